What follows belongs to an exercise in optimizing a design on an open flow for small area, a short achievable clock period and few clock cycles per item; a production flow would make more cautious choices.
At most, simulation tests tie the RTL to the original design; equivalence was not proved.
Order is by start time. A run may have started before the one above it ended, and the first run may already hold edits.
Some runs may be left out. An edit can pass the tests and still lose a function that they never use.
Function not checked in run 1: the RTL went through the layout flow alone.
Power and IR drop assume default switching activity.

### flow/config.mk
export PLATFORM = sky130hd
export DESIGN_NAME = division_signed_32
export DESIGN_NICKNAME = division_signed_32
export VERILOG_FILES = /design/flow/design.v
export SDC_FILE = /design/flow/constraint.sdc
export NUM_CORES = 4
export LEC_CHECK = 0
export CAP_MARGIN = 20
export CORE_MARGIN = 2
export CORE_UTILIZATION = 40
export SLEW_MARGIN = 20
### flow/constraint.sdc
create_clock -name core_clock -period 6.5 [get_ports {clock}]
set_input_delay 1.3000 -clock core_clock [delete_from_list [all_inputs] [get_ports {clock}]]
set_output_delay 1.3000 -clock core_clock [all_outputs]
set_load 0.01 [all_outputs]
### flow/design.v
`timescale 1ns / 1ps
module division_signed_32(clock, start, operand1, operand2, result, finish, illegal);  
	input clock;  
	input start;  
	input [31:0] operand1, operand2;  
	output reg [63:0] result;  
	output reg finish;  
	output illegal;  
	reg [63:0] temp_operand1, temp_operand2;  
	reg [5:0] step;  
	reg [31:0] op1_u, op2_u;  
	reg [63:0] sub_result;  
	always @(posedge clock) begin  
		if(start) begin
			op1_u = operand1[31] ? (operand1 ^ 32'hFFFFFFFF) + 1 : operand1;  
			op2_u = operand2[31] ? (operand2 ^ 32'hFFFFFFFF) + 1 : operand2;
			temp_operand1 = op1_u;  
			temp_operand2 = {op2_u, 32'b0};  
			finish = 0;  
			step = 0;  
		end
		if(step == 32) begin  
			sub_result = temp_operand1;  
			result[31:0] = (operand1[31] ^ operand2[31]) ? (sub_result[31:0] ^ 32'hFFFFFFFF) + 1 : sub_result[31:0];
			result[63:32] = operand1[31] ? (sub_result[63:32] ^  32'hFFFFFFFF) + 1 : sub_result[63:32];
			finish = 1;  
		end else begin  
			temp_operand1 = temp_operand1 << 1;  
			if (temp_operand1 >= temp_operand2) temp_operand1 = temp_operand1 - temp_operand2 + 1;
			step = step + 1;  
		end
	end
	assign illegal = (operand2 == 0) ? 1 : 0;  
endmodule
### flow/run.sh
#!/bin/bash
# synth_recipe.tcl (not shown) runs the flow's synth.tcl, then flattens the netlist and writes it again
# the make line also repeats each setting of config.mk as NAME=value (left out here)
make -C /OpenROAD-flow-scripts/flow DESIGN_CONFIG=/design/flow/config.mk WORK_HOME=/design/flow/orfs CLKGATE_MAP_FILE= SYNTH_SCRIPT=/design/flow/synth_recipe.tcl finish
==> flow_summary.html, run 1 <==
<table>
<tr><th>Metric</th><th>Value</th></tr>
<tr><th colspan="2">Outcome</th></tr>
<tr><td>Run status</td><td>complete, no violations</td></tr>
<tr><th colspan="2">Critical path</th></tr>
<tr><td>Data arrival time of the worst path</td><td>6.72 ns</td></tr>
<tr><td>Worst setup EP type</td><td>flip-flop</td></tr>
<tr><td>Destination of the worst register-to-register timing path</td><td>temp_operand1[50]</td></tr>
<tr><td>CP required</td><td>6.90 ns</td></tr>
<tr><td>Logic depth of the worst register-to-register path</td><td>15</td></tr>
<tr><td>Critical setup path kind</td><td>primary input to flip-flop</td></tr>
<tr><td>Crit path launch type</td><td>primary input</td></tr>
<tr><td>Launching point of the worst reg2reg path</td><td>temp_operand1[3]</td></tr>
<tr><td>Reg-to-reg slack, setup</td><td>2.46 ns</td></tr>
<tr><td>Crit path launch</td><td>operand1[13]</td></tr>
<tr><td>Max Fanout on Critical Path</td><td>3</td></tr>
<tr><th colspan="2">Power and ir drop</th></tr>
<tr><td>Part of the power in combinational logic</td><td>0.589</td></tr>
<tr><td>Total power after layout</td><td>6620 uW</td></tr>
<tr><td>Total internal power</td><td>3870 uW</td></tr>
<tr><td>Switching part of the total power</td><td>0.415</td></tr>
<tr><td>Proportion of power drawn by flip-flops and latches</td><td>0.251</td></tr>
<tr><td>Share of power burned in the clock network</td><td>0.161</td></tr>
<tr><td>Peak ir drop on the vdd network</td><td>0.245 mV</td></tr>
<tr><td>Total net switching power</td><td>2750 uW</td></tr>
<tr><td>Leakage component of the power</td><td>0.00880 uW</td></tr>
<tr><td>Power density of the placed cells</td><td>330 nW/um2</td></tr>
<tr><th colspan="2">Clock network</th></tr>
<tr><td>Hold-fix buffer count after cts</td><td>0</td></tr>
<tr><td>Total clock sinks</td><td>199</td></tr>
<tr><td>Clock-pin transition on the worst setup and hold timing paths</td><td>0.08 ns</td></tr>
<tr><td>Largest buffer count on any clock path</td><td>2</td></tr>
<tr><td>Post CTS Setup Buffer Count</td><td>0</td></tr>
<tr><td>Clk Tree Root Cell</td><td>sky130_fd_sc_hd__clkbuf_16</td></tr>
<tr><td>H-tree levels</td><td>4</td></tr>
<tr><td>Worst-Skew Late Latency</td><td>0.47 ns</td></tr>
<tr><td>Clock buffer count from CTS</td><td>17</td></tr>
<tr><td>CTS tree</td><td>built</td></tr>
<tr><th colspan="2">STA</th></tr>
<tr><td>Total count of max-transition violations in the final report</td><td>0</td></tr>
<tr><td>Max_slew headroom</td><td>0.439</td></tr>
<tr><td>Worst Setup Slack, final</td><td>0.178 ns</td></tr>
<tr><td>Final setup violation count</td><td>0</td></tr>
<tr><td>RSZ-0062 raised after global routing</td><td>true</td></tr>
<tr><td>Part of the cycle the worst path needs</td><td>0.973</td></tr>
<tr><td>Final period demand of the worst path</td><td>6.32 ns</td></tr>
<tr><td>Maximum operating frequency</td><td>158 MHz</td></tr>
<tr><td>Clock skew</td><td>0.0252 ns</td></tr>
<tr><td>Number of hold-slack violations in the final timing report</td><td>0</td></tr>
<tr><td>Worst Hold Slack</td><td>0.448 ns</td></tr>
<tr><td>Least-Margin Pin Slew</td><td>0.842 ns</td></tr>
<tr><th colspan="2">Global route</th></tr>
<tr><td>Grt ovf</td><td>0</td></tr>
<tr><td>Initial antenna violation count</td><td>0</td></tr>
<tr><td>GRT Total Usage</td><td>0.234</td></tr>
<tr><td>First-pass GRT wire length</td><td>76100 um</td></tr>
<tr><td>Pin count of the biggest net entering global routing</td><td>71</td></tr>
<tr><td>Via count of the first global-routing pass</td><td>14500</td></tr>
<tr><th colspan="2">Logic synthesis</th></tr>
<tr><td>Simple-gate share of the synthesized area</td><td>0.184</td></tr>
<tr><td>Xor/xnor cell area share of the yosys netlist</td><td>0.0937</td></tr>
<tr><td>Synthesized-area fraction occupied by adder cells</td><td>0.148</td></tr>
<tr><td>Post-synth design cell area</td><td>15700 um2</td></tr>
<tr><td>Post-Synthesis Mean Instance Area</td><td>8.19 um2</td></tr>
<tr><td>Warnings from Yosys</td><td>1</td></tr>
<tr><td>Count of flip-flops with a built-in enable after synthesis</td><td>64</td></tr>
<tr><td>Dominant combinational cell family by area after synthesis</td><td>compound AO/OA/AOI/OAI gates</td></tr>
<tr><td>Area fraction in compound gates after synthesis</td><td>0.208</td></tr>
<tr><td>Number of instances in the synthesized netlist</td><td>1916</td></tr>
<tr><td>Fraction of synthesis flops using an asynchronous set or reset pin</td><td>0</td></tr>
<tr><td>#FFs+latches synth</td><td>199</td></tr>
<tr><td>Most frequently used flop master after synthesis</td><td>sky130_fd_sc_hd__dfxtp_1</td></tr>
<tr><td>Share of synthesized area spent on multiplexers</td><td>0.0139</td></tr>
<tr><td>Sequential cell area fraction in the yosys report</td><td>0.295</td></tr>
<tr><td>Distinct cells, synth</td><td>84</td></tr>
<tr><td>Mapped Nets</td><td>2148</td></tr>
<tr><th colspan="2">Drt</th></tr>
<tr><td>Number of routed nets with antenna violations</td><td>0</td></tr>
<tr><td>Number of search-and-repair iterations in the first detailed-routing pass</td><td>7</td></tr>
<tr><td>Detail-routed via count per cell</td><td>5.31</td></tr>
<tr><td>Drt initial violations</td><td>848</td></tr>
<tr><td>Wire per inst</td><td>17.1 um</td></tr>
<tr><td>Remaining routing DRC violations</td><td>0</td></tr>
<tr><td>Number of vias after detailed routing</td><td>14700</td></tr>
<tr><td>Routed Wire Length</td><td>47400 um</td></tr>
<tr><th colspan="2">Die</th></tr>
<tr><td>Core area</td><td>38700 um2</td></tr>
<tr><td>Die Height</td><td>202 um</td></tr>
<tr><td>Starting density of the core</td><td>0.405</td></tr>
<tr><td>Number of core rows</td><td>72</td></tr>
<tr><td>Number of top-level pins</td><td>132</td></tr>
<tr><td>Die outline width</td><td>202 um</td></tr>
<tr><td>Area of the die</td><td>40800 um2</td></tr>
<tr><th colspan="2">Placement</th></tr>
<tr><td>Estimated wirelength of the detail-placed design</td><td>37600 um</td></tr>
<tr><td>Pre-CTS setup slack</td><td>-0.530 ns</td></tr>
<tr><td>Final estimated routing congestion in global placement</td><td>0.889</td></tr>
<tr><td>Number of buffers inserted by port buffering</td><td>131</td></tr>
<tr><th colspan="2">Min path</th></tr>
<tr><td>End point of the worst hold path</td><td>temp_operand1[57]</td></tr>
<tr><td>Worst hold-check path type</td><td>flip-flop to flip-flop</td></tr>
<tr><td>Worst hold path stage count</td><td>2</td></tr>
<tr><td>Hold path startpoint</td><td>temp_operand1[57]</td></tr>
<tr><th colspan="2">Run</th></tr>
<tr><td>Max Cap Violations</td><td>0</td></tr>
<tr><th colspan="2">Layout</th></tr>
<tr><td>Fraction of layout instances using a drive strength above 1</td><td>0.159</td></tr>
<tr><td>Number of filler cells placed in the layout</td><td>3760</td></tr>
<tr><td>Synthesis-to-layout area growth</td><td>27.5%</td></tr>
<tr><td>Net total in the final layout</td><td>2470</td></tr>
<tr><td>Count of antenna diodes in the layout</td><td>0</td></tr>
</table>
-- kinds of logic (layout without fill, tap and decap cells) --
group / Yosys count / in the layout
AND/OR/NAND/NOR: 603 / 603
AO/OA/AOI/OAI: 521 / 521
buffers and inverters: 240 / 575
flip-flops: 199 / 199
XOR/XNOR: 168 / 168
adder cells (fa/ha/maj): 166 / 166
multiplexers: 19 / 19
-- how the worst max path moves through the flow --
stage,end,slack [ns],cells after the start
2_1_floorplan,temp_operand1[60],0.20,20
3_3_place_gp,temp_operand1[60],-0.37,19
3_5_place_dp,temp_operand1[60],-0.53,19
4_1_cts,temp_operand1[60],0.002,19
5_1_grt,temp_operand1[60],-0.05,19
6_report,temp_operand1[60],0.18,19
-- layout make-up --
cell class / count / area (um2) / share of cell area
inverters: 160 / 603 / 0.0301
clock buffers: 24 / 503 / 0.0251
well taps: 518 / 648 / 0.0324
repair buffers: 383 / 3230 / 0.161
clock inverters: 8 / 61.3 / 0.00306
flip-flops and latches: 199 / 4620 / 0.231
multi-input cells: 1477 / 10300 / 0.517
-- layer usage --
| layer | vias up | GRT usage | share of wire |
|---|---|---|---|
| met3 | 70 | 0.0316 | 0.041 |
| met1 | 6995 | 0.299 | 0.45 |
| met4 | 0 | 0.0743 | 0.022 |
| met2 | 321 | 0.410 | 0.49 |
| li1 | 7323 | - | - |
| met5 | - | 0 | 0 |
-- timing repair --
action | 4_1_cts | 5_1_grt
pin swaps | 0 | 4
endpoints found under the setup margin | 1 | 55
hold endpoints to repair | 0 | 0
gates resized for setup | 2 | 37
-- flip-flops by register name, indices dropped and copies added (netlist names) --
| name | flops |
|---|---|
| step | 6 |
| temp_operand2 | 64 |
| result | 64 |
| finish | 1 |
| temp_operand1 | 64 |
-- cells in the final DEF, fill, tap and decap left out, types with 6 or more instances in the layout --
| cell type | n |
|---|---|
| sky130_fd_sc_hd__nand3_1 | 24 |
| sky130_fd_sc_hd__nor3_1 | 29 |
| sky130_fd_sc_hd__fa_1 | 30 |
| sky130_fd_sc_hd__a21oi_2 | 8 |
| sky130_fd_sc_hd__o41ai_2 | 6 |
| sky130_fd_sc_hd__dfxtp_1 | 135 |
| sky130_fd_sc_hd__o21a_1 | 8 |
| sky130_fd_sc_hd__a211oi_1 | 12 |
| sky130_fd_sc_hd__nor2b_1 | 34 |
| sky130_fd_sc_hd__buf_4 | 250 |
| sky130_fd_sc_hd__edfxtp_1 | 64 |
| sky130_fd_sc_hd__a21o_1 | 53 |
| sky130_fd_sc_hd__o31ai_1 | 18 |
| sky130_fd_sc_hd__or4_1 | 9 |
| sky130_fd_sc_hd__nand2b_1 | 15 |
| sky130_fd_sc_hd__ha_1 | 133 |
| sky130_fd_sc_hd__o21bai_1 | 14 |
| sky130_fd_sc_hd__nor2_1 | 190 |
| sky130_fd_sc_hd__a21oi_1 | 164 |
| sky130_fd_sc_hd__nand3b_1 | 6 |
| sky130_fd_sc_hd__mux2i_1 | 15 |
| sky130_fd_sc_hd__clkdlybuf4s50_1 | 129 |
| sky130_fd_sc_hd__o21ai_0 | 121 |
| sky130_fd_sc_hd__nand2_1 | 184 |
| sky130_fd_sc_hd__and2_1 | 10 |
| sky130_fd_sc_hd__a311oi_1 | 7 |
| sky130_fd_sc_hd__or3_1 | 24 |
| sky130_fd_sc_hd__o211ai_1 | 10 |
| sky130_fd_sc_hd__a31oi_1 | 18 |
| sky130_fd_sc_hd__inv_1 | 156 |
| sky130_fd_sc_hd__nand4_1 | 17 |
| sky130_fd_sc_hd__xor2_1 | 69 |
| sky130_fd_sc_hd__clkbuf_16 | 18 |
| sky130_fd_sc_hd__xnor2_1 | 97 |
| sky130_fd_sc_hd__nor4_1 | 12 |
| sky130_fd_sc_hd__and3_1 | 10 |
-- power groups by stage --
| stage | combinational (uW) | clock (uW) | sequential, uW |
|---|---|---|---|
| after floorplan | 2420 | 0 | 1660 |
| after global placement | 3820 | 0 | 1680 |
| after detailed placement | 3840 | 0 | 1680 |
| after CTS | 3870 | 1090 | 1660 |
| after global routing | 4310 | 1130 | 1680 |
| final | 3900 | 1060 | 1660 |
-- worst max-delay path, stage by stage --
cell	delay [ns]
sky130_fd_sc_hd__clkdlybuf4s50_1	0.42
sky130_fd_sc_hd__or4_4	0.57
sky130_fd_sc_hd__or4_1	0.45
sky130_fd_sc_hd__buf_4	0.18
sky130_fd_sc_hd__o41ai_4	0.44
sky130_fd_sc_hd__xnor2_2	0.12
sky130_fd_sc_hd__mux2i_4	0.15
sky130_fd_sc_hd__inv_1	0.09
sky130_fd_sc_hd__ha_1	0.21
sky130_fd_sc_hd__fa_1	0.54
sky130_fd_sc_hd__nand4_1	0.15
sky130_fd_sc_hd__or4_1	0.56
sky130_fd_sc_hd__a31oi_2	0.20
sky130_fd_sc_hd__o211a_1	0.25
sky130_fd_sc_hd__o31ai_2	0.09
sky130_fd_sc_hd__a211o_1	0.32
sky130_fd_sc_hd__a21boi_1	0.18
sky130_fd_sc_hd__mux2_2	0.36
sky130_fd_sc_hd__a21oi_1	0.13
-- synth_stat cells (5+ instances only) --
master	number	area [um2]
sky130_fd_sc_hd__xor2_1	69	604
sky130_fd_sc_hd__edfxtp_1	64	1920
sky130_fd_sc_hd__nor2b_1	35	219
sky130_fd_sc_hd__nor3_1	29	145
sky130_fd_sc_hd__nand4_1	17	106
sky130_fd_sc_hd__o31ai_1	21	158
sky130_fd_sc_hd__a21boi_0	7	52.6
sky130_fd_sc_hd__nand3b_1	6	45.0
sky130_fd_sc_hd__a31oi_1	20	125
sky130_fd_sc_hd__ha_1	134	1680
sky130_fd_sc_hd__a221o_1	5	50.1
sky130_fd_sc_hd__buf_1	18	67.6
sky130_fd_sc_hd__and3_1	10	62.6
sky130_fd_sc_hd__nand3_1	24	120
sky130_fd_sc_hd__a211o_1	5	43.8
sky130_fd_sc_hd__fa_1	32	641
sky130_fd_sc_hd__a311oi_1	7	61.3
sky130_fd_sc_hd__a21oi_1	172	861
sky130_fd_sc_hd__nand2b_1	15	93.8
sky130_fd_sc_hd__xnor2_1	99	867
sky130_fd_sc_hd__o221ai_1	5	43.8
sky130_fd_sc_hd__nor2_1	190	713
sky130_fd_sc_hd__clkbuf_1	58	218
sky130_fd_sc_hd__and2_1	10	62.6
sky130_fd_sc_hd__nor4_1	13	81.3
sky130_fd_sc_hd__nand2_1	185	694
sky130_fd_sc_hd__or4_1	10	75.1
sky130_fd_sc_hd__dfxtp_1	135	2700
sky130_fd_sc_hd__mux2i_1	15	150
sky130_fd_sc_hd__a211oi_1	14	105
sky130_fd_sc_hd__o21a_1	8	60.1
sky130_fd_sc_hd__o41ai_1	9	78.8
sky130_fd_sc_hd__o211ai_1	10	75.1
sky130_fd_sc_hd__or3_1	26	163
sky130_fd_sc_hd__nor3b_1	5	37.5
sky130_fd_sc_hd__inv_1	158	593
sky130_fd_sc_hd__o21ai_0	124	621
sky130_fd_sc_hd__o21bai_1	14	105
sky130_fd_sc_hd__a21o_1	53	398
-- through the flow --
stage / util / area [um2] / cells / TNS (ns)
3_3_place_gp: 0.498 / 19300 / 2737 / -7.56
4_1_cts: 0.513 / 19900 / 2769 / 0
3_5_place_dp: 0.498 / 19300 / 2737 / -13.33
5_1_grt: 0.517 / 20000 / 2769 / -0.133
2_1_floorplan: - / 15700 / 1916 / 0
6_report: 0.517 / 20000 / 2769 / 0
==> run 2, diff against run 1 <==
==> flow/design.v (replaced) <==
module division_signed_32(clock, start, operand1, operand2, result, finish, illegal);
	input clock;
	input start;
	input [31:0] operand1, operand2;
	output [63:0] result;
	output finish;
	output illegal;
	reg [31:0] X;       
	reg [31:0] Z;       
	reg [31:0] Qo;      
	reg [4:0]  cnt;
	reg        chk, busy, done;
	reg        sA, sB, sQ, bz;
	reg [4:0]  lX, lZ;  
	wire bz_in = (operand2 == 32'd0);
	function [4:0] len31(input [30:0] x);
		integer i;
		begin
			len31 = 5'd0;
			for (i = 0; i < 31; i = i + 1)
				if (x[i]) len31 = i + 1;
		end
	endfunction
	wire [32:0] ya = {X[31], X};
	wire [32:0] yb = {Z[31], Z} ^ {33{~sQ}};
	wire        cin = ~sQ;
	wire [32:0] V;
	wire        vz;
	addbk #(.N(33)) u_add(.a(ya), .b(yb), .ci(cin), .s(V), .z(vz));
	wire        acc = sA ? (V[32] | vz) : ~V[32];
	wire [5:0]  k = {1'b0, lX} - {1'b0, lZ};
	wire [31:0] Za = Z << k[4:0];
	wire        quickL = bz | ((lX < lZ) & ~(sA & ~sB & (lX + 5'd1 == lZ)));
	wire        kend = sQ ? k[5] : (k == 6'd0);
	always @(posedge clock) begin
		sA <= operand1[31];
		sB <= operand2[31];
		sQ <= operand1[31] ^ operand2[31];
		bz <= bz_in;
		lX <= len31(operand1[30:0] ^ {31{operand1[31]}});
		lZ <= len31(operand2[30:0] ^ {31{operand2[31]}});
		chk <= start;
		if (start) begin
			X <= operand1;
			Z <= operand2;
			Qo <= bz_in ? {{31{~operand1[31]}}, 1'b1} : 32'd0;
			busy <= 1'b0;
			done <= 1'b0;
		end else if (chk) begin
			if (quickL | ~acc) begin
				done <= 1'b1;
			end else if (kend) begin
				X <= V[31:0];
				Qo <= {{31{sQ}}, 1'b1};
				done <= 1'b1;
			end else begin
				if (sQ) X <= V[31:0];
				Qo <= {32{sQ}};
				Z <= Za;
				cnt <= k[4:0];
				busy <= 1'b1;
			end
		end else if (busy) begin
			if (acc) X <= V[31:0];
			Qo <= {Qo[30:0], acc ^ sQ};
			Z <= {Z[31], Z[31:1]};
			cnt <= cnt - 5'd1;
			if (cnt == 5'd0) begin
				busy <= 1'b0;
				done <= 1'b1;
			end
		end
	end
	assign finish = done | (chk & quickL);
	assign result = {X, Qo};
	assign illegal = bz_in;
endmodule
module addbk #(parameter N = 33, parameter L = 6) (a, b, ci, s, z);
	input  [N-1:0] a, b;
	input          ci;
	output [N-1:0] s;
	output         z;
	wire [N-1:0] p = a ^ b;
	wire [N-1:0] o = a | b;
	wire [N-1:0] g0 = (a & b) | {{(N-1){1'b0}}, p[0] & ci};
	wire [N-1:0] gg [0:L];
	wire [N-1:0] pp [0:L];
	assign gg[0] = g0;
	assign pp[0] = p;
	genvar l, i;
	generate
		for (l = 0; l < L; l = l + 1) begin : up
			for (i = 0; i < N; i = i + 1) begin : b
				if (((i + 1) % (2 << l)) == 0) begin : n
					assign gg[l+1][i] = gg[l][i] | (pp[l][i] & gg[l][i - (1 << l)]);
					assign pp[l+1][i] = pp[l][i] & pp[l][i - (1 << l)];
				end else begin : t
					assign gg[l+1][i] = gg[l][i];
					assign pp[l+1][i] = pp[l][i];
				end
			end
		end
	endgenerate
	wire [N-1:0] dg [0:L];
	assign dg[L] = gg[L];
	generate
		for (l = L - 1; l >= 0; l = l - 1) begin : dn
			for (i = 0; i < N; i = i + 1) begin : b
				if (l < L - 1 && i >= 3 * (1 << l) - 1 && ((i + 1 - (1 << l)) % (2 << l)) == 0) begin : n
					assign dg[l][i] = dg[l+1][i] | (pp[l][i] & dg[l+1][i - (1 << l)]);
				end else begin : t
					assign dg[l][i] = dg[l+1][i];
				end
			end
		end
	endgenerate
	assign s = p ^ {dg[0][N-2:0], ci};
	assign z = ~|(p ^ {o[N-2:0], ci});
endmodule
--- a/flow/config.mk
+++ b/flow/config.mk
@@ -10,2 +10,3 @@
 export CORE_UTILIZATION = 40
+export SETUP_SLACK_MARGIN = 3
 export SLEW_MARGIN = 20
==> run 2 against run 1 <==
  * Clock power fell by about 10%
  * Wire length fell by 24%
  * Via count fell by 31%
  * Maximum frequency rose by 60%
  * Count of clock-buffer cells in the layout fell by 7
==> flow_summary.html, run 2 <==
<table>
<tr><th>Metric</th><th>Value</th></tr>
<tr><th colspan="2">Critical path</th></tr>
<tr><td>Largest stage delay on the critical path</td><td>0.53 ns (was 0.57 ns)</td></tr>
<tr><td>Top delay family on crit path</td><td>simple AND/OR/NAND/NOR gates (unchanged)</td></tr>
<tr><td>Cell-by-cell trace of the critical path</td><td>buf_8, or4_4, or3_4, nor4_4, buf_2 (was clkdlybuf4s50_1, or4_4, or4_1, buf_4, o41ai_4, xnor2_2, mux2i_4, inv_1, ha_1, fa_1, nand4_1, or4_1, a31oi_2, o211a_1, o31ai_2, a211o_1, a21boi_1, mux2_2, a21oi_1)</td></tr>
<tr><td>Critical setup path kind</td><td>primary input to primary output (was primary input to flip-flop)</td></tr>
<tr><td>Destination of the worst register-to-register timing path</td><td>Z[13] (was temp_operand1[50])</td></tr>
<tr><td>Logic depth of the worst register-to-register path</td><td>16 (was 15)</td></tr>
<tr><td>Worst setup EP type</td><td>primary output (was flip-flop)</td></tr>
<tr><td>CP required</td><td>5.20 ns (was 6.90 ns)</td></tr>
<tr><td>Critical path's slowest cell</td><td>sky130_fd_sc_hd__or4_4 (unchanged)</td></tr>
<tr><td>Crit path launch type</td><td>primary input (unchanged)</td></tr>
<tr><td>Reg-to-reg slack, setup</td><td>2.66 ns (was 2.46 ns)</td></tr>
<tr><td>Data arrival time of the worst path</td><td>2.66 ns (was 6.72 ns)</td></tr>
<tr><td>Total stage count of the critical path</td><td>5 (was 19)</td></tr>
<tr><td>Max Fanout on Critical Path</td><td>2 (was 3)</td></tr>
<tr><td>Launching point of the worst reg2reg path</td><td>sQ (was temp_operand1[3])</td></tr>
<tr><td>Crit path launch</td><td>operand2[4] (was operand1[13])</td></tr>
<tr><td>CP Capture Point</td><td>illegal (was temp_operand1[60])</td></tr>
<tr><td>Worst path bufs/invs</td><td>2 (was 3)</td></tr>
<tr><th colspan="2">STA</th></tr>
<tr><td>Max_slew headroom</td><td>0.368 (was 0.439)</td></tr>
<tr><td>Number of hold-slack violations in the final timing report</td><td>0 (unchanged)</td></tr>
<tr><td>Least-Margin Pin Slew</td><td>0.946 ns (was 0.842 ns)</td></tr>
<tr><td>Final TNS setup</td><td>0 ns (unchanged)</td></tr>
<tr><td>Maximum operating frequency</td><td>253 MHz (was 158 MHz)</td></tr>
<tr><td>RSZ-0062 raised after global routing</td><td>true (unchanged)</td></tr>
<tr><td>Part of the cycle the worst path needs</td><td>0.609 (was 0.973)</td></tr>
<tr><td>Clock skew</td><td>0.0164 ns (was 0.0252 ns)</td></tr>
<tr><td>Final setup violation count</td><td>0 (unchanged)</td></tr>
<tr><td>Final period demand of the worst path</td><td>3.96 ns (was 6.32 ns)</td></tr>
<tr><td>Total count of max-transition violations in the final report</td><td>0 (unchanged)</td></tr>
<tr><th colspan="2">Power and ir drop</th></tr>
<tr><td>Total net switching power</td><td>2820 uW (was 2750 uW)</td></tr>
<tr><td>Switching part of the total power</td><td>0.436 (was 0.415)</td></tr>
<tr><td>Total power after layout</td><td>6470 uW (was 6620 uW)</td></tr>
<tr><td>Part of the power in combinational logic</td><td>0.629 (was 0.589)</td></tr>
<tr><td>Power density of the placed cells</td><td>445 nW/um2 (was 330 nW/um2)</td></tr>
<tr><td>Leakage component of the power</td><td>0.00615 uW (was 0.00880 uW)</td></tr>
<tr><td>Proportion of power drawn by flip-flops and latches</td><td>0.224 (was 0.251)</td></tr>
<tr><td>Peak ir drop on the vdd network</td><td>0.261 mV (was 0.245 mV)</td></tr>
<tr><td>Total internal power</td><td>3650 uW (was 3870 uW)</td></tr>
<tr><td>Share of power burned in the clock network</td><td>0.147 (was 0.161)</td></tr>
<tr><th colspan="2">Global route</th></tr>
<tr><td>Pin count of the biggest net entering global routing</td><td>85 (was 71)</td></tr>
<tr><td>Via count of the first global-routing pass</td><td>9522 (was 14500)</td></tr>
<tr><td>Initial antenna violation count</td><td>0 (unchanged)</td></tr>
<tr><td>First-pass GRT wire length</td><td>53800 um (was 76100 um)</td></tr>
<tr><td>Grt ovf</td><td>0 (unchanged)</td></tr>
<tr><td>GRT Total Usage</td><td>0.249 (was 0.234)</td></tr>
<tr><th colspan="2">Placement</th></tr>
<tr><td>Final estimated routing congestion in global placement</td><td>0.926 (was 0.889)</td></tr>
<tr><td>Estimated wirelength of the detail-placed design</td><td>24600 um (was 37600 um)</td></tr>
<tr><td>Number of buffers inserted by port buffering</td><td>131 (unchanged)</td></tr>
<tr><th colspan="2">Min path</th></tr>
<tr><td>Hold path startpoint</td><td>done (was temp_operand1[57])</td></tr>
<tr><td>Worst hold-check path type</td><td>flip-flop to flip-flop (unchanged)</td></tr>
<tr><th colspan="2">Die</th></tr>
<tr><td>Die Height</td><td>166 um (was 202 um)</td></tr>
<tr><td>Starting density of the core</td><td>0.406 (was 0.405)</td></tr>
<tr><td>Number of core rows</td><td>59 (was 72)</td></tr>
<tr><td>Core area</td><td>26000 um2 (was 38700 um2)</td></tr>
<tr><td>Number of top-level pins</td><td>132 (unchanged)</td></tr>
<tr><td>Die outline width</td><td>166 um (was 202 um)</td></tr>
<tr><td>Area of the die</td><td>27700 um2 (was 40800 um2)</td></tr>
<tr><th colspan="2">Clock network</th></tr>
<tr><td>Clk Tree Root Cell</td><td>sky130_fd_sc_hd__clkbuf_16 (unchanged)</td></tr>
<tr><td>Total clock sinks</td><td>118 (was 199)</td></tr>
<tr><td>Clock buffer count from CTS</td><td>17 (unchanged)</td></tr>
<tr><td>Worst-Skew Late Latency</td><td>0.43 ns (was 0.47 ns)</td></tr>
<tr><td>CTS tree</td><td>built (unchanged)</td></tr>
<tr><td>Largest buffer count on any clock path</td><td>2 (unchanged)</td></tr>
<tr><td>Clock-pin transition on the worst setup and hold timing paths</td><td>0.06 ns (was 0.08 ns)</td></tr>
<tr><td>H-tree levels</td><td>4 (unchanged)</td></tr>
<tr><th colspan="2">Logic synthesis</th></tr>
<tr><td>Portion of synthesized cell area occupied by the leading cell type</td><td>0.287 (was 0.172)</td></tr>
<tr><td>List of most frequent post-synthesis cells</td><td>138 x sky130_fd_sc_hd__nand2_1, 110 x sky130_fd_sc_hd__o21ai_0, 101 x sky130_fd_sc_hd__edfxtp_1 (was 190 x sky130_fd_sc_hd__nor2_1, 185 x sky130_fd_sc_hd__nand2_1, 172 x sky130_fd_sc_hd__a21oi_1)</td></tr>
<tr><td>Post-synth design cell area</td><td>10600 um2 (was 15700 um2)</td></tr>
<tr><td>Warnings from Yosys</td><td>2 (was 1)</td></tr>
<tr><td>Count of flip-flops with a built-in enable after synthesis</td><td>101 (was 64)</td></tr>
<tr><td>Leading cell type by number of instances after synthesis</td><td>sky130_fd_sc_hd__nand2_1 (was sky130_fd_sc_hd__nor2_1)</td></tr>
<tr><td>Mapped Nets</td><td>1380 (was 2148)</td></tr>
<tr><td>Post-Synthesis Mean Instance Area</td><td>8.61 um2 (was 8.19 um2)</td></tr>
<tr><td>Most frequently used flop master after synthesis</td><td>sky130_fd_sc_hd__edfxtp_1 (was sky130_fd_sc_hd__dfxtp_1)</td></tr>
<tr><td>Distinct cells, synth</td><td>63 (was 84)</td></tr>
<tr><td>Sequential cell area fraction in the yosys report</td><td>0.320 (was 0.295)</td></tr>
<tr><td>Dominant cell type by area after synthesis</td><td>sky130_fd_sc_hd__edfxtp_1 (was sky130_fd_sc_hd__dfxtp_1)</td></tr>
<tr><td>#FFs+latches synth</td><td>118 (was 199)</td></tr>
<tr><td>Fraction of synthesis flops using an asynchronous set or reset pin</td><td>0 (unchanged)</td></tr>
<tr><td>Dominant cells by area after synthesis</td><td>sky130_fd_sc_hd__edfxtp_1 29%, sky130_fd_sc_hd__ha_1 8.4%, sky130_fd_sc_hd__xnor2_1 5.3% (was sky130_fd_sc_hd__dfxtp_1 17%, sky130_fd_sc_hd__edfxtp_1 12%, sky130_fd_sc_hd__ha_1 11%)</td></tr>
<tr><td>Number of instances in the synthesized netlist</td><td>1226 (was 1916)</td></tr>
<tr><th colspan="2">Drt</th></tr>
<tr><td>Number of routed nets with antenna violations</td><td>0 (unchanged)</td></tr>
<tr><td>Drt initial violations</td><td>1311 (was 848)</td></tr>
<tr><td>Number of search-and-repair iterations in the first detailed-routing pass</td><td>9 (was 7)</td></tr>
<tr><td>Number of vias after detailed routing</td><td>10100 (was 14700)</td></tr>
<tr><td>Detail-routed via count per cell</td><td>5.79 (was 5.31)</td></tr>
<tr><td>Remaining routing DRC violations</td><td>0 (unchanged)</td></tr>
<tr><td>Routed Wire Length</td><td>35900 um (was 47400 um)</td></tr>
<tr><td>Wire per inst</td><td>20.5 um (was 17.1 um)</td></tr>
<tr><th colspan="2">Layout</th></tr>
<tr><td>Net total in the final layout</td><td>1560 (was 2470)</td></tr>
<tr><td>Most used cells in the layout excluding fill and tap cells</td><td>136 x sky130_fd_sc_hd__nand2_1, 101 x sky130_fd_sc_hd__edfxtp_1, 94 x sky130_fd_sc_hd__clkdlybuf4s50_1, 90 x sky130_fd_sc_hd__o21ai_0, 87 x sky130_fd_sc_hd__inv_1 (was 250 x sky130_fd_sc_hd__buf_4, 190 x sky130_fd_sc_hd__nor2_1, 184 x sky130_fd_sc_hd__nand2_1, 164 x sky130_fd_sc_hd__a21oi_1, 156 x sky130_fd_sc_hd__inv_1)</td></tr>
<tr><td>Count of antenna diodes in the layout</td><td>0 (unchanged)</td></tr>
<tr><td>Synthesis-to-layout area growth</td><td>37.7% (was 27.5%)</td></tr>
<tr><td>Commonest non-fill, non-tap cell in the layout</td><td>sky130_fd_sc_hd__nand2_1 (was sky130_fd_sc_hd__buf_4)</td></tr>
<tr><td>Fraction of layout instances using a drive strength above 1</td><td>0.213 (was 0.159)</td></tr>
<tr><th colspan="2">Outcome</th></tr>
<tr><td>Run status</td><td>complete, no violations (unchanged)</td></tr>
<tr><th colspan="2">Run</th></tr>
<tr><td>Max Cap Violations</td><td>0 (unchanged)</td></tr>
</table>
-- run 2: cell count changes after synthesis, sizes merged, moves of 23 or more --
cell,previous run,this run
a21oi,172,68
dfxtp,135,17
edfxtp,64,101
ha,134,71
inv,160,96
nand2,186,138
nor2,191,90
nor2b,36,13
xnor2,99,64
xor2,69,30
-- run 2: through the flow --
stage,instances,hold WS [ns],instance area (um2),utilization,setup WS (ns)
after CTS,1732,0.537,13900,0.536,2.54
after detailed placement,1638,0.510,12300,0.474,1.44
after floorplan,1226,0.477,10800,-,2.62
after global routing,1754,0.566,14500,0.559,2.50
final,1754,0.520,14500,0.559,2.54
after global placement,1638,0.495,12300,0.474,1.45
-- run 2: power groups by stage --
stage	Combinational, uW	Sequential [uW]	Clock (uW)
final	4070	1450	949
after floorplan	2060	1410	0
after detailed placement	3060	1440	0
after CTS	3660	1430	954
after global placement	3060	1440	0
after global routing	4400	1480	981
-- run 2: worst min-delay path by stage --
stage	endpoint	cells after the start	slack, ns
6_report	done	2	0.52
5_1_grt	done	2	0.57
4_1_cts	busy	2	0.54
3_5_place_dp	busy	2	0.51
3_3_place_gp	busy	2	0.50
2_1_floorplan	busy	2	0.48
-- run 2: area by class of cell --
| cell class | instances | area, um2 |
|---|---|---|
| Timing Repair Buffer | 223 | 2280 |
| Clock inverter | 15 | 146 |
| Clock buffer | 17 | 425 |
| Multi-Input combinational cell | 949 | 7510 |
| Inverter | 97 | 372 |
| Fill cell | 2315 | 11500 |
| Tap cell | 335 | 419 |
| Sequential cell | 118 | 3380 |
-- run 2: repair_timing --
action,in CTS,in global routing
cloned,7,3
endpoints found under the hold margin,0,0
pin swaps,46,50
gates resized for setup,181,78
setup buffers,55,18
setup endpoints to repair,152,138
hold buffers,0,0
-- run 2: kinds of logic after synthesis --
family	count (synthesis)	share of synthesized area
buffers and inverters	164	0.0587
adder cells (fa/ha/maj)	88	0.116
AO/OA/AOI/OAI	340	0.207
XOR/XNOR	94	0.0780
flip-flops	118	0.320
multiplexers	53	0.0589
AND/OR/NAND/NOR	369	0.162
-- run 2: worst reg2reg max path: stages (launching register included) --
cell and delay (ns):
sky130_fd_sc_hd__dfxtp_4 0.41, sky130_fd_sc_hd__buf_16 0.17, sky130_fd_sc_hd__buf_4 0.14, sky130_fd_sc_hd__buf_4 0.14, sky130_fd_sc_hd__xnor2_4 0.18, sky130_fd_sc_hd__inv_2 0.09, sky130_fd_sc_hd__ha_4 0.17, sky130_fd_sc_hd__xnor2_2 0.15
sky130_fd_sc_hd__nor4_2 0.26, sky130_fd_sc_hd__nand4_1 0.20, sky130_fd_sc_hd__nor4_4 0.39, sky130_fd_sc_hd__or4_4 0.20, sky130_fd_sc_hd__o311a_4 0.20, sky130_fd_sc_hd__o211ai_4 0.11, sky130_fd_sc_hd__or3_4 0.47, sky130_fd_sc_hd__buf_4 0.20
sky130_fd_sc_hd__nand2_8 0.09
-- run 2: layer usage --
| layer | vias to the layer above | part of all wire | GRT usage |
|---|---|---|---|
| met5 | - | 0 | 0 |
| met4 | 0 | 0.043 | 0.110 |
| met3 | 75 | 0.082 | 0.0528 |
| met2 | 515 | 0.46 | 0.397 |
| met1 | 4771 | 0.42 | 0.328 |
| li1 | 4787 | - | - |
Testbench counts for the RTL of run 2, summed over its fixed seeds: cycles 14,157, items 2,048.
==> run 3, diff against run 2 <==
--- a/flow/design.v
+++ b/flow/design.v
@@ -12,5 +12,4 @@
 	reg        chk, busy, done;
-	reg        sA, sB, sQ, bz;
+	reg        sA, sB, sQ;
 	reg [4:0]  lX, lZ;  
-	wire bz_in = (operand2 == 32'd0);
 	function [4:0] len31(input [30:0] x);
@@ -32,3 +31,4 @@
 	wire [31:0] Za = Z << k[4:0];
-	wire        quickL = bz | ((lX < lZ) & ~(sA & ~sB & (lX + 5'd1 == lZ)));
+	wire        quickL = (lX < lZ) & ~(sA & ~sB & (lX + 5'd1 == lZ));
+	wire        bz = (lZ == 5'd0) & ~sB;
 	wire        kend = sQ ? k[5] : (k == 6'd0);
@@ -38,3 +38,2 @@
 		sQ <= operand1[31] ^ operand2[31];
-		bz <= bz_in;
 		lX <= len31(operand1[30:0] ^ {31{operand1[31]}});
@@ -42,6 +41,7 @@
 		chk <= start;
+		Z <= start ? operand2 : chk ? Za : {Z[31], Z[31:1]};
+		cnt <= chk ? k[4:0] : cnt - 5'd1;
 		if (start) begin
 			X <= operand1;
-			Z <= operand2;
-			Qo <= bz_in ? {{31{~operand1[31]}}, 1'b1} : 32'd0;
+			Qo <= 32'd0;
 			busy <= 1'b0;
@@ -50,2 +50,5 @@
 			if (quickL | ~acc) begin
+				done <= 1'b1;
+			end else if (bz) begin
+				Qo <= {{31{~sA}}, 1'b1};
 				done <= 1'b1;
@@ -58,4 +61,2 @@
 				Qo <= {32{sQ}};
-				Z <= Za;
-				cnt <= k[4:0];
 				busy <= 1'b1;
@@ -65,4 +66,2 @@
 			Qo <= {Qo[30:0], acc ^ sQ};
-			Z <= {Z[31], Z[31:1]};
-			cnt <= cnt - 5'd1;
 			if (cnt == 5'd0) begin
@@ -75,3 +74,3 @@
 	assign result = {X, Qo};
-	assign illegal = bz_in;
+	assign illegal = (operand2 == 32'd0);
 endmodule
==> run 3 against run 2 <==
  * Maximum frequency down 0.66%
  * Critical path depth unchanged
  * Area after synthesis down 1.8%
  * Worst setup slack worse by 0.026 ns
  * Total power down 20%
  * Synthesized cell count up 9.3%
==> flow_summary.html, run 3 <==
<table>
<tr><th>Metric</th><th>Value</th></tr>
<tr><th colspan="2">Critical path</th></tr>
<tr><td>Reg-to-reg slack, setup</td><td>2.71 ns (was 2.66 ns)</td></tr>
<tr><td>Worst setup EP type</td><td>primary output (unchanged)</td></tr>
<tr><td>Data arrival time of the worst path</td><td>2.68 ns (was 2.66 ns)</td></tr>
<tr><td>Crit path launch</td><td>operand2[5] (was operand2[4])</td></tr>
<tr><td>Cell-by-cell trace of the critical path</td><td>buf_2, or4_4, or3_4, nor4_4, buf_2 (was buf_8, or4_4, or3_4, nor4_4, buf_2)</td></tr>
<tr><td>Crit path launch type</td><td>primary input (unchanged)</td></tr>
<tr><td>Largest stage delay on the critical path</td><td>0.54 ns (was 0.53 ns)</td></tr>
<tr><td>Top delay family on crit path</td><td>simple AND/OR/NAND/NOR gates (unchanged)</td></tr>
<tr><td>Launching point of the worst reg2reg path</td><td>sQ (unchanged)</td></tr>
<tr><td>Worst path bufs/invs</td><td>2 (unchanged)</td></tr>
<tr><td>Cell occurring most often along the worst timing path</td><td>sky130_fd_sc_hd__buf_2</td></tr>
<tr><td>Critical setup path kind</td><td>primary input to primary output (unchanged)</td></tr>
<tr><td>Max Fanout on Critical Path</td><td>6 (was 2)</td></tr>
<tr><td>Critical path's slowest cell</td><td>sky130_fd_sc_hd__or4_4 (unchanged)</td></tr>
<tr><td>CP required</td><td>5.20 ns (about the same)</td></tr>
<tr><th colspan="2">Drt</th></tr>
<tr><td>Number of vias after detailed routing</td><td>10400 (was 10100)</td></tr>
<tr><td>Remaining routing DRC violations</td><td>0 (unchanged)</td></tr>
<tr><td>Drt initial violations</td><td>798 (was 1311)</td></tr>
<tr><td>Routed Wire Length</td><td>35900 um (about the same)</td></tr>
<tr><td>Wire per inst</td><td>19.5 um (was 20.5 um)</td></tr>
<tr><td>Number of routed nets with antenna violations</td><td>0 (unchanged)</td></tr>
<tr><td>Detail-routed via count per cell</td><td>5.68 (was 5.79)</td></tr>
<tr><td>Number of search-and-repair iterations in the first detailed-routing pass</td><td>5 (was 9)</td></tr>
<tr><th colspan="2">STA</th></tr>
<tr><td>Clock skew</td><td>0.0104 ns (was 0.0164 ns)</td></tr>
<tr><td>Max_slew headroom</td><td>0.379 (was 0.368)</td></tr>
<tr><td>Part of the cycle the worst path needs</td><td>0.613 (was 0.609)</td></tr>
<tr><td>Final setup violation count</td><td>0 (unchanged)</td></tr>
<tr><td>Least-Margin Pin Slew</td><td>0.931 ns (was 0.946 ns)</td></tr>
<tr><td>Final period demand of the worst path</td><td>3.98 ns (was 3.96 ns)</td></tr>
<tr><td>Worst Hold Slack</td><td>0.473 ns (was 0.520 ns)</td></tr>
<tr><td>RSZ-0062 raised after global routing</td><td>true (unchanged)</td></tr>
<tr><td>Number of hold-slack violations in the final timing report</td><td>0 (unchanged)</td></tr>
<tr><td>Final TNS setup</td><td>0 ns (unchanged)</td></tr>
<tr><td>Worst Setup Slack, final</td><td>2.52 ns (was 2.54 ns)</td></tr>
<tr><td>Total count of max-transition violations in the final report</td><td>0 (unchanged)</td></tr>
<tr><td>Maximum operating frequency</td><td>251 MHz (was 253 MHz)</td></tr>
<tr><th colspan="2">Die</th></tr>
<tr><td>Die outline width</td><td>165 um (was 166 um)</td></tr>
<tr><td>Number of top-level pins</td><td>132 (unchanged)</td></tr>
<tr><td>Core area</td><td>25300 um2 (was 26000 um2)</td></tr>
<tr><td>Number of core rows</td><td>58 (was 59)</td></tr>
<tr><td>Die Height</td><td>165 um (was 166 um)</td></tr>
<tr><td>Area of the die</td><td>27200 um2 (was 27700 um2)</td></tr>
<tr><td>Starting density of the core</td><td>0.409 (was 0.406)</td></tr>
<tr><th colspan="2">Logic synthesis</th></tr>
<tr><td>Distinct cells, synth</td><td>67 (was 63)</td></tr>
<tr><td>List of most frequent post-synthesis cells</td><td>191 x sky130_fd_sc_hd__nand2_1, 153 x sky130_fd_sc_hd__o21ai_0, 90 x sky130_fd_sc_hd__inv_1 (was 138 x sky130_fd_sc_hd__nand2_1, 110 x sky130_fd_sc_hd__o21ai_0, 101 x sky130_fd_sc_hd__edfxtp_1)</td></tr>
<tr><td>#FFs+latches synth</td><td>117 (was 118)</td></tr>
<tr><td>Mapped Nets</td><td>1493 (was 1380)</td></tr>
<tr><td>Sequential cell area fraction in the yosys report</td><td>0.259 (was 0.320)</td></tr>
<tr><td>Dominant cell type by area after synthesis</td><td>sky130_fd_sc_hd__dfxtp_1 (was sky130_fd_sc_hd__edfxtp_1)</td></tr>
<tr><td>Most frequently used flop master after synthesis</td><td>sky130_fd_sc_hd__dfxtp_1 (was sky130_fd_sc_hd__edfxtp_1)</td></tr>
<tr><td>Warnings from Yosys</td><td>2 (unchanged)</td></tr>
<tr><td>Dominant cells by area after synthesis</td><td>sky130_fd_sc_hd__dfxtp_1 16%, sky130_fd_sc_hd__edfxtp_1 9.9%, sky130_fd_sc_hd__ha_1 8.5% (was sky130_fd_sc_hd__edfxtp_1 29%, sky130_fd_sc_hd__ha_1 8.4%, sky130_fd_sc_hd__xnor2_1 5.3%)</td></tr>
<tr><td>Leading cell type by number of instances after synthesis</td><td>sky130_fd_sc_hd__nand2_1 (unchanged)</td></tr>
<tr><td>Count of flip-flops with a built-in enable after synthesis</td><td>34 (was 101)</td></tr>
<tr><td>Post-Synthesis Mean Instance Area</td><td>7.73 um2 (was 8.61 um2)</td></tr>
<tr><td>Number of instances in the synthesized netlist</td><td>1340 (was 1226)</td></tr>
<tr><td>Post-synth design cell area</td><td>10400 um2 (was 10600 um2)</td></tr>
<tr><td>Portion of synthesized cell area occupied by the leading cell type</td><td>0.160 (was 0.287)</td></tr>
<tr><td>Fraction of synthesis flops using an asynchronous set or reset pin</td><td>0 (unchanged)</td></tr>
<tr><th colspan="2">Power and ir drop</th></tr>
<tr><td>Share of power burned in the clock network</td><td>0.188 (was 0.147)</td></tr>
<tr><td>Total net switching power</td><td>2170 uW (was 2820 uW)</td></tr>
<tr><td>Power density of the placed cells</td><td>358 nW/um2 (was 445 nW/um2)</td></tr>
<tr><td>Peak ir drop on the vdd network</td><td>0.223 mV (was 0.261 mV)</td></tr>
<tr><td>Leakage component of the power</td><td>0.00581 uW (was 0.00615 uW)</td></tr>
<tr><td>Switching part of the total power</td><td>0.419 (was 0.436)</td></tr>
<tr><td>Part of the power in combinational logic</td><td>0.592 (was 0.629)</td></tr>
<tr><td>Total internal power</td><td>3010 uW (was 3650 uW)</td></tr>
<tr><td>Proportion of power drawn by flip-flops and latches</td><td>0.220 (was 0.224)</td></tr>
<tr><th colspan="2">Clock network</th></tr>
<tr><td>Clock-pin transition on the worst setup and hold timing paths</td><td>0.06 ns (about the same)</td></tr>
<tr><td>Hold-fix buffer count after cts</td><td>0 (unchanged)</td></tr>
<tr><td>Total clock sinks</td><td>117 (was 118)</td></tr>
<tr><td>Clock buffer count from CTS</td><td>17 (unchanged)</td></tr>
<tr><td>H-tree levels</td><td>4 (unchanged)</td></tr>
<tr><td>Largest buffer count on any clock path</td><td>2 (unchanged)</td></tr>
<tr><td>Clk Tree Root Cell</td><td>sky130_fd_sc_hd__clkbuf_16 (unchanged)</td></tr>
<tr><td>CTS tree</td><td>built (unchanged)</td></tr>
<tr><td>Worst-Skew Late Latency</td><td>0.43 ns (about the same)</td></tr>
<tr><th colspan="2">Layout</th></tr>
<tr><td>Fraction of layout instances using a drive strength above 1</td><td>0.219 (was 0.213)</td></tr>
<tr><td>Non-Filler Cell Area, Final</td><td>14500 um2 (about the same)</td></tr>
<tr><td>Most used cells in the layout excluding fill and tap cells</td><td>159 x sky130_fd_sc_hd__nand2_1, 143 x sky130_fd_sc_hd__o21ai_0, 105 x sky130_fd_sc_hd__clkdlybuf4s50_1, 77 x sky130_fd_sc_hd__inv_1, 76 x sky130_fd_sc_hd__dfxtp_1 (was 136 x sky130_fd_sc_hd__nand2_1, 101 x sky130_fd_sc_hd__edfxtp_1, 94 x sky130_fd_sc_hd__clkdlybuf4s50_1, 90 x sky130_fd_sc_hd__o21ai_0, 87 x sky130_fd_sc_hd__inv_1)</td></tr>
<tr><td>Commonest non-fill, non-tap cell in the layout</td><td>sky130_fd_sc_hd__nand2_1 (unchanged)</td></tr>
<tr><td>Net total in the final layout</td><td>1647 (was 1560)</td></tr>
<tr><td>Count of antenna diodes in the layout</td><td>0 (unchanged)</td></tr>
<tr><td>Number of filler cells placed in the layout</td><td>2217 (was 2315)</td></tr>
<tr><td>Synthesis-to-layout area growth</td><td>39.8% (was 37.7%)</td></tr>
<tr><th colspan="2">Min path</th></tr>
<tr><td>Worst hold-check path type</td><td>flip-flop to flip-flop (unchanged)</td></tr>
<tr><td>Hold path startpoint</td><td>cnt[0] (was done)</td></tr>
<tr><th colspan="2">Global route</th></tr>
<tr><td>Pin count of the biggest net entering global routing</td><td>101 (was 85)</td></tr>
<tr><td>Initial antenna violation count</td><td>0 (unchanged)</td></tr>
<tr><td>First-pass GRT wire length</td><td>55000 um (was 53800 um)</td></tr>
<tr><td>Via count of the first global-routing pass</td><td>9955 (was 9522)</td></tr>
<tr><td>GRT Total Usage</td><td>0.260 (was 0.249)</td></tr>
<tr><td>Grt ovf</td><td>0 (unchanged)</td></tr>
<tr><th colspan="2">Placement</th></tr>
<tr><td>Estimated wirelength of the detail-placed design</td><td>24200 um (was 24600 um)</td></tr>
<tr><td>Final estimated routing congestion in global placement</td><td>0.936 (was 0.926)</td></tr>
<tr><td>Number of buffers inserted by port buffering</td><td>131 (unchanged)</td></tr>
<tr><td>Pre-CTS setup slack</td><td>1.68 ns (was 1.44 ns)</td></tr>
<tr><td>Post-Place Cell Area</td><td>11900 um2 (was 12300 um2)</td></tr>
<tr><th colspan="2">Run</th></tr>
<tr><td>Max Cap Violations</td><td>0 (unchanged)</td></tr>
<tr><th colspan="2">Outcome</th></tr>
<tr><td>Run status</td><td>complete, no violations (unchanged)</td></tr>
</table>
-- run 3: through the flow --
stage          std cells  power, uW   util
6_report            1837       5180  0.572
5_1_grt             1837       5500  0.572
4_1_cts             1823       4840  0.547
3_5_place_dp        1739       3390  0.471
3_3_place_gp        1739       3360  0.471
2_1_floorplan       1340       2670      -
-- run 3: kinds of logic (layout without fill, tap and decap cells) --
group | count (synthesis) | after routing | synth area share
AND/OR/NAND/NOR | 434 | 434 | 0.193
AO/OA/AOI/OAI | 383 | 384 | 0.224
buffers and inverters | 170 | 336 | 0.0651
flip-flops | 117 | 117 | 0.259
XOR/XNOR | 98 | 98 | 0.0828
adder cells (fa/ha/maj) | 87 | 87 | 0.117
multiplexers | 51 | 51 | 0.0586
-- run 3: routing by layer --
metal / vias up / share of wire / track usage
met1: 5039 / 0.45 / 0.348
met2: 319 / 0.48 / 0.432
li1: 5007 / - / -
met5: - / 0 / 0
met3: 65 / 0.046 / 0.0354
met4: 0 / 0.033 / 0.0917
-- run 3: area by class of cell --
cell class | count | area [um2] | area share
clock inverter | 12 | 140 | 0.00968
timing repair buffer | 213 | 2240 | 0.155
multi-input combinational | 1054 | 8190 | 0.566
sequential | 117 | 2700 | 0.186
tap | 330 | 413 | 0.0285
clock buffer | 20 | 458 | 0.0316
inverter | 91 | 342 | 0.0236
-- run 3: path summary, 6_finish.rpt --
path | to | depth (start not counted)
worst max register to register | Qo[18] | 21
worst min-delay path | cnt[0] | 1
worst min register to register | cnt[0] | 1
worst max-delay path | illegal | 5
-- run 3: what timing repair did --
item,CTS,global route
gates cloned,9,0
setup endpoints to repair,91,84
pin swaps,92,95
gates resized for setup,186,132
buffers inserted,43,14
-- run 3: power groups by stage --
stage | Clock (uW) | Combinational [uW] | Sequential, uW
after floorplan | 0 | 1570 | 1100
after global placement | 0 | 2240 | 1120
after detailed placement | 0 | 2270 | 1130
after CTS | 974 | 2750 | 1120
after global routing | 1010 | 3330 | 1160
final | 974 | 3070 | 1140
Testbench counts for the RTL of run 3, summed over its fixed seeds: cycles 14,209, items 2,048.
==> run 4, diff against run 3 <==
--- a/flow/design.v
+++ b/flow/design.v
@@ -25,5 +25,38 @@
 	wire        cin = ~sQ;
-	wire [32:0] V;
-	wire        vz;
-	addbk #(.N(33)) u_add(.a(ya), .b(yb), .ci(cin), .s(V), .z(vz));
+	wire [32:0] p = ya ^ yb;
+	wire [32:0] o = ya | yb;
+	wire [32:0] g0 = (ya & yb) | {32'd0, p[0] & cin};
+	wire [32:0] gg [0:6];
+	wire [32:0] pp [0:6];
+	assign gg[0] = g0;
+	assign pp[0] = p;
+	genvar l, i;
+	generate
+		for (l = 0; l < 6; l = l + 1) begin : up
+			for (i = 0; i < 33; i = i + 1) begin : b
+				if (((i + 1) % (2 << l)) == 0) begin : n
+					assign gg[l+1][i] = gg[l][i] | (pp[l][i] & gg[l][i - (1 << l)]);
+					assign pp[l+1][i] = pp[l][i] & pp[l][i - (1 << l)];
+				end else begin : t
+					assign gg[l+1][i] = gg[l][i];
+					assign pp[l+1][i] = pp[l][i];
+				end
+			end
+		end
+	endgenerate
+	wire [32:0] dg [0:6];
+	assign dg[6] = gg[6];
+	generate
+		for (l = 5; l >= 0; l = l - 1) begin : dn
+			for (i = 0; i < 33; i = i + 1) begin : b
+				if (l < 5 && i >= 3 * (1 << l) - 1 && ((i + 1 - (1 << l)) % (2 << l)) == 0) begin : n
+					assign dg[l][i] = dg[l+1][i] | (pp[l][i] & dg[l+1][i - (1 << l)]);
+				end else begin : t
+					assign dg[l][i] = dg[l+1][i];
+				end
+			end
+		end
+	endgenerate
+	wire [32:0] V = p ^ {dg[0][31:0], cin};
+	wire        vz = ~|(p ^ {o[31:0], cin});
 	wire        acc = sA ? (V[32] | vz) : ~V[32];
@@ -74,45 +107,19 @@
 	assign result = {X, Qo};
-	assign illegal = (operand2 == 32'd0);
-endmodule
-module addbk #(parameter N = 33, parameter L = 6) (a, b, ci, s, z);
-	input  [N-1:0] a, b;
-	input          ci;
-	output [N-1:0] s;
-	output         z;
-	wire [N-1:0] p = a ^ b;
-	wire [N-1:0] o = a | b;
-	wire [N-1:0] g0 = (a & b) | {{(N-1){1'b0}}, p[0] & ci};
-	wire [N-1:0] gg [0:L];
-	wire [N-1:0] pp [0:L];
-	assign gg[0] = g0;
-	assign pp[0] = p;
-	genvar l, i;
+	wire [7:0] z1;
+	wire [1:0] z2;
 	generate
-		for (l = 0; l < L; l = l + 1) begin : up
-			for (i = 0; i < N; i = i + 1) begin : b
-				if (((i + 1) % (2 << l)) == 0) begin : n
-					assign gg[l+1][i] = gg[l][i] | (pp[l][i] & gg[l][i - (1 << l)]);
-					assign pp[l+1][i] = pp[l][i] & pp[l][i - (1 << l)];
-				end else begin : t
-					assign gg[l+1][i] = gg[l][i];
-					assign pp[l+1][i] = pp[l][i];
-				end
-			end
+		for (i = 0; i < 8; i = i + 1) begin : zl1
+			nor4_t u(.a(operand2[4*i+3:4*i]), .y(z1[i]));
+		end
+		for (i = 0; i < 2; i = i + 1) begin : zl2
+			nand4_t u(.a(z1[4*i+3:4*i]), .y(z2[i]));
 		end
 	endgenerate
-	wire [N-1:0] dg [0:L];
-	assign dg[L] = gg[L];
-	generate
-		for (l = L - 1; l >= 0; l = l - 1) begin : dn
-			for (i = 0; i < N; i = i + 1) begin : b
-				if (l < L - 1 && i >= 3 * (1 << l) - 1 && ((i + 1 - (1 << l)) % (2 << l)) == 0) begin : n
-					assign dg[l][i] = dg[l+1][i] | (pp[l][i] & dg[l+1][i - (1 << l)]);
-				end else begin : t
-					assign dg[l][i] = dg[l+1][i];
-				end
-			end
-		end
-	endgenerate
-	assign s = p ^ {dg[0][N-2:0], ci};
-	assign z = ~|(p ^ {o[N-2:0], ci});
+	assign illegal = ~|z2;
 endmodule
+module nor4_t(input [3:0] a, output y);
+	assign y = ~|a;
+endmodule
+module nand4_t(input [3:0] a, output y);
+	assign y = ~&a;
+endmodule
--- a/flow/config.mk
+++ b/flow/config.mk
@@ -12 +12,2 @@
 export SLEW_MARGIN = 20
+export SYNTH_HIERARCHICAL = 1
==> run 4 against run 3 <==
  * Still clean on timing, DRC and antenna
  * Critical endpoint is now Qo[13]
  * Sequential power increased by 7%
  * Critical path type is now flip-flop to flip-flop
  * Register-to-register slack improved by 0.05 ns
  * Wire length decreased by 4.8%
==> flow_summary.html, run 4 <==
<table>
<tr><th>Metric</th><th>Value</th></tr>
<tr><th colspan="2">STA</th></tr>
<tr><td>Number of hold-slack violations in the final timing report</td><td>0 (unchanged)</td></tr>
<tr><td>Clock skew</td><td>0.0152 ns (was 0.0104 ns)</td></tr>
<tr><td>Part of the cycle the worst path needs</td><td>0.575 (was 0.613)</td></tr>
<tr><td>Max_slew headroom</td><td>0.469 (was 0.379)</td></tr>
<tr><td>Worst Setup Slack, final</td><td>2.76 ns (was 2.52 ns)</td></tr>
<tr><td>Total count of max-transition violations in the final report</td><td>0 (unchanged)</td></tr>
<tr><td>RSZ-0062 raised after global routing</td><td>true (unchanged)</td></tr>
<tr><td>Maximum operating frequency</td><td>268 MHz (was 251 MHz)</td></tr>
<tr><td>Least-Margin Pin Slew</td><td>0.794 ns (was 0.931 ns)</td></tr>
<tr><td>Final TNS setup</td><td>0 ns (unchanged)</td></tr>
<tr><td>Final setup violation count</td><td>0 (unchanged)</td></tr>
<tr><td>Final period demand of the worst path</td><td>3.74 ns (was 3.98 ns)</td></tr>
<tr><th colspan="2">Die</th></tr>
<tr><td>Core area</td><td>26000 um2 (was 25300 um2)</td></tr>
<tr><td>Die Height</td><td>167 um (was 165 um)</td></tr>
<tr><td>Number of top-level pins</td><td>132 (unchanged)</td></tr>
<tr><td>Number of core rows</td><td>59 (was 58)</td></tr>
<tr><td>Starting density of the core</td><td>0.407 (was 0.409)</td></tr>
<tr><td>Area of the die</td><td>27800 um2 (was 27200 um2)</td></tr>
<tr><td>Die outline width</td><td>167 um (was 165 um)</td></tr>
<tr><th colspan="2">Logic synthesis</th></tr>
<tr><td>Most frequently used flop master after synthesis</td><td>sky130_fd_sc_hd__dfxtp_1 (unchanged)</td></tr>
<tr><td>Fraction of synthesis flops using an asynchronous set or reset pin</td><td>0 (unchanged)</td></tr>
<tr><td>#FFs+latches synth</td><td>117 (unchanged)</td></tr>
<tr><td>Leading cell type by number of instances after synthesis</td><td>sky130_fd_sc_hd__nand2_1 (unchanged)</td></tr>
<tr><td>Dominant cell type by area after synthesis</td><td>sky130_fd_sc_hd__dfxtp_1 (unchanged)</td></tr>
<tr><td>Distinct cells, synth</td><td>70 (was 67)</td></tr>
<tr><td>Count of flip-flops with a built-in enable after synthesis</td><td>34 (unchanged)</td></tr>
<tr><td>Portion of synthesized cell area occupied by the leading cell type</td><td>0.157 (was 0.160)</td></tr>
<tr><td>Dominant cells by area after synthesis</td><td>sky130_fd_sc_hd__dfxtp_1 16%, sky130_fd_sc_hd__edfxtp_1 9.6%, sky130_fd_sc_hd__ha_1 8.2% (was sky130_fd_sc_hd__dfxtp_1 16%, sky130_fd_sc_hd__edfxtp_1 9.9%, sky130_fd_sc_hd__ha_1 8.5%)</td></tr>
<tr><td>Number of instances in the synthesized netlist</td><td>1308 (was 1340)</td></tr>
<tr><td>Warnings from Yosys</td><td>7 (was 2)</td></tr>
<tr><td>Post-synth design cell area</td><td>10600 um2 (was 10400 um2)</td></tr>
<tr><td>Sequential cell area fraction in the yosys report</td><td>0.253 (was 0.259)</td></tr>
<tr><td>Post-Synthesis Mean Instance Area</td><td>8.09 um2 (was 7.73 um2)</td></tr>
<tr><td>Mapped Nets</td><td>1460 (was 1493)</td></tr>
<tr><td>List of most frequent post-synthesis cells</td><td>131 x sky130_fd_sc_hd__nand2_1, 121 x sky130_fd_sc_hd__o21ai_0, 120 x sky130_fd_sc_hd__a21oi_1 (was 191 x sky130_fd_sc_hd__nand2_1, 153 x sky130_fd_sc_hd__o21ai_0, 90 x sky130_fd_sc_hd__inv_1)</td></tr>
<tr><th colspan="2">Min path</th></tr>
<tr><td>Hold path startpoint</td><td>cnt[0] (unchanged)</td></tr>
<tr><td>Worst hold path stage count</td><td>1 (unchanged)</td></tr>
<tr><td>Worst hold-check path type</td><td>flip-flop to flip-flop (unchanged)</td></tr>
<tr><td>End point of the worst hold path</td><td>cnt[0] (unchanged)</td></tr>
<tr><th colspan="2">Critical path</th></tr>
<tr><td>CP required</td><td>6.78 ns (was 5.20 ns)</td></tr>
<tr><td>Reg-to-reg slack, setup</td><td>2.76 ns (was 2.71 ns)</td></tr>
<tr><td>Data arrival time of the worst path</td><td>4.02 ns (was 2.68 ns)</td></tr>
<tr><td>Max Fanout on Critical Path</td><td>9 (was 6)</td></tr>
<tr><td>Logic depth of the worst register-to-register path</td><td>15 (was 21)</td></tr>
<tr><td>Critical setup path kind</td><td>flip-flop to flip-flop (was primary input to primary output)</td></tr>
<tr><td>Worst setup EP type</td><td>flip-flop (was primary output)</td></tr>
<tr><td>Crit path launch type</td><td>flip-flop (was primary input)</td></tr>
<tr><td>Destination of the worst register-to-register timing path</td><td>Qo[13] (was Qo[18])</td></tr>
<tr><td>Launching point of the worst reg2reg path</td><td>sQ (unchanged)</td></tr>
<tr><th colspan="2">Power and ir drop</th></tr>
<tr><td>Part of the power in combinational logic</td><td>0.583 (was 0.592)</td></tr>
<tr><td>Proportion of power drawn by flip-flops and latches</td><td>0.238 (was 0.220)</td></tr>
<tr><td>Peak ir drop on the vdd network</td><td>0.221 mV (was 0.223 mV)</td></tr>
<tr><td>Total power after layout</td><td>5150 uW (was 5180 uW)</td></tr>
<tr><td>Switching part of the total power</td><td>0.438 (was 0.419)</td></tr>
<tr><td>Share of power burned in the clock network</td><td>0.179 (was 0.188)</td></tr>
<tr><td>Leakage component of the power</td><td>0.00550 uW (was 0.00581 uW)</td></tr>
<tr><td>Power density of the placed cells</td><td>376 nW/um2 (was 358 nW/um2)</td></tr>
<tr><td>Total net switching power</td><td>2250 uW (was 2170 uW)</td></tr>
<tr><td>Total internal power</td><td>2900 uW (was 3010 uW)</td></tr>
<tr><th colspan="2">Placement</th></tr>
<tr><td>Pre-CTS setup slack</td><td>1.89 ns (was 1.68 ns)</td></tr>
<tr><td>Number of buffers inserted by port buffering</td><td>131 (unchanged)</td></tr>
<tr><td>Post-Place Cell Area</td><td>12100 um2 (was 11900 um2)</td></tr>
<tr><td>Final estimated routing congestion in global placement</td><td>0.932 (was 0.936)</td></tr>
<tr><td>Estimated wirelength of the detail-placed design</td><td>23700 um (was 24200 um)</td></tr>
<tr><th colspan="2">Clock network</th></tr>
<tr><td>Worst-Skew Late Latency</td><td>0.43 ns (about the same)</td></tr>
<tr><td>CTS tree</td><td>built (unchanged)</td></tr>
<tr><td>Hold-fix buffer count after cts</td><td>0 (unchanged)</td></tr>
<tr><td>Largest buffer count on any clock path</td><td>2 (unchanged)</td></tr>
<tr><td>Clock buffer count from CTS</td><td>17 (unchanged)</td></tr>
<tr><td>Clk Tree Root Cell</td><td>sky130_fd_sc_hd__clkbuf_16 (unchanged)</td></tr>
<tr><td>Total clock sinks</td><td>117 (unchanged)</td></tr>
<tr><td>H-tree levels</td><td>4 (unchanged)</td></tr>
<tr><td>Clock-pin transition on the worst setup and hold timing paths</td><td>0.06 ns (about the same)</td></tr>
<tr><th colspan="2">Drt</th></tr>
<tr><td>Wire per inst</td><td>19.1 um (was 19.5 um)</td></tr>
<tr><td>Routed Wire Length</td><td>34200 um (was 35900 um)</td></tr>
<tr><td>Number of search-and-repair iterations in the first detailed-routing pass</td><td>5 (unchanged)</td></tr>
<tr><td>Number of vias after detailed routing</td><td>10200 (was 10400)</td></tr>
<tr><td>Detail-routed via count per cell</td><td>5.70 (was 5.68)</td></tr>
<tr><td>Number of routed nets with antenna violations</td><td>0 (unchanged)</td></tr>
<tr><td>Drt initial violations</td><td>988 (was 798)</td></tr>
<tr><td>Remaining routing DRC violations</td><td>0 (unchanged)</td></tr>
<tr><th colspan="2">Layout</th></tr>
<tr><td>Fraction of layout instances using a drive strength above 1</td><td>0.199 (was 0.219)</td></tr>
<tr><td>Most used cells in the layout excluding fill and tap cells</td><td>131 x sky130_fd_sc_hd__nand2_1, 115 x sky130_fd_sc_hd__a21oi_1, 115 x sky130_fd_sc_hd__o21ai_0, 90 x sky130_fd_sc_hd__clkdlybuf4s50_1, 83 x sky130_fd_sc_hd__nor2_1 (was 159 x sky130_fd_sc_hd__nand2_1, 143 x sky130_fd_sc_hd__o21ai_0, 105 x sky130_fd_sc_hd__clkdlybuf4s50_1, 77 x sky130_fd_sc_hd__inv_1, 76 x sky130_fd_sc_hd__dfxtp_1)</td></tr>
<tr><td>Share of the core filled with cells</td><td>0.527 (was 0.572)</td></tr>
<tr><td>Synthesis-to-layout area growth</td><td>29.3% (was 39.8%)</td></tr>
<tr><td>Non-Filler Cell Area, Final</td><td>13700 um2 (was 14500 um2)</td></tr>
<tr><td>Count of antenna diodes in the layout</td><td>0 (unchanged)</td></tr>
<tr><td>Commonest non-fill, non-tap cell in the layout</td><td>sky130_fd_sc_hd__nand2_1 (unchanged)</td></tr>
<tr><td>Net total in the final layout</td><td>1590 (was 1647)</td></tr>
<tr><th colspan="2">Global route</th></tr>
<tr><td>Pin count of the biggest net entering global routing</td><td>70 (was 101)</td></tr>
<tr><td>First-pass GRT wire length</td><td>51800 um (was 55000 um)</td></tr>
<tr><td>Via count of the first global-routing pass</td><td>9383 (was 9955)</td></tr>
<tr><td>Initial antenna violation count</td><td>1 (was 0)</td></tr>
<tr><td>GRT Total Usage</td><td>0.232 (was 0.260)</td></tr>
<tr><td>Grt ovf</td><td>0 (unchanged)</td></tr>
<tr><th colspan="2">Run</th></tr>
<tr><td>Max Cap Violations</td><td>0 (unchanged)</td></tr>
<tr><th colspan="2">Outcome</th></tr>
<tr><td>Run status</td><td>complete, no violations (unchanged)</td></tr>
</table>
run 4: cell types whose count changed in the layout (fill, tap and decap cells not counted), sizes merged, moves of 11 or more:
cell,previous run,this run
o21ai,159,122
a211oi,11,52
nor3,17,29
nor2,74,118
buf,92,79
or2,34,3
clkdlybuf4s50,105,90
a21oi,102,122
nand2,191,131
dlygate4sd2,11,0
nand3,37,18
run 4: kinds of logic after synthesis:
family | synth area share
flip-flops | 0.253
buffers and inverters | 0.0694
multiplexers | 0.0615
XOR/XNOR | 0.0811
AND/OR/NAND/NOR | 0.174
adder cells (fa/ha/maj) | 0.114
AO/OA/AOI/OAI | 0.247
run 4: worst max-delay path by stage:
stage	slack (ns)	to	from	depth (start not counted)
2_1_floorplan	2.95	Qo[23]	sQ	17
3_3_place_gp	1.96	Qo[0]	sQ	14
3_5_place_dp	1.89	Qo[0]	sQ	13
4_1_cts	2.79	finish	lX[0]	10
5_1_grt	2.68	Qo[0]	sQ	14
6_report	2.76	Qo[13]	sQ	15
run 4: power by group through the flow:
stage,combinational [uW],sequential [uW],clock [uW]
floorplan,1810,1200,0
global placement,2600,1230,0
CTS,2730,1210,939
global route,3280,1250,971
detailed placement,2620,1230,0
finish,3000,1220,923
run 4: Yosys stat by module (local to each module, per instance):
module              flops+latches  copies in the design  cells
division_signed_32            117                     1   1298
nand4_t                         0                     2      1
nor4_t                          0                     8      1
run 4: repair_timing:
item / in CTS / in global routing
endpoints found under the hold margin: 0 / 0
setup endpoints to repair: 92 / 88
setup buffers: 9 / 25
cloned: 4 / 8
pin swaps: 22 / 41
gates resized for setup: 173 / 126
run 4: through the flow:
step | std cells | hold WS, ns
floorplan | 1308 | 0.435
global placement | 1708 | 0.457
detailed placement | 1708 | 0.469
CTS | 1753 | 0.482
global route | 1786 | 0.497
finish | 1786 | 0.482
run 4: final cells by class:
type / instances / area (um2)
inverter: 90 / 342
timing repair inverter: 1 / 7.51
multi-input combinational: 1028 / 7870
clock buffer: 17 / 425
fill: 2471 / 12300
sequential: 117 / 2690
clock inverter: 15 / 144
tap: 335 / 419
timing repair buffer: 183 / 1780
run 4: worst max-delay path, cell delays in order (launching register included):
cell and delay, ns:
sky130_fd_sc_hd__dfxtp_4 0.41, sky130_fd_sc_hd__buf_12 0.17, sky130_fd_sc_hd__xor2_4 0.18, sky130_fd_sc_hd__fa_2 0.36, sky130_fd_sc_hd__or2b_1 0.26, sky130_fd_sc_hd__a21oi_2 0.21, sky130_fd_sc_hd__o41ai_4 0.09, sky130_fd_sc_hd__a211o_1 0.29
sky130_fd_sc_hd__o21a_1 0.20, sky130_fd_sc_hd__o31ai_2 0.28, sky130_fd_sc_hd__mux2_4 0.35, sky130_fd_sc_hd__nor2b_4 0.17, sky130_fd_sc_hd__mux2_4 0.31, sky130_fd_sc_hd__buf_12 0.16, sky130_fd_sc_hd__nor2_2 0.09, sky130_fd_sc_hd__a211oi_2 0.05
run 4: per-layer routing:
metal	track usage	vias to the layer above	wire length [um]
met5	0	-	0
met4	0.0532	0	490
met3	0.0304	43	1820
met2	0.375	323	16000
met1	0.329	4891	15800
li1	-	4918	-
Testbench counts for the RTL of run 4, summed over its fixed seeds: cycles 14,209, items 2,048.
==> run 5, diff against run 4 <==
==> flow/flow/run.sh (new file) <==
#!/bin/bash
# The standard flow, except that the port buffers start as buf_1 cells
# (the resizer still upsizes them where timing needs it).
set -euo pipefail
bash standard.sh synth > synth.log 2>&1
export BUFFER_PORTS_ARGS="-buffer_cell sky130_fd_sc_hd__buf_1"
bash standard.sh > layout.log 2>&1
==> flow/standard.sh (new file) <==
#!/bin/bash
# synth_recipe.tcl (not shown) runs the flow's synth.tcl, then flattens the netlist and writes it again
# the make line also repeats each setting of config.mk as NAME=value (left out here)
make -C /OpenROAD-flow-scripts/flow DESIGN_CONFIG=/design/flow/config.mk WORK_HOME=/design/flow/orfs CLKGATE_MAP_FILE= SYNTH_SCRIPT=/design/flow/synth_recipe.tcl "${@:-finish}"
--- a/flow/config.mk
+++ b/flow/config.mk
@@ -9,3 +9,3 @@
 export CORE_MARGIN = 2
-export CORE_UTILIZATION = 40
+export CORE_UTILIZATION = 55
 export SETUP_SLACK_MARGIN = 3
removed: flow/run.sh
==> run 5 against run 4 <==
  * Total power fell by 4.3%
  * First-iteration DRC count down 7.4%
  * Sequential power about the same
  * Core utilization grew 15 points
  * Still clean on timing, DRC and antenna
  * Non-clock buffer count down 13
  * Worst setup slack worse by 0.12 ns
  * Critical path depth rose by 1
  * Worst hold slack lost 0.013 ns
  * Combinational power down 7.0%
  * Synthesized cell count unchanged
  * Largest power group unchanged
  * Wire length is 6.3% lower
==> flow_summary.html, run 5 <==
<table>
<tr><th>Metric</th><th>Value</th></tr>
<tr><th colspan="2">Min path</th></tr>
<tr><td>Hold path startpoint</td><td>cnt[0] (unchanged)</td></tr>
<tr><td>Worst hold path stage count</td><td>1 (unchanged)</td></tr>
<tr><td>End point of the worst hold path</td><td>cnt[0] (unchanged)</td></tr>
<tr><td>Worst hold-check path type</td><td>flip-flop to flip-flop (unchanged)</td></tr>
<tr><th colspan="2">Die</th></tr>
<tr><td>Area of the die</td><td>20400 um2 (was 27800 um2)</td></tr>
<tr><td>Die outline width</td><td>143 um (was 167 um)</td></tr>
<tr><td>Number of core rows</td><td>50 (was 59)</td></tr>
<tr><td>Core area</td><td>18800 um2 (was 26000 um2)</td></tr>
<tr><td>Die Height</td><td>143 um (was 167 um)</td></tr>
<tr><td>Starting density of the core</td><td>0.564 (was 0.407)</td></tr>
<tr><td>Number of top-level pins</td><td>132 (unchanged)</td></tr>
<tr><th colspan="2">Drt</th></tr>
<tr><td>Detail-routed via count per cell</td><td>6.04 (was 5.70)</td></tr>
<tr><td>Number of search-and-repair iterations in the first detailed-routing pass</td><td>5 (unchanged)</td></tr>
<tr><td>Number of vias after detailed routing</td><td>10100 (was 10200)</td></tr>
<tr><td>Remaining routing DRC violations</td><td>0 (unchanged)</td></tr>
<tr><td>Wire per inst</td><td>19.1 um (about the same)</td></tr>
<tr><td>Drt initial violations</td><td>915 (was 988)</td></tr>
<tr><td>Routed Wire Length</td><td>32000 um (was 34200 um)</td></tr>
<tr><td>Number of routed nets with antenna violations</td><td>0 (unchanged)</td></tr>
<tr><th colspan="2">Placement</th></tr>
<tr><td>Placed cell count</td><td>1606 (was 1708)</td></tr>
<tr><td>Final estimated routing congestion in global placement</td><td>0.893 (was 0.932)</td></tr>
<tr><td>Number of buffers inserted by port buffering</td><td>131 (unchanged)</td></tr>
<tr><td>Pre-CTS setup slack</td><td>1.85 ns (was 1.89 ns)</td></tr>
<tr><td>Post-Place Cell Area</td><td>11100 um2 (was 12100 um2)</td></tr>
<tr><td>Estimated wirelength of the detail-placed design</td><td>21700 um (was 23700 um)</td></tr>
<tr><th colspan="2">Logic synthesis</th></tr>
<tr><td>Portion of synthesized cell area occupied by the leading cell type</td><td>0.157 (unchanged)</td></tr>
<tr><td>Mapped Nets</td><td>1460 (unchanged)</td></tr>
<tr><td>Number of instances in the synthesized netlist</td><td>1308 (unchanged)</td></tr>
<tr><td>Post-synth design cell area</td><td>10600 um2 (unchanged)</td></tr>
<tr><td>#FFs+latches synth</td><td>117 (unchanged)</td></tr>
<tr><td>Post-Synthesis Mean Instance Area</td><td>8.09 um2 (unchanged)</td></tr>
<tr><td>Leading cell type by number of instances after synthesis</td><td>sky130_fd_sc_hd__nand2_1 (unchanged)</td></tr>
<tr><td>Warnings from Yosys</td><td>7 (unchanged)</td></tr>
<tr><td>Count of flip-flops with a built-in enable after synthesis</td><td>34 (unchanged)</td></tr>
<tr><td>Fraction of synthesis flops using an asynchronous set or reset pin</td><td>0 (unchanged)</td></tr>
<tr><td>Sequential cell area fraction in the yosys report</td><td>0.253 (unchanged)</td></tr>
<tr><td>Dominant cell type by area after synthesis</td><td>sky130_fd_sc_hd__dfxtp_1 (unchanged)</td></tr>
<tr><td>List of most frequent post-synthesis cells</td><td>131 x sky130_fd_sc_hd__nand2_1, 121 x sky130_fd_sc_hd__o21ai_0, 120 x sky130_fd_sc_hd__a21oi_1 (unchanged)</td></tr>
<tr><td>Distinct cells, synth</td><td>70 (unchanged)</td></tr>
<tr><td>Most frequently used flop master after synthesis</td><td>sky130_fd_sc_hd__dfxtp_1 (unchanged)</td></tr>
<tr><td>Dominant cells by area after synthesis</td><td>sky130_fd_sc_hd__dfxtp_1 16%, sky130_fd_sc_hd__edfxtp_1 9.6%, sky130_fd_sc_hd__ha_1 8.2% (unchanged)</td></tr>
<tr><th colspan="2">Critical path</th></tr>
<tr><td>Cell-by-cell trace of the critical path</td><td>buf_8, buf_16, nor2_4, a21oi_2, fa_2, or2b_1, a21oi_2, o41ai_4, a211o_1, o21a_1, o31ai_2, mux2_4, nor2b_4, mux2_4, nor2_2, a211oi_2 (was buf_12, xor2_4, fa_2, or2b_1, a21oi_2, o41ai_4, a211o_1, o21a_1, o31ai_2, mux2_4, nor2b_4, mux2_4, buf_12, nor2_2, a211oi_2)</td></tr>
<tr><td>Max Fanout on Critical Path</td><td>8 (was 9)</td></tr>
<tr><td>Logic depth of the worst register-to-register path</td><td>16 (was 15)</td></tr>
<tr><td>Destination of the worst register-to-register timing path</td><td>Qo[5] (was Qo[13])</td></tr>
<tr><td>Crit path launch type</td><td>flip-flop (unchanged)</td></tr>
<tr><td>Worst path bufs/invs</td><td>2 (unchanged)</td></tr>
<tr><td>Reg-to-reg slack, setup</td><td>2.65 ns (was 2.76 ns)</td></tr>
<tr><td>Data arrival time of the worst path</td><td>4.12 ns (was 4.02 ns)</td></tr>
<tr><td>Launching point of the worst reg2reg path</td><td>sQ (unchanged)</td></tr>
<tr><td>Critical path's slowest cell</td><td>sky130_fd_sc_hd__fa_2 (was sky130_fd_sc_hd__dfxtp_4)</td></tr>
<tr><td>Worst setup EP type</td><td>flip-flop (unchanged)</td></tr>
<tr><td>CP required</td><td>6.77 ns (was 6.78 ns)</td></tr>
<tr><td>Critical setup path kind</td><td>flip-flop to flip-flop (unchanged)</td></tr>
<tr><td>Top delay family on crit path</td><td>compound AO/OA/AOI/OAI gates (unchanged)</td></tr>
<tr><td>Largest stage delay on the critical path</td><td>0.39 ns (was 0.41 ns)</td></tr>
<tr><th colspan="2">Clock network</th></tr>
<tr><td>CTS tree</td><td>built (unchanged)</td></tr>
<tr><td>Clock-pin transition on the worst setup and hold timing paths</td><td>0.06 ns (about the same)</td></tr>
<tr><td>Largest buffer count on any clock path</td><td>2 (unchanged)</td></tr>
<tr><td>Worst-Skew Late Latency</td><td>0.43 ns (about the same)</td></tr>
<tr><td>Clock buffer count from CTS</td><td>17 (unchanged)</td></tr>
<tr><td>H-tree levels</td><td>4 (unchanged)</td></tr>
<tr><td>Total clock sinks</td><td>117 (unchanged)</td></tr>
<tr><td>Clk Tree Root Cell</td><td>sky130_fd_sc_hd__clkbuf_16 (unchanged)</td></tr>
<tr><th colspan="2">Layout</th></tr>
<tr><td>Share of the core filled with cells</td><td>0.672 (was 0.527)</td></tr>
<tr><td>Commonest non-fill, non-tap cell in the layout</td><td>sky130_fd_sc_hd__nand2_1 (unchanged)</td></tr>
<tr><td>Non-Filler Cell Area, Final</td><td>12600 um2 (was 13700 um2)</td></tr>
<tr><td>Fraction of layout instances using a drive strength above 1</td><td>0.172 (was 0.199)</td></tr>
<tr><td>Most used cells in the layout excluding fill and tap cells</td><td>131 x sky130_fd_sc_hd__nand2_1, 116 x sky130_fd_sc_hd__o21ai_0, 114 x sky130_fd_sc_hd__a21oi_1, 114 x sky130_fd_sc_hd__buf_1, 86 x sky130_fd_sc_hd__inv_1 (was 131 x sky130_fd_sc_hd__nand2_1, 115 x sky130_fd_sc_hd__a21oi_1, 115 x sky130_fd_sc_hd__o21ai_0, 90 x sky130_fd_sc_hd__clkdlybuf4s50_1, 83 x sky130_fd_sc_hd__nor2_1)</td></tr>
<tr><td>Synthesis-to-layout area growth</td><td>19.1% (was 29.3%)</td></tr>
<tr><td>Count of antenna diodes in the layout</td><td>0 (unchanged)</td></tr>
<tr><td>Layout Cells excl Fill</td><td>1672 (was 1786)</td></tr>
<tr><td>Net total in the final layout</td><td>1577 (was 1590)</td></tr>
<tr><th colspan="2">Global route</th></tr>
<tr><td>Met1 track demand over resource</td><td>0.433 (was 0.329)</td></tr>
<tr><td>GRT Total Usage</td><td>0.309 (was 0.232)</td></tr>
<tr><td>Global routing met2 resource utilization</td><td>0.495 (was 0.375)</td></tr>
<tr><td>Via count of the first global-routing pass</td><td>9088 (was 9383)</td></tr>
<tr><td>Layer with the highest usage</td><td>met2 (unchanged)</td></tr>
<tr><td>Grt ovf</td><td>0 (unchanged)</td></tr>
<tr><td>Pin count of the biggest net entering global routing</td><td>95 (was 70)</td></tr>
<tr><td>Initial antenna violation count</td><td>1 (unchanged)</td></tr>
<tr><td>First-pass GRT wire length</td><td>49100 um (was 51800 um)</td></tr>
<tr><td>Met3 capacity usage during global routing</td><td>0.0506 (was 0.0304)</td></tr>
<tr><th colspan="2">STA</th></tr>
<tr><td>RSZ-0062 raised after global routing</td><td>true (unchanged)</td></tr>
<tr><td>Worst Setup Slack, final</td><td>2.65 ns (was 2.76 ns)</td></tr>
<tr><td>Final period demand of the worst path</td><td>3.85 ns (was 3.74 ns)</td></tr>
<tr><td>Final setup violation count</td><td>0 (unchanged)</td></tr>
<tr><td>Least-Margin Pin Slew</td><td>0.896 ns (was 0.794 ns)</td></tr>
<tr><td>Final TNS setup</td><td>0 ns (unchanged)</td></tr>
<tr><td>Total count of max-transition violations in the final report</td><td>0 (unchanged)</td></tr>
<tr><td>Part of the cycle the worst path needs</td><td>0.593 (was 0.575)</td></tr>
<tr><td>Max_slew headroom</td><td>0.402 (was 0.469)</td></tr>
<tr><td>Number of hold-slack violations in the final timing report</td><td>0 (unchanged)</td></tr>
<tr><td>Clock skew</td><td>0.0138 ns (was 0.0152 ns)</td></tr>
<tr><td>Maximum operating frequency</td><td>260 MHz (was 268 MHz)</td></tr>
<tr><th colspan="2">Power and ir drop</th></tr>
<tr><td>Power density of the placed cells</td><td>391 nW/um2 (was 376 nW/um2)</td></tr>
<tr><td>Peak ir drop on the vdd network</td><td>0.320 mV (was 0.221 mV)</td></tr>
<tr><td>Leakage component of the power</td><td>0.00501 uW (was 0.00550 uW)</td></tr>
<tr><th colspan="2">Run</th></tr>
<tr><td>Max Cap Violations</td><td>0 (unchanged)</td></tr>
<tr><th colspan="2">Outcome</th></tr>
<tr><td>Run status</td><td>complete, no violations (unchanged)</td></tr>
</table>
[run 5: cell types whose count changed in the layout (fill, tap and decap cells not counted), moves of 7 or more]
| cell | before | now |
|---|---|---|
| sky130_fd_sc_hd__buf_2 | 19 | 6 |
| sky130_fd_sc_hd__buf_4 | 44 | 31 |
| sky130_fd_sc_hd__buf_1 | 0 | 114 |
| sky130_fd_sc_hd__xnor2_1 | 59 | 68 |
| sky130_fd_sc_hd__clkdlybuf4s50_1 | 90 | 0 |
| sky130_fd_sc_hd__xnor2_2 | 12 | 5 |
[run 5: worst max-delay path by stage]
stage / cells after the start / slack [ns] / end / start
finish: 16 / 2.65 / Qo[5] / sQ
global route: 15 / 2.56 / Qo[0] / sQ
CTS: 15 / 2.85 / Qo[0] / sQ
detailed placement: 13 / 1.85 / Qo[0] / sQ
global placement: 13 / 1.94 / Qo[0] / sQ
floorplan: 17 / 2.95 / Qo[23] / sQ
[run 5: final cells by class]
cell class | instances | area, um2
repair buffers | 170 | 961
flip-flops and latches | 117 | 2690
inverters | 90 | 342
well taps | 234 | 293
multi-input cells | 1028 | 7730
clock buffers | 17 | 425
clock inverters | 15 | 156
repair inverters | 1 | 7.51
fillers | 1604 | 6160
[run 5: modules after synthesis (local to each module, per instance)]
module | cells | flops+latches | copies in the design | cell area [um2]
division_signed_32 | 1298 | 117 | 1 | 10500
nand4_t | 1 | 0 | 2 | 6.26
nor4_t | 1 | 0 | 8 | 12.5
[run 5: timing repair]
action / CTS / global route
gates cloned: 7 / 3
buffers inserted: 15 / 9
gates resized for setup: 61 / 72
pin swaps: 19 / 30
setup endpoints to repair: 91 / 84
hold buffers: 0 / 0
[run 5: worst register-to-register path, stage by stage (launching register included)]
cell	delay [ns]
sky130_fd_sc_hd__dfxtp_4	0.36
sky130_fd_sc_hd__buf_8	0.15
sky130_fd_sc_hd__buf_16	0.13
sky130_fd_sc_hd__nor2_4	0.09
sky130_fd_sc_hd__a21oi_2	0.05
sky130_fd_sc_hd__fa_2	0.39
sky130_fd_sc_hd__or2b_1	0.27
sky130_fd_sc_hd__a21oi_2	0.23
sky130_fd_sc_hd__o41ai_4	0.11
sky130_fd_sc_hd__a211o_1	0.30
sky130_fd_sc_hd__o21a_1	0.23
sky130_fd_sc_hd__o31ai_2	0.27
sky130_fd_sc_hd__mux2_4	0.38
sky130_fd_sc_hd__nor2b_4	0.17
sky130_fd_sc_hd__mux2_4	0.38
sky130_fd_sc_hd__nor2_2	0.14
sky130_fd_sc_hd__a211oi_2	0.06
[run 5: cells by family (layout without fill, tap and decap cells)]
group	after synthesis	after routing	share of synthesized area
AO/OA/AOI/OAI	401	401	0.247
XOR/XNOR	98	98	0.0811
flip-flops	117	117	0.253
adder cells (fa/ha/maj)	86	86	0.114
buffers and inverters	171	293	0.0694
AND/OR/NAND/NOR	381	382	0.174
multiplexers	54	61	0.0615
[run 5: where the power goes]
part | switching (uW) | internal, uW
logic | 1620 | 1170
clock network | 393 | 542
registers | 224 | 983
total | 2240 | 2690
[run 5: per-layer routing]
layer	up-vias	share of wire	wire length (um)
met5	-	0	0
met1	4824	0.45	14400
met3	29	0.060	1930
li1	4904	-	-
met4	0	0.013	422
met2	340	0.48	15300
[run 5: through the flow]
stage / power (uW) / hold slack, ns
2_1_floorplan: 3000 / 0.435
3_3_place_gp: 3590 / 0.451
3_5_place_dp: 3620 / 0.456
4_1_cts: 4770 / 0.468
5_1_grt: 5250 / 0.487
6_report: 4930 / 0.469
==> run 6, diff against run 5 <==
--- a/flow/config.mk
+++ b/flow/config.mk
@@ -7,2 +7,3 @@
 export LEC_CHECK = 0
+export ABC_AREA = 1
 export CAP_MARGIN = 20
==> run 6 against run 5 <==
  * Synthesized cell count is 14% higher
  * Critical path depth up 7
  * Critical endpoint is now X[14]
  * Critical path type unchanged
  * Largest cell class unchanged
  * Total power is 16% higher
==> flow_summary.html, run 6 <==
<table>
<tr><th>Metric</th><th>Value</th></tr>
<tr><th colspan="2">STA</th></tr>
<tr><td>Maximum operating frequency</td><td>272 MHz (was 260 MHz)</td></tr>
<tr><td>Clock skew</td><td>0.0116 ns (was 0.0138 ns)</td></tr>
<tr><td>RSZ-0062 raised after global routing</td><td>true (unchanged)</td></tr>
<tr><td>Final TNS setup</td><td>0 ns (unchanged)</td></tr>
<tr><td>Least-Margin Pin Slew</td><td>1.03 ns (was 0.896 ns)</td></tr>
<tr><td>Max_slew headroom</td><td>0.310 (was 0.402)</td></tr>
<tr><td>Part of the cycle the worst path needs</td><td>0.565 (was 0.593)</td></tr>
<tr><td>Final setup violation count</td><td>0 (unchanged)</td></tr>
<tr><td>Total count of max-transition violations in the final report</td><td>0 (unchanged)</td></tr>
<tr><td>Final period demand of the worst path</td><td>3.67 ns (was 3.85 ns)</td></tr>
<tr><td>Number of hold-slack violations in the final timing report</td><td>0 (unchanged)</td></tr>
<tr><th colspan="2">Die</th></tr>
<tr><td>Area of the die</td><td>19800 um2 (was 20400 um2)</td></tr>
<tr><td>Starting density of the core</td><td>0.556 (was 0.564)</td></tr>
<tr><td>Number of core rows</td><td>50 (unchanged)</td></tr>
<tr><td>Die Height</td><td>141 um (was 143 um)</td></tr>
<tr><td>Core area</td><td>18500 um2 (was 18800 um2)</td></tr>
<tr><td>Number of top-level pins</td><td>132 (unchanged)</td></tr>
<tr><td>Die outline width</td><td>141 um (was 143 um)</td></tr>
<tr><th colspan="2">Placement</th></tr>
<tr><td>Number of buffers inserted by port buffering</td><td>131 (unchanged)</td></tr>
<tr><td>Estimated wirelength of the detail-placed design</td><td>21400 um (was 21700 um)</td></tr>
<tr><td>Post-Place Cell Area</td><td>10900 um2 (was 11100 um2)</td></tr>
<tr><td>Final estimated routing congestion in global placement</td><td>0.906 (was 0.893)</td></tr>
<tr><td>Placed cell count</td><td>1793 (was 1606)</td></tr>
<tr><th colspan="2">Critical path</th></tr>
<tr><td>Destination of the worst register-to-register timing path</td><td>X[14] (was Qo[5])</td></tr>
<tr><td>Max Fanout on Critical Path</td><td>8 (unchanged)</td></tr>
<tr><td>Data arrival time of the worst path</td><td>3.81 ns (was 4.12 ns)</td></tr>
<tr><td>Cell-by-cell trace of the critical path</td><td>buf_6, xor2_4, fa_2, inv_2, nand3_2, nand3_4, a31oi_4, o21ai_2, a21oi_2, nand3b_4, o21ai_4, nand3_2, nand2_1, nand2_1, nand2_1, o21ai_2, nand2_2, nand2_2, nor2_4, nor2_4, a211oi_4, buf_6, buf_12 (was buf_8, buf_16, nor2_4, a21oi_2, fa_2, or2b_1, a21oi_2, o41ai_4, a211o_1, o21a_1, o31ai_2, mux2_4, nor2b_4, mux2_4, nor2_2, a211oi_2)</td></tr>
<tr><td>Top delay family on crit path</td><td>simple AND/OR/NAND/NOR gates (was compound AO/OA/AOI/OAI gates)</td></tr>
<tr><td>Largest stage delay on the critical path</td><td>0.37 ns (was 0.39 ns)</td></tr>
<tr><td>Worst path bufs/invs</td><td>4 (was 2)</td></tr>
<tr><td>Total stage count of the critical path</td><td>23 (was 16)</td></tr>
<tr><td>Worst setup EP type</td><td>flip-flop (unchanged)</td></tr>
<tr><td>Cell occurring most often along the worst timing path</td><td>sky130_fd_sc_hd__nand2_1</td></tr>
<tr><td>Reg-to-reg slack, setup</td><td>2.83 ns (was 2.65 ns)</td></tr>
<tr><td>CP required</td><td>6.63 ns (was 6.77 ns)</td></tr>
<tr><td>Critical path's slowest cell</td><td>sky130_fd_sc_hd__fa_2 (unchanged)</td></tr>
<tr><td>Crit path launch type</td><td>flip-flop (unchanged)</td></tr>
<tr><td>Logic depth of the worst register-to-register path</td><td>23 (was 16)</td></tr>
<tr><td>Critical setup path kind</td><td>flip-flop to flip-flop (unchanged)</td></tr>
<tr><td>Launching point of the worst reg2reg path</td><td>sQ (unchanged)</td></tr>
<tr><th colspan="2">Layout</th></tr>
<tr><td>Net total in the final layout</td><td>1783 (was 1577)</td></tr>
<tr><td>Most used cells in the layout excluding fill and tap cells</td><td>371 x sky130_fd_sc_hd__nand2_1, 193 x sky130_fd_sc_hd__inv_1, 137 x sky130_fd_sc_hd__o21ai_0, 126 x sky130_fd_sc_hd__buf_1, 103 x sky130_fd_sc_hd__nor2_1 (was 131 x sky130_fd_sc_hd__nand2_1, 116 x sky130_fd_sc_hd__o21ai_0, 114 x sky130_fd_sc_hd__a21oi_1, 114 x sky130_fd_sc_hd__buf_1, 86 x sky130_fd_sc_hd__inv_1)</td></tr>
<tr><td>Area used by multi-input combinational logic</td><td>7090 um2 (was 7730 um2)</td></tr>
<tr><td>Fraction of layout instances using a drive strength above 1</td><td>0.130 (was 0.172)</td></tr>
<tr><td>Count of antenna diodes in the layout</td><td>0 (unchanged)</td></tr>
<tr><td>Non-Filler Cell Area, Final</td><td>12700 um2 (was 12600 um2)</td></tr>
<tr><td>Synthesis-to-layout area growth</td><td>23.2% (was 19.1%)</td></tr>
<tr><td>Commonest non-fill, non-tap cell in the layout</td><td>sky130_fd_sc_hd__nand2_1 (unchanged)</td></tr>
<tr><td>Register cell area after layout</td><td>2690 um2 (unchanged)</td></tr>
<tr><td>Number of filler cells placed in the layout</td><td>1685 (was 1604)</td></tr>
<tr><td>Layout Cells excl Fill</td><td>1878 (was 1672)</td></tr>
<tr><th colspan="2">Logic synthesis</th></tr>
<tr><td>Fraction of synthesis flops using an asynchronous set or reset pin</td><td>0 (unchanged)</td></tr>
<tr><td>Mapped Nets</td><td>1638 (was 1460)</td></tr>
<tr><td>Count of flip-flops with a built-in enable after synthesis</td><td>34 (unchanged)</td></tr>
<tr><td>Warnings from Yosys</td><td>7 (unchanged)</td></tr>
<tr><td>Dominant cells by area after synthesis</td><td>sky130_fd_sc_hd__dfxtp_1 16%, sky130_fd_sc_hd__nand2_1 14%, sky130_fd_sc_hd__edfxtp_1 9.9% (was sky130_fd_sc_hd__dfxtp_1 16%, sky130_fd_sc_hd__edfxtp_1 9.6%, sky130_fd_sc_hd__ha_1 8.2%)</td></tr>
<tr><td>Sequential cell area fraction in the yosys report</td><td>0.261 (was 0.253)</td></tr>
<tr><td>Number of instances in the synthesized netlist</td><td>1486 (was 1308)</td></tr>
<tr><td>Leading cell type by number of instances after synthesis</td><td>sky130_fd_sc_hd__nand2_1 (unchanged)</td></tr>
<tr><td>Dominant cell type by area after synthesis</td><td>sky130_fd_sc_hd__dfxtp_1 (unchanged)</td></tr>
<tr><td>Post-synth design cell area</td><td>10300 um2 (was 10600 um2)</td></tr>
<tr><td>Post-Synthesis Mean Instance Area</td><td>6.92 um2 (was 8.09 um2)</td></tr>
<tr><td>Most frequently used flop master after synthesis</td><td>sky130_fd_sc_hd__dfxtp_1 (unchanged)</td></tr>
<tr><td>Distinct cells, synth</td><td>50 (was 70)</td></tr>
<tr><td>Portion of synthesized cell area occupied by the leading cell type</td><td>0.162 (was 0.157)</td></tr>
<tr><td>#FFs+latches synth</td><td>117 (unchanged)</td></tr>
<tr><td>List of most frequent post-synthesis cells</td><td>377 x sky130_fd_sc_hd__nand2_1, 198 x sky130_fd_sc_hd__inv_1, 153 x sky130_fd_sc_hd__o21ai_0 (was 131 x sky130_fd_sc_hd__nand2_1, 121 x sky130_fd_sc_hd__o21ai_0, 120 x sky130_fd_sc_hd__a21oi_1)</td></tr>
<tr><th colspan="2">Global route</th></tr>
<tr><td>GRT Total Usage</td><td>0.304 (was 0.309)</td></tr>
<tr><td>Initial antenna violation count</td><td>0 (was 1)</td></tr>
<tr><td>Pin count of the biggest net entering global routing</td><td>95 (unchanged)</td></tr>
<tr><td>Grt ovf</td><td>0 (unchanged)</td></tr>
<tr><td>Via count of the first global-routing pass</td><td>9455 (was 9088)</td></tr>
<tr><td>First-pass GRT wire length</td><td>47900 um (was 49100 um)</td></tr>
<tr><th colspan="2">Drt</th></tr>
<tr><td>Number of routed nets with antenna violations</td><td>0 (unchanged)</td></tr>
<tr><td>Number of search-and-repair iterations in the first detailed-routing pass</td><td>5 (unchanged)</td></tr>
<tr><td>Routed Wire Length</td><td>30900 um (was 32000 um)</td></tr>
<tr><td>Drt initial violations</td><td>843 (was 915)</td></tr>
<tr><td>Remaining routing DRC violations</td><td>0 (unchanged)</td></tr>
<tr><td>Number of vias after detailed routing</td><td>10200 (was 10100)</td></tr>
<tr><td>Wire per inst</td><td>16.5 um (was 19.1 um)</td></tr>
<tr><td>Detail-routed via count per cell</td><td>5.42 (was 6.04)</td></tr>
<tr><th colspan="2">Min path</th></tr>
<tr><td>Hold path startpoint</td><td>cnt[0] (unchanged)</td></tr>
<tr><td>Worst hold-check path type</td><td>flip-flop to flip-flop (unchanged)</td></tr>
<tr><td>Worst hold path stage count</td><td>1 (unchanged)</td></tr>
<tr><td>End point of the worst hold path</td><td>cnt[0] (unchanged)</td></tr>
<tr><th colspan="2">Clock network</th></tr>
<tr><td>Largest buffer count on any clock path</td><td>2 (unchanged)</td></tr>
<tr><td>Hold-fix buffer count after cts</td><td>0 (unchanged)</td></tr>
<tr><td>Clock-pin transition on the worst setup and hold timing paths</td><td>0.06 ns (about the same)</td></tr>
<tr><td>Worst-Skew Late Latency</td><td>0.43 ns (about the same)</td></tr>
<tr><td>Clock buffer count from CTS</td><td>17 (unchanged)</td></tr>
<tr><td>CTS tree</td><td>built (unchanged)</td></tr>
<tr><td>Clk Tree Root Cell</td><td>sky130_fd_sc_hd__clkbuf_16 (unchanged)</td></tr>
<tr><td>H-tree levels</td><td>4 (unchanged)</td></tr>
<tr><td>Total clock sinks</td><td>117 (unchanged)</td></tr>
<tr><th colspan="2">Power and ir drop</th></tr>
<tr><td>Power density of the placed cells</td><td>453 nW/um2 (was 391 nW/um2)</td></tr>
<tr><td>Peak ir drop on the vdd network</td><td>0.226 mV (was 0.320 mV)</td></tr>
<tr><td>Leakage component of the power</td><td>0.00598 uW (was 0.00501 uW)</td></tr>
<tr><th colspan="2">Run</th></tr>
<tr><td>Max Cap Violations</td><td>0 (unchanged)</td></tr>
<tr><th colspan="2">Outcome</th></tr>
<tr><td>Run status</td><td>complete, no violations (unchanged)</td></tr>
</table>
-- run 6: cell types whose count changed after synthesis, moves of 24 or more --
cell | before | now
sky130_fd_sc_hd__a211oi_2 | 31 | 0
sky130_fd_sc_hd__a21oi_1 | 120 | 30
sky130_fd_sc_hd__inv_1 | 89 | 198
sky130_fd_sc_hd__nand2_1 | 131 | 377
sky130_fd_sc_hd__nor2_1 | 89 | 130
sky130_fd_sc_hd__nor2_2 | 29 | 0
sky130_fd_sc_hd__nor3_1 | 29 | 5
sky130_fd_sc_hd__o21ai_0 | 121 | 153
sky130_fd_sc_hd__xor2_1 | 25 | 72
-- run 6: worst max path at each step --
| stage | startpoint | end |
|---|---|---|
| 6_report | sQ | X[14] |
| 3_5_place_dp | sQ | X[3] |
| 4_1_cts | sQ | X[30] |
| 2_1_floorplan | sQ | X[0] |
| 3_3_place_gp | sQ | X[6] |
| 5_1_grt | sQ | X[14] |
-- run 6: logic make-up (layout without fill, tap and decap cells) --
logic type,Yosys count,after routing,share of synthesized area
simple gates,576,578,0.225
xor+xnor,128,128,0.109
compound gates,285,285,0.162
fa+ha+maj,86,86,0.117
buf+inv,272,428,0.104
flops,117,117,0.261
mux,22,22,0.0214
-- run 6: power breakdown --
| group | switching [uW] | internal (uW) |
|---|---|---|
| sequential | 258 | 1070 |
| combinational | 2090 | 1450 |
| clock | 387 | 495 |
| total | 2730 | 3010 |
-- run 6: per-module statistics from Yosys (local to each module, per instance) --
module              cells inside  times used  flip-flops and latches  cell area [um2]
division_signed_32          1420           1                     117            10000
nand4_t                        5           2                       0             18.8
nor4_t                         7           8                       0             26.3
-- run 6: stage by stage --
stage | hold WS, ns | utilization | setup slack [ns] | power, uW
2_1_floorplan | 0.411 | - | 2.46 | 3360
3_3_place_gp | 0.429 | 0.588 | 2.14 | 4040
3_5_place_dp | 0.442 | 0.588 | 2.04 | 4070
4_1_cts | 0.450 | 0.649 | 2.96 | 5280
5_1_grt | 0.477 | 0.684 | 2.70 | 6200
6_report | 0.460 | 0.684 | 2.83 | 5740
-- run 6: layer usage --
| layer | up-vias | GRT usage | wire length (um) |
|---|---|---|---|
| met1 | 4738 | 0.430 | 14400 |
| met2 | 311 | 0.491 | 14200 |
| met4 | 0 | 0.0811 | 639 |
| met3 | 51 | 0.0425 | 1680 |
| met5 | - | 0 | 0 |
| li1 | 5083 | - | - |
-- run 6: final cells by class --
type | count | share of cell area
Tap cell | 234 | 0.0231
Clock buffer | 17 | 0.0336
Multi-Input combinational cell | 1099 | 0.559
Clock inverter | 15 | 0.00948
Timing Repair Buffer | 190 | 0.0964
Timing Repair inverter | 4 | 0.00346
Sequential cell | 117 | 0.213
Inverter | 202 | 0.0622
-- run 6: repair_timing --
item,in CTS,in global routing
gates cloned,4,6
buffers inserted,28,14
pin swaps,16,21
endpoints found under the hold margin,0,0
setup endpoints to repair,88,80
gates resized for setup,61,112
==> run 7, diff against run 6 <==
--- a/flow/config.mk
+++ b/flow/config.mk
@@ -11,2 +11,3 @@
 export CORE_UTILIZATION = 55
+export CTS_BUF_LIST = sky130_fd_sc_hd__clkbuf_8
 export SETUP_SLACK_MARGIN = 3
==> run 7 against run 6 <==
  * Worst hold slack worse by 0.0065 ns
  * Wire length shrank 0.99%
  * Total power is 6.0% lower
  * Global-route usage fell by 0.082 points
  * Sequential cell count did not move
  * Sequential power is essentially flat
  * Register-to-register slack better by 0.02 ns
  * Critical path type unchanged
  * Largest cell class unchanged
  * Highest routed layer unchanged
==> flow_summary.html, run 7 <==
<table>
<tr><th>Metric</th><th>Value</th></tr>
<tr><th colspan="2">Logic synthesis</th></tr>
<tr><td>#FFs+latches synth</td><td>117 (unchanged)</td></tr>
<tr><td>Area fraction in compound gates after synthesis</td><td>0.162 (unchanged)</td></tr>
<tr><td>Number of instances in the synthesized netlist</td><td>1486 (unchanged)</td></tr>
<tr><td>Xor/xnor cell area share of the yosys netlist</td><td>0.109 (unchanged)</td></tr>
<tr><td>Warnings from Yosys</td><td>7 (unchanged)</td></tr>
<tr><td>Dominant combinational cell family by area after synthesis</td><td>simple AND/OR/NAND/NOR gates (unchanged)</td></tr>
<tr><td>Portion of synthesized cell area occupied by the leading cell type</td><td>0.162 (unchanged)</td></tr>
<tr><td>Leading cell type by number of instances after synthesis</td><td>sky130_fd_sc_hd__nand2_1 (unchanged)</td></tr>
<tr><td>Count of flip-flops with a built-in enable after synthesis</td><td>34 (unchanged)</td></tr>
<tr><td>List of most frequent post-synthesis cells</td><td>377 x sky130_fd_sc_hd__nand2_1, 198 x sky130_fd_sc_hd__inv_1, 153 x sky130_fd_sc_hd__o21ai_0 (unchanged)</td></tr>
<tr><td>Mapped Nets</td><td>1638 (unchanged)</td></tr>
<tr><td>Distinct cells, synth</td><td>50 (unchanged)</td></tr>
<tr><td>Synthesized-area fraction occupied by adder cells</td><td>0.117 (unchanged)</td></tr>
<tr><td>Dominant cells by area after synthesis</td><td>sky130_fd_sc_hd__dfxtp_1 16%, sky130_fd_sc_hd__nand2_1 14%, sky130_fd_sc_hd__edfxtp_1 9.9% (unchanged)</td></tr>
<tr><td>Most frequently used flop master after synthesis</td><td>sky130_fd_sc_hd__dfxtp_1 (unchanged)</td></tr>
<tr><td>Post-synth design cell area</td><td>10300 um2 (unchanged)</td></tr>
<tr><td>Share of synthesized area spent on multiplexers</td><td>0.0214 (unchanged)</td></tr>
<tr><td>Simple-gate share of the synthesized area</td><td>0.225 (unchanged)</td></tr>
<tr><td>Dominant cell type by area after synthesis</td><td>sky130_fd_sc_hd__dfxtp_1 (unchanged)</td></tr>
<tr><td>Fraction of synthesis flops using an asynchronous set or reset pin</td><td>0 (unchanged)</td></tr>
<tr><td>Post-Synthesis Mean Instance Area</td><td>6.92 um2 (unchanged)</td></tr>
<tr><td>Sequential cell area fraction in the yosys report</td><td>0.261 (unchanged)</td></tr>
<tr><th colspan="2">STA</th></tr>
<tr><td>Clock skew</td><td>0.0201 ns (was 0.0116 ns)</td></tr>
<tr><td>Final period demand of the worst path</td><td>3.65 ns (was 3.67 ns)</td></tr>
<tr><td>Max_slew headroom</td><td>0.342 (was 0.310)</td></tr>
<tr><td>Number of hold-slack violations in the final timing report</td><td>0 (unchanged)</td></tr>
<tr><td>Worst Setup Slack, final</td><td>2.85 ns (was 2.83 ns)</td></tr>
<tr><td>Total count of max-transition violations in the final report</td><td>0 (unchanged)</td></tr>
<tr><td>Final setup violation count</td><td>0 (unchanged)</td></tr>
<tr><td>Part of the cycle the worst path needs</td><td>0.562 (was 0.565)</td></tr>
<tr><td>Final TNS setup</td><td>0 ns (unchanged)</td></tr>
<tr><td>RSZ-0062 raised after global routing</td><td>true (unchanged)</td></tr>
<tr><td>Least-Margin Pin Slew</td><td>0.983 ns (was 1.03 ns)</td></tr>
<tr><td>Maximum operating frequency</td><td>274 MHz (was 272 MHz)</td></tr>
<tr><th colspan="2">Power and ir drop</th></tr>
<tr><td>Power density of the placed cells</td><td>436 nW/um2 (was 453 nW/um2)</td></tr>
<tr><td>Share of power burned in the clock network</td><td>0.117 (was 0.154)</td></tr>
<tr><td>Part of the power in combinational logic</td><td>0.638 (was 0.616)</td></tr>
<tr><td>Total power after layout</td><td>5400 uW (was 5740 uW)</td></tr>
<tr><td>Peak ir drop on the vdd network</td><td>0.176 mV (was 0.226 mV)</td></tr>
<tr><td>Total internal power</td><td>2740 uW (was 3010 uW)</td></tr>
<tr><td>Total net switching power</td><td>2660 uW (was 2730 uW)</td></tr>
<tr><td>Leakage component of the power</td><td>0.00586 uW (was 0.00598 uW)</td></tr>
<tr><td>Proportion of power drawn by flip-flops and latches</td><td>0.245 (was 0.231)</td></tr>
<tr><td>Switching part of the total power</td><td>0.493 (was 0.476)</td></tr>
<tr><th colspan="2">Clock network</th></tr>
<tr><td>Total clock sinks</td><td>117 (unchanged)</td></tr>
<tr><td>CTS tree</td><td>built (unchanged)</td></tr>
<tr><td>Clock-pin transition on the worst setup and hold timing paths</td><td>0.08 ns (was 0.06 ns)</td></tr>
<tr><td>Worst-Skew Late Latency</td><td>0.47 ns (was 0.43 ns)</td></tr>
<tr><td>Clock buffer count from CTS</td><td>17 (unchanged)</td></tr>
<tr><td>Hold-fix buffer count after cts</td><td>0 (unchanged)</td></tr>
<tr><td>Largest buffer count on any clock path</td><td>2 (unchanged)</td></tr>
<tr><td>H-tree levels</td><td>4 (unchanged)</td></tr>
<tr><td>Clk Tree Root Cell</td><td>sky130_fd_sc_hd__clkbuf_8 (was sky130_fd_sc_hd__clkbuf_16)</td></tr>
<tr><th colspan="2">Die</th></tr>
<tr><td>Die Height</td><td>141 um (unchanged)</td></tr>
<tr><td>Starting density of the core</td><td>0.556 (unchanged)</td></tr>
<tr><td>Area of the die</td><td>19800 um2 (unchanged)</td></tr>
<tr><td>Number of top-level pins</td><td>132 (unchanged)</td></tr>
<tr><td>Number of core rows</td><td>50 (unchanged)</td></tr>
<tr><td>Core area</td><td>18500 um2 (unchanged)</td></tr>
<tr><td>Die outline width</td><td>141 um (unchanged)</td></tr>
<tr><th colspan="2">Critical path</th></tr>
<tr><td>Max Fanout on Critical Path</td><td>8 (unchanged)</td></tr>
<tr><td>Worst path bufs/invs</td><td>3 (was 4)</td></tr>
<tr><td>Top delay family on crit path</td><td>simple AND/OR/NAND/NOR gates (unchanged)</td></tr>
<tr><td>Crit path launch type</td><td>flip-flop (unchanged)</td></tr>
<tr><td>Cell-by-cell trace of the critical path</td><td>buf_12, xor2_4, ha_4, nand3_2, nand3_2, a31oi_4, o21ai_2, a21oi_2, nand3b_4, o21ai_4, nand3_2, nand2_1, nand2_1, nand2_1, o21ai_2, nand2_2, nand2_2, nor2_4, nor2_4, a211oi_4, buf_6, clkbuf_16 (was buf_6, xor2_4, fa_2, inv_2, nand3_2, nand3_4, a31oi_4, o21ai_2, a21oi_2, nand3b_4, o21ai_4, nand3_2, nand2_1, nand2_1, nand2_1, o21ai_2, nand2_2, nand2_2, nor2_4, nor2_4, a211oi_4, buf_6, buf_12)</td></tr>
<tr><td>Worst setup EP type</td><td>flip-flop (unchanged)</td></tr>
<tr><td>Critical setup path kind</td><td>flip-flop to flip-flop (unchanged)</td></tr>
<tr><td>Launching point of the worst reg2reg path</td><td>sQ (unchanged)</td></tr>
<tr><td>CP required</td><td>6.68 ns (was 6.63 ns)</td></tr>
<tr><td>Largest stage delay on the critical path</td><td>0.42 ns (was 0.37 ns)</td></tr>
<tr><td>Data arrival time of the worst path</td><td>3.84 ns (was 3.81 ns)</td></tr>
<tr><td>Crit path launch</td><td>sQ (unchanged)</td></tr>
<tr><td>Critical path's slowest cell</td><td>sky130_fd_sc_hd__dfxtp_4 (was sky130_fd_sc_hd__fa_2)</td></tr>
<tr><th colspan="2">Drt</th></tr>
<tr><td>Detail-routed via count per cell</td><td>5.41 (was 5.42)</td></tr>
<tr><td>Number of search-and-repair iterations in the first detailed-routing pass</td><td>7 (was 5)</td></tr>
<tr><td>Routed Wire Length</td><td>30600 um (was 30900 um)</td></tr>
<tr><td>Number of routed nets with antenna violations</td><td>0 (unchanged)</td></tr>
<tr><td>Remaining routing DRC violations</td><td>0 (unchanged)</td></tr>
<tr><td>Number of vias after detailed routing</td><td>10100 (was 10200)</td></tr>
<tr><td>Wire per inst</td><td>16.3 um (was 16.5 um)</td></tr>
<tr><td>Drt initial violations</td><td>789 (was 843)</td></tr>
<tr><th colspan="2">Global route</th></tr>
<tr><td>Grt ovf</td><td>0 (unchanged)</td></tr>
<tr><td>Pin count of the biggest net entering global routing</td><td>95 (unchanged)</td></tr>
<tr><td>Initial antenna violation count</td><td>0 (unchanged)</td></tr>
<tr><td>Via count of the first global-routing pass</td><td>9411 (was 9455)</td></tr>
<tr><td>GRT Total Usage</td><td>0.303 (was 0.304)</td></tr>
<tr><td>First-pass GRT wire length</td><td>47900 um (about the same)</td></tr>
<tr><th colspan="2">Min path</th></tr>
<tr><td>Hold path startpoint</td><td>cnt[0] (unchanged)</td></tr>
<tr><td>Worst hold-check path type</td><td>flip-flop to flip-flop (unchanged)</td></tr>
<tr><th colspan="2">Placement</th></tr>
<tr><td>Post-Place Cell Area</td><td>10900 um2 (unchanged)</td></tr>
<tr><td>Placed cell count</td><td>1793 (unchanged)</td></tr>
<tr><td>Final estimated routing congestion in global placement</td><td>0.906 (unchanged)</td></tr>
<tr><td>Number of buffers inserted by port buffering</td><td>131 (unchanged)</td></tr>
<tr><td>Estimated wirelength of the detail-placed design</td><td>21400 um (unchanged)</td></tr>
<tr><td>Pre-CTS setup slack</td><td>2.04 ns (unchanged)</td></tr>
<tr><th colspan="2">Run</th></tr>
<tr><td>Max Cap Violations</td><td>0 (unchanged)</td></tr>
<tr><th colspan="2">Layout</th></tr>
<tr><td>Non-Filler Cell Area, Final</td><td>12400 um2 (was 12700 um2)</td></tr>
<tr><td>Layout Cells excl Fill</td><td>1875 (was 1878)</td></tr>
<tr><td>Commonest non-fill, non-tap cell in the layout</td><td>sky130_fd_sc_hd__nand2_1 (unchanged)</td></tr>
<tr><td>Synthesis-to-layout area growth</td><td>20.4% (was 23.2%)</td></tr>
<tr><td>Net total in the final layout</td><td>1780 (was 1783)</td></tr>
<tr><td>Fraction of layout instances using a drive strength above 1</td><td>0.124 (was 0.130)</td></tr>
<tr><td>Count of antenna diodes in the layout</td><td>0 (unchanged)</td></tr>
<tr><td>Most used cells in the layout excluding fill and tap cells</td><td>371 x sky130_fd_sc_hd__nand2_1, 191 x sky130_fd_sc_hd__inv_1, 144 x sky130_fd_sc_hd__o21ai_0, 126 x sky130_fd_sc_hd__buf_1, 118 x sky130_fd_sc_hd__nor2_1 (was 371 x sky130_fd_sc_hd__nand2_1, 193 x sky130_fd_sc_hd__inv_1, 137 x sky130_fd_sc_hd__o21ai_0, 126 x sky130_fd_sc_hd__buf_1, 103 x sky130_fd_sc_hd__nor2_1)</td></tr>
<tr><th colspan="2">Outcome</th></tr>
<tr><td>Run status</td><td>complete, no violations (unchanged)</td></tr>
</table>
==> run 7: final cells by class <==
| type | instances | area [um2] |
|---|---|---|
| inverter | 202 | 788 |
| timing repair inverter | 3 | 27.5 |
| multi-input combinational | 1101 | 7110 |
| clock inverter | 15 | 120 |
| sequential | 117 | 2690 |
| timing repair buffer | 186 | 1120 |
| tap | 234 | 293 |
| fill | 1722 | 6130 |
| clock buffer | 17 | 234 |
==> run 7: routing by layer <==
metal | track usage | up-vias | part of all wire
met4 | 0.0858 | 0 | 0.020
met5 | 0 | - | 0
met1 | 0.432 | 4728 | 0.47
li1 | - | 5067 | -
met3 | 0.0472 | 46 | 0.052
met2 | 0.480 | 301 | 0.46
==> run 7: Yosys stat by module, one instance, submodules excluded <==
module              flip-flops and latches  area (um2)
division_signed_32                     117       10000
nor4_t                                   0        26.3
nand4_t                                  0        18.8
==> run 7: worst paths after layout <==
path / endpoint / slack, ns / depth (start not counted)
worst min register to register: cnt[0] / 0.45 / 1
worst max register to register: X[25] / 2.85 / 22
worst min-delay path: cnt[0] / 0.45 / 1
worst max-delay path: X[25] / 2.85 / 22
==> run 7: cells by family (layout without fill, tap and decap cells) <==
kind of cell,Yosys count,in the layout
AOI/OAI and AO/OA,285,285
DFF,117,117
adders and majority gates,86,86
muxes,22,22
and+or+nand+nor,576,580
buffers and inverters,272,423
xor gates and xnor gates,128,128
==> run 7: timing repair <==
| action | 4_1_cts | 5_1_grt |
|---|---|---|
| setup endpoints to repair | 87 | 78 |
| setup buffers | 28 | 11 |
| hold endpoints to repair | 0 | 0 |
| resized for setup | 49 | 98 |
| pin swaps | 10 | 29 |
| cloned | 4 | 7 |
==> run 7: worst register-to-register path: cells and delay by family, from the launching register on <==
family                   cells  cell delay [ns]
AND/OR/NAND/NOR             11             1.06
flip-flops                   1             0.42
AO/OA/AOI/OAI                6             0.89
adder cells (fa/ha/maj)      1             0.29
buffers and inverters        3             0.51
XOR/XNOR                     1             0.19
==> run 7: power by group through the flow <==
| stage | logic (uW) | registers [uW] | clock network [uW] |
|---|---|---|---|
| 2_1_floorplan | 2030 | 1330 | 0 |
| 3_3_place_gp | 2720 | 1320 | 0 |
| 3_5_place_dp | 2750 | 1320 | 0 |
| 4_1_cts | 3040 | 1300 | 632 |
| 5_1_grt | 3830 | 1360 | 668 |
| 6_report | 3440 | 1320 | 630 |
==> run 7: metrics by stage <==
step	hold slack, ns	utilization
final	0.454	0.669
after global routing	0.476	0.669
after CTS	0.452	0.636
after detailed placement	0.442	0.588
after global placement	0.429	0.588
after floorplan	0.411	-
==> run 8, diff against run 7 <==
--- a/flow/design.v
+++ b/flow/design.v
@@ -23,3 +23,3 @@
 	wire [32:0] ya = {X[31], X};
-	wire [32:0] yb = {Z[31], Z} ^ {33{~sQ}};
+	wire [32:0] yb = {Z[31], Z};
 	wire        cin = ~sQ;
@@ -63,3 +63,3 @@
 	wire [5:0]  k = {1'b0, lX} - {1'b0, lZ};
-	wire [31:0] Za = Z << k[4:0];
+	wire [31:0] Za = (Z << k[4:0]) | ({32{~sQ}} & ~(32'hFFFFFFFF << k[4:0]));
 	wire        quickL = (lX < lZ) & ~(sA & ~sB & (lX + 5'd1 == lZ));
@@ -74,3 +74,3 @@
 		chk <= start;
-		Z <= start ? operand2 : chk ? Za : {Z[31], Z[31:1]};
+		Z <= start ? operand2 ^ {32{~(operand1[31] ^ operand2[31])}} : chk ? Za : {Z[31], Z[31:1]};
 		cnt <= chk ? k[4:0] : cnt - 5'd1;
==> run 8 against run 7 <==
  * First-iteration DRC count decreased by 2.8%
  * Still clean on timing, DRC and antenna
  * Maximum frequency is 3.1% higher
  * Largest power group unchanged
  * Via count is 8.2% higher
  * Synthesized cell count increased by 6.7%
  * Final area about the same
  * Sequential cell count did not move
==> flow_summary.html, run 8 <==
<table>
<tr><th>Metric</th><th>Value</th></tr>
<tr><th colspan="2">Logic synthesis</th></tr>
<tr><td>Count of flip-flops with a built-in enable after synthesis</td><td>33 (was 34)</td></tr>
<tr><td>Dominant cell type by area after synthesis</td><td>sky130_fd_sc_hd__dfxtp_1 (unchanged)</td></tr>
<tr><td>Dominant cells by area after synthesis</td><td>sky130_fd_sc_hd__dfxtp_1 16%, sky130_fd_sc_hd__nand2_1 16%, sky130_fd_sc_hd__edfxtp_1 9.2% (was sky130_fd_sc_hd__dfxtp_1 16%, sky130_fd_sc_hd__nand2_1 14%, sky130_fd_sc_hd__edfxtp_1 9.9%)</td></tr>
<tr><td>Mapped Nets</td><td>1740 (was 1638)</td></tr>
<tr><td>Warnings from Yosys</td><td>7 (unchanged)</td></tr>
<tr><td>Most frequently used flop master after synthesis</td><td>sky130_fd_sc_hd__dfxtp_1 (unchanged)</td></tr>
<tr><td>Fraction of synthesis flops using an asynchronous set or reset pin</td><td>0 (unchanged)</td></tr>
<tr><td>Portion of synthesized cell area occupied by the leading cell type</td><td>0.157 (was 0.162)</td></tr>
<tr><td>List of most frequent post-synthesis cells</td><td>447 x sky130_fd_sc_hd__nand2_1, 185 x sky130_fd_sc_hd__inv_1, 136 x sky130_fd_sc_hd__o21ai_0 (was 377 x sky130_fd_sc_hd__nand2_1, 198 x sky130_fd_sc_hd__inv_1, 153 x sky130_fd_sc_hd__o21ai_0)</td></tr>
<tr><td>Post-synth design cell area</td><td>10700 um2 (was 10300 um2)</td></tr>
<tr><td>Leading cell type by number of instances after synthesis</td><td>sky130_fd_sc_hd__nand2_1 (unchanged)</td></tr>
<tr><td>Distinct cells, synth</td><td>53 (was 50)</td></tr>
<tr><td>Sequential cell area fraction in the yosys report</td><td>0.249 (was 0.261)</td></tr>
<tr><td>Post-Synthesis Mean Instance Area</td><td>6.77 um2 (was 6.92 um2)</td></tr>
<tr><td>#FFs+latches synth</td><td>117 (unchanged)</td></tr>
<tr><td>Number of instances in the synthesized netlist</td><td>1586 (was 1486)</td></tr>
<tr><th colspan="2">Die</th></tr>
<tr><td>Number of top-level pins</td><td>132 (unchanged)</td></tr>
<tr><td>Core area</td><td>19300 um2 (was 18500 um2)</td></tr>
<tr><td>Starting density of the core</td><td>0.555 (was 0.556)</td></tr>
<tr><td>Die Height</td><td>144 um (was 141 um)</td></tr>
<tr><td>Area of the die</td><td>20700 um2 (was 19800 um2)</td></tr>
<tr><td>Die outline width</td><td>144 um (was 141 um)</td></tr>
<tr><td>Number of core rows</td><td>51 (was 50)</td></tr>
<tr><th colspan="2">Clock network</th></tr>
<tr><td>CTS tree</td><td>built (unchanged)</td></tr>
<tr><td>Clock-pin transition on the worst setup and hold timing paths</td><td>0.08 ns (about the same)</td></tr>
<tr><td>H-tree levels</td><td>4 (unchanged)</td></tr>
<tr><td>Largest buffer count on any clock path</td><td>2 (unchanged)</td></tr>
<tr><td>Worst-Skew Late Latency</td><td>0.47 ns (about the same)</td></tr>
<tr><td>Clk Tree Root Cell</td><td>sky130_fd_sc_hd__clkbuf_8 (unchanged)</td></tr>
<tr><td>Total clock sinks</td><td>117 (unchanged)</td></tr>
<tr><td>Clock buffer count from CTS</td><td>17 (unchanged)</td></tr>
<tr><td>Hold-fix buffer count after cts</td><td>0 (unchanged)</td></tr>
<tr><th colspan="2">STA</th></tr>
<tr><td>Total count of max-transition violations in the final report</td><td>0 (unchanged)</td></tr>
<tr><td>Maximum operating frequency</td><td>282 MHz (was 274 MHz)</td></tr>
<tr><td>Part of the cycle the worst path needs</td><td>0.545 (was 0.562)</td></tr>
<tr><td>Final TNS setup</td><td>0 ns (unchanged)</td></tr>
<tr><td>RSZ-0062 raised after global routing</td><td>true (unchanged)</td></tr>
<tr><td>Final setup violation count</td><td>0 (unchanged)</td></tr>
<tr><td>Final period demand of the worst path</td><td>3.54 ns (was 3.65 ns)</td></tr>
<tr><td>Clock skew</td><td>0.0163 ns (was 0.0201 ns)</td></tr>
<tr><td>Max_slew headroom</td><td>0.468 (was 0.342)</td></tr>
<tr><td>Number of hold-slack violations in the final timing report</td><td>0 (unchanged)</td></tr>
<tr><td>Least-Margin Pin Slew</td><td>0.798 ns (was 0.983 ns)</td></tr>
<tr><th colspan="2">Layout</th></tr>
<tr><td>Count of antenna diodes in the layout</td><td>0 (unchanged)</td></tr>
<tr><td>Non-Filler Cell Area, Final</td><td>12400 um2 (about the same)</td></tr>
<tr><td>Net total in the final layout</td><td>1871 (was 1780)</td></tr>
<tr><td>Area used by multi-input combinational logic</td><td>7130 um2 (was 7110 um2)</td></tr>
<tr><td>Register cell area after layout</td><td>2690 um2 (about the same)</td></tr>
<tr><td>Most used cells in the layout excluding fill and tap cells</td><td>440 x sky130_fd_sc_hd__nand2_1, 176 x sky130_fd_sc_hd__inv_1, 133 x sky130_fd_sc_hd__o21ai_0, 126 x sky130_fd_sc_hd__buf_1, 121 x sky130_fd_sc_hd__nor2_1 (was 371 x sky130_fd_sc_hd__nand2_1, 191 x sky130_fd_sc_hd__inv_1, 144 x sky130_fd_sc_hd__o21ai_0, 126 x sky130_fd_sc_hd__buf_1, 118 x sky130_fd_sc_hd__nor2_1)</td></tr>
<tr><td>Commonest non-fill, non-tap cell in the layout</td><td>sky130_fd_sc_hd__nand2_1 (unchanged)</td></tr>
<tr><td>Fraction of layout instances using a drive strength above 1</td><td>0.110 (was 0.124)</td></tr>
<tr><td>Synthesis-to-layout area growth</td><td>15.4% (was 20.4%)</td></tr>
<tr><td>Number of filler cells placed in the layout</td><td>1867 (was 1722)</td></tr>
<tr><th colspan="2">Critical path</th></tr>
<tr><td>Destination of the worst register-to-register timing path</td><td>X[9] (was X[25])</td></tr>
<tr><td>Critical setup path kind</td><td>flip-flop to flip-flop (unchanged)</td></tr>
<tr><td>Logic depth of the worst register-to-register path</td><td>21 (was 22)</td></tr>
<tr><td>Worst setup EP type</td><td>flip-flop (unchanged)</td></tr>
<tr><td>Data arrival time of the worst path</td><td>3.73 ns (was 3.84 ns)</td></tr>
<tr><td>Crit path launch type</td><td>flip-flop (unchanged)</td></tr>
<tr><td>CP required</td><td>6.68 ns (about the same)</td></tr>
<tr><td>Max Fanout on Critical Path</td><td>7 (was 8)</td></tr>
<tr><td>Launching point of the worst reg2reg path</td><td>Z[10] (was sQ)</td></tr>
<tr><td>Crit path launch</td><td>Z[10] (was sQ)</td></tr>
<tr><td>Reg-to-reg slack, setup</td><td>2.96 ns (was 2.85 ns)</td></tr>
<tr><td>CP Capture Point</td><td>X[9] (was X[25])</td></tr>
<tr><th colspan="2">Global route</th></tr>
<tr><td>First-pass GRT wire length</td><td>55500 um (was 47900 um)</td></tr>
<tr><td>Pin count of the biggest net entering global routing</td><td>52 (was 95)</td></tr>
<tr><td>GRT Total Usage</td><td>0.352 (was 0.303)</td></tr>
<tr><td>Grt ovf</td><td>0 (unchanged)</td></tr>
<tr><td>Via count of the first global-routing pass</td><td>10100 (was 9411)</td></tr>
<tr><td>Initial antenna violation count</td><td>0 (unchanged)</td></tr>
<tr><th colspan="2">Drt</th></tr>
<tr><td>Drt initial violations</td><td>767 (was 789)</td></tr>
<tr><td>Number of search-and-repair iterations in the first detailed-routing pass</td><td>6 (was 7)</td></tr>
<tr><td>Number of vias after detailed routing</td><td>11000 (was 10100)</td></tr>
<tr><td>Wire per inst</td><td>18.3 um (was 16.3 um)</td></tr>
<tr><td>Remaining routing DRC violations</td><td>0 (unchanged)</td></tr>
<tr><td>Detail-routed via count per cell</td><td>5.50 (was 5.41)</td></tr>
<tr><td>Number of routed nets with antenna violations</td><td>0 (unchanged)</td></tr>
<tr><td>Routed Wire Length</td><td>36400 um (was 30600 um)</td></tr>
<tr><th colspan="2">Power and ir drop</th></tr>
<tr><td>Total power after layout</td><td>5100 uW (was 5400 uW)</td></tr>
<tr><td>Total net switching power</td><td>2590 uW (was 2660 uW)</td></tr>
<tr><td>Share of power burned in the clock network</td><td>0.134 (was 0.117)</td></tr>
<tr><td>Peak ir drop on the vdd network</td><td>0.206 mV (was 0.176 mV)</td></tr>
<tr><td>Power density of the placed cells</td><td>411 nW/um2 (was 436 nW/um2)</td></tr>
<tr><td>Switching part of the total power</td><td>0.507 (was 0.493)</td></tr>
<tr><td>Part of the power in combinational logic</td><td>0.606 (was 0.638)</td></tr>
<tr><td>Proportion of power drawn by flip-flops and latches</td><td>0.260 (was 0.245)</td></tr>
<tr><td>Leakage component of the power</td><td>0.00581 uW (was 0.00586 uW)</td></tr>
<tr><td>Total internal power</td><td>2510 uW (was 2740 uW)</td></tr>
<tr><th colspan="2">Min path</th></tr>
<tr><td>Hold path startpoint</td><td>cnt[0] (unchanged)</td></tr>
<tr><td>Worst hold-check path type</td><td>flip-flop to flip-flop (unchanged)</td></tr>
<tr><th colspan="2">Placement</th></tr>
<tr><td>Estimated wirelength of the detail-placed design</td><td>26900 um (was 21400 um)</td></tr>
<tr><td>Post-Place Cell Area</td><td>11300 um2 (was 10900 um2)</td></tr>
<tr><td>Final estimated routing congestion in global placement</td><td>0.950 (was 0.906)</td></tr>
<tr><td>Number of buffers inserted by port buffering</td><td>131 (unchanged)</td></tr>
<tr><th colspan="2">Outcome</th></tr>
<tr><td>Run status</td><td>complete, no violations (unchanged)</td></tr>
<tr><th colspan="2">Run</th></tr>
<tr><td>Max Cap Violations</td><td>0 (unchanged)</td></tr>
</table>
## run 8: cell count changes after synthesis, moves of 17 or more
cell	before	now
sky130_fd_sc_hd__nand2_1	377	447
sky130_fd_sc_hd__xor2_1	72	17
sky130_fd_sc_hd__a22oi_1	32	0
sky130_fd_sc_hd__nor2_2	0	30
sky130_fd_sc_hd__o21ai_0	153	136
sky130_fd_sc_hd__xnor2_1	56	84
sky130_fd_sc_hd__o21ai_1	13	30
## run 8: kinds of logic after synthesis
family                     share of synthesized area
xor gates and xnor gates                      0.0824
AOI/OAI and AO/OA                              0.154
DFF                                            0.249
and+or+nand+nor                                0.270
adders and majority gates                      0.115
buffers and inverters                          0.101
muxes                                         0.0280
## run 8: worst max-delay path, cell delays in order, from the launching register on
cell and delay [ns]:
sky130_fd_sc_hd__dfxtp_1 0.57, sky130_fd_sc_hd__inv_1 0.14, sky130_fd_sc_hd__ha_1 0.38, sky130_fd_sc_hd__nand2_1 0.11
sky130_fd_sc_hd__inv_1 0.04, sky130_fd_sc_hd__a221oi_1 0.29, sky130_fd_sc_hd__nand2_2 0.10, sky130_fd_sc_hd__nand3_2 0.07
sky130_fd_sc_hd__nand2_2 0.06, sky130_fd_sc_hd__a21oi_2 0.17, sky130_fd_sc_hd__inv_2 0.09, sky130_fd_sc_hd__nand4_4 0.08
sky130_fd_sc_hd__nand3b_1 0.12, sky130_fd_sc_hd__nand2_2 0.08, sky130_fd_sc_hd__nand2_2 0.06, sky130_fd_sc_hd__nand2_4 0.13
sky130_fd_sc_hd__nand2_8 0.08, sky130_fd_sc_hd__o21ai_2 0.12, sky130_fd_sc_hd__nand2_2 0.10, sky130_fd_sc_hd__buf_6 0.14
sky130_fd_sc_hd__a21oi_4 0.17, sky130_fd_sc_hd__buf_6 0.17
## run 8: final cells by class
cell class                 count  share of cell area
timing repair buffer         183              0.0884
timing repair inverter         3             0.00182
clock inverter                15              0.0125
sequential                   117               0.217
multi-input combinational   1205               0.575
inverter                     190              0.0595
clock buffer                  17              0.0189
tap                          265              0.0268
## run 8: how the worst min path moves through the flow
stage / end / cells after the start / slack [ns]
2_1_floorplan: cnt[0] / 1 / 0.45
3_3_place_gp: Qo[31] / 2 / 0.48
3_5_place_dp: cnt[0] / 1 / 0.49
4_1_cts: cnt[0] / 1 / 0.50
5_1_grt: Qo[31] / 2 / 0.54
6_report: cnt[0] / 1 / 0.50
## run 8: per-module statistics from Yosys (local to each module, per instance)
module,flip-flops and latches,area (um2),cells
division_signed_32,117,10500,1520
nor4_t,0,26.3,7
nand4_t,0,18.8,5
## run 8: per-layer routing
metal,global-route usage,part of all wire,vias up
met5,0,0,-
met4,0.156,0.045,0
met2,0.576,0.47,431
li1,-,-,5398
met1,0.448,0.42,5046
met3,0.0730,0.067,103
## run 8: per-stage QoR
| stage | worst slack [ns] | hold WS (ns) | cells | utilization |
|---|---|---|---|---|
| after floorplan | 2.98 | 0.450 | 1586 | - |
| after global placement | 2.18 | 0.482 | 1919 | 0.586 |
| after CTS | 2.97 | 0.502 | 1976 | 0.626 |
| final | 2.96 | 0.500 | 1995 | 0.641 |
| after detailed placement | 2.13 | 0.488 | 1919 | 0.586 |
| after global routing | 2.80 | 0.540 | 1995 | 0.641 |
## run 8: timing repair
action	CTS	global route
pin swaps	13	14
resized for setup	35	31
gates cloned	7	3
buffers inserted	18	16
endpoints found under the setup margin	83	71
## run 8: power by group through the flow
stage / Clock (uW) / Sequential, uW / Combinational (uW)
final: 682 / 1330 / 3090
after global routing: 724 / 1360 / 3390
after CTS: 689 / 1320 / 2870
after detailed placement: 0 / 1330 / 2700
after global placement: 0 / 1330 / 2680
after floorplan: 0 / 1300 / 1920
Testbench counts for the RTL of run 8, summed over its fixed seeds: cycles 14,209, items 2,048.
==> run 9, diff against run 8 <==
--- a/flow/config.mk
+++ b/flow/config.mk
@@ -7,3 +7,2 @@
 export LEC_CHECK = 0
-export ABC_AREA = 1
 export CAP_MARGIN = 20
==> run 9 against run 8 <==
  * Wire length fell by 7.5%
  * Critical path depth fell by 5
  * Sequential cell count did not move
  * Clock skew rose by 0.0037 ns
  * Maximum frequency fell by 7.5%
  * Combinational power fell by 9.7%
==> flow_summary.html, run 9 <==
<table>
<tr><th>Metric</th><th>Value</th></tr>
<tr><th colspan="2">Layout</th></tr>
<tr><td>Share of the core filled with cells</td><td>0.647 (was 0.641)</td></tr>
<tr><td>Net total in the final layout</td><td>1652 (was 1871)</td></tr>
<tr><td>Fraction of layout instances using a drive strength above 1</td><td>0.132 (was 0.110)</td></tr>
<tr><td>Synthesis-to-layout area growth</td><td>16.2% (was 15.4%)</td></tr>
<tr><td>Most used cells in the layout excluding fill and tap cells</td><td>160 x sky130_fd_sc_hd__nand2_1, 139 x sky130_fd_sc_hd__o21ai_0, 128 x sky130_fd_sc_hd__a21oi_1, 112 x sky130_fd_sc_hd__buf_1, 92 x sky130_fd_sc_hd__nor2_1 (was 440 x sky130_fd_sc_hd__nand2_1, 176 x sky130_fd_sc_hd__inv_1, 133 x sky130_fd_sc_hd__o21ai_0, 126 x sky130_fd_sc_hd__buf_1, 121 x sky130_fd_sc_hd__nor2_1)</td></tr>
<tr><td>Layout Cells excl Fill</td><td>1776 (was 1995)</td></tr>
<tr><td>Commonest non-fill, non-tap cell in the layout</td><td>sky130_fd_sc_hd__nand2_1 (unchanged)</td></tr>
<tr><td>Count of antenna diodes in the layout</td><td>0 (unchanged)</td></tr>
<tr><th colspan="2">Clock network</th></tr>
<tr><td>Hold-fix buffer count after cts</td><td>0 (unchanged)</td></tr>
<tr><td>Largest buffer count on any clock path</td><td>2 (unchanged)</td></tr>
<tr><td>CTS tree</td><td>built (unchanged)</td></tr>
<tr><td>Worst-Skew Late Latency</td><td>0.48 ns (was 0.47 ns)</td></tr>
<tr><td>Clk Tree Root Cell</td><td>sky130_fd_sc_hd__clkbuf_8 (unchanged)</td></tr>
<tr><td>H-tree levels</td><td>4 (unchanged)</td></tr>
<tr><td>Total clock sinks</td><td>117 (unchanged)</td></tr>
<tr><td>Clock-pin transition on the worst setup and hold timing paths</td><td>0.09 ns (was 0.08 ns)</td></tr>
<tr><td>Clock buffer count from CTS</td><td>17 (unchanged)</td></tr>
<tr><th colspan="2">STA</th></tr>
<tr><td>Least-Margin Pin Slew</td><td>0.947 ns (was 0.798 ns)</td></tr>
<tr><td>Part of the cycle the worst path needs</td><td>0.589 (was 0.545)</td></tr>
<tr><td>Final TNS setup</td><td>0 ns (unchanged)</td></tr>
<tr><td>Maximum operating frequency</td><td>261 MHz (was 282 MHz)</td></tr>
<tr><td>Final setup violation count</td><td>0 (unchanged)</td></tr>
<tr><td>Final period demand of the worst path</td><td>3.83 ns (was 3.54 ns)</td></tr>
<tr><td>Max_slew headroom</td><td>0.365 (was 0.468)</td></tr>
<tr><td>Total count of max-transition violations in the final report</td><td>0 (unchanged)</td></tr>
<tr><td>Number of hold-slack violations in the final timing report</td><td>0 (unchanged)</td></tr>
<tr><td>Worst Hold Slack</td><td>0.465 ns (was 0.500 ns)</td></tr>
<tr><td>RSZ-0062 raised after global routing</td><td>true (unchanged)</td></tr>
<tr><td>Clock skew</td><td>0.0200 ns (was 0.0163 ns)</td></tr>
<tr><th colspan="2">Global route</th></tr>
<tr><td>Grt ovf</td><td>0 (unchanged)</td></tr>
<tr><td>First-pass GRT wire length</td><td>51900 um (was 55500 um)</td></tr>
<tr><td>Pin count of the biggest net entering global routing</td><td>89 (was 52)</td></tr>
<tr><td>GRT Total Usage</td><td>0.323 (was 0.352)</td></tr>
<tr><td>Via count of the first global-routing pass</td><td>9496 (was 10100)</td></tr>
<tr><td>Initial antenna violation count</td><td>0 (unchanged)</td></tr>
<tr><th colspan="2">Power and ir drop</th></tr>
<tr><td>Power density of the placed cells</td><td>372 nW/um2 (was 411 nW/um2)</td></tr>
<tr><td>Total power after layout</td><td>4670 uW (was 5100 uW)</td></tr>
<tr><td>Peak ir drop on the vdd network</td><td>0.274 mV (was 0.206 mV)</td></tr>
<tr><td>Leakage component of the power</td><td>0.00514 uW (was 0.00581 uW)</td></tr>
<tr><th colspan="2">Critical path</th></tr>
<tr><td>Launching point of the worst reg2reg path</td><td>X[0] (was Z[10])</td></tr>
<tr><td>Critical path's slowest cell</td><td>sky130_fd_sc_hd__edfxtp_1 (was sky130_fd_sc_hd__dfxtp_1)</td></tr>
<tr><td>Max Fanout on Critical Path</td><td>3 (was 7)</td></tr>
<tr><td>Destination of the worst register-to-register timing path</td><td>X[31] (was X[9])</td></tr>
<tr><td>Crit path launch type</td><td>flip-flop (unchanged)</td></tr>
<tr><td>Largest stage delay on the critical path</td><td>0.40 ns (was 0.57 ns)</td></tr>
<tr><td>Logic depth of the worst register-to-register path</td><td>16 (was 21)</td></tr>
<tr><td>Worst setup EP type</td><td>flip-flop (unchanged)</td></tr>
<tr><td>Critical setup path kind</td><td>flip-flop to flip-flop (unchanged)</td></tr>
<tr><td>Cell occurring most often along the worst timing path</td><td>sky130_fd_sc_hd__a21o_1 (was sky130_fd_sc_hd__nand2_2)</td></tr>
<tr><td>CP required</td><td>6.73 ns (was 6.68 ns)</td></tr>
<tr><td>Reg-to-reg slack, setup</td><td>2.67 ns (was 2.96 ns)</td></tr>
<tr><td>Data arrival time of the worst path</td><td>4.06 ns (was 3.73 ns)</td></tr>
<tr><td>Cell-by-cell trace of the critical path</td><td>inv_2, fa_2, inv_2, fa_2, a21o_1, a21o_1, a21o_1, a31o_4, a21oi_2, a21boi_4, o21bai_1, a21o_1, a21o_1, fa_1, xor2_1, mux2_2 (was inv_1, ha_1, nand2_1, inv_1, a221oi_1, nand2_2, nand3_2, nand2_2, a21oi_2, inv_2, nand4_4, nand3b_1, nand2_2, nand2_2, nand2_4, nand2_8, o21ai_2, nand2_2, buf_6, a21oi_4, buf_6)</td></tr>
<tr><th colspan="2">Logic synthesis</th></tr>
<tr><td>Portion of synthesized cell area occupied by the leading cell type</td><td>0.156 (was 0.157)</td></tr>
<tr><td>Fraction of synthesis flops using an asynchronous set or reset pin</td><td>0 (unchanged)</td></tr>
<tr><td>Number of instances in the synthesized netlist</td><td>1379 (was 1586)</td></tr>
<tr><td>#FFs+latches synth</td><td>117 (unchanged)</td></tr>
<tr><td>Leading cell type by number of instances after synthesis</td><td>sky130_fd_sc_hd__nand2_1 (unchanged)</td></tr>
<tr><td>Mapped Nets</td><td>1533 (was 1740)</td></tr>
<tr><td>Distinct cells, synth</td><td>70 (was 53)</td></tr>
<tr><td>Sequential cell area fraction in the yosys report</td><td>0.247 (was 0.249)</td></tr>
<tr><td>Post-Synthesis Mean Instance Area</td><td>7.84 um2 (was 6.77 um2)</td></tr>
<tr><td>Dominant cells by area after synthesis</td><td>sky130_fd_sc_hd__dfxtp_1 16%, sky130_fd_sc_hd__edfxtp_1 9.2%, sky130_fd_sc_hd__ha_1 8.1% (was sky130_fd_sc_hd__dfxtp_1 16%, sky130_fd_sc_hd__nand2_1 16%, sky130_fd_sc_hd__edfxtp_1 9.2%)</td></tr>
<tr><td>Dominant cell type by area after synthesis</td><td>sky130_fd_sc_hd__dfxtp_1 (unchanged)</td></tr>
<tr><td>Warnings from Yosys</td><td>7 (unchanged)</td></tr>
<tr><td>Most frequently used flop master after synthesis</td><td>sky130_fd_sc_hd__dfxtp_1 (unchanged)</td></tr>
<tr><td>Post-synth design cell area</td><td>10800 um2 (was 10700 um2)</td></tr>
<tr><td>List of most frequent post-synthesis cells</td><td>160 x sky130_fd_sc_hd__nand2_1, 146 x sky130_fd_sc_hd__o21ai_0, 134 x sky130_fd_sc_hd__a21oi_1 (was 447 x sky130_fd_sc_hd__nand2_1, 185 x sky130_fd_sc_hd__inv_1, 136 x sky130_fd_sc_hd__o21ai_0)</td></tr>
<tr><td>Count of flip-flops with a built-in enable after synthesis</td><td>33 (unchanged)</td></tr>
<tr><th colspan="2">Die</th></tr>
<tr><td>Starting density of the core</td><td>0.557 (was 0.555)</td></tr>
<tr><td>Number of top-level pins</td><td>132 (unchanged)</td></tr>
<tr><td>Die outline width</td><td>144 um (about the same)</td></tr>
<tr><td>Die Height</td><td>144 um (about the same)</td></tr>
<tr><td>Number of core rows</td><td>51 (unchanged)</td></tr>
<tr><td>Area of the die</td><td>20800 um2 (was 20700 um2)</td></tr>
<tr><td>Core area</td><td>19400 um2 (was 19300 um2)</td></tr>
<tr><th colspan="2">Outcome</th></tr>
<tr><td>Run status</td><td>complete, no violations (unchanged)</td></tr>
<tr><th colspan="2">Drt</th></tr>
<tr><td>Detail-routed via count per cell</td><td>5.98 (was 5.50)</td></tr>
<tr><td>Number of vias after detailed routing</td><td>10600 (was 11000)</td></tr>
<tr><td>Routed Wire Length</td><td>33700 um (was 36400 um)</td></tr>
<tr><td>Number of routed nets with antenna violations</td><td>0 (unchanged)</td></tr>
<tr><td>Wire per inst</td><td>19.0 um (was 18.3 um)</td></tr>
<tr><td>Drt initial violations</td><td>1184 (was 767)</td></tr>
<tr><td>Remaining routing DRC violations</td><td>0 (unchanged)</td></tr>
<tr><td>Number of search-and-repair iterations in the first detailed-routing pass</td><td>7 (was 6)</td></tr>
<tr><th colspan="2">Min path</th></tr>
<tr><td>End point of the worst hold path</td><td>Qo[31] (was cnt[0])</td></tr>
<tr><td>Worst hold-check path type</td><td>flip-flop to flip-flop (unchanged)</td></tr>
<tr><td>Hold path startpoint</td><td>Qo[31] (was cnt[0])</td></tr>
<tr><td>Worst hold path stage count</td><td>2 (was 1)</td></tr>
<tr><th colspan="2">Run</th></tr>
<tr><td>Max Cap Violations</td><td>0 (unchanged)</td></tr>
<tr><th colspan="2">Placement</th></tr>
<tr><td>Estimated wirelength of the detail-placed design</td><td>23800 um (was 26900 um)</td></tr>
<tr><td>Placed cell count</td><td>1704 (was 1919)</td></tr>
<tr><td>Number of buffers inserted by port buffering</td><td>131 (unchanged)</td></tr>
<tr><td>Final estimated routing congestion in global placement</td><td>0.985 (was 0.950)</td></tr>
</table>
## run 9: cell count changes after synthesis, sizes merged, moves of 22 or more
cell,before,now
a21oi,46,134
nand3,54,28
a21o,2,24
or2,4,32
nor2,154,92
nand2,455,160
inv,188,92
## run 9: area by class of cell
cell class | count | area, um2
multi-input cells | 1092 | 7840
fillers | 1765 | 6840
flip-flops and latches | 117 | 2680
repair buffers | 176 | 972
inverters | 94 | 353
well taps | 265 | 332
clock buffers | 17 | 234
clock inverters | 15 | 151
## run 9: logic make-up after synthesis
family	share of synthesized area
compound gates	0.227
xor+xnor	0.0794
fa+ha+maj	0.114
buf+inv	0.0660
flops	0.247
mux	0.0783
simple gates	0.187
## run 9: per-module statistics from Yosys (local to each module, per instance)
module / flip-flops and latches / times used / cells / cell area (um2)
division_signed_32: 117 / 1 / 1369 / 10700
nand4_t: 0 / 2 / 1 / 6.26
nor4_t: 0 / 8 / 1 / 12.5
## run 9: worst max-delay path: cells and delay by family, from the launching register on
kind | cells | cell delay [ns]
adders and majority gates | 3 | 0.93
muxes | 1 | 0.26
buffers and inverters | 2 | 0.13
DFF | 1 | 0.40
AOI/OAI and AO/OA | 9 | 1.68
xor gates and xnor gates | 1 | 0.17
## run 9: worst max-delay path by stage
| stage | from | endpoint | slack [ns] | cells past startpoint |
|---|---|---|---|---|
| after floorplan | X[0] | X[22] | 2.79 | 17 |
| after global placement | Z[0] | Qo[14] | 2.19 | 15 |
| after detailed placement | Z[0] | Qo[14] | 2.12 | 15 |
| after CTS | X[0] | X[22] | 2.64 | 17 |
| after global routing | X[0] | X[31] | 2.50 | 16 |
| final | X[0] | X[31] | 2.67 | 16 |
## run 9: metrics by stage
stage / cell area, um2 / worst slack [ns]
6_report: 12600 / 2.67
5_1_grt: 12600 / 2.50
4_1_cts: 12300 / 2.64
3_5_place_dp: 11500 / 2.12
3_3_place_gp: 11500 / 2.19
2_1_floorplan: 10800 / 2.79
## run 9: power by group
group	leakage (uW)	internal, uW	switching (uW)
Sequential	0.00103	972	229
Clock	0.000192	287	393
Combinational	0.00392	1270	1520
Total	0.00514	2520	2140
## run 9: what timing repair did
item	4_1_cts	5_1_grt
pin swaps	24	24
hold endpoints to repair	0	0
cloned	8	0
setup buffers	27	5
setup endpoints to repair	90	96
resized for setup	43	58
## run 9: routing by layer
metal / up-vias / wire length [um] / global-route usage
met5: - / 0 / 0
met4: 0 / 811 / 0.0879
met3: 54 / 2720 / 0.0553
met2: 425 / 15200 / 0.511
met1: 5001 / 15000 / 0.456
li1: 5142 / - / -
==> run 10, diff against run 9 <==
--- a/flow/design.v
+++ b/flow/design.v
@@ -63,3 +63,4 @@
 	wire [5:0]  k = {1'b0, lX} - {1'b0, lZ};
-	wire [31:0] Za = (Z << k[4:0]) | ({32{~sQ}} & ~(32'hFFFFFFFF << k[4:0]));
+	wire [31:0] Z0 = operand2 ^ {32{~(operand1[31] ^ operand2[31])}};
+	wire [31:0] Za = (Z0 << k[4:0]) | ({32{~sQ}} & ~(32'hFFFFFFFF << k[4:0]));
 	wire        quickL = (lX < lZ) & ~(sA & ~sB & (lX + 5'd1 == lZ));
@@ -74,3 +75,3 @@
 		chk <= start;
-		Z <= start ? operand2 ^ {32{~(operand1[31] ^ operand2[31])}} : chk ? Za : {Z[31], Z[31:1]};
+		Z <= start ? Z0 : chk ? Za : {Z[31], Z[31:1]};
 		cnt <= chk ? k[4:0] : cnt - 5'd1;
--- a/flow/config.mk
+++ b/flow/config.mk
@@ -7,2 +7,3 @@
 export LEC_CHECK = 0
+export ABC_AREA = 1
 export CAP_MARGIN = 20
==> run 10 against run 9 <==
  * Non-clock buffer count is 10 higher
  * Cell count is 11% higher
  * Critical path depth is 1 lower
  * Worst hold slack better by 0.040 ns
  * Clock skew is 0.00054 ns lower
  * Highest routed layer unchanged
==> flow_summary.html, run 10 <==
<table>
<tr><th>Metric</th><th>Value</th></tr>
<tr><th colspan="2">STA</th></tr>
<tr><td>Total count of max-transition violations in the final report</td><td>0 (unchanged)</td></tr>
<tr><td>Least-Margin Pin Slew</td><td>0.888 ns (was 0.947 ns)</td></tr>
<tr><td>Part of the cycle the worst path needs</td><td>0.545 (was 0.589)</td></tr>
<tr><td>Maximum operating frequency</td><td>282 MHz (was 261 MHz)</td></tr>
<tr><td>Clock skew</td><td>0.0194 ns (was 0.0200 ns)</td></tr>
<tr><td>RSZ-0062 raised after global routing</td><td>true (unchanged)</td></tr>
<tr><td>Number of hold-slack violations in the final timing report</td><td>0 (unchanged)</td></tr>
<tr><td>Final TNS setup</td><td>0 ns (unchanged)</td></tr>
<tr><td>Max_slew headroom</td><td>0.404 (was 0.365)</td></tr>
<tr><td>Final setup violation count</td><td>0 (unchanged)</td></tr>
<tr><td>Final period demand of the worst path</td><td>3.54 ns (was 3.83 ns)</td></tr>
<tr><th colspan="2">Clock network</th></tr>
<tr><td>CTS tree</td><td>built (unchanged)</td></tr>
<tr><td>Clk Tree Root Cell</td><td>sky130_fd_sc_hd__clkbuf_8 (unchanged)</td></tr>
<tr><td>Total clock sinks</td><td>117 (unchanged)</td></tr>
<tr><td>Hold-fix buffer count after cts</td><td>0 (unchanged)</td></tr>
<tr><td>Clock-pin transition on the worst setup and hold timing paths</td><td>0.07 ns (was 0.09 ns)</td></tr>
<tr><td>Largest buffer count on any clock path</td><td>2 (unchanged)</td></tr>
<tr><td>H-tree levels</td><td>4 (unchanged)</td></tr>
<tr><td>Worst-Skew Late Latency</td><td>0.46 ns (was 0.48 ns)</td></tr>
<tr><td>Clock buffer count from CTS</td><td>17 (unchanged)</td></tr>
<tr><th colspan="2">Global route</th></tr>
<tr><td>Initial antenna violation count</td><td>0 (unchanged)</td></tr>
<tr><td>First-pass GRT wire length</td><td>52100 um (was 51900 um)</td></tr>
<tr><td>Via count of the first global-routing pass</td><td>9772 (was 9496)</td></tr>
<tr><td>Global routing met2 resource utilization</td><td>0.505 (was 0.511)</td></tr>
<tr><td>Layer with the highest usage</td><td>met2 (unchanged)</td></tr>
<tr><td>Met3 capacity usage during global routing</td><td>0.0691 (was 0.0553)</td></tr>
<tr><td>Met1 track demand over resource</td><td>0.464 (was 0.456)</td></tr>
<tr><td>Grt ovf</td><td>0 (unchanged)</td></tr>
<tr><td>GRT Total Usage</td><td>0.329 (was 0.323)</td></tr>
<tr><td>Pin count of the biggest net entering global routing</td><td>60 (was 89)</td></tr>
<tr><th colspan="2">Die</th></tr>
<tr><td>Number of top-level pins</td><td>132 (unchanged)</td></tr>
<tr><td>Starting density of the core</td><td>0.562 (was 0.557)</td></tr>
<tr><td>Area of the die</td><td>20400 um2 (was 20800 um2)</td></tr>
<tr><td>Core area</td><td>18800 um2 (was 19400 um2)</td></tr>
<tr><td>Die Height</td><td>143 um (was 144 um)</td></tr>
<tr><td>Number of core rows</td><td>50 (was 51)</td></tr>
<tr><td>Die outline width</td><td>143 um (was 144 um)</td></tr>
<tr><th colspan="2">Logic synthesis</th></tr>
<tr><td>Warnings from Yosys</td><td>7 (unchanged)</td></tr>
<tr><td>Most frequently used flop master after synthesis</td><td>sky130_fd_sc_hd__dfxtp_1 (unchanged)</td></tr>
<tr><td>Distinct cells, synth</td><td>50 (was 70)</td></tr>
<tr><td>Dominant cells by area after synthesis</td><td>sky130_fd_sc_hd__dfxtp_1 16%, sky130_fd_sc_hd__nand2_1 16%, sky130_fd_sc_hd__edfxtp_1 9.4% (was sky130_fd_sc_hd__dfxtp_1 16%, sky130_fd_sc_hd__edfxtp_1 9.2%, sky130_fd_sc_hd__ha_1 8.1%)</td></tr>
<tr><td>Number of instances in the synthesized netlist</td><td>1555 (was 1379)</td></tr>
<tr><td>Post-Synthesis Mean Instance Area</td><td>6.81 um2 (was 7.84 um2)</td></tr>
<tr><td>Leading cell type by number of instances after synthesis</td><td>sky130_fd_sc_hd__nand2_1 (unchanged)</td></tr>
<tr><td>Post-synth design cell area</td><td>10600 um2 (was 10800 um2)</td></tr>
<tr><td>Portion of synthesized cell area occupied by the leading cell type</td><td>0.159 (was 0.156)</td></tr>
<tr><td>Dominant cell type by area after synthesis</td><td>sky130_fd_sc_hd__dfxtp_1 (unchanged)</td></tr>
<tr><td>Fraction of synthesis flops using an asynchronous set or reset pin</td><td>0 (unchanged)</td></tr>
<tr><td>Sequential cell area fraction in the yosys report</td><td>0.252 (was 0.247)</td></tr>
<tr><td>#FFs+latches synth</td><td>117 (unchanged)</td></tr>
<tr><td>Count of flip-flops with a built-in enable after synthesis</td><td>33 (unchanged)</td></tr>
<tr><td>Mapped Nets</td><td>1709 (was 1533)</td></tr>
<tr><td>List of most frequent post-synthesis cells</td><td>440 x sky130_fd_sc_hd__nand2_1, 178 x sky130_fd_sc_hd__inv_1, 163 x sky130_fd_sc_hd__o21ai_0 (was 160 x sky130_fd_sc_hd__nand2_1, 146 x sky130_fd_sc_hd__o21ai_0, 134 x sky130_fd_sc_hd__a21oi_1)</td></tr>
<tr><th colspan="2">Critical path</th></tr>
<tr><td>Crit path launch type</td><td>flip-flop (unchanged)</td></tr>
<tr><td>Launching point of the worst reg2reg path</td><td>Z[24] (was X[0])</td></tr>
<tr><td>Critical setup path kind</td><td>flip-flop to flip-flop (unchanged)</td></tr>
<tr><td>Logic depth of the worst register-to-register path</td><td>15 (was 16)</td></tr>
<tr><td>Crit path launch</td><td>Z[24] (was X[0])</td></tr>
<tr><td>Max Fanout on Critical Path</td><td>5 (was 3)</td></tr>
<tr><td>Reg-to-reg slack, setup</td><td>2.96 ns (was 2.67 ns)</td></tr>
<tr><td>CP required</td><td>6.67 ns (was 6.73 ns)</td></tr>
<tr><td>Destination of the worst register-to-register timing path</td><td>X[3] (was X[31])</td></tr>
<tr><td>Data arrival time of the worst path</td><td>3.71 ns (was 4.06 ns)</td></tr>
<tr><td>Worst setup EP type</td><td>flip-flop (unchanged)</td></tr>
<tr><th colspan="2">Layout</th></tr>
<tr><td>Fraction of layout instances using a drive strength above 1</td><td>0.108 (was 0.132)</td></tr>
<tr><td>Net total in the final layout</td><td>1849 (was 1652)</td></tr>
<tr><td>Count of antenna diodes in the layout</td><td>0 (unchanged)</td></tr>
<tr><td>Commonest non-fill, non-tap cell in the layout</td><td>sky130_fd_sc_hd__nand2_1 (unchanged)</td></tr>
<tr><td>Synthesis-to-layout area growth</td><td>17.4% (was 16.2%)</td></tr>
<tr><td>Most used cells in the layout excluding fill and tap cells</td><td>431 x sky130_fd_sc_hd__nand2_1, 171 x sky130_fd_sc_hd__inv_1, 153 x sky130_fd_sc_hd__o21ai_0, 125 x sky130_fd_sc_hd__buf_1, 117 x sky130_fd_sc_hd__nor2_1 (was 160 x sky130_fd_sc_hd__nand2_1, 139 x sky130_fd_sc_hd__o21ai_0, 128 x sky130_fd_sc_hd__a21oi_1, 112 x sky130_fd_sc_hd__buf_1, 92 x sky130_fd_sc_hd__nor2_1)</td></tr>
<tr><th colspan="2">Power and ir drop</th></tr>
<tr><td>Total power after layout</td><td>5190 uW (was 4670 uW)</td></tr>
<tr><td>Power density of the placed cells</td><td>417 nW/um2 (was 372 nW/um2)</td></tr>
<tr><td>Leakage component of the power</td><td>0.00579 uW (was 0.00514 uW)</td></tr>
<tr><td>Peak ir drop on the vdd network</td><td>0.165 mV (was 0.274 mV)</td></tr>
<tr><th colspan="2">Drt</th></tr>
<tr><td>Detail-routed via count per cell</td><td>5.58 (was 5.98)</td></tr>
<tr><td>Number of search-and-repair iterations in the first detailed-routing pass</td><td>7 (unchanged)</td></tr>
<tr><td>Number of routed nets with antenna violations</td><td>0 (unchanged)</td></tr>
<tr><td>Number of vias after detailed routing</td><td>11000 (was 10600)</td></tr>
<tr><td>Drt initial violations</td><td>1150 (was 1184)</td></tr>
<tr><td>Routed Wire Length</td><td>34600 um (was 33700 um)</td></tr>
<tr><td>Wire per inst</td><td>17.6 um (was 19.0 um)</td></tr>
<tr><td>Remaining routing DRC violations</td><td>0 (unchanged)</td></tr>
<tr><th colspan="2">Placement</th></tr>
<tr><td>Estimated wirelength of the detail-placed design</td><td>24200 um (was 23800 um)</td></tr>
<tr><td>Final estimated routing congestion in global placement</td><td>1.03 (was 0.985)</td></tr>
<tr><td>Number of buffers inserted by port buffering</td><td>131 (unchanged)</td></tr>
<tr><th colspan="2">Min path</th></tr>
<tr><td>End point of the worst hold path</td><td>cnt[0] (was Qo[31])</td></tr>
<tr><td>Hold path startpoint</td><td>cnt[0] (was Qo[31])</td></tr>
<tr><td>Worst hold path stage count</td><td>1 (was 2)</td></tr>
<tr><td>Worst hold-check path type</td><td>flip-flop to flip-flop (unchanged)</td></tr>
<tr><th colspan="2">Run</th></tr>
<tr><td>Max Cap Violations</td><td>0 (unchanged)</td></tr>
<tr><th colspan="2">Outcome</th></tr>
<tr><td>Run status</td><td>complete, no violations (unchanged)</td></tr>
</table>
==> run 10: cell types whose count changed after synthesis, moves of 16 or more <==
cell                       delta
sky130_fd_sc_hd__mux2_2      -21
sky130_fd_sc_hd__a21o_1      -24
sky130_fd_sc_hd__a21oi_1    -102
sky130_fd_sc_hd__or2_1       -30
sky130_fd_sc_hd__o221ai_1    +22
sky130_fd_sc_hd__nand2_1    +280
sky130_fd_sc_hd__o21ai_1     +17
sky130_fd_sc_hd__nor3_1      -16
sky130_fd_sc_hd__xnor2_1     +22
sky130_fd_sc_hd__mux4_2      -18
sky130_fd_sc_hd__nor2_1      +30
sky130_fd_sc_hd__inv_1       +86
sky130_fd_sc_hd__o21ai_0     +17
==> run 10: layout make-up <==
| cell class | count | area (um2) |
|---|---|---|
| Multi-Input combinational cell | 1187 | 7160 |
| Fill cell | 1773 | 6390 |
| Sequential cell | 117 | 2680 |
| Timing Repair Buffer | 186 | 1050 |
| Inverter | 185 | 712 |
| Tap cell | 260 | 325 |
| Clock inverter | 15 | 262 |
| Clock buffer | 17 | 234 |
| Timing Repair inverter | 1 | 7.51 |
==> run 10: how the worst max path moves through the flow <==
stage                  end  slack, ns  cells after the start
global route         X[28]       2.90                     27
floorplan             X[0]       3.10                     23
global placement     Z[30]       1.86                     12
detailed placement   Z[30]       1.96                     12
CTS                 finish       3.00                     12
finish                X[3]       2.96                     15
==> run 10: cell families after synthesis <==
kind of cell | count (synthesis) | share of synthesized area
mux | 8 | 0.00756
simple gates | 666 | 0.260
xor+xnor | 124 | 0.103
flops | 117 | 0.252
buf+inv | 257 | 0.0990
compound gates | 295 | 0.162
fa+ha+maj | 88 | 0.117
==> run 10: report_power, final <==
| group | switching, uW | internal [uW] | total (uW) | leakage (uW) |
|---|---|---|---|---|
| Clock | 334 | 531 | 865 | 0.000252 |
| Sequential | 254 | 1040 | 1300 | 0.00103 |
| Combinational | 1850 | 1170 | 3030 | 0.00451 |
==> run 10: what timing repair did <==
| item | in CTS | in global routing |
|---|---|---|
| setup buffers | 18 | 22 |
| pin swaps | 9 | 22 |
| gates cloned | 4 | 5 |
| endpoints found under the hold margin | 0 | 0 |
| resized for setup | 36 | 53 |
| endpoints found under the setup margin | 95 | 91 |
==> run 10: routing by layer <==
layer,part of all wire,vias to the layer above,wire (um)
met3,0.090,78,3120
met5,0,-,0
met4,0.028,0,976
met2,0.44,560,15100
li1,-,5331,-
met1,0.44,5013,15400
==> run 10: metrics by stage <==
| stage | instances | worst slack [ns] | utilization | hold WS (ns) | area, um2 |
|---|---|---|---|---|---|
| 2_1_floorplan | 1555 | 3.10 | - | 0.450 | 10600 |
| 3_3_place_gp | 1886 | 1.86 | 0.593 | 0.473 | 11200 |
| 3_5_place_dp | 1887 | 1.96 | 0.594 | 0.489 | 11200 |
| 4_1_cts | 1941 | 3.00 | 0.640 | 0.501 | 12100 |
| 5_1_grt | 1968 | 2.90 | 0.661 | 0.548 | 12400 |
| 6_report | 1968 | 2.96 | 0.661 | 0.505 | 12400 |
==> run 10: per-module statistics from Yosys (local to each module, per instance) <==
| module | flip-flops and latches | copies in the design | cell area [um2] | cells inside |
|---|---|---|---|---|
| nand4_t | 0 | 2 | 18.8 | 5 |
| nor4_t | 0 | 8 | 26.3 | 7 |
| division_signed_32 | 117 | 1 | 10300 | 1489 |
==> run 10: critical path: stages, from the launching register on <==
cell                      delay [ns]
sky130_fd_sc_hd__dfxtp_1        0.48
sky130_fd_sc_hd__inv_1          0.13
sky130_fd_sc_hd__ha_1           0.36
sky130_fd_sc_hd__xnor2_1        0.15
sky130_fd_sc_hd__nor4b_1        0.39
sky130_fd_sc_hd__nand4_1        0.24
sky130_fd_sc_hd__nor3_2         0.30
sky130_fd_sc_hd__nand4_1        0.17
sky130_fd_sc_hd__nand2_1        0.12
sky130_fd_sc_hd__nand2_2        0.08
sky130_fd_sc_hd__nand2_4        0.09
sky130_fd_sc_hd__nand2_2        0.07
sky130_fd_sc_hd__o21ai_4        0.21
sky130_fd_sc_hd__and2_4         0.22
sky130_fd_sc_hd__buf_12         0.11
sky130_fd_sc_hd__buf_12         0.12
Testbench counts for the RTL of run 10, summed over its fixed seeds: cycles 14,209, items 2,048.
==> run 11, diff against run 10 <==
--- a/flow/design.v
+++ b/flow/design.v
@@ -63,4 +63,3 @@
 	wire [5:0]  k = {1'b0, lX} - {1'b0, lZ};
-	wire [31:0] Z0 = operand2 ^ {32{~(operand1[31] ^ operand2[31])}};
-	wire [31:0] Za = (Z0 << k[4:0]) | ({32{~sQ}} & ~(32'hFFFFFFFF << k[4:0]));
+	wire [31:0] Za = (Z << k[4:0]) | ({32{~sQ}} & ~(32'hFFFFFFFF << k[4:0]));
 	wire        quickL = (lX < lZ) & ~(sA & ~sB & (lX + 5'd1 == lZ));
@@ -75,3 +74,3 @@
 		chk <= start;
-		Z <= start ? Z0 : chk ? Za : {Z[31], Z[31:1]};
+		Z <= start ? operand2 ^ {32{~(operand1[31] ^ operand2[31])}} : chk ? Za : {Z[31], Z[31:1]};
 		cnt <= chk ? k[4:0] : cnt - 5'd1;
--- a/flow/config.mk
+++ b/flow/config.mk
@@ -10,5 +10,5 @@
 export CORE_MARGIN = 2
-export CORE_UTILIZATION = 55
+export CORE_UTILIZATION = 60
 export CTS_BUF_LIST = sky130_fd_sc_hd__clkbuf_8
-export SETUP_SLACK_MARGIN = 3
+export SETUP_SLACK_MARGIN = 3.2
 export SLEW_MARGIN = 20
==> run 11 against run 10 <==
  * Total power rose by 6.4%
  * Clock power down about 20%
  * Critical endpoint is now X[4]
  * Sequential power increased by 4%
  * Clock skew increased by 0.0073 ns
  * Synthesized cell count is 2.0% higher
  * Via count is 5.5% higher
  * Worst setup slack worse by 0.075 ns
  * Critical path type unchanged
  * Non-clock buffer count grew 18
  * Core utilization grew 8.8 points
  * Worst hold slack worse by 0.0078 ns
  * Critical path depth rose by 2
==> flow_summary.html, run 11 <==
<table>
<tr><th>Metric</th><th>Value</th></tr>
<tr><th colspan="2">Critical path</th></tr>
<tr><td>Reg-to-reg slack, setup</td><td>2.88 ns (was 2.96 ns)</td></tr>
<tr><td>CP required</td><td>6.68 ns (was 6.67 ns)</td></tr>
<tr><td>Worst path bufs/invs</td><td>5 (was 3)</td></tr>
<tr><td>Crit path launch type</td><td>flip-flop (unchanged)</td></tr>
<tr><td>Data arrival time of the worst path</td><td>3.80 ns (was 3.71 ns)</td></tr>
<tr><td>Largest stage delay on the critical path</td><td>0.59 ns (was 0.48 ns)</td></tr>
<tr><td>Top delay family on crit path</td><td>compound AO/OA/AOI/OAI gates (was simple AND/OR/NAND/NOR gates)</td></tr>
<tr><td>Logic depth of the worst register-to-register path</td><td>17 (was 15)</td></tr>
<tr><td>Max Fanout on Critical Path</td><td>8 (was 5)</td></tr>
<tr><td>Worst setup EP type</td><td>flip-flop (unchanged)</td></tr>
<tr><td>Critical setup path kind</td><td>flip-flop to flip-flop (unchanged)</td></tr>
<tr><td>Cell-by-cell trace of the critical path</td><td>inv_1, ha_1, inv_1, nor3_1, nor2_1, nand2_1, a221o_1, a21oi_1, nand3b_1, nand2_1, nand2_2, nand2_4, buf_4, buf_6, nand2_4, a21oi_4, clkbuf_16 (was inv_1, ha_1, xnor2_1, nor4b_1, nand4_1, nor3_2, nand4_1, nand2_1, nand2_2, nand2_4, nand2_2, o21ai_4, and2_4, buf_12, buf_12)</td></tr>
<tr><td>Total stage count of the critical path</td><td>17 (was 15)</td></tr>
<tr><td>Critical path's slowest cell</td><td>sky130_fd_sc_hd__dfxtp_1 (unchanged)</td></tr>
<tr><th colspan="2">STA</th></tr>
<tr><td>Final setup violation count</td><td>0 (unchanged)</td></tr>
<tr><td>Total count of max-transition violations in the final report</td><td>0 (unchanged)</td></tr>
<tr><td>Maximum operating frequency</td><td>276 MHz (was 282 MHz)</td></tr>
<tr><td>Clock skew</td><td>0.0268 ns (was 0.0194 ns)</td></tr>
<tr><td>Final TNS setup</td><td>0 ns (unchanged)</td></tr>
<tr><td>Max_slew headroom</td><td>0.434 (was 0.404)</td></tr>
<tr><td>RSZ-0062 raised after global routing</td><td>true (unchanged)</td></tr>
<tr><td>Part of the cycle the worst path needs</td><td>0.557 (was 0.545)</td></tr>
<tr><td>Worst Setup Slack, final</td><td>2.88 ns (was 2.96 ns)</td></tr>
<tr><td>Number of hold-slack violations in the final timing report</td><td>0 (unchanged)</td></tr>
<tr><td>Least-Margin Pin Slew</td><td>0.845 ns (was 0.888 ns)</td></tr>
<tr><td>Final period demand of the worst path</td><td>3.62 ns (was 3.54 ns)</td></tr>
<tr><td>Worst Hold Slack</td><td>0.497 ns (was 0.505 ns)</td></tr>
<tr><th colspan="2">Logic synthesis</th></tr>
<tr><td>Sequential cell area fraction in the yosys report</td><td>0.249 (was 0.252)</td></tr>
<tr><td>Synthesized-area fraction occupied by adder cells</td><td>0.115 (was 0.117)</td></tr>
<tr><td>Simple-gate share of the synthesized area</td><td>0.270 (was 0.260)</td></tr>
<tr><td>Portion of synthesized cell area occupied by the leading cell type</td><td>0.157 (was 0.159)</td></tr>
<tr><td>Warnings from Yosys</td><td>7 (unchanged)</td></tr>
<tr><td>Post-synth design cell area</td><td>10700 um2 (was 10600 um2)</td></tr>
<tr><td>Number of instances in the synthesized netlist</td><td>1586 (was 1555)</td></tr>
<tr><td>Dominant cells by area after synthesis</td><td>sky130_fd_sc_hd__dfxtp_1 16%, sky130_fd_sc_hd__nand2_1 16%, sky130_fd_sc_hd__edfxtp_1 9.2% (was sky130_fd_sc_hd__dfxtp_1 16%, sky130_fd_sc_hd__nand2_1 16%, sky130_fd_sc_hd__edfxtp_1 9.4%)</td></tr>
<tr><td>Dominant cell type by area after synthesis</td><td>sky130_fd_sc_hd__dfxtp_1 (unchanged)</td></tr>
<tr><td>Mapped Nets</td><td>1740 (was 1709)</td></tr>
<tr><td>Share of synthesized area spent on multiplexers</td><td>0.0280 (was 0.00756)</td></tr>
<tr><td>Post-Synthesis Mean Instance Area</td><td>6.77 um2 (was 6.81 um2)</td></tr>
<tr><td>Area fraction in compound gates after synthesis</td><td>0.154 (was 0.162)</td></tr>
<tr><td>Xor/xnor cell area share of the yosys netlist</td><td>0.0824 (was 0.103)</td></tr>
<tr><td>Fraction of synthesis flops using an asynchronous set or reset pin</td><td>0 (unchanged)</td></tr>
<tr><td>Most frequently used flop master after synthesis</td><td>sky130_fd_sc_hd__dfxtp_1 (unchanged)</td></tr>
<tr><td>List of most frequent post-synthesis cells</td><td>447 x sky130_fd_sc_hd__nand2_1, 185 x sky130_fd_sc_hd__inv_1, 136 x sky130_fd_sc_hd__o21ai_0 (was 440 x sky130_fd_sc_hd__nand2_1, 178 x sky130_fd_sc_hd__inv_1, 163 x sky130_fd_sc_hd__o21ai_0)</td></tr>
<tr><td>Count of flip-flops with a built-in enable after synthesis</td><td>33 (unchanged)</td></tr>
<tr><td>Leading cell type by number of instances after synthesis</td><td>sky130_fd_sc_hd__nand2_1 (unchanged)</td></tr>
<tr><td>Distinct cells, synth</td><td>53 (was 50)</td></tr>
<tr><td>Dominant combinational cell family by area after synthesis</td><td>simple AND/OR/NAND/NOR gates (unchanged)</td></tr>
<tr><td>#FFs+latches synth</td><td>117 (unchanged)</td></tr>
<tr><th colspan="2">Layout</th></tr>
<tr><td>Share of the core filled with cells</td><td>0.748 (was 0.661)</td></tr>
<tr><td>Count of antenna diodes in the layout</td><td>0 (unchanged)</td></tr>
<tr><td>Layout Cells excl Fill</td><td>1977 (was 1968)</td></tr>
<tr><td>Most used cells in the layout excluding fill and tap cells</td><td>427 x sky130_fd_sc_hd__nand2_1, 175 x sky130_fd_sc_hd__inv_1, 126 x sky130_fd_sc_hd__o21ai_0, 120 x sky130_fd_sc_hd__buf_1, 114 x sky130_fd_sc_hd__nor2_1 (was 431 x sky130_fd_sc_hd__nand2_1, 171 x sky130_fd_sc_hd__inv_1, 153 x sky130_fd_sc_hd__o21ai_0, 125 x sky130_fd_sc_hd__buf_1, 117 x sky130_fd_sc_hd__nor2_1)</td></tr>
<tr><td>Synthesis-to-layout area growth</td><td>21.4% (was 17.4%)</td></tr>
<tr><td>Fraction of layout instances using a drive strength above 1</td><td>0.148 (was 0.108)</td></tr>
<tr><td>Commonest non-fill, non-tap cell in the layout</td><td>sky130_fd_sc_hd__nand2_1 (unchanged)</td></tr>
<tr><td>Net total in the final layout</td><td>1893 (was 1849)</td></tr>
<tr><td>Number of filler cells placed in the layout</td><td>1369 (was 1773)</td></tr>
<tr><th colspan="2">Die</th></tr>
<tr><td>Die Height</td><td>138 um (was 143 um)</td></tr>
<tr><td>Area of the die</td><td>19000 um2 (was 20400 um2)</td></tr>
<tr><td>Number of core rows</td><td>48 (was 50)</td></tr>
<tr><td>Starting density of the core</td><td>0.617 (was 0.562)</td></tr>
<tr><td>Core area</td><td>17400 um2 (was 18800 um2)</td></tr>
<tr><td>Die outline width</td><td>138 um (was 143 um)</td></tr>
<tr><td>Number of top-level pins</td><td>132 (unchanged)</td></tr>
<tr><th colspan="2">Drt</th></tr>
<tr><td>Remaining routing DRC violations</td><td>0 (unchanged)</td></tr>
<tr><td>Routed Wire Length</td><td>39000 um (was 34600 um)</td></tr>
<tr><td>Detail-routed via count per cell</td><td>5.86 (was 5.58)</td></tr>
<tr><td>Drt initial violations</td><td>1351 (was 1150)</td></tr>
<tr><td>Number of search-and-repair iterations in the first detailed-routing pass</td><td>6 (was 7)</td></tr>
<tr><td>Wire per inst</td><td>19.7 um (was 17.6 um)</td></tr>
<tr><td>Number of vias after detailed routing</td><td>11600 (was 11000)</td></tr>
<tr><td>Number of routed nets with antenna violations</td><td>0 (unchanged)</td></tr>
<tr><th colspan="2">Placement</th></tr>
<tr><td>Placed cell count</td><td>1879 (was 1887)</td></tr>
<tr><td>Pre-CTS setup slack</td><td>2.16 ns (was 1.96 ns)</td></tr>
<tr><td>Final estimated routing congestion in global placement</td><td>1.01 (was 1.03)</td></tr>
<tr><td>Number of buffers inserted by port buffering</td><td>131 (unchanged)</td></tr>
<tr><td>Estimated wirelength of the detail-placed design</td><td>26500 um (was 24200 um)</td></tr>
<tr><th colspan="2">Clock network</th></tr>
<tr><td>Total clock sinks</td><td>117 (unchanged)</td></tr>
<tr><td>Largest buffer count on any clock path</td><td>2 (unchanged)</td></tr>
<tr><td>H-tree levels</td><td>4 (unchanged)</td></tr>
<tr><td>CTS tree</td><td>built (unchanged)</td></tr>
<tr><td>Clock buffer count from CTS</td><td>17 (unchanged)</td></tr>
<tr><td>Clock-pin transition on the worst setup and hold timing paths</td><td>0.08 ns (was 0.07 ns)</td></tr>
<tr><td>Worst-Skew Late Latency</td><td>0.48 ns (was 0.46 ns)</td></tr>
<tr><td>Clk Tree Root Cell</td><td>sky130_fd_sc_hd__clkbuf_8 (unchanged)</td></tr>
<tr><th colspan="2">Min path</th></tr>
<tr><td>Worst hold path stage count</td><td>1 (unchanged)</td></tr>
<tr><td>Worst hold-check path type</td><td>flip-flop to flip-flop (unchanged)</td></tr>
<tr><th colspan="2">Global route</th></tr>
<tr><td>Via count of the first global-routing pass</td><td>10700 (was 9772)</td></tr>
<tr><td>Grt ovf</td><td>0 (unchanged)</td></tr>
<tr><td>First-pass GRT wire length</td><td>57700 um (was 52100 um)</td></tr>
<tr><td>GRT Total Usage</td><td>0.401 (was 0.329)</td></tr>
<tr><td>Initial antenna violation count</td><td>0 (unchanged)</td></tr>
<tr><td>Pin count of the biggest net entering global routing</td><td>51 (was 60)</td></tr>
<tr><th colspan="2">Power and ir drop</th></tr>
<tr><td>Power density of the placed cells</td><td>424 nW/um2 (was 417 nW/um2)</td></tr>
<tr><td>Leakage component of the power</td><td>0.00607 uW (was 0.00579 uW)</td></tr>
<tr><td>Peak ir drop on the vdd network</td><td>0.296 mV (was 0.165 mV)</td></tr>
<tr><th colspan="2">Outcome</th></tr>
<tr><td>Run status</td><td>complete, no violations (unchanged)</td></tr>
<tr><th colspan="2">Run</th></tr>
<tr><td>Max Cap Violations</td><td>0 (unchanged)</td></tr>
</table>
==> run 11: cell types whose count changed after synthesis, sizes merged, moves of 5 or more <==
cell    delta
nor2      +22
o21ai     -16
mux2i     +22
nand3     +16
a221o      +8
a21oi     +14
xor2      -10
inv        +7
o221ai    -20
xnor2     -13
buf        +5
==> run 11: final cells by class <==
| class | count | area [um2] | area share |
|---|---|---|---|
| Clock buffer | 17 | 234 | 0.0180 |
| Clock inverter | 15 | 153 | 0.0117 |
| Timing Repair inverter | 4 | 65.1 | 0.00499 |
| Sequential cell | 117 | 2680 | 0.206 |
| Timing Repair Buffer | 204 | 1380 | 0.106 |
| Multi-Input combinational cell | 1205 | 7490 | 0.574 |
| Inverter | 190 | 747 | 0.0573 |
| Tap cell | 225 | 282 | 0.0216 |
==> run 11: logic make-up (layout without fill, tap and decap cells) <==
family | Yosys count | in the layout
xor+xnor | 101 | 101
mux | 30 | 30
fa+ha+maj | 88 | 88
simple gates | 700 | 700
buf+inv | 266 | 430
compound gates | 284 | 286
flops | 117 | 117
==> run 11: what timing repair did <==
item | 4_1_cts | 5_1_grt
resized for setup | 99 | 90
pin swaps | 33 | 33
endpoints found under the setup margin | 89 | 91
hold buffers | 0 | 0
cloned | 10 | 3
setup buffers | 41 | 12
==> run 11: per-module statistics from Yosys (local to each module, per instance) <==
| module | copies in the design | flip-flops and latches |
|---|---|---|
| nand4_t | 2 | 0 |
| division_signed_32 | 1 | 117 |
| nor4_t | 8 | 0 |
==> run 11: routing by layer <==
metal / GRT usage / up-vias / wire length (um)
met5: 0 / - / 0
met4: 0.189 / 0 / 2130
met3: 0.0905 / 165 / 3590
met2: 0.640 / 665 / 17800
met1: 0.516 / 5315 / 15500
li1: - / 5443 / -
==> run 11: power breakdown <==
part,total (uW),internal [uW],switching (uW)
combinational,3480,1410,2070
sequential,1350,1030,323
clock,690,286,404
total,5520,2720,2800
==> run 11: path summary, 6_finish.rpt <==
| path | startpoint | end |
|---|---|---|
| worst max-delay path | Z[18] | X[4] |
| worst min-delay path | cnt[0] | cnt[0] |
| worst max register to register | Z[18] | X[4] |
| worst min register to register | cnt[0] | cnt[0] |
==> run 11: worst register-to-register path: cells and delay by family, from the launching register on <==
| kind | cells | cell delay, ns |
|---|---|---|
| flip-flops | 1 | 0.59 |
| buffers and inverters | 5 | 0.69 |
| adder cells (fa/ha/maj) | 1 | 0.35 |
| AO/OA/AOI/OAI | 3 | 0.84 |
| AND/OR/NAND/NOR | 8 | 0.84 |
==> run 11: metrics by stage <==
step,power (uW),area (um2)
finish,5520,13000
global route,5850,13000
CTS,5130,12600
detailed placement,4010,11300
global placement,3960,11300
floorplan,3210,10800
Testbench counts for the RTL of run 11, summed over its fixed seeds: cycles 14,209, items 2,048.
==> run 12, diff against run 11 <==
--- a/flow/design.v
+++ b/flow/design.v
@@ -60,6 +60,21 @@
 	wire [32:0] V = p ^ {dg[0][31:0], cin};
-	wire        vz = ~|(p ^ {o[31:0], cin});
+	wire [32:0] zt = ~(p ^ {o[31:0], cin});
+	wire [10:0] zn1;
+	wire [3:0]  zp2;
+	wire        nvz;
+	generate
+		for (i = 0; i < 11; i = i + 1) begin : zv1
+			nand3_t u(.a(zt[3*i+2:3*i]), .y(zn1[i]));
+		end
+		for (i = 0; i < 3; i = i + 1) begin : zv2
+			nor3_t u(.a(zn1[3*i+2:3*i]), .y(zp2[i]));
+		end
+	endgenerate
+	nor2_t u_zv2(.a(zn1[10:9]), .y(zp2[3]));
+	nand4_t u_zv3(.a(zp2), .y(nvz));
+	wire        vz = ~nvz;
 	wire        acc = sA ? (V[32] | vz) : ~V[32];
 	wire [5:0]  k = {1'b0, lX} - {1'b0, lZ};
-	wire [31:0] Za = (Z << k[4:0]) | ({32{~sQ}} & ~(32'hFFFFFFFF << k[4:0]));
+	wire [31:0] Z0 = operand2 ^ {32{~(operand1[31] ^ operand2[31])}};
+	wire [31:0] Za = (Z0 << k[4:0]) | ({32{~sQ}} & ~(32'hFFFFFFFF << k[4:0]));
 	wire        quickL = (lX < lZ) & ~(sA & ~sB & (lX + 5'd1 == lZ));
@@ -74,3 +89,3 @@
 		chk <= start;
-		Z <= start ? operand2 ^ {32{~(operand1[31] ^ operand2[31])}} : chk ? Za : {Z[31], Z[31:1]};
+		Z <= start ? Z0 : chk ? Za : {Z[31], Z[31:1]};
 		cnt <= chk ? k[4:0] : cnt - 5'd1;
@@ -125 +140,10 @@
 endmodule
+module nand3_t(input [2:0] a, output y);
+	assign y = ~&a;
+endmodule
+module nor3_t(input [2:0] a, output y);
+	assign y = ~|a;
+endmodule
+module nor2_t(input [1:0] a, output y);
+	assign y = ~|a;
+endmodule
--- a/flow/config.mk
+++ b/flow/config.mk
@@ -10,5 +10,5 @@
 export CORE_MARGIN = 2
-export CORE_UTILIZATION = 60
+export CORE_UTILIZATION = 55
 export CTS_BUF_LIST = sky130_fd_sc_hd__clkbuf_8
-export SETUP_SLACK_MARGIN = 3.2
+export SETUP_SLACK_MARGIN = 3
 export SLEW_MARGIN = 20
==> run 12 against run 11 <==
  * Critical path type is now flip-flop to primary output
  * Clock skew shrank 0.010 ns
  * Die area grew 8.3%
  * Count of clock-buffer cells in the layout is the same
  * Largest cell class unchanged
  * Largest power group unchanged
  * Combinational power shrank 14%
  * Sequential cell count is the same
==> flow_summary.html, run 12 <==
<table>
<tr><th>Metric</th><th>Value</th></tr>
<tr><th colspan="2">Logic synthesis</th></tr>
<tr><td>Fraction of synthesis flops using an asynchronous set or reset pin</td><td>0 (unchanged)</td></tr>
<tr><td>Distinct cells, synth</td><td>52 (was 53)</td></tr>
<tr><td>List of most frequent post-synthesis cells</td><td>431 x sky130_fd_sc_hd__nand2_1, 184 x sky130_fd_sc_hd__inv_1, 93 x sky130_fd_sc_hd__o21ai_0 (was 447 x sky130_fd_sc_hd__nand2_1, 185 x sky130_fd_sc_hd__inv_1, 136 x sky130_fd_sc_hd__o21ai_0)</td></tr>
<tr><td>Count of flip-flops with a built-in enable after synthesis</td><td>33 (unchanged)</td></tr>
<tr><td>Number of instances in the synthesized netlist</td><td>1561 (was 1586)</td></tr>
<tr><td>Post-Synthesis Mean Instance Area</td><td>6.85 um2 (was 6.77 um2)</td></tr>
<tr><td>Leading cell type by number of instances after synthesis</td><td>sky130_fd_sc_hd__nand2_1 (unchanged)</td></tr>
<tr><td>Warnings from Yosys</td><td>7 (unchanged)</td></tr>
<tr><td>Post-synth design cell area</td><td>10700 um2 (about the same)</td></tr>
<tr><td>Sequential cell area fraction in the yosys report</td><td>0.250 (was 0.249)</td></tr>
<tr><td>Most frequently used flop master after synthesis</td><td>sky130_fd_sc_hd__dfxtp_1 (unchanged)</td></tr>
<tr><td>Portion of synthesized cell area occupied by the leading cell type</td><td>0.157 (about the same)</td></tr>
<tr><td>Mapped Nets</td><td>1714 (was 1740)</td></tr>
<tr><td>Dominant cell type by area after synthesis</td><td>sky130_fd_sc_hd__dfxtp_1 (unchanged)</td></tr>
<tr><td>Dominant cells by area after synthesis</td><td>sky130_fd_sc_hd__dfxtp_1 16%, sky130_fd_sc_hd__nand2_1 15%, sky130_fd_sc_hd__edfxtp_1 9.3% (was sky130_fd_sc_hd__dfxtp_1 16%, sky130_fd_sc_hd__nand2_1 16%, sky130_fd_sc_hd__edfxtp_1 9.2%)</td></tr>
<tr><td>#FFs+latches synth</td><td>117 (unchanged)</td></tr>
<tr><th colspan="2">STA</th></tr>
<tr><td>Final period demand of the worst path</td><td>3.49 ns (was 3.62 ns)</td></tr>
<tr><td>Clock skew</td><td>0.0167 ns (was 0.0268 ns)</td></tr>
<tr><td>Least-Margin Pin Slew</td><td>0.915 ns (was 0.845 ns)</td></tr>
<tr><td>Maximum operating frequency</td><td>286 MHz (was 276 MHz)</td></tr>
<tr><td>Number of hold-slack violations in the final timing report</td><td>0 (unchanged)</td></tr>
<tr><td>Part of the cycle the worst path needs</td><td>0.537 (was 0.557)</td></tr>
<tr><td>Total count of max-transition violations in the final report</td><td>0 (unchanged)</td></tr>
<tr><td>Max_slew headroom</td><td>0.390 (was 0.434)</td></tr>
<tr><td>Final setup violation count</td><td>0 (unchanged)</td></tr>
<tr><td>RSZ-0062 raised after global routing</td><td>true (unchanged)</td></tr>
<tr><td>Final TNS setup</td><td>0 ns (unchanged)</td></tr>
<tr><th colspan="2">Layout</th></tr>
<tr><td>Count of antenna diodes in the layout</td><td>0 (unchanged)</td></tr>
<tr><td>Layout Cells excl Fill</td><td>1964 (was 1977)</td></tr>
<tr><td>Number of filler cells placed in the layout</td><td>1740 (was 1369)</td></tr>
<tr><td>Most used cells in the layout excluding fill and tap cells</td><td>420 x sky130_fd_sc_hd__nand2_1, 176 x sky130_fd_sc_hd__inv_1, 126 x sky130_fd_sc_hd__buf_1, 91 x sky130_fd_sc_hd__o21ai_0, 88 x sky130_fd_sc_hd__nor2_1 (was 427 x sky130_fd_sc_hd__nand2_1, 175 x sky130_fd_sc_hd__inv_1, 126 x sky130_fd_sc_hd__o21ai_0, 120 x sky130_fd_sc_hd__buf_1, 114 x sky130_fd_sc_hd__nor2_1)</td></tr>
<tr><td>Commonest non-fill, non-tap cell in the layout</td><td>sky130_fd_sc_hd__nand2_1 (unchanged)</td></tr>
<tr><td>Net total in the final layout</td><td>1844 (was 1893)</td></tr>
<tr><td>Fraction of layout instances using a drive strength above 1</td><td>0.123 (was 0.148)</td></tr>
<tr><td>Synthesis-to-layout area growth</td><td>17.3% (was 21.4%)</td></tr>
<tr><th colspan="2">Power and ir drop</th></tr>
<tr><td>Peak ir drop on the vdd network</td><td>0.186 mV (was 0.296 mV)</td></tr>
<tr><td>Power density of the placed cells</td><td>395 nW/um2 (was 424 nW/um2)</td></tr>
<tr><td>Leakage component of the power</td><td>0.00591 uW (was 0.00607 uW)</td></tr>
<tr><th colspan="2">Critical path</th></tr>
<tr><td>Top delay family on crit path</td><td>compound AO/OA/AOI/OAI gates (unchanged)</td></tr>
<tr><td>CP required</td><td>5.20 ns (was 6.68 ns)</td></tr>
<tr><td>Critical setup path kind</td><td>flip-flop to primary output (was flip-flop to flip-flop)</td></tr>
<tr><td>Data arrival time of the worst path</td><td>2.19 ns (was 3.80 ns)</td></tr>
<tr><td>Worst setup EP type</td><td>primary output (was flip-flop)</td></tr>
<tr><td>Critical path's slowest cell</td><td>sky130_fd_sc_hd__a2111o_1 (was sky130_fd_sc_hd__dfxtp_1)</td></tr>
<tr><td>Crit path launch type</td><td>flip-flop (unchanged)</td></tr>
<tr><td>Cell-by-cell trace of the critical path</td><td>buf_6, ha_4, xor2_1, a2111o_1, o41ai_4, o21ai_1, buf_2 (was inv_1, ha_1, inv_1, nor3_1, nor2_1, nand2_1, a221o_1, a21oi_1, nand3b_1, nand2_1, nand2_2, nand2_4, buf_4, buf_6, nand2_4, a21oi_4, clkbuf_16)</td></tr>
<tr><td>Max Fanout on Critical Path</td><td>2 (was 8)</td></tr>
<tr><td>Worst path bufs/invs</td><td>2 (was 5)</td></tr>
<tr><td>Largest stage delay on the critical path</td><td>0.38 ns (was 0.59 ns)</td></tr>
<tr><th colspan="2">Placement</th></tr>
<tr><td>Number of buffers inserted by port buffering</td><td>131 (unchanged)</td></tr>
<tr><td>Placed cell count</td><td>1893 (was 1879)</td></tr>
<tr><td>Final estimated routing congestion in global placement</td><td>0.984 (was 1.01)</td></tr>
<tr><td>Estimated wirelength of the detail-placed design</td><td>24000 um (was 26500 um)</td></tr>
<tr><th colspan="2">Drt</th></tr>
<tr><td>Remaining routing DRC violations</td><td>0 (unchanged)</td></tr>
<tr><td>Wire per inst</td><td>17.1 um (was 19.7 um)</td></tr>
<tr><td>Number of vias after detailed routing</td><td>10800 (was 11600)</td></tr>
<tr><td>Detail-routed via count per cell</td><td>5.49 (was 5.86)</td></tr>
<tr><td>Routed Wire Length</td><td>33600 um (was 39000 um)</td></tr>
<tr><td>Number of search-and-repair iterations in the first detailed-routing pass</td><td>6 (unchanged)</td></tr>
<tr><td>Drt initial violations</td><td>966 (was 1351)</td></tr>
<tr><td>Number of routed nets with antenna violations</td><td>0 (unchanged)</td></tr>
<tr><th colspan="2">Die</th></tr>
<tr><td>Number of core rows</td><td>50 (was 48)</td></tr>
<tr><td>Area of the die</td><td>20600 um2 (was 19000 um2)</td></tr>
<tr><td>Die outline width</td><td>143 um (was 138 um)</td></tr>
<tr><td>Starting density of the core</td><td>0.566 (was 0.617)</td></tr>
<tr><td>Number of top-level pins</td><td>132 (unchanged)</td></tr>
<tr><td>Core area</td><td>18900 um2 (was 17400 um2)</td></tr>
<tr><td>Die Height</td><td>143 um (was 138 um)</td></tr>
<tr><th colspan="2">Global route</th></tr>
<tr><td>First-pass GRT wire length</td><td>50800 um (was 57700 um)</td></tr>
<tr><td>Via count of the first global-routing pass</td><td>9719 (was 10700)</td></tr>
<tr><td>Grt ovf</td><td>0 (unchanged)</td></tr>
<tr><td>Pin count of the biggest net entering global routing</td><td>45 (was 51)</td></tr>
<tr><td>Initial antenna violation count</td><td>0 (unchanged)</td></tr>
<tr><td>GRT Total Usage</td><td>0.318 (was 0.401)</td></tr>
<tr><th colspan="2">Min path</th></tr>
<tr><td>Worst hold-check path type</td><td>flip-flop to flip-flop (unchanged)</td></tr>
<tr><th colspan="2">Clock network</th></tr>
<tr><td>CTS tree</td><td>built (unchanged)</td></tr>
<tr><td>Clock-pin transition on the worst setup and hold timing paths</td><td>0.09 ns (was 0.08 ns)</td></tr>
<tr><td>Clk Tree Root Cell</td><td>sky130_fd_sc_hd__clkbuf_8 (unchanged)</td></tr>
<tr><td>H-tree levels</td><td>4 (unchanged)</td></tr>
<tr><td>Clock buffer count from CTS</td><td>17 (unchanged)</td></tr>
<tr><td>Worst-Skew Late Latency</td><td>0.46 ns (was 0.48 ns)</td></tr>
<tr><td>Total clock sinks</td><td>117 (unchanged)</td></tr>
<tr><td>Hold-fix buffer count after cts</td><td>0 (unchanged)</td></tr>
<tr><td>Largest buffer count on any clock path</td><td>2 (unchanged)</td></tr>
<tr><th colspan="2">Run</th></tr>
<tr><td>Max Cap Violations</td><td>0 (unchanged)</td></tr>
<tr><th colspan="2">Outcome</th></tr>
<tr><td>Run status</td><td>complete, no violations (unchanged)</td></tr>
</table>
[run 12: cell types whose count changed in the layout (fill, tap and decap cells not counted), moves of 9 or more]
cell,change
sky130_fd_sc_hd__buf_6,-11
sky130_fd_sc_hd__o21ai_0,-35
sky130_fd_sc_hd__nor2_1,-26
sky130_fd_sc_hd__a21oi_1,-9
sky130_fd_sc_hd__o21ai_1,+44
sky130_fd_sc_hd__o221ai_1,+20
sky130_fd_sc_hd__inv_2,+10
sky130_fd_sc_hd__nor2_2,+25
sky130_fd_sc_hd__nand2_2,-13
sky130_fd_sc_hd__buf_4,-9
sky130_fd_sc_hd__a221o_1,-9
sky130_fd_sc_hd__nor2_4,-28
sky130_fd_sc_hd__xor2_1,+38
sky130_fd_sc_hd__mux2i_1,-23
[run 12: per-stage QoR]
stage	power [uW]	util	worst slack, ns	instance area (um2)	hold WS, ns
after global routing	5350	0.663	2.89	12500	0.522
after floorplan	3260	-	2.79	10700	0.450
final	4960	0.663	3.01	12500	0.499
after CTS	4790	0.641	2.79	12100	0.499
after detailed placement	3920	0.599	1.75	11300	0.484
after global placement	3910	0.599	1.68	11300	0.479
[run 12: worst paths after layout]
path,start,cells past startpoint,to,slack [ns]
worst max register to register,X[0],25,X[16],3.03
worst min register to register,cnt[0],1,cnt[0],0.50
worst min-delay path,cnt[0],1,cnt[0],0.50
worst max-delay path,lX[0],7,finish,3.01
[run 12: metal layers]
metal,track usage,share of wire,vias to the layer above
met4,0.135,0.037,0
met1,0.430,0.43,4925
li1,-,-,5301
met5,0,0,-
met3,0.0740,0.094,87
met2,0.487,0.44,472
[run 12: worst register-to-register path, stage by stage (launching register included)]
cell	delay, ns
sky130_fd_sc_hd__edfxtp_1	0.44
sky130_fd_sc_hd__inv_2	0.10
sky130_fd_sc_hd__fa_2	0.19
sky130_fd_sc_hd__inv_2	0.04
sky130_fd_sc_hd__fa_2	0.39
sky130_fd_sc_hd__nand3_2	0.07
sky130_fd_sc_hd__nand2_2	0.06
sky130_fd_sc_hd__nand3_2	0.07
sky130_fd_sc_hd__nand2_2	0.06
sky130_fd_sc_hd__nand3_2	0.08
sky130_fd_sc_hd__nand2_4	0.06
sky130_fd_sc_hd__nand4_2	0.08
sky130_fd_sc_hd__nand2_2	0.06
sky130_fd_sc_hd__nand3_2	0.07
sky130_fd_sc_hd__nand2_2	0.06
sky130_fd_sc_hd__nand2_2	0.08
sky130_fd_sc_hd__nand2_4	0.07
sky130_fd_sc_hd__nand2_4	0.10
sky130_fd_sc_hd__nand2_4	0.05
sky130_fd_sc_hd__nand2_4	0.11
sky130_fd_sc_hd__nand3_2	0.13
sky130_fd_sc_hd__a21boi_4	0.18
sky130_fd_sc_hd__a21oi_2	0.09
sky130_fd_sc_hd__nor3_4	0.22
sky130_fd_sc_hd__buf_6	0.17
sky130_fd_sc_hd__buf_12	0.15
[run 12: power by group]
part	switching [uW]	leakage (uW)	internal (uW)
Clock	377	0.000195	319
Combinational	1830	0.00469	1170
Sequential	240	0.00103	1030
Total	2440	0.00591	2510
[run 12: kinds of logic after synthesis]
logic type               share of synthesized area
adder cells (fa/ha/maj)                      0.115
AO/OA/AOI/OAI                                0.153
AND/OR/NAND/NOR                              0.259
multiplexers                               0.00656
XOR/XNOR                                     0.116
flip-flops                                   0.250
buffers and inverters                        0.102
[run 12: cell type report]
| cell class | count | area, um2 | share of cell area |
|---|---|---|---|
| inverter | 198 | 769 | 0.0614 |
| timing repair buffer | 181 | 1100 | 0.0880 |
| tap | 260 | 325 | 0.0260 |
| sequential | 117 | 2690 | 0.214 |
| multi-input combinational | 1175 | 7250 | 0.578 |
| timing repair inverter | 1 | 8.76 | 0.000699 |
| clock inverter | 15 | 158 | 0.0126 |
| clock buffer | 17 | 234 | 0.0187 |
[run 12: timing repair]
item,CTS,global route
setup buffers,14,14
endpoints found under the setup margin,108,92
pin swaps,8,13
gates cloned,5,6
gates resized for setup,43,55
[run 12: Yosys stat by module (local to each module, per instance)]
module | cell area [um2] | flops+latches | copies in the design
nand4_t | 18.8 | 0 | 3
division_signed_32 | 10300 | 117 | 1
nand3_t | 5.00 | 0 | 11
nor2_t | 3.75 | 0 | 1
nor4_t | 26.3 | 0 | 8
nor3_t | 17.5 | 0 | 3
Testbench counts for the RTL of run 12, summed over its fixed seeds: cycles 14,209, items 2,048.
==> run 13, diff against run 12 <==
--- a/flow/design.v
+++ b/flow/design.v
@@ -27,3 +27,6 @@
 	wire [32:0] o = ya | yb;
-	wire [32:0] g0 = (ya & yb) | {32'd0, p[0] & cin};
+	wire [32:0] g = ya & yb;
+	wire [32:0] g0;
+	assign g0[32:1] = g[32:1];
+	gc_t u_g0(.gh(g[0]), .ph(p[0]), .gl(cin), .g(g0[0]));
 	wire [32:0] gg [0:6];
@@ -37,4 +40,4 @@
 				if (((i + 1) % (2 << l)) == 0) begin : n
-					assign gg[l+1][i] = gg[l][i] | (pp[l][i] & gg[l][i - (1 << l)]);
-					assign pp[l+1][i] = pp[l][i] & pp[l][i - (1 << l)];
+					gpc_t u(.gh(gg[l][i]), .ph(pp[l][i]), .gl(gg[l][i - (1 << l)]), .pl(pp[l][i - (1 << l)]),
+					        .g(gg[l+1][i]), .p(pp[l+1][i]));
 				end else begin : t
@@ -52,3 +55,3 @@
 				if (l < 5 && i >= 3 * (1 << l) - 1 && ((i + 1 - (1 << l)) % (2 << l)) == 0) begin : n
-					assign dg[l][i] = dg[l+1][i] | (pp[l][i] & dg[l+1][i - (1 << l)]);
+					gc_t u(.gh(dg[l+1][i]), .ph(pp[l][i]), .gl(dg[l+1][i - (1 << l)]), .g(dg[l][i]));
 				end else begin : t
@@ -140,2 +143,9 @@
 endmodule
+module gpc_t(input gh, input ph, input gl, input pl, output g, output p);
+	assign g = gh | (ph & gl);
+	assign p = ph & pl;
+endmodule
+module gc_t(input gh, input ph, input gl, output g);
+	assign g = gh | (ph & gl);
+endmodule
 module nand3_t(input [2:0] a, output y);
==> run 13 against run 12 <==
  * Register-to-register slack improved by 0.09 ns
  * Sequential cell count did not move
  * Worst setup slack improved by 0.11 ns
  * Still clean on timing, DRC and antenna
  * Highest routed layer unchanged
==> flow_summary.html, run 13 <==
<table>
<tr><th>Metric</th><th>Value</th></tr>
<tr><th colspan="2">STA</th></tr>
<tr><td>RSZ-0062 raised after global routing</td><td>true (unchanged)</td></tr>
<tr><td>Max_slew headroom</td><td>0.314 (was 0.390)</td></tr>
<tr><td>Final setup violation count</td><td>0 (unchanged)</td></tr>
<tr><td>Final TNS setup</td><td>0 ns (unchanged)</td></tr>
<tr><td>Least-Margin Pin Slew</td><td>1.02 ns (was 0.915 ns)</td></tr>
<tr><td>Part of the cycle the worst path needs</td><td>0.520 (was 0.537)</td></tr>
<tr><td>Number of hold-slack violations in the final timing report</td><td>0 (unchanged)</td></tr>
<tr><td>Total count of max-transition violations in the final report</td><td>0 (unchanged)</td></tr>
<tr><td>Final period demand of the worst path</td><td>3.38 ns (was 3.49 ns)</td></tr>
<tr><td>Clock skew</td><td>0.0276 ns (was 0.0167 ns)</td></tr>
<tr><td>Maximum operating frequency</td><td>296 MHz (was 286 MHz)</td></tr>
<tr><th colspan="2">Die</th></tr>
<tr><td>Number of core rows</td><td>51 (was 50)</td></tr>
<tr><td>Core area</td><td>19400 um2 (was 18900 um2)</td></tr>
<tr><td>Number of top-level pins</td><td>132 (unchanged)</td></tr>
<tr><td>Starting density of the core</td><td>0.559 (was 0.566)</td></tr>
<tr><td>Die outline width</td><td>144 um (was 143 um)</td></tr>
<tr><td>Area of the die</td><td>20800 um2 (was 20600 um2)</td></tr>
<tr><td>Die Height</td><td>144 um (was 143 um)</td></tr>
<tr><th colspan="2">Clock network</th></tr>
<tr><td>CTS tree</td><td>built (unchanged)</td></tr>
<tr><td>Clock buffer count from CTS</td><td>17 (unchanged)</td></tr>
<tr><td>Clock-pin transition on the worst setup and hold timing paths</td><td>0.08 ns (was 0.09 ns)</td></tr>
<tr><td>Worst-Skew Late Latency</td><td>0.46 ns (about the same)</td></tr>
<tr><td>H-tree levels</td><td>4 (unchanged)</td></tr>
<tr><td>Clk Tree Root Cell</td><td>sky130_fd_sc_hd__clkbuf_8 (unchanged)</td></tr>
<tr><td>Hold-fix buffer count after cts</td><td>0 (unchanged)</td></tr>
<tr><td>Total clock sinks</td><td>117 (unchanged)</td></tr>
<tr><td>Largest buffer count on any clock path</td><td>2 (unchanged)</td></tr>
<tr><th colspan="2">Drt</th></tr>
<tr><td>Wire per inst</td><td>16.0 um (was 17.1 um)</td></tr>
<tr><td>Number of routed nets with antenna violations</td><td>0 (unchanged)</td></tr>
<tr><td>Detail-routed via count per cell</td><td>5.25 (was 5.49)</td></tr>
<tr><td>Drt initial violations</td><td>892 (was 966)</td></tr>
<tr><td>Number of vias after detailed routing</td><td>10700 (was 10800)</td></tr>
<tr><td>Number of search-and-repair iterations in the first detailed-routing pass</td><td>6 (unchanged)</td></tr>
<tr><td>Remaining routing DRC violations</td><td>0 (unchanged)</td></tr>
<tr><td>Routed Wire Length</td><td>32500 um (was 33600 um)</td></tr>
<tr><th colspan="2">Logic synthesis</th></tr>
<tr><td>Post-Synthesis Mean Instance Area</td><td>6.66 um2 (was 6.85 um2)</td></tr>
<tr><td>Post-synth design cell area</td><td>10800 um2 (was 10700 um2)</td></tr>
<tr><td>Warnings from Yosys</td><td>7 (unchanged)</td></tr>
<tr><td>Mapped Nets</td><td>1766 (was 1714)</td></tr>
<tr><td>Number of instances in the synthesized netlist</td><td>1627 (was 1561)</td></tr>
<tr><th colspan="2">Global route</th></tr>
<tr><td>Initial antenna violation count</td><td>0 (unchanged)</td></tr>
<tr><td>Pin count of the biggest net entering global routing</td><td>78 (was 45)</td></tr>
<tr><td>GRT Total Usage</td><td>0.310 (was 0.318)</td></tr>
<tr><td>Via count of the first global-routing pass</td><td>9432 (was 9719)</td></tr>
<tr><td>First-pass GRT wire length</td><td>49700 um (was 50800 um)</td></tr>
<tr><td>Grt ovf</td><td>0 (unchanged)</td></tr>
<tr><th colspan="2">Critical path</th></tr>
<tr><td>Crit path launch type</td><td>primary input (was flip-flop)</td></tr>
<tr><td>Critical setup path kind</td><td>primary input to primary output (was flip-flop to primary output)</td></tr>
<tr><td>Worst setup EP type</td><td>primary output (unchanged)</td></tr>
<tr><td>Data arrival time of the worst path</td><td>2.08 ns (was 2.19 ns)</td></tr>
<tr><td>CP required</td><td>5.20 ns (about the same)</td></tr>
<tr><td>Max Fanout on Critical Path</td><td>3 (was 2)</td></tr>
<tr><th colspan="2">Power and ir drop</th></tr>
<tr><td>Leakage component of the power</td><td>0.00599 uW (was 0.00591 uW)</td></tr>
<tr><td>Peak ir drop on the vdd network</td><td>0.241 mV (was 0.186 mV)</td></tr>
<tr><td>Power density of the placed cells</td><td>415 nW/um2 (was 395 nW/um2)</td></tr>
<tr><th colspan="2">Placement</th></tr>
<tr><td>Number of buffers inserted by port buffering</td><td>131 (unchanged)</td></tr>
<tr><td>Placed cell count</td><td>1968 (was 1893)</td></tr>
<tr><td>Estimated wirelength of the detail-placed design</td><td>23400 um (was 24000 um)</td></tr>
<tr><td>Final estimated routing congestion in global placement</td><td>0.961 (was 0.984)</td></tr>
<tr><th colspan="2">Run</th></tr>
<tr><td>Max Cap Violations</td><td>0 (unchanged)</td></tr>
<tr><th colspan="2">Layout</th></tr>
<tr><td>Number of filler cells placed in the layout</td><td>1855 (was 1740)</td></tr>
<tr><td>Layout Cells excl Fill</td><td>2033 (was 1964)</td></tr>
<tr><td>Commonest non-fill, non-tap cell in the layout</td><td>sky130_fd_sc_hd__nand2_1 (unchanged)</td></tr>
<tr><td>Net total in the final layout</td><td>1894 (was 1844)</td></tr>
<tr><td>Most used cells in the layout excluding fill and tap cells</td><td>480 x sky130_fd_sc_hd__nand2_1, 256 x sky130_fd_sc_hd__inv_1, 128 x sky130_fd_sc_hd__o21ai_0, 125 x sky130_fd_sc_hd__buf_1, 94 x sky130_fd_sc_hd__xnor2_1 (was 420 x sky130_fd_sc_hd__nand2_1, 176 x sky130_fd_sc_hd__inv_1, 126 x sky130_fd_sc_hd__buf_1, 91 x sky130_fd_sc_hd__o21ai_0, 88 x sky130_fd_sc_hd__nor2_1)</td></tr>
<tr><td>Fraction of layout instances using a drive strength above 1</td><td>0.0871 (was 0.123)</td></tr>
<tr><td>Count of antenna diodes in the layout</td><td>0 (unchanged)</td></tr>
<tr><td>Synthesis-to-layout area growth</td><td>15.2% (was 17.3%)</td></tr>
<tr><th colspan="2">Outcome</th></tr>
<tr><td>Run status</td><td>complete, no violations (unchanged)</td></tr>
<tr><th colspan="2">Min path</th></tr>
<tr><td>Worst hold-check path type</td><td>flip-flop to flip-flop (unchanged)</td></tr>
</table>
-- run 13: cell types whose count changed in the layout (fill, tap and decap cells not counted), sizes merged, moves of 21 or more --
cell	change
nand2	+54
nor2	-62
inv	+65
a31oi	+31
xnor2	+24
nand3	-21
-- run 13: layer usage --
metal  track usage  up-vias  wire, um
met5             0        -         0
met3        0.0593       64      2510
met1         0.448     4765     15200
li1              -     5426         -
met4         0.111        0      1020
met2         0.458      424     13800
-- run 13: per-stage QoR --
step           power (uW)   util  instance area, um2  setup WS, ns  hold slack [ns]
2_1_floorplan        3500      -               10800          3.01            0.430
3_3_place_gp         4210  0.589               11400          2.16            0.439
3_5_place_dp         4230  0.589               11400          2.15            0.453
4_1_cts              5010  0.621               12000          3.00            0.468
5_1_grt              5660  0.643               12500          2.98            0.493
6_report             5180  0.643               12500          3.12            0.462
-- run 13: cell type report --
class | count | area [um2] | share of cell area
Timing Repair inverter | 1 | 5.00 | 0.000401
Sequential cell | 117 | 2680 | 0.215
Timing Repair Buffer | 179 | 1080 | 0.0866
Multi-Input combinational cell | 1168 | 6980 | 0.559
Inverter | 271 | 1020 | 0.0820
Clock inverter | 15 | 145 | 0.0116
Tap cell | 265 | 332 | 0.0266
Clock buffer | 17 | 234 | 0.0188
-- run 13: critical path, cell delays in order --
cell and delay, ns:
sky130_fd_sc_hd__buf_1 0.19, sky130_fd_sc_hd__inv_1 0.09, sky130_fd_sc_hd__nand2_1 0.05, sky130_fd_sc_hd__nor2_1 0.08, sky130_fd_sc_hd__nand2_1 0.05, sky130_fd_sc_hd__inv_1 0.06, sky130_fd_sc_hd__nand2_1 0.05, sky130_fd_sc_hd__nor2_1 0.08
sky130_fd_sc_hd__buf_2 0.13
-- run 13: worst paths after layout --
path / start / end / slack [ns] / depth (start not counted)
worst max-delay path: operand2[6] / illegal / 3.12 / 9
worst min-delay path: done / done / 0.46 / 2
worst max register to register: lX[0] / Z[28] / 3.12 / 16
worst min register to register: done / done / 0.46 / 2
-- run 13: report_power, final --
| group | internal (uW) | switching [uW] |
|---|---|---|
| Clock | 312 | 367 |
| Combinational | 1260 | 1940 |
| Sequential | 1070 | 228 |
| Total | 2640 | 2540 |
-- run 13: what timing repair did --
| item | CTS | global route |
|---|---|---|
| cloned | 5 | 3 |
| pin swaps | 3 | 16 |
| gates resized for setup | 29 | 48 |
| endpoints found under the setup margin | 94 | 90 |
| setup buffers | 3 | 21 |
Testbench counts for the RTL of run 13, summed over its fixed seeds: cycles 14,209, items 2,048.
==> run 14, diff against run 13 <==
--- a/flow/config.mk
+++ b/flow/config.mk
@@ -12,3 +12,3 @@
 export CTS_BUF_LIST = sky130_fd_sc_hd__clkbuf_8
-export SETUP_SLACK_MARGIN = 3
+export SETUP_SLACK_MARGIN = 3.2
 export SLEW_MARGIN = 20
==> run 14 against run 13 <==
  * Still clean
  * Worst setup slack got worse by 0.043 ns
  * Core utilization increased by 3.1 points
  * First-iteration DRC count increased by 11%
  * Final area increased by 4.8%
  * Non-clock buffer count increased by 17
  * Wire length increased by 4.3%
  * Area after synthesis unchanged
  * Largest power group unchanged
==> flow_summary.html, run 14 <==
<table>
<tr><th>Metric</th><th>Value</th></tr>
<tr><th colspan="2">Power and ir drop</th></tr>
<tr><td>Part of the power in combinational logic</td><td>0.618 (about the same)</td></tr>
<tr><td>Power density of the placed cells</td><td>410 nW/um2 (was 415 nW/um2)</td></tr>
<tr><td>Peak ir drop on the vdd network</td><td>0.196 mV (was 0.241 mV)</td></tr>
<tr><td>Switching part of the total power</td><td>0.487 (was 0.491)</td></tr>
<tr><td>Proportion of power drawn by flip-flops and latches</td><td>0.243 (was 0.251)</td></tr>
<tr><td>Total internal power</td><td>2750 uW (was 2640 uW)</td></tr>
<tr><td>Total net switching power</td><td>2610 uW (was 2540 uW)</td></tr>
<tr><td>Share of power burned in the clock network</td><td>0.139 (was 0.131)</td></tr>
<tr><td>Leakage component of the power</td><td>0.00629 uW (was 0.00599 uW)</td></tr>
<tr><th colspan="2">Drt</th></tr>
<tr><td>Number of vias after detailed routing</td><td>11000 (was 10700)</td></tr>
<tr><td>Number of search-and-repair iterations in the first detailed-routing pass</td><td>9 (was 6)</td></tr>
<tr><td>Wire per inst</td><td>16.5 um (was 16.0 um)</td></tr>
<tr><td>Detail-routed via count per cell</td><td>5.36 (was 5.25)</td></tr>
<tr><td>Number of routed nets with antenna violations</td><td>0 (unchanged)</td></tr>
<tr><td>Routed Wire Length</td><td>33900 um (was 32500 um)</td></tr>
<tr><td>Remaining routing DRC violations</td><td>0 (unchanged)</td></tr>
<tr><td>Drt initial violations</td><td>989 (was 892)</td></tr>
<tr><th colspan="2">Min path</th></tr>
<tr><td>End point of the worst hold path</td><td>done (unchanged)</td></tr>
<tr><td>Hold path startpoint</td><td>done (unchanged)</td></tr>
<tr><td>Worst hold path stage count</td><td>2 (unchanged)</td></tr>
<tr><td>Worst hold-check path type</td><td>flip-flop to flip-flop (unchanged)</td></tr>
<tr><th colspan="2">Global route</th></tr>
<tr><td>Met3 capacity usage during global routing</td><td>0.0649 (was 0.0593)</td></tr>
<tr><td>GRT Total Usage</td><td>0.323 (was 0.310)</td></tr>
<tr><td>Global routing met2 resource utilization</td><td>0.492 (was 0.458)</td></tr>
<tr><td>Via count of the first global-routing pass</td><td>9775 (was 9432)</td></tr>
<tr><td>Grt ovf</td><td>0 (unchanged)</td></tr>
<tr><td>First-pass GRT wire length</td><td>52000 um (was 49700 um)</td></tr>
<tr><td>Initial antenna violation count</td><td>0 (unchanged)</td></tr>
<tr><td>Layer with the highest usage</td><td>met2 (unchanged)</td></tr>
<tr><td>Met1 track demand over resource</td><td>0.462 (was 0.448)</td></tr>
<tr><td>Pin count of the biggest net entering global routing</td><td>78 (unchanged)</td></tr>
<tr><th colspan="2">Clock network</th></tr>
<tr><td>Clk Tree Root Cell</td><td>sky130_fd_sc_hd__clkbuf_8 (unchanged)</td></tr>
<tr><td>H-tree levels</td><td>4 (unchanged)</td></tr>
<tr><td>CTS tree</td><td>built (unchanged)</td></tr>
<tr><td>Clock buffer count from CTS</td><td>17 (unchanged)</td></tr>
<tr><td>Total clock sinks</td><td>117 (unchanged)</td></tr>
<tr><td>Largest buffer count on any clock path</td><td>2 (unchanged)</td></tr>
<tr><td>Clock-pin transition on the worst setup and hold timing paths</td><td>0.08 ns (about the same)</td></tr>
<tr><td>Worst-Skew Late Latency</td><td>0.48 ns (was 0.46 ns)</td></tr>
<tr><th colspan="2">STA</th></tr>
<tr><td>Total count of max-transition violations in the final report</td><td>0 (unchanged)</td></tr>
<tr><td>Clock skew</td><td>0.0273 ns (was 0.0276 ns)</td></tr>
<tr><td>Final setup violation count</td><td>0 (unchanged)</td></tr>
<tr><td>Max_slew headroom</td><td>0.490 (was 0.314)</td></tr>
<tr><td>Worst Hold Slack</td><td>0.461 ns (was 0.462 ns)</td></tr>
<tr><td>Number of hold-slack violations in the final timing report</td><td>0 (unchanged)</td></tr>
<tr><td>Final period demand of the worst path</td><td>3.42 ns (was 3.38 ns)</td></tr>
<tr><td>Least-Margin Pin Slew</td><td>0.765 ns (was 1.02 ns)</td></tr>
<tr><td>Final TNS setup</td><td>0 ns (unchanged)</td></tr>
<tr><td>Part of the cycle the worst path needs</td><td>0.527 (was 0.520)</td></tr>
<tr><td>RSZ-0062 raised after global routing</td><td>true (unchanged)</td></tr>
<tr><td>Maximum operating frequency</td><td>292 MHz (was 296 MHz)</td></tr>
<tr><th colspan="2">Critical path</th></tr>
<tr><td>Worst setup EP type</td><td>primary output (unchanged)</td></tr>
<tr><td>Critical path's slowest cell</td><td>sky130_fd_sc_hd__dfxtp_4 (was sky130_fd_sc_hd__buf_1)</td></tr>
<tr><td>Largest stage delay on the critical path</td><td>0.38 ns (was 0.19 ns)</td></tr>
<tr><td>Crit path launch type</td><td>flip-flop (was primary input)</td></tr>
<tr><td>Logic depth of the worst register-to-register path</td><td>18 (was 16)</td></tr>
<tr><td>CP required</td><td>5.20 ns (about the same)</td></tr>
<tr><td>Cell occurring most often along the worst timing path</td><td>sky130_fd_sc_hd__inv_2 (was sky130_fd_sc_hd__nand2_1)</td></tr>
<tr><td>Launching point of the worst reg2reg path</td><td>lX[0] (unchanged)</td></tr>
<tr><td>Data arrival time of the worst path</td><td>2.12 ns (was 2.08 ns)</td></tr>
<tr><td>Reg-to-reg slack, setup</td><td>3.12 ns (about the same)</td></tr>
<tr><td>Destination of the worst register-to-register timing path</td><td>X[10] (was Z[28])</td></tr>
<tr><td>Cell-by-cell trace of the critical path</td><td>inv_2, ha_4, inv_2, fa_2, nand2_2, inv_2, nand2_2, nand2_1, nand2_1, o211ai_1, o21ai_1, buf_2 (was buf_1, inv_1, nand2_1, nor2_1, nand2_1, inv_1, nand2_1, nor2_1, buf_2)</td></tr>
<tr><td>Max Fanout on Critical Path</td><td>3 (unchanged)</td></tr>
<tr><td>Critical setup path kind</td><td>flip-flop to primary output (was primary input to primary output)</td></tr>
<tr><th colspan="2">Layout</th></tr>
<tr><td>Net total in the final layout</td><td>1912 (was 1894)</td></tr>
<tr><td>Layout Cells excl Fill</td><td>2051 (was 2033)</td></tr>
<tr><td>Fraction of layout instances using a drive strength above 1</td><td>0.142 (was 0.0871)</td></tr>
<tr><td>Number of filler cells placed in the layout</td><td>1776 (was 1855)</td></tr>
<tr><td>Commonest non-fill, non-tap cell in the layout</td><td>sky130_fd_sc_hd__nand2_1 (unchanged)</td></tr>
<tr><td>Most used cells in the layout excluding fill and tap cells</td><td>469 x sky130_fd_sc_hd__nand2_1, 244 x sky130_fd_sc_hd__inv_1, 118 x sky130_fd_sc_hd__o21ai_0, 101 x sky130_fd_sc_hd__buf_1, 83 x sky130_fd_sc_hd__xnor2_1 (was 480 x sky130_fd_sc_hd__nand2_1, 256 x sky130_fd_sc_hd__inv_1, 128 x sky130_fd_sc_hd__o21ai_0, 125 x sky130_fd_sc_hd__buf_1, 94 x sky130_fd_sc_hd__xnor2_1)</td></tr>
<tr><td>Count of antenna diodes in the layout</td><td>0 (unchanged)</td></tr>
<tr><td>Synthesis-to-layout area growth</td><td>20.7% (was 15.2%)</td></tr>
<tr><th colspan="2">Placement</th></tr>
<tr><td>Placed cell count</td><td>1969 (was 1968)</td></tr>
<tr><td>Final estimated routing congestion in global placement</td><td>0.999 (was 0.961)</td></tr>
<tr><td>Estimated wirelength of the detail-placed design</td><td>23900 um (was 23400 um)</td></tr>
<tr><td>Number of buffers inserted by port buffering</td><td>131 (unchanged)</td></tr>
<tr><th colspan="2">Die</th></tr>
<tr><td>Die outline width</td><td>144 um (unchanged)</td></tr>
<tr><td>Area of the die</td><td>20800 um2 (unchanged)</td></tr>
<tr><td>Die Height</td><td>144 um (unchanged)</td></tr>
<tr><td>Number of top-level pins</td><td>132 (unchanged)</td></tr>
<tr><td>Core area</td><td>19400 um2 (unchanged)</td></tr>
<tr><td>Starting density of the core</td><td>0.559 (unchanged)</td></tr>
<tr><td>Number of core rows</td><td>51 (unchanged)</td></tr>
<tr><th colspan="2">Logic synthesis</th></tr>
<tr><td>Number of instances in the synthesized netlist</td><td>1627 (unchanged)</td></tr>
<tr><td>Mapped Nets</td><td>1766 (unchanged)</td></tr>
<tr><td>Post-Synthesis Mean Instance Area</td><td>6.66 um2 (unchanged)</td></tr>
<tr><td>Warnings from Yosys</td><td>7 (unchanged)</td></tr>
<tr><td>Post-synth design cell area</td><td>10800 um2 (unchanged)</td></tr>
<tr><th colspan="2">Run</th></tr>
<tr><td>Max Cap Violations</td><td>0 (unchanged)</td></tr>
<tr><th colspan="2">Outcome</th></tr>
<tr><td>Run status</td><td>complete, no violations (unchanged)</td></tr>
</table>
[run 14: repair_timing]
item,4_1_cts,5_1_grt
cloned,6,3
hold buffers,0,0
gates resized for setup,58,158
setup endpoints to repair,99,98
pin swaps,15,34
buffers inserted,23,18
[run 14: how the worst max path moves through the flow]
| stage | cells after the start | slack, ns | start | to |
|---|---|---|---|---|
| 3_3_place_gp | 15 | 1.74 | operand1[31] | Z[12] |
| 3_5_place_dp | 15 | 1.79 | operand1[31] | Z[12] |
| 6_report | 12 | 3.08 | lX[0] | finish |
| 4_1_cts | 12 | 3.05 | lX[0] | finish |
| 5_1_grt | 18 | 2.96 | lX[0] | X[6] |
| 2_1_floorplan | 21 | 3.21 | X[0] | X[0] |
[run 14: routing by layer]
layer	vias up	wire length [um]
li1	5477	-
met1	4955	15400
met2	476	14600
met3	85	2940
met4	0	964
met5	-	0
[run 14: critical path: cells and delay by family (launching register included)]
kind	cells	cell delay, ns
adder cells (fa/ha/maj)	2	0.46
flip-flops	1	0.38
buffers and inverters	4	0.30
AND/OR/NAND/NOR	4	0.26
AO/OA/AOI/OAI	2	0.25
[run 14: power by group through the flow]
stage	clock [uW]	sequential, uW	combinational, uW
2_1_floorplan	0	1330	2190
3_3_place_gp	0	1300	2930
3_5_place_dp	0	1310	2950
4_1_cts	753	1300	3110
5_1_grt	781	1340	3700
6_report	743	1300	3310
[run 14: stage by stage]
| step | power, uW | area (um2) | util | worst slack (ns) |
|---|---|---|---|---|
| 3_3_place_gp | 4230 | 11500 | 0.591 | 1.74 |
| 6_report | 5360 | 13100 | 0.674 | 3.08 |
| 5_1_grt | 5820 | 13100 | 0.674 | 2.96 |
| 3_5_place_dp | 4260 | 11500 | 0.591 | 1.79 |
| 4_1_cts | 5160 | 12400 | 0.641 | 3.05 |
| 2_1_floorplan | 3520 | 10900 | - | 3.21 |
[run 14: layout make-up]
| class | instances | area, um2 | share of cell area |
|---|---|---|---|
| clock inverter | 15 | 178 | 0.0136 |
| timing repair inverter | 1 | 5.00 | 0.000383 |
| timing repair buffer | 196 | 1340 | 0.102 |
| inverter | 271 | 1040 | 0.0798 |
| clock buffer | 17 | 234 | 0.0179 |
| tap | 265 | 332 | 0.0254 |
| sequential | 117 | 2680 | 0.205 |
| multi-input combinational | 1169 | 7270 | 0.556 |
==> run 15, diff against run 14 <==
--- a/flow/config.mk
+++ b/flow/config.mk
@@ -12,3 +12,3 @@
 export CTS_BUF_LIST = sky130_fd_sc_hd__clkbuf_8
-export SETUP_SLACK_MARGIN = 3.2
+export SETUP_SLACK_MARGIN = 3.5
 export SLEW_MARGIN = 20
==> run 15 against run 14 <==
  * Still clean on timing, DRC and antenna
  * Via count up 3.6%
  * Worst setup slack lost 0.098 ns
  * Area after synthesis is the same
  * Clock skew down 0.0036 ns
  * Cell count is 1.4% higher
  * Count of clock-buffer cells in the layout stayed put
  * Worst hold slack improved by 0.040 ns
  * Sequential power barely moved
  * Sequential share of layout area decreased by 1.1 points
  * Largest cell class unchanged
==> flow_summary.html, run 15 <==
<table>
<tr><th>Metric</th><th>Value</th></tr>
<tr><th colspan="2">Critical path</th></tr>
<tr><td>Cell-by-cell trace of the critical path</td><td>inv_2, ha_4, inv_2, fa_2, nand2_2, inv_2, nand2_2, nand2_1, nand2_1, o211ai_1, o21ai_1, buf_2 (unchanged)</td></tr>
<tr><td>Cell occurring most often along the worst timing path</td><td>sky130_fd_sc_hd__inv_2 (unchanged)</td></tr>
<tr><td>Critical path's slowest cell</td><td>sky130_fd_sc_hd__dfxtp_2 (was sky130_fd_sc_hd__dfxtp_4)</td></tr>
<tr><td>Max Fanout on Critical Path</td><td>2 (was 3)</td></tr>
<tr><td>Destination of the worst register-to-register timing path</td><td>X[30] (was X[10])</td></tr>
<tr><td>Worst setup EP type</td><td>primary output (unchanged)</td></tr>
<tr><td>Worst path bufs/invs</td><td>4 (unchanged)</td></tr>
<tr><td>CP required</td><td>5.20 ns (about the same)</td></tr>
<tr><td>Crit path launch type</td><td>flip-flop (unchanged)</td></tr>
<tr><td>Largest stage delay on the critical path</td><td>0.35 ns (was 0.38 ns)</td></tr>
<tr><td>Logic depth of the worst register-to-register path</td><td>24 (was 18)</td></tr>
<tr><td>Data arrival time of the worst path</td><td>2.22 ns (was 2.12 ns)</td></tr>
<tr><td>Reg-to-reg slack, setup</td><td>3.25 ns (was 3.12 ns)</td></tr>
<tr><td>Critical setup path kind</td><td>flip-flop to primary output (unchanged)</td></tr>
<tr><td>Launching point of the worst reg2reg path</td><td>X[0] (was lX[0])</td></tr>
<tr><td>Top delay family on crit path</td><td>adder cells (unchanged)</td></tr>
<tr><th colspan="2">Clock network</th></tr>
<tr><td>Largest buffer count on any clock path</td><td>2 (unchanged)</td></tr>
<tr><td>H-tree levels</td><td>4 (unchanged)</td></tr>
<tr><td>Total clock sinks</td><td>117 (unchanged)</td></tr>
<tr><td>Clock-pin transition on the worst setup and hold timing paths</td><td>0.09 ns (was 0.08 ns)</td></tr>
<tr><td>Clk Tree Root Cell</td><td>sky130_fd_sc_hd__clkbuf_8 (unchanged)</td></tr>
<tr><td>CTS tree</td><td>built (unchanged)</td></tr>
<tr><td>Worst-Skew Late Latency</td><td>0.47 ns (was 0.48 ns)</td></tr>
<tr><td>Hold-fix buffer count after cts</td><td>0 (unchanged)</td></tr>
<tr><td>Clock buffer count from CTS</td><td>17 (unchanged)</td></tr>
<tr><th colspan="2">Drt</th></tr>
<tr><td>Routed Wire Length</td><td>35700 um (was 33900 um)</td></tr>
<tr><td>Number of search-and-repair iterations in the first detailed-routing pass</td><td>6 (was 9)</td></tr>
<tr><td>Number of vias after detailed routing</td><td>11400 (was 11000)</td></tr>
<tr><td>Number of routed nets with antenna violations</td><td>0 (unchanged)</td></tr>
<tr><td>Remaining routing DRC violations</td><td>0 (unchanged)</td></tr>
<tr><td>Drt initial violations</td><td>982 (was 989)</td></tr>
<tr><td>Wire per inst</td><td>17.2 um (was 16.5 um)</td></tr>
<tr><td>Detail-routed via count per cell</td><td>5.48 (was 5.36)</td></tr>
<tr><th colspan="2">Logic synthesis</th></tr>
<tr><td>Number of instances in the synthesized netlist</td><td>1627 (unchanged)</td></tr>
<tr><td>Post-synth design cell area</td><td>10800 um2 (unchanged)</td></tr>
<tr><td>Mapped Nets</td><td>1766 (unchanged)</td></tr>
<tr><td>Post-Synthesis Mean Instance Area</td><td>6.66 um2 (unchanged)</td></tr>
<tr><td>Warnings from Yosys</td><td>7 (unchanged)</td></tr>
<tr><th colspan="2">Placement</th></tr>
<tr><td>Estimated wirelength of the detail-placed design</td><td>23900 um (about the same)</td></tr>
<tr><td>Final estimated routing congestion in global placement</td><td>0.976 (was 0.999)</td></tr>
<tr><td>Number of buffers inserted by port buffering</td><td>131 (unchanged)</td></tr>
<tr><th colspan="2">Global route</th></tr>
<tr><td>Grt ovf</td><td>0 (unchanged)</td></tr>
<tr><td>GRT Total Usage</td><td>0.328 (was 0.323)</td></tr>
<tr><td>Pin count of the biggest net entering global routing</td><td>65 (was 78)</td></tr>
<tr><td>First-pass GRT wire length</td><td>52800 um (was 52000 um)</td></tr>
<tr><td>Initial antenna violation count</td><td>0 (unchanged)</td></tr>
<tr><td>Via count of the first global-routing pass</td><td>9931 (was 9775)</td></tr>
<tr><th colspan="2">Min path</th></tr>
<tr><td>Worst hold-check path type</td><td>flip-flop to flip-flop (unchanged)</td></tr>
<tr><td>Worst hold path stage count</td><td>2 (unchanged)</td></tr>
<tr><td>Hold path startpoint</td><td>done (unchanged)</td></tr>
<tr><td>End point of the worst hold path</td><td>done (unchanged)</td></tr>
<tr><th colspan="2">Layout</th></tr>
<tr><td>Register cell area after layout</td><td>2680 um2 (about the same)</td></tr>
<tr><td>Most used cells in the layout excluding fill and tap cells</td><td>467 x sky130_fd_sc_hd__nand2_1, 235 x sky130_fd_sc_hd__inv_1, 105 x sky130_fd_sc_hd__buf_1, 102 x sky130_fd_sc_hd__o21ai_0, 86 x sky130_fd_sc_hd__xnor2_1 (was 469 x sky130_fd_sc_hd__nand2_1, 244 x sky130_fd_sc_hd__inv_1, 118 x sky130_fd_sc_hd__o21ai_0, 101 x sky130_fd_sc_hd__buf_1, 83 x sky130_fd_sc_hd__xnor2_1)</td></tr>
<tr><td>Count of antenna diodes in the layout</td><td>0 (unchanged)</td></tr>
<tr><td>Synthesis-to-layout area growth</td><td>27.6% (was 20.7%)</td></tr>
<tr><td>Area used by multi-input combinational logic</td><td>7600 um2 (was 7270 um2)</td></tr>
<tr><td>Fraction of layout instances using a drive strength above 1</td><td>0.180 (was 0.142)</td></tr>
<tr><td>Commonest non-fill, non-tap cell in the layout</td><td>sky130_fd_sc_hd__nand2_1 (unchanged)</td></tr>
<tr><td>Number of filler cells placed in the layout</td><td>1680 (was 1776)</td></tr>
<tr><td>Net total in the final layout</td><td>1940 (was 1912)</td></tr>
<tr><th colspan="2">Power and ir drop</th></tr>
<tr><td>Total internal power</td><td>2950 uW (was 2750 uW)</td></tr>
<tr><td>Power density of the placed cells</td><td>416 nW/um2 (was 410 nW/um2)</td></tr>
<tr><td>Switching part of the total power</td><td>0.487 (about the same)</td></tr>
<tr><td>Leakage component of the power</td><td>0.00655 uW (was 0.00629 uW)</td></tr>
<tr><td>Part of the power in combinational logic</td><td>0.650 (was 0.618)</td></tr>
<tr><td>Peak ir drop on the vdd network</td><td>0.219 mV (was 0.196 mV)</td></tr>
<tr><td>Share of power burned in the clock network</td><td>0.123 (was 0.139)</td></tr>
<tr><td>Proportion of power drawn by flip-flops and latches</td><td>0.227 (was 0.243)</td></tr>
<tr><td>Total power after layout</td><td>5750 uW (was 5360 uW)</td></tr>
<tr><td>Total net switching power</td><td>2800 uW (was 2610 uW)</td></tr>
<tr><th colspan="2">Die</th></tr>
<tr><td>Core area</td><td>19400 um2 (unchanged)</td></tr>
<tr><td>Die Height</td><td>144 um (unchanged)</td></tr>
<tr><td>Die outline width</td><td>144 um (unchanged)</td></tr>
<tr><td>Number of core rows</td><td>51 (unchanged)</td></tr>
<tr><td>Number of top-level pins</td><td>132 (unchanged)</td></tr>
<tr><td>Starting density of the core</td><td>0.559 (unchanged)</td></tr>
<tr><td>Area of the die</td><td>20800 um2 (unchanged)</td></tr>
<tr><th colspan="2">STA</th></tr>
<tr><td>Clock skew</td><td>0.0237 ns (was 0.0273 ns)</td></tr>
<tr><td>Max_slew headroom</td><td>0.541 (was 0.490)</td></tr>
<tr><td>Number of hold-slack violations in the final timing report</td><td>0 (unchanged)</td></tr>
<tr><td>Least-Margin Pin Slew</td><td>0.687 ns (was 0.765 ns)</td></tr>
<tr><td>Final setup violation count</td><td>0 (unchanged)</td></tr>
<tr><td>Final period demand of the worst path</td><td>3.52 ns (was 3.42 ns)</td></tr>
<tr><td>Total count of max-transition violations in the final report</td><td>0 (unchanged)</td></tr>
<tr><td>Maximum operating frequency</td><td>284 MHz (was 292 MHz)</td></tr>
<tr><td>RSZ-0062 raised after global routing</td><td>true (unchanged)</td></tr>
<tr><td>Part of the cycle the worst path needs</td><td>0.542 (was 0.527)</td></tr>
<tr><td>Final TNS setup</td><td>0 ns (unchanged)</td></tr>
<tr><th colspan="2">Outcome</th></tr>
<tr><td>Run status</td><td>complete, no violations (unchanged)</td></tr>
<tr><th colspan="2">Run</th></tr>
<tr><td>Max Cap Violations</td><td>0 (unchanged)</td></tr>
</table>
## run 15: cell types whose count changed in the layout (fill, tap and decap cells not counted), sizes merged
cell and change:
buf +20, clkbuf +7, clkinvlp -2, inv +2
bufinv -1, clkinv +1, nand2 +1
## run 15: power groups by stage
stage	Combinational [uW]	Clock (uW)	Sequential [uW]
2_1_floorplan	2200	0	1330
3_3_place_gp	2950	0	1300
3_5_place_dp	2970	0	1310
4_1_cts	3300	711	1300
5_1_grt	4130	741	1340
6_report	3740	708	1310
## run 15: layer usage
layer / part of all wire / vias up / track usage
met5: 0 / - / 0
met4: 0.034 / 0 / 0.123
met3: 0.092 / 96 / 0.0682
met2: 0.43 / 558 / 0.495
met1: 0.44 / 5194 / 0.461
li1: - / 5543 / -
## run 15: per-stage QoR
step	util	hold slack [ns]	setup slack, ns	area [um2]	instances
6_report	0.712	0.501	2.98	13800	2079
5_1_grt	0.712	0.505	2.95	13800	2079
4_1_cts	0.663	0.474	3.10	12900	2050
3_5_place_dp	0.594	0.457	2.23	11500	1969
3_3_place_gp	0.594	0.446	2.14	11500	1969
2_1_floorplan	-	0.430	3.26	10900	1627
## run 15: timing repair
item	4_1_cts	5_1_grt
pin swaps	9	51
gates resized for setup	110	174
buffers inserted	40	23
setup endpoints to repair	102	103
gates cloned	9	6
hold endpoints to repair	0	0
## run 15: area by class of cell
class,instances,share of cell area
tap,265,0.0240
multi-input combinational,1170,0.550
inverter,271,0.0774
clock inverter,15,0.0113
sequential,117,0.194
timing repair buffer,223,0.126
timing repair inverter,1,0.000543
clock buffer,17,0.0169
## run 15: worst max path at each step
stage,startpoint,to,slack [ns],depth (start not counted)
CTS,operand2[31],illegal,3.10,10
floorplan,X[0],X[0],3.26,21
finish,lX[0],finish,2.98,12
global placement,operand2[31],Z[28],2.14,14
detailed placement,operand2[31],Z[28],2.23,14
global route,lX[0],finish,2.95,12
## run 15: worst reg2reg max path, stage by stage (launching register included)
cell and delay, ns:
sky130_fd_sc_hd__edfxtp_1 0.47, sky130_fd_sc_hd__inv_2 0.10, sky130_fd_sc_hd__ha_4 0.20, sky130_fd_sc_hd__nand2_2 0.07, sky130_fd_sc_hd__nand2_2 0.07, sky130_fd_sc_hd__nand2_2 0.09, sky130_fd_sc_hd__nand2_4 0.07, sky130_fd_sc_hd__nand2_4 0.08
sky130_fd_sc_hd__nand2_4 0.07, sky130_fd_sc_hd__nand2_4 0.07, sky130_fd_sc_hd__nand2_4 0.06, sky130_fd_sc_hd__nand2_4 0.07, sky130_fd_sc_hd__nand2_4 0.06, sky130_fd_sc_hd__nand2_2 0.07, sky130_fd_sc_hd__nand2_2 0.06, sky130_fd_sc_hd__xnor2_2 0.20
sky130_fd_sc_hd__nand2_1 0.09, sky130_fd_sc_hd__o21ai_2 0.10, sky130_fd_sc_hd__and2_4 0.19, sky130_fd_sc_hd__nand2_2 0.05, sky130_fd_sc_hd__o21a_1 0.21, sky130_fd_sc_hd__a21oi_4 0.14, sky130_fd_sc_hd__buf_12 0.15, sky130_fd_sc_hd__buf_6 0.11
sky130_fd_sc_hd__buf_16 0.13
==> run 16, diff against run 15 <==
--- a/flow/config.mk
+++ b/flow/config.mk
@@ -10,5 +10,5 @@
 export CORE_MARGIN = 2
-export CORE_UTILIZATION = 55
+export CORE_UTILIZATION = 50
 export CTS_BUF_LIST = sky130_fd_sc_hd__clkbuf_8
-export SETUP_SLACK_MARGIN = 3.5
+export SETUP_SLACK_MARGIN = 3
 export SLEW_MARGIN = 20
==> run 16 against run 15 <==
  * Still clean
  * Sequential power about the same
  * Clock power increased by about 10%
  * Combinational power down 14%
  * Area after synthesis is the same
  * Total power shrank 8.0%
  * Maximum frequency grew 1.9%
  * Count of clock-buffer cells in the layout did not move
  * Global-route usage decreased by 3.1 points
  * First-iteration DRC count grew 6.2%
  * Cell count decreased by 2.2%
  * Critical path type is now primary input to flip-flop
  * Highest routed layer unchanged
==> flow_summary.html, run 16 <==
<table>
<tr><th>Metric</th><th>Value</th></tr>
<tr><th colspan="2">Critical path</th></tr>
<tr><td>Crit path launch type</td><td>primary input (was flip-flop)</td></tr>
<tr><td>Max Fanout on Critical Path</td><td>10 (was 2)</td></tr>
<tr><td>Data arrival time of the worst path</td><td>3.78 ns (was 2.22 ns)</td></tr>
<tr><td>Critical setup path kind</td><td>primary input to flip-flop (was flip-flop to primary output)</td></tr>
<tr><td>Worst setup EP type</td><td>flip-flop (was primary output)</td></tr>
<tr><td>CP required</td><td>6.82 ns (was 5.20 ns)</td></tr>
<tr><th colspan="2">Drt</th></tr>
<tr><td>Remaining routing DRC violations</td><td>0 (unchanged)</td></tr>
<tr><td>Number of routed nets with antenna violations</td><td>0 (unchanged)</td></tr>
<tr><td>Routed Wire Length</td><td>33800 um (was 35700 um)</td></tr>
<tr><td>Wire per inst</td><td>16.6 um (was 17.2 um)</td></tr>
<tr><td>Drt initial violations</td><td>1043 (was 982)</td></tr>
<tr><td>Number of search-and-repair iterations in the first detailed-routing pass</td><td>6 (unchanged)</td></tr>
<tr><td>Number of vias after detailed routing</td><td>10800 (was 11400)</td></tr>
<tr><td>Detail-routed via count per cell</td><td>5.30 (was 5.48)</td></tr>
<tr><th colspan="2">Clock network</th></tr>
<tr><td>Clock-pin transition on the worst setup and hold timing paths</td><td>0.08 ns (was 0.09 ns)</td></tr>
<tr><td>Clk Tree Root Cell</td><td>sky130_fd_sc_hd__clkbuf_8 (unchanged)</td></tr>
<tr><td>H-tree levels</td><td>4 (unchanged)</td></tr>
<tr><td>Largest buffer count on any clock path</td><td>2 (unchanged)</td></tr>
<tr><td>Worst-Skew Late Latency</td><td>0.47 ns (about the same)</td></tr>
<tr><td>Clock buffer count from CTS</td><td>17 (unchanged)</td></tr>
<tr><td>Hold-fix buffer count after cts</td><td>0 (unchanged)</td></tr>
<tr><td>Total clock sinks</td><td>117 (unchanged)</td></tr>
<tr><td>CTS tree</td><td>built (unchanged)</td></tr>
<tr><th colspan="2">STA</th></tr>
<tr><td>Maximum operating frequency</td><td>289 MHz (was 284 MHz)</td></tr>
<tr><td>Worst Setup Slack, final</td><td>3.04 ns (was 2.98 ns)</td></tr>
<tr><td>Final TNS setup</td><td>0 ns (unchanged)</td></tr>
<tr><td>Total count of max-transition violations in the final report</td><td>0 (unchanged)</td></tr>
<tr><td>Final period demand of the worst path</td><td>3.46 ns (was 3.52 ns)</td></tr>
<tr><td>Number of hold-slack violations in the final timing report</td><td>0 (unchanged)</td></tr>
<tr><td>Final setup violation count</td><td>0 (unchanged)</td></tr>
<tr><td>Max_slew headroom</td><td>0.553 (was 0.541)</td></tr>
<tr><td>Least-Margin Pin Slew</td><td>0.670 ns (was 0.687 ns)</td></tr>
<tr><td>Clock skew</td><td>0.0177 ns (was 0.0237 ns)</td></tr>
<tr><td>RSZ-0062 raised after global routing</td><td>true (unchanged)</td></tr>
<tr><td>Part of the cycle the worst path needs</td><td>0.532 (was 0.542)</td></tr>
<tr><th colspan="2">Layout</th></tr>
<tr><td>Fraction of layout instances using a drive strength above 1</td><td>0.0899 (was 0.180)</td></tr>
<tr><td>Most used cells in the layout excluding fill and tap cells</td><td>479 x sky130_fd_sc_hd__nand2_1, 258 x sky130_fd_sc_hd__inv_1, 126 x sky130_fd_sc_hd__o21ai_0, 122 x sky130_fd_sc_hd__buf_1, 88 x sky130_fd_sc_hd__xnor2_1 (was 467 x sky130_fd_sc_hd__nand2_1, 235 x sky130_fd_sc_hd__inv_1, 105 x sky130_fd_sc_hd__buf_1, 102 x sky130_fd_sc_hd__o21ai_0, 86 x sky130_fd_sc_hd__xnor2_1)</td></tr>
<tr><td>Number of filler cells placed in the layout</td><td>2122 (was 1680)</td></tr>
<tr><td>Count of antenna diodes in the layout</td><td>0 (unchanged)</td></tr>
<tr><td>Layout Cells excl Fill</td><td>2033 (was 2079)</td></tr>
<tr><td>Commonest non-fill, non-tap cell in the layout</td><td>sky130_fd_sc_hd__nand2_1 (unchanged)</td></tr>
<tr><td>Area used by multi-input combinational logic</td><td>7050 um2 (was 7600 um2)</td></tr>
<tr><td>Synthesis-to-layout area growth</td><td>15.5% (was 27.6%)</td></tr>
<tr><td>Net total in the final layout</td><td>1884 (was 1940)</td></tr>
<tr><td>Register cell area after layout</td><td>2680 um2 (unchanged)</td></tr>
<tr><td>Share of the core filled with cells</td><td>0.592 (was 0.712)</td></tr>
<tr><th colspan="2">Placement</th></tr>
<tr><td>Placed cell count</td><td>1980 (was 1969)</td></tr>
<tr><td>Estimated wirelength of the detail-placed design</td><td>24800 um (was 23900 um)</td></tr>
<tr><td>Number of buffers inserted by port buffering</td><td>131 (unchanged)</td></tr>
<tr><td>Final estimated routing congestion in global placement</td><td>0.982 (was 0.976)</td></tr>
<tr><td>Pre-CTS setup slack</td><td>2.07 ns (was 2.23 ns)</td></tr>
<tr><th colspan="2">Die</th></tr>
<tr><td>Starting density of the core</td><td>0.512 (was 0.559)</td></tr>
<tr><td>Area of the die</td><td>22900 um2 (was 20800 um2)</td></tr>
<tr><td>Number of core rows</td><td>53 (was 51)</td></tr>
<tr><td>Number of top-level pins</td><td>132 (unchanged)</td></tr>
<tr><td>Die outline width</td><td>151 um (was 144 um)</td></tr>
<tr><td>Die Height</td><td>151 um (was 144 um)</td></tr>
<tr><td>Core area</td><td>21200 um2 (was 19400 um2)</td></tr>
<tr><th colspan="2">Global route</th></tr>
<tr><td>Initial antenna violation count</td><td>0 (unchanged)</td></tr>
<tr><td>First-pass GRT wire length</td><td>52200 um (was 52800 um)</td></tr>
<tr><td>Pin count of the biggest net entering global routing</td><td>66 (was 65)</td></tr>
<tr><td>Grt ovf</td><td>0 (unchanged)</td></tr>
<tr><td>GRT Total Usage</td><td>0.297 (was 0.328)</td></tr>
<tr><td>Via count of the first global-routing pass</td><td>9819 (was 9931)</td></tr>
<tr><th colspan="2">Power and ir drop</th></tr>
<tr><td>Peak ir drop on the vdd network</td><td>0.179 mV (was 0.219 mV)</td></tr>
<tr><td>Leakage component of the power</td><td>0.00601 uW (was 0.00655 uW)</td></tr>
<tr><td>Power density of the placed cells</td><td>423 nW/um2 (was 416 nW/um2)</td></tr>
<tr><th colspan="2">Logic synthesis</th></tr>
<tr><td>Post-Synthesis Mean Instance Area</td><td>6.66 um2 (unchanged)</td></tr>
<tr><td>Mapped Nets</td><td>1766 (unchanged)</td></tr>
<tr><td>Post-synth design cell area</td><td>10800 um2 (unchanged)</td></tr>
<tr><td>Warnings from Yosys</td><td>7 (unchanged)</td></tr>
<tr><td>Number of instances in the synthesized netlist</td><td>1627 (unchanged)</td></tr>
<tr><th colspan="2">Outcome</th></tr>
<tr><td>Run status</td><td>complete, no violations (unchanged)</td></tr>
<tr><th colspan="2">Min path</th></tr>
<tr><td>Worst hold-check path type</td><td>flip-flop to flip-flop (unchanged)</td></tr>
<tr><th colspan="2">Run</th></tr>
<tr><td>Max Cap Violations</td><td>0 (unchanged)</td></tr>
</table>
==> run 16: layout make-up <==
type	instances	area share
Multi-Input combinational cell	1169	0.563
Sequential cell	117	0.214
Inverter	271	0.0820
Timing Repair Buffer	168	0.0781
Tap cell	275	0.0275
Clock buffer	17	0.0187
Clock inverter	15	0.0160
Timing Repair inverter	1	0.000400
==> run 16: where the power goes <==
part	internal (uW)	switching, uW
sequential	1070	228
combinational	1260	1960
clock	421	358
==> run 16: routing by layer <==
layer | wire (um) | track usage
met5 | 0 | 0.00455
met1 | 16200 | 0.431
met2 | 14400 | 0.455
met4 | 708 | 0.0785
met3 | 2350 | 0.0497
==> run 16: final timing paths <==
check               startpoint     to  slack, ns  depth (start not counted)
hold reg to reg           done   done       0.46                          2
hold / removal            done   done       0.46                          2
setup / recovery  operand1[31]  Z[28]       3.04                         14
setup reg to reg         lX[0]  X[22]       3.12                         17
==> run 16: what timing repair did <==
action | CTS | global route
resized for setup | 32 | 60
gates cloned | 5 | 2
buffers inserted | 7 | 6
pin swaps | 3 | 13
setup endpoints to repair | 94 | 96
==> run 16: through the flow <==
| step | hold WS, ns | total power (uW) | instance area (um2) |
|---|---|---|---|
| 6_report | 0.458 | 5300 | 12500 |
| 5_1_grt | 0.474 | 5770 | 12500 |
| 4_1_cts | 0.460 | 5150 | 12200 |
| 3_5_place_dp | 0.446 | 4270 | 11500 |
| 3_3_place_gp | 0.440 | 4240 | 11500 |
| 2_1_floorplan | 0.430 | 3500 | 10800 |
==> run 16: critical path: stages <==
cell                       delay, ns
sky130_fd_sc_hd__clkbuf_4       0.25
sky130_fd_sc_hd__inv_2          0.12
sky130_fd_sc_hd__nand2_2        0.25
sky130_fd_sc_hd__nand2_8        0.17
sky130_fd_sc_hd__xnor2_2        0.31
sky130_fd_sc_hd__o21ai_0        0.17
sky130_fd_sc_hd__nand2_1        0.08
sky130_fd_sc_hd__o21ai_1        0.10
sky130_fd_sc_hd__mux2i_1        0.27
sky130_fd_sc_hd__nand2_1        0.08
sky130_fd_sc_hd__o21ai_1        0.17
sky130_fd_sc_hd__o221ai_1       0.18
sky130_fd_sc_hd__o21ai_1        0.18
sky130_fd_sc_hd__o221ai_1       0.13
==> run 17, diff against run 16 <==
--- a/flow/config.mk
+++ b/flow/config.mk
@@ -10,5 +10,5 @@
 export CORE_MARGIN = 2
-export CORE_UTILIZATION = 50
+export CORE_UTILIZATION = 55
 export CTS_BUF_LIST = sky130_fd_sc_hd__clkbuf_8
-export SETUP_SLACK_MARGIN = 3
+export SETUP_SLACK_MARGIN = 2.8
 export SLEW_MARGIN = 20
==> run 17 against run 16 <==
  * Area after synthesis unchanged
  * Global-route usage increased by 0.76 points
  * Critical path depth unchanged
  * Critical endpoint unchanged
  * Clock power decreased by 13%
  * Sequential share of layout area increased by 0.85 points
  * Sequential cell count unchanged
  * Clock skew increased by 0.0062 ns
  * Final area decreased by 4.0%
  * Worst setup slack got worse by 0.081 ns
  * Maximum frequency decreased by 2.3%
  * Still clean on timing, DRC and antenna
==> flow_summary.html, run 17 <==
<table>
<tr><th>Metric</th><th>Value</th></tr>
<tr><th colspan="2">Outcome</th></tr>
<tr><td>Run status</td><td>complete, no violations (unchanged)</td></tr>
<tr><th colspan="2">Placement</th></tr>
<tr><td>Number of buffers inserted by port buffering</td><td>131 (unchanged)</td></tr>
<tr><td>Post-Place Cell Area</td><td>11400 um2 (was 11500 um2)</td></tr>
<tr><td>Final estimated routing congestion in global placement</td><td>0.961 (was 0.982)</td></tr>
<tr><td>Placed cell count</td><td>1968 (was 1980)</td></tr>
<tr><td>Estimated wirelength of the detail-placed design</td><td>23400 um (was 24800 um)</td></tr>
<tr><th colspan="2">Die</th></tr>
<tr><td>Number of top-level pins</td><td>132 (unchanged)</td></tr>
<tr><td>Die Height</td><td>144 um (was 151 um)</td></tr>
<tr><td>Number of core rows</td><td>51 (was 53)</td></tr>
<tr><td>Core area</td><td>19400 um2 (was 21200 um2)</td></tr>
<tr><td>Area of the die</td><td>20800 um2 (was 22900 um2)</td></tr>
<tr><td>Die outline width</td><td>144 um (was 151 um)</td></tr>
<tr><td>Starting density of the core</td><td>0.559 (was 0.512)</td></tr>
<tr><th colspan="2">Logic synthesis</th></tr>
<tr><td>Warnings from Yosys</td><td>7 (unchanged)</td></tr>
<tr><td>Post-Synthesis Mean Instance Area</td><td>6.66 um2 (unchanged)</td></tr>
<tr><td>Number of instances in the synthesized netlist</td><td>1627 (unchanged)</td></tr>
<tr><td>Mapped Nets</td><td>1766 (unchanged)</td></tr>
<tr><td>Post-synth design cell area</td><td>10800 um2 (unchanged)</td></tr>
<tr><th colspan="2">Clock network</th></tr>
<tr><td>Clock buffer count from CTS</td><td>17 (unchanged)</td></tr>
<tr><td>CTS tree</td><td>built (unchanged)</td></tr>
<tr><td>Total clock sinks</td><td>117 (unchanged)</td></tr>
<tr><td>Worst-Skew Late Latency</td><td>0.45 ns (was 0.47 ns)</td></tr>
<tr><td>Clk Tree Root Cell</td><td>sky130_fd_sc_hd__clkbuf_8 (unchanged)</td></tr>
<tr><td>Clock-pin transition on the worst setup and hold timing paths</td><td>0.08 ns (about the same)</td></tr>
<tr><td>H-tree levels</td><td>4 (unchanged)</td></tr>
<tr><td>Largest buffer count on any clock path</td><td>2 (unchanged)</td></tr>
<tr><th colspan="2">Power and ir drop</th></tr>
<tr><td>Leakage component of the power</td><td>0.00577 uW (was 0.00601 uW)</td></tr>
<tr><td>Total power after layout</td><td>5020 uW (was 5300 uW)</td></tr>
<tr><td>Peak ir drop on the vdd network</td><td>0.241 mV (was 0.179 mV)</td></tr>
<tr><td>Power density of the placed cells</td><td>418 nW/um2 (was 423 nW/um2)</td></tr>
<tr><th colspan="2">Global route</th></tr>
<tr><td>First-pass GRT wire length</td><td>49100 um (was 52200 um)</td></tr>
<tr><td>Pin count of the biggest net entering global routing</td><td>78 (was 66)</td></tr>
<tr><td>Via count of the first global-routing pass</td><td>9340 (was 9819)</td></tr>
<tr><td>Initial antenna violation count</td><td>0 (unchanged)</td></tr>
<tr><td>Grt ovf</td><td>0 (unchanged)</td></tr>
<tr><td>GRT Total Usage</td><td>0.305 (was 0.297)</td></tr>
<tr><th colspan="2">Layout</th></tr>
<tr><td>Most used cells in the layout excluding fill and tap cells</td><td>490 x sky130_fd_sc_hd__nand2_1, 261 x sky130_fd_sc_hd__inv_1, 129 x sky130_fd_sc_hd__o21ai_0, 127 x sky130_fd_sc_hd__buf_1, 98 x sky130_fd_sc_hd__xnor2_1 (was 479 x sky130_fd_sc_hd__nand2_1, 258 x sky130_fd_sc_hd__inv_1, 126 x sky130_fd_sc_hd__o21ai_0, 122 x sky130_fd_sc_hd__buf_1, 88 x sky130_fd_sc_hd__xnor2_1)</td></tr>
<tr><td>Area used by multi-input combinational logic</td><td>6850 um2 (was 7050 um2)</td></tr>
<tr><td>Register cell area after layout</td><td>2680 um2 (about the same)</td></tr>
<tr><td>Share of the core filled with cells</td><td>0.619 (was 0.592)</td></tr>
<tr><td>Layout Cells excl Fill</td><td>2008 (was 2033)</td></tr>
<tr><td>Commonest non-fill, non-tap cell in the layout</td><td>sky130_fd_sc_hd__nand2_1 (unchanged)</td></tr>
<tr><td>Count of antenna diodes in the layout</td><td>0 (unchanged)</td></tr>
<tr><td>Synthesis-to-layout area growth</td><td>10.9% (was 15.5%)</td></tr>
<tr><td>Number of filler cells placed in the layout</td><td>1913 (was 2122)</td></tr>
<tr><td>Net total in the final layout</td><td>1869 (was 1884)</td></tr>
<tr><td>Non-Filler Cell Area, Final</td><td>12000 um2 (was 12500 um2)</td></tr>
<tr><td>Fraction of layout instances using a drive strength above 1</td><td>0.0585 (was 0.0899)</td></tr>
<tr><th colspan="2">STA</th></tr>
<tr><td>Final TNS setup</td><td>0 ns (unchanged)</td></tr>
<tr><td>Part of the cycle the worst path needs</td><td>0.544 (was 0.532)</td></tr>
<tr><td>Least-Margin Pin Slew</td><td>0.850 ns (was 0.670 ns)</td></tr>
<tr><td>Maximum operating frequency</td><td>283 MHz (was 289 MHz)</td></tr>
<tr><td>Total count of max-transition violations in the final report</td><td>0 (unchanged)</td></tr>
<tr><td>Number of hold-slack violations in the final timing report</td><td>0 (unchanged)</td></tr>
<tr><td>RSZ-0062 raised after global routing</td><td>false (was true)</td></tr>
<tr><td>Final period demand of the worst path</td><td>3.54 ns (was 3.46 ns)</td></tr>
<tr><td>Max_slew headroom</td><td>0.433 (was 0.553)</td></tr>
<tr><td>Clock skew</td><td>0.0239 ns (was 0.0177 ns)</td></tr>
<tr><td>Final setup violation count</td><td>0 (unchanged)</td></tr>
<tr><th colspan="2">Run</th></tr>
<tr><td>Max Cap Violations</td><td>0 (unchanged)</td></tr>
<tr><th colspan="2">Critical path</th></tr>
<tr><td>CP required</td><td>6.79 ns (was 6.82 ns)</td></tr>
<tr><td>Critical setup path kind</td><td>primary input to flip-flop (unchanged)</td></tr>
<tr><td>Data arrival time of the worst path</td><td>3.83 ns (was 3.78 ns)</td></tr>
<tr><td>Max Fanout on Critical Path</td><td>16 (was 10)</td></tr>
<tr><td>Worst setup EP type</td><td>flip-flop (unchanged)</td></tr>
<tr><td>Crit path launch type</td><td>primary input (unchanged)</td></tr>
<tr><th colspan="2">Drt</th></tr>
<tr><td>Routed Wire Length</td><td>31600 um (was 33800 um)</td></tr>
<tr><td>Number of vias after detailed routing</td><td>10500 (was 10800)</td></tr>
<tr><td>Drt initial violations</td><td>840 (was 1043)</td></tr>
<tr><td>Wire per inst</td><td>15.8 um (was 16.6 um)</td></tr>
<tr><td>Detail-routed via count per cell</td><td>5.25 (was 5.30)</td></tr>
<tr><td>Number of routed nets with antenna violations</td><td>0 (unchanged)</td></tr>
<tr><td>Remaining routing DRC violations</td><td>0 (unchanged)</td></tr>
<tr><td>Number of search-and-repair iterations in the first detailed-routing pass</td><td>7 (was 6)</td></tr>
<tr><th colspan="2">Min path</th></tr>
<tr><td>Worst hold-check path type</td><td>flip-flop to flip-flop (unchanged)</td></tr>
</table>
[run 17: timing repair]
| action | CTS | global route |
|---|---|---|
| gates cloned | 2 | 2 |
| gates resized for setup | 12 | 17 |
| hold endpoints to repair | 0 | 0 |
| setup endpoints to repair | 78 | 82 |
| setup buffers | 0 | 2 |
| hold buffers | 0 | 0 |
| pin swaps | 0 | 3 |
[run 17: routing by layer]
metal,wire [um],up-vias,global-route usage
met4,669,0,0.0976
met2,13500,407,0.450
li1,-,5384,-
met1,14900,4695,0.444
met3,2600,53,0.0626
met5,0,-,0
[run 17: where the power goes]
part / internal, uW / switching, uW
combinational: 1160 / 1890
clock: 312 / 362
sequential: 1070 / 228
[run 17: stage by stage]
stage,hold slack [ns],setup WS (ns)
after floorplan,0.430,3.01
after global placement,0.439,2.16
after detailed placement,0.453,2.15
after CTS,0.466,2.83
after global routing,0.490,2.79
final,0.459,2.96
[run 17: layout make-up]
| cell class | instances | share of cell area |
|---|---|---|
| Multi-Input combinational cell | 1168 | 0.570 |
| Sequential cell | 117 | 0.223 |
| Inverter | 271 | 0.0850 |
| Timing Repair Buffer | 154 | 0.0628 |
| Tap cell | 265 | 0.0276 |
| Clock buffer | 17 | 0.0195 |
| Clock inverter | 15 | 0.0121 |
| Timing Repair inverter | 1 | 0.000416 |
[run 17: worst paths after layout]
| path | slack [ns] | from | depth (start not counted) | endpoint |
|---|---|---|---|---|
| worst max register to register | 2.99 | lX[0] | 15 | Z[29] |
| worst min register to register | 0.46 | done | 2 | done |
| worst max-delay path | 2.96 | operand1[31] | 14 | Z[28] |
| worst min-delay path | 0.46 | done | 2 | done |
[run 17: worst max-delay path, stage by stage]
cell and delay [ns]:
sky130_fd_sc_hd__clkbuf_2 0.12, sky130_fd_sc_hd__inv_2 0.09, sky130_fd_sc_hd__nand2_1 0.26, sky130_fd_sc_hd__nand2_8 0.21, sky130_fd_sc_hd__xnor2_1 0.48, sky130_fd_sc_hd__o21ai_0 0.20
sky130_fd_sc_hd__nand2_1 0.09, sky130_fd_sc_hd__o21ai_1 0.10, sky130_fd_sc_hd__mux2i_1 0.24, sky130_fd_sc_hd__nand2_1 0.07, sky130_fd_sc_hd__o21ai_1 0.15, sky130_fd_sc_hd__o221ai_1 0.18
sky130_fd_sc_hd__o21ai_1 0.20, sky130_fd_sc_hd__o221ai_1 0.14

-- what the ideal ports hide --
The flow's constraints put no driver on any port. The routed layouts listed below were extracted and timed again, unchanged, in two steps.
Step 1 sets driving cells, clkbuf_16 on the clock port and buf_2 on the other inputs (assumed; they add their load-dependent delay and slew).
Step 2 also shifts input and output timing later by t, the mid clock arrival at the registers, as if the neighbouring blocks saw the same clock.
Slacks: ideal ports / drivers / drivers and shift; pairs: ideal ports / drivers.
| run | t (ns) | slack for setup (ns) | worst setup path after step 2 | worst data-port slew with drivers (ns) | cell pins on the clock port's net |
|---|---|---|---|---|---|
| run 1 | 0.514 | 0.178 / 0.207 / -0.307 | input to register | 0.07 | 1 |
| run 2 | 0.477 | 2.543 / 2.500 / 2.500 | input to output | 0.06 | 1 |
| run 3 | 0.467 | 2.517 / 2.499 / 2.499 | input to output | 0.04 | 1 |
| run 4 | 0.468 | 2.764 / 2.764 / 2.764 | register to register | 0.06 | 1 |
| run 5 | 0.468 | 2.648 / 2.648 / 2.648 | register to register | 0.05 | 1 |
| run 6 | 0.470 | 2.825 / 2.825 / 2.825 | register to register | 0.06 | 1 |
| run 7 | 0.501 | 2.848 / 2.848 / 2.828 | input to register | 0.06 | 1 |
| run 8 | 0.504 | 2.957 / 2.957 / 2.789 | input to register | 0.05 | 1 |
| run 9 | 0.514 | 2.670 / 2.670 / 2.670 | register to register | 0.05 | 1 |
| run 10 | 0.491 | 2.956 / 2.956 / 2.634 | input to register | 0.04 | 1 |
| run 11 | 0.518 | 2.881 / 2.881 / 2.834 | input to register | 0.06 | 1 |
| run 12 | 0.497 | 3.007 / 2.964 / 2.549 | input to register | 0.04 | 1 |
| run 13 | 0.491 | 3.119 / 3.073 / 2.674 | input to register | 0.05 | 1 |
| run 14 | 0.516 | 3.076 / 3.031 / 2.682 | input to register | 0.06 | 1 |
| run 15 | 0.501 | 2.977 / 2.930 / 2.899 | input to register | 0.06 | 1 |
| run 16 | 0.506 | 3.043 / 3.033 / 2.562 | input to register | 0.05 | 1 |
| run 17 | 0.488 | 2.962 / 2.942 / 2.495 | input to register | 0.05 | 1 |
With both steps, setup timing fails in run 1, where it was met with ideal ports. The setup slack of run 1, which loses most, moves by +0.029 ns with the drivers and by -0.485 ns with both steps.
